What follows belongs to an exercise in optimizing a design on an open flow for small area, a short achievable clock period and few clock cycles; a production flow would make more cautious choices.
Where RTL was checked, it was by simulation tests only, not by an equivalence proof against the original.
The runs stand in the order in which they began. Some may have run side by side, so a run need not build on the results above it, and the first need not be the original design.
Some runs may be left out. An edit can pass the tests and still lose a function that they never use.
Function not checked in runs 4 to 6: the RTL went through the layout flow alone.
Power is estimated from default activity; no workload was simulated.

===== run.sh =====
#!/bin/bash
# synth_recipe.tcl (not shown) runs the flow's synth.tcl, then flattens the netlist and writes it again
# the make line also repeats each setting of config.mk as NAME=value (left out here)
make -C /OpenROAD-flow-scripts/flow DESIGN_CONFIG=/design/flow/config.mk WORK_HOME=/design/flow/orfs CLKGATE_MAP_FILE= SYNTH_SCRIPT=/design/flow/synth_recipe.tcl finish

===== config.mk =====
export PLATFORM = sky130hd
export DESIGN_NAME = matmul
export DESIGN_NICKNAME = matmul
export VERILOG_FILES = /design/flow/design.v
export SDC_FILE = /design/flow/constraint.sdc
export NUM_CORES = 4
export LEC_CHECK = 0
export CAP_MARGIN = 20
export CORE_MARGIN = 2
export CORE_UTILIZATION = 40
export SLEW_MARGIN = 20

===== constraint.sdc =====
create_clock -name core_clock -period 5.0 [get_ports {clk_i}]
set_input_delay 1.0000 -clock core_clock [delete_from_list [all_inputs] [get_ports {clk_i}]]
set_output_delay 1.0000 -clock core_clock [all_outputs]
set_load 0.01 [all_outputs]

===== design.v =====
`resetall
`timescale 1ns/10ps
module address_decoder(clk_i, rst_ni,paddr_i,
			Address_sel_Mat_A,Address_sel_Mat_B,Address_sel_control_reg,Address_sel_SP,Address_sel_flags_reg);
input clk_i, rst_ni;
input [2:0] paddr_i;
output reg  Address_sel_Mat_A,Address_sel_Mat_B,Address_sel_control_reg,Address_sel_SP,Address_sel_flags_reg;
always @(*) begin 
	if(!rst_ni) begin 
		Address_sel_Mat_A       =	0;
		Address_sel_Mat_B       =	0;
		Address_sel_control_reg       =	0;
		Address_sel_flags_reg	=0;
		Address_sel_SP	=	0;
	end else begin 
		if(paddr_i[0] && !paddr_i[1] && !paddr_i[2]) begin 
			Address_sel_Mat_A       =	1;
			Address_sel_Mat_B       =	0;
			Address_sel_control_reg =	0;
			Address_sel_flags_reg	= 0;
			Address_sel_SP	=	0;
		end
		else if(!paddr_i[0] && paddr_i[1] && !paddr_i[2]) begin						
			Address_sel_Mat_B      =	1;		
			Address_sel_Mat_A      =	0;
			Address_sel_control_reg       =	0;
			Address_sel_flags_reg	= 0;
			Address_sel_SP	=	0;
		end
		else if(!paddr_i[0] && !paddr_i[1] && !paddr_i[2] ) begin
			Address_sel_control_reg       =	1;
			Address_sel_Mat_A       =	0;
			Address_sel_Mat_B       =	0;
			Address_sel_flags_reg	= 0;
	        Address_sel_SP	=	0;
		end	
		else if(paddr_i[0] && paddr_i[1] && !paddr_i[2]) begin
			Address_sel_Mat_A       =	0;
			Address_sel_Mat_B       =	0;
			Address_sel_control_reg       =	0;
			Address_sel_flags_reg	=1;
			Address_sel_SP	=	0;
		end
		else if(paddr_i[2] ) begin
			Address_sel_Mat_A       =	0;
			Address_sel_Mat_B       =	0;
			Address_sel_control_reg       =	0;
			Address_sel_flags_reg	= 0;
			Address_sel_SP	=	1;
		end
		else begin 
		Address_sel_Mat_A      =	0;
		Address_sel_Mat_B       =	0;
		Address_sel_control_reg    =	0;
		Address_sel_flags_reg	= 0;
		Address_sel_SP	=	0;
		end
	end
end
endmodule
`resetall
`timescale 1ns/10ps
module control_reg(clk_i,rst_ni,done,ena_write_control_reg,start_bit,mode_bit,write_target,read_target,dataflow_type,dimension_n,dimension_k
					,dimension_m,reload_operand_a,reload_operand_b,control_register);
  input clk_i;      
  input rst_ni;
  input done;
  input ena_write_control_reg;  
  input start_bit;
  input mode_bit;
  input [1:0] write_target;
  input [1:0] read_target;
  input [1:0] dataflow_type;
  input [1:0] dimension_n;
  input [1:0] dimension_k;
  input [1:0] dimension_m;
  input reload_operand_a;
  input reload_operand_b;
  output wire [15:0] control_register;   
  reg [15:0] data_reg;
  always @(posedge clk_i ) begin
    if (!rst_ni) begin
		data_reg  <= 0;
    end 
	else if (ena_write_control_reg) begin
		data_reg [0]  <= done ? 0:start_bit;
		data_reg [1]  <= mode_bit;
		data_reg [3:2] <= write_target;
		data_reg [5:4] <= read_target;
		data_reg [7:6] <= dataflow_type;
		data_reg [9:8] <= dimension_n;  
		data_reg [11:10] <= dimension_k;  
		data_reg [13:12] <= dimension_m;  
		data_reg [14] <= reload_operand_a;  
		data_reg [15] <= reload_operand_b;  
    end
  end
  assign control_register = data_reg;
endmodule
module scratchpad#(parameter BUS_WIDTH = 16,parameter DATA_WIDTH = 8,parameter SP_NTARGETS = 2)  
			(clk_i, rst_ni,write_target,ena_write,address_i_for_op_c,sub_address_i,address_i,
			Data_i, Data_o,Mat_o);
	localparam MAX_DIM = BUS_WIDTH/DATA_WIDTH;
	input wire [BUS_WIDTH*MAX_DIM**2-1:0] Data_i;
	input wire [1:0]  write_target;
	input wire [1:0]  address_i;
	input wire [1:0]  address_i_for_op_c;
	input wire [2*$clog2(MAX_DIM)-1:0] sub_address_i;
	input wire clk_i, rst_ni,ena_write;
	output wire [BUS_WIDTH*MAX_DIM**2-1:0] Mat_o;
	output reg[BUS_WIDTH-1:0] Data_o;
	reg [BUS_WIDTH - 1:0] scratchpad_reg [SP_NTARGETS-1:0][MAX_DIM**2-1:0];
	integer i;
	wire [BUS_WIDTH-1:0] zeros = 0;
	genvar num_mat;
	generate for(num_mat = 0 ; num_mat < SP_NTARGETS ; num_mat = num_mat + 1) begin : write_block
		genvar num_element;
		for(num_element = 0; num_element < MAX_DIM**2 ; num_element = 	num_element + 1) begin : write_element
			always @(posedge clk_i) begin
				if(!rst_ni) begin 
					scratchpad_reg[num_mat][num_element]  <= zeros;
				end 
				else  if(ena_write && num_mat[1:0] == write_target[1:0]) begin 		 
					scratchpad_reg[num_mat][num_element]  <= Data_i[(num_element+1)*BUS_WIDTH - 1:num_element*BUS_WIDTH];
				end
			end
		end
	end
	endgenerate
	always @(*) begin 
		Data_o	= scratchpad_reg[address_i][sub_address_i];
	end
	genvar j;
	generate for(j=0;j<MAX_DIM**2;j=j+1) begin : read_mat_block
		assign Mat_o[BUS_WIDTH*(j+1)-1:BUS_WIDTH*j] = scratchpad_reg[address_i_for_op_c][j];
	end
	endgenerate
endmodule
`resetall
`timescale 1ns/10ps
module pe#(parameter DATA_WIDTH = 32,parameter BUS_WIDTH = 64)(
	up_i, left_i, clk_i, rst_ni,start_bit, down_o, right_o, c_i, res_o, overflow_o,start_bit_o,mode_bit,done,counter);
	localparam MAX_DIM  = BUS_WIDTH/DATA_WIDTH;
	input signed  [DATA_WIDTH-1:0] up_i, left_i;
	input signed  [BUS_WIDTH-1:0] c_i;
	output reg signed [DATA_WIDTH-1:0] down_o, right_o;
	input wire clk_i, rst_ni,start_bit,mode_bit;
	output reg start_bit_o;
	output reg overflow_o;
	output reg signed [BUS_WIDTH -1:0] res_o;
	output reg  done;
	output reg   [$clog2(3*MAX_DIM-2) -1:0] counter;
	reg  signed [BUS_WIDTH-1:0] res_temp;
	reg signed [BUS_WIDTH-1:0] A_mul_B;
	reg  signed [DATA_WIDTH-1:0] A_prev;
	reg  signed [DATA_WIDTH-1:0] B_prev;
	wire signed [BUS_WIDTH-1:0] acc_a = (counter == 0) ? (mode_bit ? c_i : {BUS_WIDTH{1'b0}}) : res_temp;
	wire signed [BUS_WIDTH-1:0] acc_sum = acc_a + A_mul_B;
	wire acc_ovf = (acc_a[BUS_WIDTH-1] == A_mul_B[BUS_WIDTH-1]) && (acc_sum[BUS_WIDTH-1] != acc_a[BUS_WIDTH-1]);
	always @(posedge clk_i) begin
	if(!rst_ni || !start_bit) begin
		down_o <= 0;
		right_o <= 0;
		overflow_o <= 0;
		start_bit_o <= 0;
		counter <=0;
		done <= 0;
		res_temp <= 0;
		A_prev <= 0;
        B_prev	<= 0;
		A_mul_B <= 0;
	end
	else if (start_bit ) begin
			A_prev <= left_i;
			B_prev	<= up_i;
			res_temp <= acc_sum;
			A_mul_B[BUS_WIDTH-1:0] <= up_i*left_i;
		if(acc_ovf) begin 
			overflow_o <= 1;
		end
		else  begin 
			overflow_o <= overflow_o ;
		end
		right_o <= left_i;
		down_o <= up_i;
		start_bit_o <= start_bit;
		if(counter[$clog2(3*MAX_DIM-2) -1:0] == 2*MAX_DIM-2) begin  
			done<=1;
		end
		else begin 
			done <= 0;
		end
		counter <= counter + 1;
		res_o <= res_temp[BUS_WIDTH -1:0];
	end
	end
endmodule
`resetall
`timescale 1ns/10ps
module matmul_calculator#(parameter BUS_WIDTH = 16,parameter DATA_WIDTH = 8)(
	 clk_i, rst_ni, A, B, C, M, flags,start_bit,mode_bit,done,counter); 
	localparam MAX_DIM  = BUS_WIDTH/DATA_WIDTH; 
	input wire [BUS_WIDTH-1:0] A, B;
	input wire [BUS_WIDTH*MAX_DIM*MAX_DIM-1:0]  C;
	output wire [BUS_WIDTH*MAX_DIM*MAX_DIM-1:0]  M;
	input wire clk_i, rst_ni,start_bit,mode_bit;
	output wire [MAX_DIM*MAX_DIM-1:0] flags;
	output wire done;
	output wire   [$clog2(3*MAX_DIM-2) -1:0] counter;
	wire [DATA_WIDTH-1:0] A_internal [MAX_DIM*MAX_DIM - 1:0] ;
	wire [DATA_WIDTH-1:0] B_internal [MAX_DIM*MAX_DIM - 1:0] ;
	wire [0:0] done_internal[MAX_DIM*MAX_DIM - 1:0], start_bit_internal[MAX_DIM*MAX_DIM - 1:0] ;
	wire [$clog2(3*MAX_DIM-2) -1:0] counter_i [MAX_DIM*MAX_DIM - 1:0] ;
	genvar row;
	generate for(row=0; row<MAX_DIM;row = row + 1) begin: GEN_DIM_X
		genvar col;
		for(col=0; col<MAX_DIM;col = col + 1) begin: GEN_DIM_Y
				wire signed [DATA_WIDTH-1:0] A_in	;
				wire signed [DATA_WIDTH-1:0] B_in	;
				wire start_bit_i ;
				if (row == 0 && col == 0) begin 
					assign A_in = A[DATA_WIDTH-1:0];
					assign B_in = B[DATA_WIDTH-1:0];
					assign start_bit_i = start_bit;
				end	
				else if (row == 0) begin 
					assign A_in = A_internal[col - 1];
					assign B_in = B[(col + 1 )*DATA_WIDTH-1:( col )*DATA_WIDTH];
					assign start_bit_i = start_bit_internal[col-1];
				end	
				else if (col == 0 ) begin 
					assign A_in = A[(row + 1 )*DATA_WIDTH-1:(row)*DATA_WIDTH];
					assign B_in = B_internal[(row-1)*MAX_DIM];
					assign start_bit_i = start_bit_internal[(row-1)*MAX_DIM];
				end	
				else  begin 
					assign A_in = A_internal[row*MAX_DIM + col - 1];
				    assign B_in = B_internal[(row-1)*MAX_DIM + col];
					assign start_bit_i = start_bit_internal[(row-1)*MAX_DIM + col];
				end	
				assign done = done_internal[MAX_DIM**2-1];
				assign counter = counter_i[0];
				pe #(.DATA_WIDTH(DATA_WIDTH),.BUS_WIDTH(BUS_WIDTH)) pe_generate_0_j (
						.up_i(B_in),
						.left_i(A_in),
						.c_i(C[(row*MAX_DIM+col+1)*BUS_WIDTH-1:(row*MAX_DIM+col)*BUS_WIDTH]),
						.clk_i(clk_i),
						.rst_ni(rst_ni),
						.down_o(B_internal[row*MAX_DIM + col]),
						.right_o(A_internal[row*MAX_DIM + col]),
						.res_o(M[(row*MAX_DIM + col+1)*BUS_WIDTH-1:(row*MAX_DIM + col)*BUS_WIDTH]),
						.overflow_o(flags[(row*MAX_DIM + col + 1 )-1:(row*MAX_DIM + col )]),
						.start_bit(start_bit_i),
						.mode_bit(mode_bit),
						.start_bit_o(start_bit_internal[(row)*MAX_DIM+col]),
						.done(done_internal[row*MAX_DIM + col])	,
						.counter(counter_i[row*MAX_DIM+col])
			    	);
		end
	end endgenerate
endmodule
`resetall
`timescale 1ns/10ps
module operand_register_a#(parameter BUS_WIDTH = 16,parameter DATA_WIDTH = 8)(
	clk_i, rst_ni,start_bit, pwdata_i,counter, addr_Mat_i,write_en_Mat_i, pstrb_i, read_data_Mat_o,addr_rd_i,buff,reload_op,n,k);
localparam MAX_DIM  = BUS_WIDTH/DATA_WIDTH;		
input wire clk_i;          
input wire rst_ni;
input wire start_bit;
input wire reload_op;            
input wire [BUS_WIDTH-1:0] pwdata_i;  
input wire [$clog2(3*MAX_DIM-2) -1:0] counter;  
input wire [$clog2(MAX_DIM)-1:0] addr_Mat_i;   
input wire [$clog2(MAX_DIM)-1:0] addr_rd_i;   
input wire [2-1:0] n,k;   
input wire write_en_Mat_i;               
input wire [MAX_DIM-1:0] pstrb_i;  
output reg [BUS_WIDTH-1:0] read_data_Mat_o;  
output reg [BUS_WIDTH-1:0] buff;  
wire [DATA_WIDTH-1:0] zeros = 0;
reg [DATA_WIDTH-1:0] matrix_Mat [0:MAX_DIM-1][0:MAX_DIM-1];
reg [DATA_WIDTH-1:0] write_data_Mat [0:MAX_DIM-1];
genvar r;
generate for(r=0;r<MAX_DIM;r=r+1) begin : generate_buffer_mult
	always @(posedge clk_i) begin 
		if(!rst_ni) begin
			buff[(r+1)*DATA_WIDTH-1:r*DATA_WIDTH] <= zeros;
		end
		else if(start_bit) begin 
			if( counter - r[$clog2(3*MAX_DIM-2) -1:0] < MAX_DIM) begin
				if(r[1:0] <= n && (counter[1:0] - r[1:0] ) <= k) begin 
					buff[(r+1)*DATA_WIDTH-1:r*DATA_WIDTH] <= matrix_Mat[r][counter-r];
				end 
				else begin 
					buff[(r+1)*DATA_WIDTH-1:r*DATA_WIDTH] <= zeros;
				end
			end
			else begin 
				buff[(r+1)*DATA_WIDTH-1:r*DATA_WIDTH] <= zeros;
			end
		end
	end
end
endgenerate
genvar c;
generate
    for (c = 0; c < MAX_DIM; c = c + 1) begin: generate_vaild_word
        always @(*) begin
			if(pstrb_i[c]) begin 
				if(c>k) begin 
					write_data_Mat[c] <= 0;
				end
				else begin
					write_data_Mat[c] <= pwdata_i[(c+1)*DATA_WIDTH-1:c*DATA_WIDTH];
				end
			end 
			else begin 
				write_data_Mat[c] <= matrix_Mat[addr_Mat_i][c];
			end
        end
    end
endgenerate
genvar u;
generate for(u = 0; u < MAX_DIM; u = u + 1) begin: generate_write_mat_row
	genvar j;
	for (j = 0; j < MAX_DIM; j = j + 1) begin: generate_write_mat_col
		always @(posedge clk_i ) begin
			if (!rst_ni) begin
				matrix_Mat[u][j] <= 0;
			end
			else if(write_en_Mat_i && u[$clog2(MAX_DIM)-1:0] == addr_Mat_i) begin
					if(u > n) begin 
						matrix_Mat[u][j] <= 0;
					end
					else begin 				
						matrix_Mat[u][j]	<=	write_data_Mat[j];
					end
			end
			else if(u > n || j > k) begin 
				matrix_Mat[u][j] <= 0;
			end
		end
	end
  end
  endgenerate
genvar w;
generate for(w=0;w<MAX_DIM;w=w+1) begin :generate_read_mat
  always @(*) begin
  	if (!rst_ni) begin
		read_data_Mat_o[(w+1)*DATA_WIDTH - 1:w*DATA_WIDTH] <= 0;
	end 
	else begin			
		read_data_Mat_o[(w+1)*DATA_WIDTH - 1:w*DATA_WIDTH] <= matrix_Mat[addr_rd_i][w];
	end
  end
 end
 endgenerate
endmodule
`resetall
`timescale 1ns/10ps
module operand_register_b#(parameter BUS_WIDTH = 16,parameter DATA_WIDTH = 8)(
	clk_i, rst_ni,start_bit, pwdata_i,counter, addr_Mat_i,write_en_Mat_i, pstrb_i, read_data_Mat_o,addr_rd_i,buff,reload_op,k,m);
localparam MAX_DIM  = BUS_WIDTH/DATA_WIDTH;		
input wire clk_i;          
input wire rst_ni;
input wire start_bit; 
input wire reload_op;                   
input wire [BUS_WIDTH-1:0] pwdata_i;  
input wire [$clog2(3*MAX_DIM-2) -1:0] counter;  
input wire [$clog2(MAX_DIM)-1:0] addr_Mat_i;   
input wire [$clog2(MAX_DIM)-1:0] addr_rd_i;   
input wire [2-1:0] k,m;   
input wire write_en_Mat_i;               
input wire [MAX_DIM-1:0] pstrb_i;  
output reg [BUS_WIDTH-1:0] read_data_Mat_o;  
output reg [BUS_WIDTH-1:0] buff;  
wire [DATA_WIDTH-1:0] zeros = 0;
reg [DATA_WIDTH-1:0] matrix_Mat [0:MAX_DIM-1][0:MAX_DIM-1];
reg [DATA_WIDTH-1:0] write_data_Mat [0:MAX_DIM-1];
genvar r;
generate for(r=0;r<MAX_DIM;r=r+1) begin  : generate_buffer_mult
	always @(posedge clk_i) begin 
		if(!rst_ni) begin
			buff[(r+1)*DATA_WIDTH-1:r*DATA_WIDTH] <= zeros;
		end
		else if(start_bit) begin 
			if(counter - r[$clog2(3*MAX_DIM-2) -1:0] < MAX_DIM) begin
				if(counter[1:0] - r[1:0] <= k && r[1:0] <= m) begin 
					buff[(r+1)*DATA_WIDTH-1:r*DATA_WIDTH] <= matrix_Mat[counter-r][r];
				end 
				else begin
					buff[(r+1)*DATA_WIDTH-1:r*DATA_WIDTH] <= zeros;
				end
			end
			else begin 
				buff[(r+1)*DATA_WIDTH-1:r*DATA_WIDTH] <= zeros;
			end
		end
	end
end
endgenerate
genvar c;
generate
    for (c = 0; c < MAX_DIM; c = c + 1) begin: generate_vaild_word
        always @(*) begin
		if(pstrb_i[c]) begin 
				if(c>m) begin 
					write_data_Mat[c] = 0;
				end
				else begin
					write_data_Mat[c] = pwdata_i[(c+1)*DATA_WIDTH-1:c*DATA_WIDTH];
				end
			end 
			else begin 
				write_data_Mat[c] = matrix_Mat[addr_Mat_i][c];
			end
        end
    end
endgenerate
genvar u;
generate for(u = 0; u < MAX_DIM; u = u + 1) begin: generate_write_mat_row
	genvar j;
	for (j = 0; j < MAX_DIM; j = j + 1) begin: generate_write_mat_col
		always @(posedge clk_i ) begin
			if (!rst_ni) begin
				matrix_Mat[u][j] <= 0;
			end
			else if(write_en_Mat_i && u[$clog2(MAX_DIM)-1:0] == addr_Mat_i) begin
					if(u > k) begin 
						matrix_Mat[u][j] <= 0;
					end
					else begin 				
						matrix_Mat[u][j]	<=	write_data_Mat[j];
					end
			end
			else if(u>k || j>m) begin 
				matrix_Mat[u][j] <= 0;
			end
		end
	end
  end
  endgenerate
genvar w;
generate for(w=0;w<MAX_DIM;w=w+1) begin :generate_read_mat
  always @(*) begin
  	if (!rst_ni) begin
		read_data_Mat_o[(w+1)*DATA_WIDTH - 1:w*DATA_WIDTH] <= 0;
	end 
	else begin			
		read_data_Mat_o[(w+1)*DATA_WIDTH - 1:w*DATA_WIDTH] <= matrix_Mat[addr_rd_i][w];
	end
  end
 end
 endgenerate
endmodule
`resetall
`timescale 1ns/10ps
module matmul#(parameter BUS_WIDTH = 16,parameter DATA_WIDTH = 4,parameter ADDR_WIDTH = 32,parameter SP_NTARGETS = 4)(clk_i, rst_ni, psel_i, penable_i,
			pwrite_i, pstrb_i, pwdata_i, paddr_i,
			pready_o, pslverr_o, prdata_o, busy_o, done_o);
    localparam MAX_DIM  = BUS_WIDTH/DATA_WIDTH;			
	input clk_i, rst_ni, psel_i, penable_i, pwrite_i;	
	input [MAX_DIM-1:0] pstrb_i;
	input [BUS_WIDTH-1:0] pwdata_i;
	input [ADDR_WIDTH-1:0] paddr_i;
	output reg  pready_o, pslverr_o;
	output reg [BUS_WIDTH-1:0] prdata_o;
	output wire busy_o,done_o;
	wire [BUS_WIDTH-1:0] read_data_Mat_A,read_data_Mat_B,read_data_SP;
	reg [BUS_WIDTH-1:0] write_data_Mat_A,write_data_Mat_B;
	reg [MAX_DIM-1:0] write_strb;  
	reg [15:0] write_data_control;
	wire [BUS_WIDTH-1:0] buffer_Mat_A,buffer_Mat_B;
	reg [BUS_WIDTH-1:0] prdata_mux;
	wire [MAX_DIM**2 - 1:0] flags_i;
	reg [MAX_DIM**2 - 1:0] flags_reg;
	wire [15:0] control_register;
	wire [BUS_WIDTH*MAX_DIM**2 - 1:0] MAT_RES,operand_C_i;
	reg [BUS_WIDTH*MAX_DIM**2 - 1:0] operand_C_o;
	wire [1:0] n;
	wire [1:0] k;
	wire [1:0] m;
	wire done;
	wire   [$clog2(3*MAX_DIM-2) -1:0] counter;
	reg [0:0] state;
	reg busy_signal,start_bit ;
	reg [5+$clog2(MAX_DIM)-1:5] sub_addressing_operand ;
	reg [5+2*$clog2(MAX_DIM)-1:5] sub_addressing_sp ;
	wire  Address_sel_Mat_A,Address_sel_Mat_B,Address_sel_control_reg,Address_sel_SP,Address_sel_flags_reg;
	reg  write_ena_Mat_A,write_ena_Mat_B,write_ena_control_reg;
	wire [1:0] write_target_sp,read_target_sp;
	assign write_target_sp = control_register[3:2];
	assign read_target_sp = write_ena_control_reg ? write_data_control[5:4] : control_register[5:4];
	  operand_register_a #(
		.DATA_WIDTH(DATA_WIDTH),
		.BUS_WIDTH(BUS_WIDTH)
	  ) operand_A_inst (
		.clk_i(clk_i),
		.rst_ni(rst_ni),
		.start_bit(control_register [0]),
		.reload_op(control_register[14]),
		.pwdata_i(write_data_Mat_A),
		.read_data_Mat_o(read_data_Mat_A),
		.addr_rd_i(paddr_i[5+$clog2(MAX_DIM)-1:5]),
		.buff(buffer_Mat_A),
		.addr_Mat_i(sub_addressing_operand),
		.write_en_Mat_i(write_ena_Mat_A),
		.pstrb_i(write_strb),
		.counter(counter),
		.n(n),
		.k(k)
	  );
	  operand_register_b #(
		.DATA_WIDTH(DATA_WIDTH),
		.BUS_WIDTH(BUS_WIDTH)
	  ) operand_B_inst (
		.clk_i(clk_i),
		.rst_ni(rst_ni),
		.start_bit(control_register [0]),
		.reload_op(control_register[15]),
		.pwdata_i(write_data_Mat_B),
		.read_data_Mat_o(read_data_Mat_B),
		.addr_rd_i(paddr_i[5+$clog2(MAX_DIM)-1:5]),
		.buff(buffer_Mat_B),
		.addr_Mat_i(sub_addressing_operand),
		.write_en_Mat_i(write_ena_Mat_B),
		.pstrb_i(write_strb),
		.counter(counter),
		.k(k),
		.m(m)
	  );
	control_reg control_register_module (        
		.clk_i(clk_i),
		.rst_ni(rst_ni),
		.done(done),
		.ena_write_control_reg(write_ena_control_reg||done),
		.start_bit(start_bit),
		.mode_bit(write_data_control[1]),
		.write_target(write_data_control[3:2]),
        .read_target(write_data_control[5:4]),
		.dataflow_type(write_data_control[7:6]),
		.dimension_n(write_data_control[9:8]),
		.dimension_k(write_data_control[11:10]),
		.dimension_m(write_data_control[13:12]),
		.reload_operand_a(write_data_control[14]),
		.reload_operand_b(write_data_control[15]),
		.control_register(control_register)
		);
	address_decoder  address_decoder_inst (
		.clk_i(clk_i),
		.rst_ni(rst_ni),
		.paddr_i(paddr_i[4:2]),
		.Address_sel_Mat_A(Address_sel_Mat_A),
		.Address_sel_Mat_B(Address_sel_Mat_B),
		.Address_sel_control_reg(Address_sel_control_reg),
		.Address_sel_SP(Address_sel_SP),
		.Address_sel_flags_reg(Address_sel_flags_reg)
	  );
	scratchpad#(.BUS_WIDTH(BUS_WIDTH),.DATA_WIDTH(DATA_WIDTH),.SP_NTARGETS(SP_NTARGETS)) scratchpad_inst
			(.clk_i(clk_i), 
			 .rst_ni(rst_ni),
			 .write_target(write_target_sp),
			 .address_i(paddr_i[3:2]),
			 .address_i_for_op_c(read_target_sp),
			 .ena_write(busy_signal && control_register[0]),
			 .sub_address_i(sub_addressing_sp),
			 .Data_i(MAT_RES),
 			 .Data_o(read_data_SP),
			 .Mat_o(operand_C_i));
    matmul_calculator#(.DATA_WIDTH(DATA_WIDTH),.BUS_WIDTH(BUS_WIDTH)) matmul_calculator_by_systolic_array (
        .A(buffer_Mat_A),
		.B(buffer_Mat_B),
		.C(operand_C_o),
		.clk_i(clk_i),
		.rst_ni(rst_ni),
		.start_bit(control_register [0]),
		.mode_bit(control_register[1]),
		.flags(flags_i),
        .M(MAT_RES),
		.done(done),
		.counter(counter)
    );
assign n = control_register[9:8];
assign k = control_register[11:10];
assign m = control_register[13:12]; 
 always	@(*) begin : mux_for_pdata_o
	if(!rst_ni) begin 
		prdata_mux <= 0;
	end
	else begin 
		if(Address_sel_Mat_A) begin 
			prdata_mux<=read_data_Mat_A;
		end 
		else if(Address_sel_Mat_B) begin 
			prdata_mux<=read_data_Mat_B;
		end
		else if(Address_sel_control_reg) begin 
			prdata_mux<=control_register;
		end
		else if(Address_sel_SP) begin 
			prdata_mux	<=	read_data_SP;
		end
		else if(Address_sel_flags_reg) begin 
			prdata_mux	<=	flags_reg;
		end
		else begin 
			prdata_mux <= 0;
		end
	end
end
always @(posedge clk_i) begin 
	if(!rst_ni) begin 
		operand_C_o <= 0;
	end
	else if(!control_register[0]) begin  
		operand_C_o <= operand_C_i;
	end
	else begin 
		operand_C_o <= operand_C_o;
	end
end
 always @(posedge clk_i)
 begin
   if(!rst_ni)
     begin
		state <= 1'b0;  
		prdata_o <= 0;
		pready_o <=0;
		busy_signal	<=	0;
		pslverr_o	<= 1'b0;	
		write_ena_control_reg <= 0;	
		write_ena_Mat_B <= 0;
		write_ena_Mat_A <= 0;
		start_bit <= 0;
		flags_reg <= 0;
     end
   else
     begin
		case (state)
		1'b0: begin 
			prdata_o <= 0;
			busy_signal <= done ? 0:busy_signal;
			start_bit <= done ?   0:start_bit;
			write_ena_control_reg <= 0;
			write_ena_Mat_A <= 0;
			write_ena_Mat_B <= 0;
			if(psel_i) begin
				pready_o <= 1'b1;
				state <= 1'b1;
				sub_addressing_sp <= paddr_i[5+2*$clog2(MAX_DIM)-1:5];
			end
			else begin
				pready_o	<= 1'b0;
				state <= 1'b0;
			end								
		end
		1'b1: begin
			if(psel_i) begin 
				pready_o <= 1'b1;
				state <= 1'b1;
				sub_addressing_sp <= paddr_i[5+2*$clog2(MAX_DIM)-1:5];
			end
			else begin 
				state <= 1'b0;
				pready_o <= 1'b0;
			end
			if(psel_i&&penable_i) begin 
				prdata_o <= prdata_mux;
				if(pwrite_i) begin
					busy_signal <= done ? 0:busy_signal;
					if(busy_signal || pstrb_i == 0) begin 
						pslverr_o	<= 1'b1;
					end
					else if(!paddr_i[2] && !paddr_i[3] && !paddr_i[4]) begin 
						write_data_control[15:1] <= pwdata_i[15:1];
						start_bit <= pwdata_i[0];
						write_data_control[0] <= pwdata_i[0];
						busy_signal <= pwdata_i[0];
						write_ena_control_reg <= 1;
						write_ena_Mat_A <= 0;
						write_ena_Mat_B <= 0;
					end
					else if(paddr_i[2] && !paddr_i[3] && !paddr_i[4]) begin 
						write_data_Mat_A <= pwdata_i;
						write_ena_Mat_A <= 1;
						write_strb <= pstrb_i;
						write_ena_Mat_B <= 0;
						write_ena_control_reg <= 0;
						sub_addressing_operand <= paddr_i[5+$clog2(MAX_DIM)-1:5];
					end
					else if(!paddr_i[2] && paddr_i[3] && !paddr_i[4]) begin 
						write_data_Mat_B <= pwdata_i;
						write_ena_Mat_B <= 1;
						write_strb <= pstrb_i;
						write_ena_Mat_A <= 0;
						write_ena_control_reg <= 0;
						sub_addressing_operand <= paddr_i[5+$clog2(MAX_DIM)-1:5];
					end
					else begin 
						write_ena_control_reg <= 0;
						write_ena_Mat_A <= 0;
						write_ena_Mat_B <= 0;
					end
				end
				else begin 
					busy_signal <= done ? 0:busy_signal;
					start_bit <= done ? 0:start_bit;
				end
			end
			else begin 
				busy_signal <= done ? 0:busy_signal;
				start_bit <= done ? 0:start_bit;	
			end
		end	
		default: begin
			state = 1'b0;
		end
		endcase
		flags_reg  <= done? flags_i:flags_reg;
	end
end
assign  busy_o = busy_signal;
assign done_o = done;
endmodule

==> impl_metrics.yaml, run 1 <==
grt:
  grt_start_max_net_pins: 197
  antenna_found_initial: 31
  use_met3: 0.0684
  grt_pass1_vias: 92835
  met1_usage: 0.439
  top_usage_layer: "met2"
  overflow: 0
  use_met2: 0.492
  grt_pass1_wl_microns: 721000
  grt.total_usage: 0.335
timing:
  tightest_slew_ns: 1.20
  max_freq_ghz: 0.233
  relSlewSlack: 0.198
  rsz0062_at_grt: "false"
  final.setup.tns_ns: 0
  layout_setup_ws_ns: 0.700
  slew_viol_final: 0
  fin_skew_ns: 0.0528
  period_share: 0.860
  finalHoldViolations: 0
  finalSetupViolations: 0
  period_needed_ns: 4.30
drt:
  antenna_left: 0
  vias_per_cell: 6.03
  wl_microns: 520000
  avgRoutedWirePerCell_microns: 30.9
  vias: 101558
  drt_first_pass_iters: 8
  remaining_drc_errors: 0
  drt_iter0_markers: 13478
cts:
  clk_path_buf_depth: 4
  hold_buffers: 0
  h-tree-depth: 5
  cts_made_buffers: 274
  cts.clk_slew.worst_paths_ns: 0.06
  cts_setup_buffers: 0
  cts.sinks: 2375
  cts_resized: 0
  cts_root_buf: "clkbuf_16"
  cts_tree: "built"
  clk_latency_ns: 0.94
yosys:
  synth_edf_count: 313
  netlist_area_sq_um: 118000
  synth.distinct_cells: 90
  ys_ff_latch: 2375
  syn-mean-instance-area_sq_um: 9.22
  ys_async_sr_fraction: 0
  ys.flop_type: "dfxtp_1"
  syn_nets: 13488
  yosysWarnings: 13
  synth_cells: 12789
  yosysSeqAreaShare: 0.430
place:
  place_congestion: 1.07
  place.detailed.hpwl_microns: 385000
  io_buffers: 51
  place_ws_ns: 0.438
outcome:
  status: "complete, no violations"
worst_setup_path:
  slowest_stage: "nand2_1"
  path_cells: "inv_1 -> ha_1 -> nand2_1 -> o21ai_0 -> ha_1 -> a211oi_1 -> nor2_1 -> o31a_1 -> a211o_1 -> o41ai_1 -> o21a_1 -> a31oi_1 -> a21oi_1"
  cp.arrival_ns: 5.14
  critical_path_class: "reg -> reg"
  path_max_fanout: 14
  worstPathRequired_ns: 5.84
  cp-start-kind: "register"
  cpPeakStageDelay_ns: 0.65
  timing.critical_path.mode_cell: "ha_1"
  end_kind: "register"
floorplan:
  die_h_microns: 547
  core-area_sq_um: 294000
  initial_core_util: 0.402
  die_w_microns: 547
  floorplan.rows: 199
  ios: 77
  fp.dieArea_sq_um: 299000
final_layout:
  drive_gt1_frac: 0.0966
  layout_commonest_cell: "nand2_1"
  area_growth_pct: 12.8
  layout_common_cells: "nand2_1 (3071), dfxtp_1 (2060), a21boi_0 (1062)"
  layout.nets: 13345
worst_hold_path:
  hp-class: "reg -> reg"
job:
  cap_violations: 0
-- Yosys cell counts, types with 21 or more instances --
cell | n | share of area
mux2i_1 | 40 | 0.0034
nor3b_1 | 23 | 0.0015
clkbuf_1 | 708 | 0.023
and3_1 | 200 | 0.011
a21boi_0 | 1062 | 0.068
and2_1 | 235 | 0.012
ha_1 | 482 | 0.051
nor4_1 | 37 | 0.0020
a222oi_1 | 27 | 0.0023
a211oi_1 | 65 | 0.0041
edfxtp_1 | 313 | 0.080
o21a_1 | 74 | 0.0047
nor3_1 | 133 | 0.0056
nand3_1 | 158 | 0.0067
o211ai_1 | 21 | 0.0013
dfxtp_1 | 2062 | 0.35
nand4_1 | 60 | 0.0032
o21ai_0 | 491 | 0.021
xnor2_1 | 190 | 0.014
buf_1 | 35 | 0.0011
xor2_1 | 100 | 0.0074
nand2b_1 | 67 | 0.0036
nor2b_1 | 106 | 0.0056
a21o_1 | 87 | 0.0055
a22o_1 | 291 | 0.022
a221oi_1 | 29 | 0.0022
fa_1 | 160 | 0.027
nor2_1 | 580 | 0.018
inv_1 | 335 | 0.011
buf_2 | 71 | 0.0030
a21oi_1 | 219 | 0.0093
a22oi_1 | 526 | 0.033
nand2_1 | 3078 | 0.098
or3_1 | 34 | 0.0018
a31oi_1 | 69 | 0.0037
a32oi_1 | 21 | 0.0016
mux4_2 | 320 | 0.061
-- worst paths after layout --
check                 from        to  slack, ns  depth (start not counted)
setup / recovery  register  register       0.70                         13
hold / removal    register  register       0.41                          0
setup reg to reg  register  register       0.70                         13
hold reg to reg   register  register       0.41                          0
-- per-layer routing --
| metal | vias up | part of all wire |
|---|---|---|
| li1 | 44747 | - |
| met1 | 49683 | 0.40 |
| met2 | 5698 | 0.42 |
| met3 | 1416 | 0.095 |
| met4 | 14 | 0.085 |
| met5 | - | 0.00019 |
-- worst max-delay path, delay by kind of cell, from the launching register on --
| family | cells | cell delay (ns) |
|---|---|---|
| AOI/OAI and AO/OA | 8 | 2.46 |
| adders and majority gates | 2 | 0.54 |
| buffers and inverters | 1 | 0.06 |
| DFF | 1 | 0.37 |
| and+or+nand+nor | 2 | 0.78 |
-- cell type report --
| class | count | area [sq um] |
|---|---|---|
| Fill cell | 28138 | 161000 |
| Multi-Input combinational cell | 9250 | 63000 |
| Sequential cell | 2375 | 50700 |
| Clock buffer | 397 | 8080 |
| Tap cell | 3919 | 4900 |
| Timing Repair Buffer | 406 | 3840 |
| Inverter | 339 | 1280 |
| Clock inverter | 104 | 1140 |
| Antenna cell | 41 | 103 |
-- metrics by stage --
stage               hold WS, ns  utilization  instances  area (sq um)
detailed placement        0.412        0.421      16289        124000
global route              0.412        0.453      16828        133000
finish                    0.411        0.453      16831        133000
floorplan                 0.408            -      12789        118000
global placement          0.409        0.421      16288        124000
CTS                       0.408        0.453      16790        133000
-- kinds of logic after synthesis --
group | synth area share
simple gates | 0.176
compound gates | 0.191
flops | 0.430
buf+inv | 0.0382
fa+ha+maj | 0.0783
mux | 0.0656
xor+xnor | 0.0217
Testbench counts, summed over its fixed seeds: cycles 21,309.
Power of run 1 is not shown: the default activity estimate is doubtful for this run.
==> inputs of run 2 (changes only) <==
==> design.v (replaced) <==
`resetall
`timescale 1ns/10ps
module matmul #(parameter BUS_WIDTH = 16, parameter DATA_WIDTH = 4, parameter ADDR_WIDTH = 32, parameter SP_NTARGETS = 4) (
  clk_i, rst_ni, psel_i, penable_i, pwrite_i, pstrb_i, pwdata_i, paddr_i,
  pready_o, pslverr_o, prdata_o, busy_o, done_o);
  input clk_i, rst_ni, psel_i, penable_i, pwrite_i;
  input [3:0] pstrb_i;
  input [15:0] pwdata_i;
  input [31:0] paddr_i;
  output reg pready_o, pslverr_o;
  output reg [15:0] prdata_o;
  output reg busy_o, done_o;
  reg        rst_q;             
  reg [6:2]  a_q;               
  reg [3:0]  rsel_q;            
  reg [15:0] wd_q;
  reg [3:0]  st_q;
  reg        wr_q;
  reg [3:0]  ph;                
  always @(posedge clk_i) begin
    rst_q  <= ~rst_ni;
    a_q    <= paddr_i[6:2];
    rsel_q <= {paddr_i[3:2], paddr_i[8:7]} + ph + 4'd1;
    wd_q   <= pwdata_i;
    st_q   <= pstrb_i;
    wr_q   <= pwrite_i;
  end
  always @(posedge clk_i)
    if (!rst_ni) ph <= 4'd0;
    else         ph <= ph + 4'd1;
  reg [15:1] ctl;
  reg [3:0]  valid;             
  reg [3:0]  nb;                
  reg        nbacc;
  reg [15:0] flags;
  reg        pA, pB, pC;        
  reg        wr_act;            
  reg [3:0]  cnt;               
  reg [1:0]  dly;
  reg        slowop;
  wire acc     = psel_i & penable_i;
  wire wr_acc  = acc & wr_q;
  wire wr_ok   = wr_acc & (|st_q) & ~busy_o;
  wire ctl_wr  = wr_ok & (a_q[4:2] == 3'b000);
  wire start   = ctl_wr & wd_q[0];
  wire same_dims = (wd_q[13:8] == ctl[13:8]);
  wire near    = wd_q[1] & valid[wd_q[5:4]] & nb[wd_q[5:4]];
  wire [1:0] n = ctl[9:8];
  wire [1:0] k = ctl[11:10];
  wire [1:0] m = ctl[13:12];
  always @(posedge clk_i) begin
    pready_o <= psel_i & rst_ni;
    if (!rst_ni) begin
      pslverr_o <= 1'b0;
      pA <= 1'b0; pB <= 1'b0; pC <= 1'b0;
      wr_act <= 1'b0; cnt <= 4'd0; dly <= 2'd0; slowop <= 1'b0;
      busy_o <= 1'b0; done_o <= 1'b0;
    end else begin
      if (wr_acc & (~|st_q | busy_o)) pslverr_o <= 1'b1;
      pA <= wr_ok & (a_q[4:2] == 3'b001);
      pB <= wr_ok & (a_q[4:2] == 3'b010);
      pC <= ctl_wr;
      done_o <= wr_act & (cnt == 4'd14);
      if (start) busy_o <= 1'b1;
      else if (done_o) busy_o <= 1'b0;
      if (start) begin
        if (same_dims & ~near) begin wr_act <= 1'b1; cnt <= 4'd12; end
        else begin dly <= 2'd2; slowop <= near; end
      end else begin
        if (dly != 2'd0) begin
          dly <= dly - 2'd1;
          if (dly == 2'd1) begin wr_act <= 1'b1; cnt <= {~slowop, ~slowop, 2'b00}; end
        end
        if (wr_act) begin
          cnt <= cnt + 4'd1;
          if (cnt == 4'd15) wr_act <= 1'b0;
        end
      end
    end
  end
  always @(posedge clk_i)
    if (rst_q) ctl <= 15'd0;
    else if (ctl_wr) ctl <= wd_q[15:1];
  reg [63:0] Am, Bm;
  genvar gr, gj;
  generate
    for (gr = 0; gr < 4; gr = gr + 1) begin : g_row
      for (gj = 0; gj < 4; gj = gj + 1) begin : g_col
        always @(posedge clk_i) begin
          if (rst_q)
            Am[16*gr+4*gj +: 4] <= 4'd0;
          else if (pA && a_q[6:5] == gr && st_q[gj] && gr <= n && gj <= k)
            Am[16*gr+4*gj +: 4] <= wd_q[4*gj +: 4];
          else if (pC && (gr > n || gj > k))
            Am[16*gr+4*gj +: 4] <= 4'd0;
        end
        always @(posedge clk_i) begin
          if (rst_q)
            Bm[16*gr+4*gj +: 4] <= 4'd0;
          else if (pB && a_q[6:5] == gr && st_q[gj] && gr <= k && gj <= m)
            Bm[16*gr+4*gj +: 4] <= wd_q[4*gj +: 4];
          else if (pC && (gr > k || gj > m))
            Bm[16*gr+4*gj +: 4] <= 4'd0;
        end
      end
    end
  endgenerate
  reg [1:0] qn;
  always @(*) begin
    if (wr_act && cnt != 4'd15) qn = cnt[3:2] + {1'b0, &cnt[1:0]};
    else if (dly == 2'd1)       qn = {~slowop, ~slowop};
    else                        qn = 2'd3;
  end
  wire [1:0]  rn    = ~(ph[1:0] + 2'd1);    
  wire [1:0]  arsel = (a_q[4:2] == 3'b001 && !busy_o) ? a_q[6:5] : rn;
  wire [15:0] arow  = Am[16*arsel +: 16];
  wire [15:0] arm   = {arow[15:12] & {4{qn == 2'd3}}, arow[11:8] & {4{qn[1]}},
                       arow[7:4] & {4{qn != 2'd0}}, arow[3:0]};
  reg [39:0] abq;    
  genvar gc, gq, gi, gk;
  generate
    for (gc = 0; gc < 4; gc = gc + 1) begin : g_dot
      wire [63:0] pp;
      for (gq = 0; gq < 4; gq = gq + 1) begin : g_q
        wire [3:0] a = arm[4*gq +: 4];
        wire [3:0] b = Bm[16*gq+4*gc +: 4];
        assign pp[16*gq +: 16] = {
          a[3] & b[3],
          ~(a[3] & b[2]), ~(a[3] & b[1]), ~(a[3] & b[0]),
          ~(a[2] & b[3]), ~(a[1] & b[3]), ~(a[0] & b[3]),
          a[2] & b[2], a[2] & b[1], a[2] & b[0],
          a[1] & b[2], a[1] & b[1], a[1] & b[0],
          a[0] & b[2], a[0] & b[1], a[0] & b[0]};
      end
      wire [9:0] s = 10'd576
        + pp[0] + pp[16] + pp[32] + pp[48]
        + {pp[1], 1'b0} + {pp[17], 1'b0} + {pp[33], 1'b0} + {pp[49], 1'b0}
        + {pp[3], 1'b0} + {pp[19], 1'b0} + {pp[35], 1'b0} + {pp[51], 1'b0}
        + {pp[2], 2'b0} + {pp[18], 2'b0} + {pp[34], 2'b0} + {pp[50], 2'b0}
        + {pp[4], 2'b0} + {pp[20], 2'b0} + {pp[36], 2'b0} + {pp[52], 2'b0}
        + {pp[6], 2'b0} + {pp[22], 2'b0} + {pp[38], 2'b0} + {pp[54], 2'b0}
        + {pp[5], 3'b0} + {pp[21], 3'b0} + {pp[37], 3'b0} + {pp[53], 3'b0}
        + {pp[7], 3'b0} + {pp[23], 3'b0} + {pp[39], 3'b0} + {pp[55], 3'b0}
        + {pp[9], 3'b0} + {pp[25], 3'b0} + {pp[41], 3'b0} + {pp[57], 3'b0}
        + {pp[12], 3'b0} + {pp[28], 3'b0} + {pp[44], 3'b0} + {pp[60], 3'b0}
        + {pp[8], 4'b0} + {pp[24], 4'b0} + {pp[40], 4'b0} + {pp[56], 4'b0}
        + {pp[10], 4'b0} + {pp[26], 4'b0} + {pp[42], 4'b0} + {pp[58], 4'b0}
        + {pp[13], 4'b0} + {pp[29], 4'b0} + {pp[45], 4'b0} + {pp[61], 4'b0}
        + {pp[11], 5'b0} + {pp[27], 5'b0} + {pp[43], 5'b0} + {pp[59], 5'b0}
        + {pp[14], 5'b0} + {pp[30], 5'b0} + {pp[46], 5'b0} + {pp[62], 5'b0}
        + {pp[15], 6'b0} + {pp[31], 6'b0} + {pp[47], 6'b0} + {pp[63], 6'b0};
      always @(posedge clk_i) abq[10*gc +: 10] <= s;
    end
  endgenerate
  reg [1023:0] ring;    
  wire [1:0] kw  = ctl[3:2] + ph[3:2];     
  wire [1:0] kr  = ctl[5:4] + ph[3:2];     
  wire [1:0] wj  = kw + 2'd1;
  wire [1:0] rc  = ~ph[1:0];               
  wire       cen = ctl[1] & valid[ctl[5:4]];
  wire       wen = wr_act & (cnt[3:2] == 2'd3);
  wire [1:0]  g3sel = busy_o ? kr : rsel_q[3:2];
  wire [63:0] craw  = ring[64*{g3sel, 2'b11} +: 64];
  wire [63:0] res;
  wire [3:0]  ovf, nbr;
  generate
    for (gc = 0; gc < 4; gc = gc + 1) begin : g_acc
      wire [15:0] c  = cen ? craw[16*gc +: 16] : 16'd0;
      wire [9:0]  ab = abq[10*gc +: 10];
      wire [15:0] r  = c + {{6{ab[9]}}, ab};
      assign res[16*gc +: 16] = r;
      assign ovf[gc] = (c[15] == ab[9]) & (r[15] != c[15]);
      assign nbr[gc] = (r[15:8] == 8'h7f) | (r[15:8] == 8'h80);
    end
  endgenerate
  genvar gs;
  generate
    for (gs = 0; gs < 16; gs = gs + 1) begin : g_ring
      if (gs % 4 == 0) begin : g_wp
        always @(posedge clk_i)
          if (wen && wj == gs / 4) ring[64*gs +: 64] <= res;
          else ring[64*gs +: 64] <= ring[64*((gs + 15) % 16) +: 64];
      end else begin : g_sh
        always @(posedge clk_i) ring[64*gs +: 64] <= ring[64*(gs - 1) +: 64];
      end
    end
  endgenerate
  always @(posedge clk_i) begin
    if (rst_q) begin
      valid <= 4'd0;
      nb    <= 4'd0;
      nbacc <= 1'b0;
      flags <= 16'd0;
    end else begin
      if (start) flags <= 16'd0;
      else if (wr_act) flags[4*rc +: 4] <= flags[4*rc +: 4] | ovf;
      if (wen) begin
        nbacc <= (cnt[1:0] != 2'd0 && nbacc) || (|nbr);
        if (cnt[1:0] == 2'd3) begin
          valid[ctl[3:2]] <= 1'b1;
          nb[ctl[3:2]]    <= nbacc | (|nbr);
        end
      end
    end
  end
  wire [1:0]  g    = rsel_q[1:0];
  wire [63:0] rrow = (g == 2'd3) ? craw : ring[64*{rsel_q[3:2], g} +: 64];
  wire [15:0] rel  = rrow[16*a_q[6:5] +: 16];
  always @(posedge clk_i)
    case (a_q[4:2])
      3'b000:  prdata_o <= {ctl, 1'b0};
      3'b001:  prdata_o <= arow;
      3'b010:  prdata_o <= Bm[16*a_q[6:5] +: 16];
      3'b011:  prdata_o <= flags;
      default: prdata_o <= valid[a_q[3:2]] ? rel : 16'd0;
    endcase
endmodule
==> run 2 against run 1 <==
The layout now fails its checks (negative setup slack). Clock skew is 0.012 ns higher. Register-to-register slack worse by 2.1 ns. Critical path type unchanged. Largest cell class unchanged. Final area is 49% lower. Final cell count is 56% lower. Synthesized area is 53% lower. Sequential cell count is 1077 lower. Highest routed layer unchanged. Clock-buffer cell count is 212 lower. Global-route usage is 10 points lower. Non-clock buffer count is 169 higher. First-iteration DRC count is 75% lower.
==> impl_metrics.yaml, run 2 <==
power_and_ir_drop:
  seqPwrFrac: 0.457
  power_density_nw_per_um2: 336
  p_sw_uw: 5660
  vdd_drop_max_v: 0.000331
  internal-power_uw: 17300
  clkPwrFrac: 0.462
  combPwrFrac: 0.082
  swShare: 0.247
  leakage_uw: 0.0272
floorplan:
  floorplan.rows: 137
  core-area_sq_um: 139000
  initial_core_util: 0.402
  die_w_microns: 378
  die_h_microns: 378
  ios: 77
  fp.dieArea_sq_um: 143000
worst_setup_path:
  cp.arrival_ns: 7.07
  path_max_fanout: 8
  end_kind: "register"
  worstPathRequired_ns: 5.69
  critical_path_class: "reg -> reg"
  timing.critical_path.mode_cell: "fa_1"
  slowest_stage: "mux4_2"
  cpPeakStageDelay_ns: 0.51
  cp-start-kind: "register"
job:
  cap_violations: 0
final_layout:
  largest-register: "ring"
  final_util: 0.492
  largest_register_ffs: 1024
  drive_gt1_frac: 0.258
  layout_commonest_cell: "dfxtp_1"
  layout_common_cells: "dfxtp_1 (1285), nand2_1 (599), buf_4 (453)"
  layout.nets: 5864
  area_growth_pct: 22.3
  top_regs: "ring: 1024 flops, Am: 64 flops, Bm: 64 flops"
  fin_cells: 7399
timing:
  max_freq_ghz: 0.157
  holdWs_ns: 0.318
  finalHoldViolations: 0
  layout_setup_ws_ns: -1.38
  rsz0062_at_grt: "true"
  fin_skew_ns: 0.0646
  relSlewSlack: 0.232
  finalSetupViolations: 33
  period_needed_ns: 6.38
  tightest_slew_ns: 1.15
  slew_viol_final: 0
  period_share: 1.28
place:
  io_buffers: 51
  place.detailed.hpwl_microns: 118000
  placedCellCount: 7086
  place_congestion: 0.906
yosys:
  yosysWarnings: 1
  syn_nets: 5418
  synth_edf_count: 0
  syn-mean-instance-area_sq_um: 11.2
  synth_top_cells_by_area: "dfxtp_1 (47%), mux4_2 (13%), fa_1 (7.4%), ha_1 (4.2%), nand2_1 (4.1%)"
  netlist.area_leader.share: 0.465
  yosys.area.top_type: "dfxtp_1"
  synth.most_common_cell: "dfxtp_1"
  ys.flop_type: "dfxtp_1"
  ys_ff_latch: 1298
  ys_async_sr_fraction: 0
  yosys-top-cells-count: "dfxtp_1 (1298), nand2_1 (609), o21ai_0 (323)"
  yosysSeqAreaShare: 0.465
  synth.distinct_cells: 83
  synth_cells: 4969
  netlist_area_sq_um: 55900
drt:
  vias: 39852
  antenna_left: 0
  vias_per_cell: 5.39
  drt_first_pass_iters: 6
  met1_length_microns: 74400
  wl_microns: 167000
  drt_iter0_markers: 3357
  top_layer: "met5"
  route.met3.wl_microns: 11900
  wl_met2_microns: 74500
  avgRoutedWirePerCell_microns: 22.6
  remaining_drc_errors: 0
worst_hold_path:
  hp-class: "reg -> reg"
grt:
  antenna_found_initial: 4
  grt_pass1_vias: 40111
  grt_pass1_wl_microns: 251000
  overflow: 0
  grt.total_usage: 0.234
  grt_start_max_net_pins: 85
cts:
  cts_tree: "built"
  cts_root_buf: "clkbuf_16"
  clk_latency_ns: 0.80
  cts.sinks: 1298
  cts.clk_slew.worst_paths_ns: 0.06
  clk_path_buf_depth: 3
  cts_made_buffers: 136
  hold_buffers: 0
  h-tree-depth: 4
outcome:
  status: "finished with violations"
  so_faults: "negative setup slack"
run 2: cell count changes in the layout (fill, tap and decap cells not counted), moves of 152 or more:
cell,previous run,this run
nand2_1,3071,599
a21boi_0,1062,4
dfxtp_1,2060,1285
a22oi_1,526,28
ha_1,477,137
nor2_1,534,214
edfxtp_1,313,0
a22o_1,291,1
o21ai_0,489,311
clkbuf_16,291,137
buf_4,301,453
run 2: power groups by stage:
stage	clock, uW	combinational, uW	sequential, uW
after CTS	10800	1860	10500
after floorplan	0	1160	10600
after global routing	11200	1970	10500
after global placement	0	1760	10700
after detailed placement	0	1750	10700
final	10600	1880	10500
run 2: per-layer routing:
layer,vias up,track usage
met3,297,0.0458
met4,6,0.0900
met5,-,0
met2,1441,0.359
met1,19870,0.325
li1,18238,-
run 2: logic make-up after synthesis:
group                      after synthesis  share of synthesized area
adders and majority gates              392                      0.115
and+or+nand+nor                       1328                      0.109
DFF                                   1298                      0.465
muxes                                  606                      0.183
xor gates and xnor gates                92                     0.0151
buffers and inverters                  521                     0.0358
AOI/OAI and AO/OA                      732                     0.0762
run 2: metrics by stage:
| stage | area [sq um] | setup TNS, ns | total power, uW | worst slack, ns |
|---|---|---|---|---|
| after detailed placement | 61900 | -34.54 | 12500 | -1.44 |
| after floorplan | 56200 | -29.39 | 11800 | -1.43 |
| final | 68300 | -31.72 | 23000 | -1.38 |
| after global routing | 68300 | -37.18 | 23700 | -1.60 |
| after global placement | 61800 | -32.26 | 12500 | -1.38 |
| after CTS | 67800 | -31.76 | 23200 | -1.38 |
run 2: final cells by class:
cell class	count	area, sq um
tap	1876	2350
inverter	252	946
sequential	1298	26000
clock buffer	185	3840
clock inverter	59	908
antenna	2	5.00
multi-input combinational	3152	29200
timing repair buffer	575	5050
fill	12357	70700
run 2: final timing paths:
check,from,end,slack [ns],cells after the start
worst max-delay path,a_q[3]$_DFF_P_,abq[18]$_DFF_P_,-1.38,26
worst min-delay path,ring[33]$_DFF_P_,ring[97]$_DFF_P_,0.32,0
worst max register to register,a_q[3]$_DFF_P_,abq[18]$_DFF_P_,-1.38,26
worst min register to register,ring[33]$_DFF_P_,ring[97]$_DFF_P_,0.32,0
run 2: critical path: cells and delay by family (launching register included):
| kind | cells | cell delay [ns] |
|---|---|---|
| fa+ha+maj | 7 | 3.14 |
| simple gates | 7 | 1.08 |
| buf+inv | 6 | 0.55 |
| compound gates | 4 | 0.53 |
| mux | 1 | 0.51 |
| flops | 1 | 0.33 |
| xor+xnor | 1 | 0.11 |
run 2: what timing repair did:
action                     in CTS  in global routing
buffers inserted               41                 28
setup endpoints to repair      38                 38
resized for setup             146                104
gates cloned                    5                  0
pin swaps                      75                 72
Testbench counts for the RTL of run 2, summed over its fixed seeds: cycles 17,085.
==> inputs of run 3 (changes only) <==
==> design.v (replaced) <==
`resetall
`timescale 1ns/10ps
module pe (clk_i, bc, ns, bcol, c, x, y);
  input clk_i;
  input [23:0] bc;      
  input [4:0] ns;       
  input [15:0] bcol;    
  input [15:0] c;       
  output reg [15:0] x, y;
  wire w1 = (bc[0] & bcol[0]) ^ bc[2];
  wire w2 = ((bc[0] & bcol[1]) | (bc[1] & bcol[0])) ^ bc[2];
  wire w3 = ((bc[0] & bcol[2]) | (bc[1] & bcol[1])) ^ bc[2];
  wire w4 = ((bc[0] & bcol[3]) | (bc[1] & bcol[2])) ^ bc[2];
  wire w5 = ((bc[0] | bc[1]) & bcol[3]) ^ bc[2];
  wire w6 = ~w5;
  wire w7 = (bc[3] & bcol[0]) ^ bc[5];
  wire w8 = ((bc[3] & bcol[1]) | (bc[4] & bcol[0])) ^ bc[5];
  wire w9 = ((bc[3] & bcol[2]) | (bc[4] & bcol[1])) ^ bc[5];
  wire w10 = ((bc[3] & bcol[3]) | (bc[4] & bcol[2])) ^ bc[5];
  wire w11 = ((bc[3] | bc[4]) & bcol[3]) ^ bc[5];
  wire w12 = ~w11;
  wire w13 = (bc[6] & bcol[4]) ^ bc[8];
  wire w14 = ((bc[6] & bcol[5]) | (bc[7] & bcol[4])) ^ bc[8];
  wire w15 = ((bc[6] & bcol[6]) | (bc[7] & bcol[5])) ^ bc[8];
  wire w16 = ((bc[6] & bcol[7]) | (bc[7] & bcol[6])) ^ bc[8];
  wire w17 = ((bc[6] | bc[7]) & bcol[7]) ^ bc[8];
  wire w18 = ~w17;
  wire w19 = (bc[9] & bcol[4]) ^ bc[11];
  wire w20 = ((bc[9] & bcol[5]) | (bc[10] & bcol[4])) ^ bc[11];
  wire w21 = ((bc[9] & bcol[6]) | (bc[10] & bcol[5])) ^ bc[11];
  wire w22 = ((bc[9] & bcol[7]) | (bc[10] & bcol[6])) ^ bc[11];
  wire w23 = ((bc[9] | bc[10]) & bcol[7]) ^ bc[11];
  wire w24 = ~w23;
  wire w25 = (bc[12] & bcol[8]) ^ bc[14];
  wire w26 = ((bc[12] & bcol[9]) | (bc[13] & bcol[8])) ^ bc[14];
  wire w27 = ((bc[12] & bcol[10]) | (bc[13] & bcol[9])) ^ bc[14];
  wire w28 = ((bc[12] & bcol[11]) | (bc[13] & bcol[10])) ^ bc[14];
  wire w29 = ((bc[12] | bc[13]) & bcol[11]) ^ bc[14];
  wire w30 = ~w29;
  wire w31 = (bc[15] & bcol[8]) ^ bc[17];
  wire w32 = ((bc[15] & bcol[9]) | (bc[16] & bcol[8])) ^ bc[17];
  wire w33 = ((bc[15] & bcol[10]) | (bc[16] & bcol[9])) ^ bc[17];
  wire w34 = ((bc[15] & bcol[11]) | (bc[16] & bcol[10])) ^ bc[17];
  wire w35 = ((bc[15] | bc[16]) & bcol[11]) ^ bc[17];
  wire w36 = ~w35;
  wire w37 = (bc[18] & bcol[12]) ^ bc[20];
  wire w38 = ((bc[18] & bcol[13]) | (bc[19] & bcol[12])) ^ bc[20];
  wire w39 = ((bc[18] & bcol[14]) | (bc[19] & bcol[13])) ^ bc[20];
  wire w40 = ((bc[18] & bcol[15]) | (bc[19] & bcol[14])) ^ bc[20];
  wire w41 = ((bc[18] | bc[19]) & bcol[15]) ^ bc[20];
  wire w42 = ~w41;
  wire w43 = (bc[21] & bcol[12]) ^ bc[23];
  wire w44 = ((bc[21] & bcol[13]) | (bc[22] & bcol[12])) ^ bc[23];
  wire w45 = ((bc[21] & bcol[14]) | (bc[22] & bcol[13])) ^ bc[23];
  wire w46 = ((bc[21] & bcol[15]) | (bc[22] & bcol[14])) ^ bc[23];
  wire w47 = ((bc[21] | bc[22]) & bcol[15]) ^ bc[23];
  wire w48 = ~w47;
  wire w49 = w3 ^ w7 ^ w15;
  wire w50 = (w3 & w7) | (w3 & w15) | (w7 & w15);
  wire w51 = w19 ^ w27;
  wire w52 = w19 & w27;
  wire w53 = w4 ^ w8 ^ w16;
  wire w54 = (w4 & w8) | (w4 & w16) | (w8 & w16);
  wire w55 = w20 ^ w28 ^ w32;
  wire w56 = (w20 & w28) | (w20 & w32) | (w28 & w32);
  wire w57 = w40 ^ w44;
  wire w58 = w40 & w44;
  wire w59 = w5 ^ w9 ^ w17;
  wire w60 = (w5 & w9) | (w5 & w17) | (w9 & w17);
  wire w61 = w21 ^ w29 ^ w33;
  wire w62 = (w21 & w29) | (w21 & w33) | (w29 & w33);
  wire w63 = w41 ^ w45 ^ ns[4];
  wire w64 = (w41 & w45) | (w41 & ns[4]) | (w45 & ns[4]);
  wire w65 = w6 ^ w10 ^ w18;
  wire w66 = (w6 & w10) | (w6 & w18) | (w10 & w18);
  wire w67 = w22 ^ w30 ^ w34;
  wire w68 = (w22 & w30) | (w22 & w34) | (w30 & w34);
  wire w69 = w42 ^ w46;
  wire w70 = w42 & w46;
  wire w71 = w11 ^ w23;
  wire w72 = w11 & w23;
  wire w73 = w1 ^ w13;
  wire w74 = w1 & w13;
  wire w75 = w2 ^ w14 ^ w26;
  wire w76 = (w2 & w14) | (w2 & w26) | (w14 & w26);
  wire w77 = w49 ^ w51 ^ w31;
  wire w78 = (w49 & w51) | (w49 & w31) | (w51 & w31);
  wire w79 = w39 ^ w43;
  wire w80 = w39 & w43;
  wire w81 = w53 ^ w55 ^ w57;
  wire w82 = (w53 & w55) | (w53 & w57) | (w55 & w57);
  wire w83 = ns[3] ^ w50 ^ w52;
  wire w84 = (ns[3] & w50) | (ns[3] & w52) | (w50 & w52);
  wire w85 = w59 ^ w61 ^ w63;
  wire w86 = (w59 & w61) | (w59 & w63) | (w61 & w63);
  wire w87 = w54 ^ w56 ^ w58;
  wire w88 = (w54 & w56) | (w54 & w58) | (w56 & w58);
  wire w89 = w65 ^ w67 ^ w69;
  wire w90 = (w65 & w67) | (w65 & w69) | (w67 & w69);
  wire w91 = w60 ^ w62 ^ w64;
  wire w92 = (w60 & w62) | (w60 & w64) | (w62 & w64);
  wire w93 = w71 ^ w35 ^ w47;
  wire w94 = (w71 & w35) | (w71 & w47) | (w35 & w47);
  wire w95 = w66 ^ w68 ^ w70;
  wire w96 = (w66 & w68) | (w66 & w70) | (w68 & w70);
  wire w97 = w12 ^ w24 ^ w36;
  wire w98 = (w12 & w24) | (w12 & w36) | (w24 & w36);
  wire w99 = ~(w48 ^ w72);
  wire w100 = w48 | w72;
  reg m0;
  reg m1;
  reg m2;
  reg m3;
  reg m4;
  reg m5;
  reg m6;
  reg m7;
  reg m8;
  reg m9;
  reg m10;
  reg m11;
  reg m12;
  reg m13;
  reg m14;
  reg m15;
  reg m16;
  reg m17;
  reg m18;
  reg m19;
  reg m20;
  reg m21;
  reg m22;
  reg m23;
  reg m24;
  reg m25;
  reg m26;
  reg m27;
  reg m28;
  reg m29;
  reg m30;
  reg m31;
  reg m32;
  reg m33;
  always @(posedge clk_i) begin
    m0 <= w73;
    m1 <= w25;
    m2 <= w37;
    m3 <= ns[0];
    m4 <= w75;
    m5 <= w38;
    m6 <= ns[1];
    m7 <= w74;
    m8 <= w77;
    m9 <= w79;
    m10 <= ns[2];
    m11 <= w76;
    m12 <= w81;
    m13 <= w83;
    m14 <= w78;
    m15 <= w80;
    m16 <= w85;
    m17 <= w87;
    m18 <= w82;
    m19 <= w84;
    m20 <= w89;
    m21 <= w91;
    m22 <= w86;
    m23 <= w88;
    m24 <= w93;
    m25 <= w95;
    m26 <= w90;
    m27 <= w92;
    m28 <= w97;
    m29 <= w99;
    m30 <= w94;
    m31 <= w96;
    m32 <= w98;
    m33 <= w100;
  end
  wire w101 = m0 ^ m1;
  wire w102 = m0 & m1;
  wire w103 = m4 ^ m5 ^ m6;
  wire w104 = (m4 & m5) | (m4 & m6) | (m5 & m6);
  wire w105 = m8 ^ m9 ^ m10;
  wire w106 = (m8 & m9) | (m8 & m10) | (m9 & m10);
  wire w107 = m12 ^ m13 ^ m14;
  wire w108 = (m12 & m13) | (m12 & m14) | (m13 & m14);
  wire w109 = m16 ^ m17 ^ m18;
  wire w110 = (m16 & m17) | (m16 & m18) | (m17 & m18);
  wire w111 = m20 ^ m21 ^ m22;
  wire w112 = (m20 & m21) | (m20 & m22) | (m21 & m22);
  wire w113 = m24 ^ m25 ^ m26;
  wire w114 = (m24 & m25) | (m24 & m26) | (m25 & m26);
  wire w115 = m28 ^ m29 ^ m30;
  wire w116 = (m28 & m29) | (m28 & m30) | (m29 & m30);
  wire w117 = ~m32;
  wire w118 = w101 ^ m2;
  wire w119 = w101 & m2;
  wire w120 = w103 ^ m7 ^ w102;
  wire w121 = (w103 & m7) | (w103 & w102) | (m7 & w102);
  wire w122 = w105 ^ m11 ^ w104;
  wire w123 = (w105 & m11) | (w105 & w104) | (m11 & w104);
  wire w124 = w107 ^ m15 ^ w106;
  wire w125 = (w107 & m15) | (w107 & w106) | (m15 & w106);
  wire w126 = w109 ^ m19 ^ w108;
  wire w127 = (w109 & m19) | (w109 & w108) | (m19 & w108);
  wire w128 = w111 ^ m23 ^ w110;
  wire w129 = (w111 & m23) | (w111 & w110) | (m23 & w110);
  wire w130 = w113 ^ m27 ^ w112;
  wire w131 = (w113 & m27) | (w113 & w112) | (m27 & w112);
  wire w132 = w115 ^ m31 ^ w114;
  wire w133 = (w115 & m31) | (w115 & w114) | (m31 & w114);
  wire w134 = w117 ^ m33 ^ w116;
  wire w135 = (w117 & m33) | (w117 & w116) | (m33 & w116);
  wire w136 = w118 ^ m3 ^ c[0];
  wire w137 = (w118 & m3) | (w118 & c[0]) | (m3 & c[0]);
  wire w138 = w120 ^ w119 ^ c[1];
  wire w139 = (w120 & w119) | (w120 & c[1]) | (w119 & c[1]);
  wire w140 = w122 ^ w121 ^ c[2];
  wire w141 = (w122 & w121) | (w122 & c[2]) | (w121 & c[2]);
  wire w142 = w124 ^ w123 ^ c[3];
  wire w143 = (w124 & w123) | (w124 & c[3]) | (w123 & c[3]);
  wire w144 = w126 ^ w125 ^ c[4];
  wire w145 = (w126 & w125) | (w126 & c[4]) | (w125 & c[4]);
  wire w146 = w128 ^ w127 ^ c[5];
  wire w147 = (w128 & w127) | (w128 & c[5]) | (w127 & c[5]);
  wire w148 = w130 ^ w129 ^ c[6];
  wire w149 = (w130 & w129) | (w130 & c[6]) | (w129 & c[6]);
  wire w150 = w132 ^ w131 ^ c[7];
  wire w151 = (w132 & w131) | (w132 & c[7]) | (w131 & c[7]);
  wire w152 = w134 ^ w133 ^ c[8];
  wire w153 = (w134 & w133) | (w134 & c[8]) | (w133 & c[8]);
  wire w154 = m32 ^ w135 ^ c[9];
  wire w155 = (m32 & w135) | (m32 & c[9]) | (w135 & c[9]);
  wire w156 = ~c[10];
  wire w157 = ~c[11];
  wire w158 = ~c[12];
  wire w159 = ~c[13];
  wire w160 = ~c[14];
  wire w161 = ~c[15];
  always @(posedge clk_i) begin
    x <= {w161, w160, w159, w158, w157, w156, w154, w152, w150, w148, w146, w144, w142, w140, w138, w136};
    y <= {c[14], c[13], c[12], c[11], c[10], w155, w153, w151, w149, w147, w145, w143, w141, w139, w137, 1'b0};
  end
endmodule
`resetall
`timescale 1ns/10ps
module matmul #(parameter BUS_WIDTH = 16, parameter DATA_WIDTH = 4, parameter ADDR_WIDTH = 32, parameter SP_NTARGETS = 4) (
  clk_i, rst_ni, psel_i, penable_i, pwrite_i, pstrb_i, pwdata_i, paddr_i,
  pready_o, pslverr_o, prdata_o, busy_o, done_o);
  input clk_i, rst_ni, psel_i, penable_i, pwrite_i;
  input [3:0] pstrb_i;
  input [15:0] pwdata_i;
  input [31:0] paddr_i;
  output reg pready_o, pslverr_o;
  output reg [15:0] prdata_o;
  output reg busy_o, done_o;
  reg        rst_q;             
  reg [6:2]  a_q;
  reg [4:0]  typ;               
  reg [15:0] rs_oh;             
  reg [3:0]  col_oh;            
  reg [3:0]  brow;              
  reg [3:0]  arp;               
  reg [3:0]  awp;               
  reg [15:0] wd_q;
  reg [3:0]  st_q;
  reg        wr_q;
  reg [3:0]  ph;                
  wire [3:0] rsn = {paddr_i[3:2], paddr_i[8:7]} + ph + 4'd1;
  wire [1:0] ph0 = ph[1:0];
  always @(posedge clk_i) begin
    rst_q  <= ~rst_ni;
    a_q    <= paddr_i[6:2];
    typ    <= paddr_i[4] ? 5'b10000 : (5'b00001 << paddr_i[3:2]);
    rs_oh  <= 16'd1 << rsn;
    col_oh <= 4'd1 << paddr_i[6:5];
    brow   <= 4'd1 << paddr_i[6:5];
    arp    <= 4'd1 << (paddr_i[6:5] + ph0 + 2'd1);
    awp    <= 4'd1 << (paddr_i[6:5] + ph0 + 2'd2);
    wd_q   <= pwdata_i;
    st_q   <= pstrb_i;
    wr_q   <= pwrite_i;
  end
  always @(posedge clk_i)
    if (!rst_ni) ph <= 4'd0;
    else         ph <= ph + 4'd1;
  reg [15:1] ctl;
  reg [3:0]  valid;             
  reg [3:0]  nb;                
  reg        nbacc;             
  reg [15:0] flags;
  reg        wr_act;            
  reg [3:0]  cnt;               
  reg [1:0]  dly;
  reg        slowop;
  wire acc     = psel_i & penable_i;
  wire wr_acc  = acc & wr_q;
  wire wr_ok   = wr_acc & (|st_q) & ~busy_o;
  wire ctl_wr  = wr_ok & typ[0];
  wire a_wr    = wr_ok & typ[1];
  wire b_wr    = wr_ok & typ[2];
  wire start   = ctl_wr & wd_q[0];
  wire same_dims = (wd_q[13:8] == ctl[13:8]);
  wire near    = wd_q[1] & valid[wd_q[5:4]] & nb[wd_q[5:4]];
  wire [1:0] n = ctl[9:8];
  wire [1:0] k = ctl[11:10];
  wire [1:0] m = ctl[13:12];
  wire [1:0] nn = wd_q[9:8];       
  wire [1:0] kn = wd_q[11:10];
  wire [1:0] mn = wd_q[13:12];
  always @(posedge clk_i) begin
    pready_o <= psel_i & rst_ni;
    if (!rst_ni) begin
      pslverr_o <= 1'b0;
      wr_act <= 1'b0; cnt <= 4'd0; dly <= 2'd0; slowop <= 1'b0;
      busy_o <= 1'b0; done_o <= 1'b0;
    end else begin
      if (wr_acc & (~|st_q | busy_o)) pslverr_o <= 1'b1;
      done_o <= wr_act & (cnt == 4'd14);
      if (start) busy_o <= 1'b1;
      else if (done_o) busy_o <= 1'b0;
      if (start) begin
        if (same_dims & ~near) begin wr_act <= 1'b1; cnt <= 4'd12; end
        else begin dly <= 2'd3; slowop <= near; end
      end else begin
        if (dly != 2'd0) begin
          dly <= dly - 2'd1;
          if (dly == 2'd1) begin wr_act <= 1'b1; cnt <= {~slowop, ~slowop, 2'b00}; end
        end
        if (wr_act) begin
          cnt <= cnt + 4'd1;
          if (cnt == 4'd15) wr_act <= 1'b0;
        end
      end
    end
  end
  always @(posedge clk_i)
    if (rst_q) ctl <= 15'd0;
    else if (ctl_wr) ctl <= wd_q[15:1];
  reg [63:0] Ar, Bm;
  genvar gr, gj;
  generate
    for (gr = 0; gr < 4; gr = gr + 1) begin : g_row
      wire [1:0] rin = gr - 1 - ph0;    
      for (gj = 0; gj < 4; gj = gj + 1) begin : g_col
        always @(posedge clk_i) begin
          if (rst_q)
            Ar[16*gr+4*gj +: 4] <= 4'd0;
          else if (a_wr && awp[gr] && st_q[gj] && a_q[6:5] <= n && gj <= k)
            Ar[16*gr+4*gj +: 4] <= wd_q[4*gj +: 4];
          else if (ctl_wr && (rin > nn || gj > kn))
            Ar[16*gr+4*gj +: 4] <= 4'd0;
          else
            Ar[16*gr+4*gj +: 4] <= Ar[16*((gr+3)%4)+4*gj +: 4];
        end
        always @(posedge clk_i) begin
          if (rst_q)
            Bm[16*gr+4*gj +: 4] <= 4'd0;
          else if (b_wr && brow[gr] && st_q[gj] && gr <= k && gj <= m)
            Bm[16*gr+4*gj +: 4] <= wd_q[4*gj +: 4];
          else if (ctl_wr && (gr > kn || gj > mn))
            Bm[16*gr+4*gj +: 4] <= 4'd0;
        end
      end
    end
  endgenerate
  reg [1:0] q3;
  always @(posedge clk_i) begin
    if (!rst_ni)          q3 <= 2'd3;
    else if (start)       q3 <= {~near, ~near};
    else if (wr_act)      q3 <= (cnt <= 4'd11) ? cnt[3:2] + 2'd1 : 2'd3;
    else if (dly != 2'd0) q3 <= {~slowop, ~slowop};
    else                  q3 <= 2'd3;
  end
  wire [15:0] arow = Ar[15:0];
  wire [15:0] arm  = {arow[15:12] & {4{q3 == 2'd3}}, arow[11:8] & {4{q3[1]}},
                      arow[7:4] & {4{q3 != 2'd0}}, arow[3:0]};
  reg [23:0] bc;     
  reg [4:0]  ns;     
  wire [23:0] bcn;
  genvar gq, gk;
  generate
    for (gq = 0; gq < 4; gq = gq + 1) begin : g_enc
      wire [4:0] x = {arm[4*gq +: 4], 1'b0};
      for (gk = 0; gk < 2; gk = gk + 1) begin : g_dig
        wire b0 = x[2*gk], b1 = x[2*gk+1], b2 = x[2*gk+2];
        assign bcn[6*gq+3*gk]   = b1 ^ b0;                                
        assign bcn[6*gq+3*gk+1] = (b2 & ~b1 & ~b0) | (~b2 & b1 & b0);     
        assign bcn[6*gq+3*gk+2] = b2 & ~(b1 & b0);                        
      end
    end
  endgenerate
  wire [2:0] n0 = bcn[2] + bcn[8] + bcn[14] + bcn[20];
  wire [2:0] n1 = bcn[5] + bcn[11] + bcn[17] + bcn[23];
  always @(posedge clk_i) begin
    bc <= bcn;
    ns <= {n1, 2'b00} + {2'b00, n0};
  end
  reg [1023:0] ring;    
  wire [1:0] kw  = ctl[3:2] + ph[3:2];     
  wire [1:0] wj  = kw + 2'd1;
  wire [1:0] rc  = ~ph[1:0];               
  wire       wen = wr_act & (cnt[3:2] == 2'd3);
  wire [1:0] rt_s  = ctl_wr ? wd_q[5:4] : (busy_o & ~done_o) ? ctl[5:4] : pwdata_i[5:4];
  wire       md_s  = ctl_wr ? wd_q[1]   : (busy_o & ~done_o) ? ctl[1]   : pwdata_i[1];
  wire [3:0] ph2   = ph + 4'd2;
  wire       lastw = wen & (cnt[1:0] == 2'd3);        
  wire [3:0] vnx   = valid | ({3'd0, lastw} << ctl[3:2]);
  reg  [3:0] cse;                                     
  always @(posedge clk_i)
    cse <= (4'b0001 << (rt_s + ph2[3:2])) & {4{md_s & vnx[rt_s] & ~rst_q}};
  wire [63:0] cin = (ring[64*2 +: 64] & {64{cse[0]}}) | (ring[64*6 +: 64] & {64{cse[1]}}) |
                    (ring[64*10 +: 64] & {64{cse[2]}}) | (ring[64*14 +: 64] & {64{cse[3]}});
  wire [63:0] xs, ys;
  reg  [7:0]  cs;    
  genvar gc;
  generate
    for (gc = 0; gc < 4; gc = gc + 1) begin : g_dot
      pe u_pe (.clk_i(clk_i), .bc(bc), .ns(ns),
               .bcol({Bm[48+4*gc +: 4], Bm[32+4*gc +: 4], Bm[16+4*gc +: 4], Bm[4*gc +: 4]}),
               .c(cin[16*gc +: 16]), .x(xs[16*gc +: 16]), .y(ys[16*gc +: 16]));
      always @(posedge clk_i)
        cs[2*gc +: 2] <= {cin[16*gc+15], cin[16*gc+15] ^ cin[16*gc+14]};
    end
  endgenerate
  wire [63:0] res;
  wire [3:0]  ovf;
  generate
    for (gc = 0; gc < 4; gc = gc + 1) begin : g_acc
      wire [15:0] r = xs[16*gc +: 16] + ys[16*gc +: 16];
      assign res[16*gc +: 16] = r;
      assign ovf[gc] = (cs[2*gc+1] ^ r[15]) & cs[2*gc];
    end
  endgenerate
  genvar gs;
  generate
    for (gs = 0; gs < 16; gs = gs + 1) begin : g_ring
      if (gs % 4 == 0) begin : g_wp
        always @(posedge clk_i)
          if (wen && wj == gs / 4) ring[64*gs +: 64] <= res;
          else ring[64*gs +: 64] <= ring[64*((gs + 15) % 16) +: 64];
      end else begin : g_sh
        always @(posedge clk_i) ring[64*gs +: 64] <= ring[64*(gs - 1) +: 64];
      end
    end
  endgenerate
  reg [3:0]  ovq;
  reg [3:0]  ovrow;              
  wire [15:0] ovf16 = {{4{ovrow[3]}} & ovq, {4{ovrow[2]}} & ovq, {4{ovrow[1]}} & ovq, {4{ovrow[0]}} & ovq};
  wire       nbr = cs[0] | cs[2] | cs[4] | cs[6];
  always @(posedge clk_i) begin
    ovq   <= ovf;
    ovrow <= wr_act ? 4'b0001 << rc : 4'b0000;
    if (rst_q) begin
      valid <= 4'd0;
      nb    <= 4'd0;
      nbacc <= 1'b0;
      flags <= 16'd0;
      ovrow <= 4'b0000;
    end else begin
      if (start) flags <= 16'd0;
      else flags <= flags | ovf16;
      if (wen) nbacc <= (cnt[1:0] != 2'd0 && nbacc) || nbr;
      if (lastw) begin
        valid[ctl[3:2]] <= 1'b1;
        nb[ctl[3:2]]    <= nbacc | nbr;
      end
    end
  end
  reg [15:0] rel;
  integer is, ic;
  always @(*) begin
    rel = 16'd0;
    for (is = 0; is < 16; is = is + 1)
      for (ic = 0; ic < 4; ic = ic + 1)
        rel = rel | (ring[64*is+16*ic +: 16] & {16{rs_oh[is] & col_oh[ic]}});
  end
  wire [15:0] ard = (Ar[15:0] & {16{arp[0]}}) | (Ar[31:16] & {16{arp[1]}}) |
                    (Ar[47:32] & {16{arp[2]}}) | (Ar[63:48] & {16{arp[3]}});
  wire [15:0] brd = (Bm[15:0] & {16{brow[0]}}) | (Bm[31:16] & {16{brow[1]}}) |
                    (Bm[47:32] & {16{brow[2]}}) | (Bm[63:48] & {16{brow[3]}});
  always @(posedge clk_i)
    prdata_o <= ({ctl, 1'b0} & {16{typ[0]}}) | (ard & {16{typ[1]}}) | (brd & {16{typ[2]}}) |
                ((flags | ovf16) & {16{typ[3]}}) | (rel & {16{typ[4] & valid[a_q[3:2]]}});
endmodule
--- a/config.mk
+++ b/config.mk
@@ -7,5 +7,8 @@
 export LEC_CHECK = 0
 export CAP_MARGIN = 20
 export CORE_MARGIN = 2
-export CORE_UTILIZATION = 40
+export CORE_UTILIZATION = 60
+export CTS_CLUSTER_DIAMETER = 80
+export CTS_CLUSTER_SIZE = 30
+export SETUP_SLACK_MARGIN = 2.55
 export SLEW_MARGIN = 20
==> run 3 against run 2 <==
Combinational power decreased by 31%. Clock skew is 0.022 ns lower. Sequential cell count rose by 287. The run now finishes clean. Critical endpoint is now ring[63]$_DFF_P_. Synthesized area increased by 4.6%. Critical path depth shrank 15. Setup slack improved by 3.7 ns. First-iteration DRC count rose by 110%. Critical path type unchanged.
==> impl_metrics.yaml, run 3 <==
outcome:
  status: "complete, no violations"
yosys:
  yosysSeqAreaShare: 0.543
  ys_async_sr_fraction: 0
  synth_top_cells_by_area: "dfxtp_1 (54%), a22oi_1 (7.8%), fa_1 (6.3%), nand2_1 (5.0%), ha_1 (2.7%)"
  yosys.area.top_type: "dfxtp_1"
  synth.distinct_cells: 77
  yosys-top-cells-count: "dfxtp_1 (1585), nand2_1 (786), a22oi_1 (609)"
  syn_nets: 5997
  yosysWarnings: 2
  netlist_area_sq_um: 58500
  synth.most_common_cell: "dfxtp_1"
  netlist.area_leader.share: 0.543
  syn-mean-instance-area_sq_um: 10.4
  synth_cells: 5632
  ys_ff_latch: 1585
  ys.flop_type: "dfxtp_1"
  synth_edf_count: 0
cts:
  cts_tree: "built"
  cts_made_buffers: 66
  cts.clk_slew.worst_paths_ns: 0.11
  h-tree-depth: 3
  cts_root_buf: "clkbuf_16"
  clk_path_buf_depth: 3
  clk_latency_ns: 0.70
  cts.sinks: 1585
  hold_buffers: 0
grt:
  grt_start_max_net_pins: 89
  grt.total_usage: 0.403
  grt_pass1_wl_microns: 293000
  antenna_found_initial: 9
  grt_pass1_vias: 43429
  overflow: 0
power_and_ir_drop:
  swShare: 0.249
  combPwrFrac: 0.061
  internal-power_uw: 15800
  leakage_uw: 0.0264
  vdd_drop_max_v: 0.000349
  power_density_nw_per_um2: 321
  seqPwrFrac: 0.616
  p_sw_uw: 5220
  clkPwrFrac: 0.323
final_layout:
  nFillCells: 7427
  drive_gt1_frac: 0.114
  largest-register: "ring"
  layout_common_cells: "dfxtp_1 (1515), nand2_1 (781), a22oi_1 (603)"
  layout_commonest_cell: "dfxtp_1"
  area_growth_pct: 12.0
  layout.nets: 6010
  final_util: 0.678
  largest_register_ffs: 1024
timing:
  finalHoldViolations: 0
  max_freq_ghz: 0.379
  fin_skew_ns: 0.0428
  final.setup.tns_ns: 0
  relSlewSlack: 0.214
  finalSetupViolations: 0
  rsz0062_at_grt: "true"
  tightest_slew_ns: 1.18
  layout_setup_ws_ns: 2.36
  slew_viol_final: 0
  period_share: 0.527
  period_needed_ns: 2.64
drt:
  avgRoutedWirePerCell_microns: 30.0
  wl_microns: 208000
  antenna_left: 0
  vias_per_cell: 6.54
  drt_iter0_markers: 7010
  drt_first_pass_iters: 9
  remaining_drc_errors: 0
  vias: 45443
floorplan:
  die_w_microns: 316
  initial_core_util: 0.605
  ios: 77
  floorplan.rows: 114
  die_h_microns: 316
  core-area_sq_um: 96600
  fp.dieArea_sq_um: 99900
worst_hold_path:
  hp-class: "reg -> reg"
place:
  place_ws_ns: 1.22
  io_buffers: 51
  place_congestion: 0.930
  place.detailed.hpwl_microns: 127000
job:
  cap_violations: 0
worst_setup_path:
  critical_path_class: "reg -> reg"
  slowest_stage: "dfxtp_2"
  cpPeakStageDelay_ns: 0.36
  path_cells: "ha_4 -> inv_2 -> fa_2 -> nor2b_2 -> o31a_1 -> o221a_4 -> o31ai_4 -> mux2i_2 -> buf_6 -> xor2_4 -> o21ai_1"
  cp-start-kind: "register"
  path_max_fanout: 4
  critPathTopFamily: "compound AO/OA/AOI/OAI gates"
  crit_buf_inv: 2
  cp.arrival_ns: 3.21
  end_kind: "register"
  worstPathRequired_ns: 5.57
run 3: cell types whose count changed after synthesis, moves of 58 or more:
cell,previous run,this run
a221oi_1,4,68
clkbuf_1,207,265
o21ai_0,323,158
and2_1,142,21
a22oi_1,28,609
dfxtp_1,1298,1585
mux4_2,321,1
a22o_1,1,152
a222oi_1,0,63
ha_1,186,125
xnor2_1,66,176
nand2_1,609,786
mux2i_1,179,12
run 3: repair_timing:
| action | 4_1_cts | 5_1_grt |
|---|---|---|
| endpoints found under the setup margin | 505 | 340 |
| pin swaps | 58 | 70 |
| buffers inserted | 93 | 52 |
| resized for setup | 246 | 147 |
| cloned | 6 | 3 |
run 3: final timing paths:
check | start | end | slack (ns) | cells after the start
min | ns[2]$_DFF_P_ | g_dot[3].u_pe.m10$_DFF_P_ | 0.33 | 0
min reg2reg | ns[2]$_DFF_P_ | g_dot[3].u_pe.m10$_DFF_P_ | 0.33 | 0
max reg2reg | g_dot[3].u_pe.y[1]$_DFF_P_ | ring[63]$_DFF_P_ | 2.36 | 11
max | g_dot[3].u_pe.y[1]$_DFF_P_ | ring[63]$_DFF_P_ | 2.36 | 11
run 3: worst register-to-register path: cells and delay by family, from the launching register on:
family                   cells  cell delay, ns
AO/OA/AOI/OAI                4            0.99
XOR/XNOR                     1            0.24
adder cells (fa/ha/maj)      2            0.39
buffers and inverters        2            0.22
flip-flops                   1            0.36
multiplexers                 1            0.27
AND/OR/NAND/NOR              1            0.05
run 3: power by group through the flow:
stage          logic, uW  clock network (uW)  registers, uW
2_1_floorplan        531                   0          13000
3_3_place_gp         750                   0          13300
3_5_place_dp         755                   0          13300
4_1_cts             1110                6790          12900
5_1_grt             1290                7220          12900
6_report            1290                6780          12900
run 3: area by class of cell:
| type | count | area, sq um | share of cell area |
|---|---|---|---|
| Clock buffer | 75 | 1790 | 0.0273 |
| Tap cell | 1276 | 1600 | 0.0244 |
| Timing Repair Buffer | 289 | 3220 | 0.0492 |
| Multi-Input combinational cell | 3402 | 25600 | 0.391 |
| Antenna cell | 1 | 2.50 | 0.0000382 |
| Inverter | 301 | 1130 | 0.0173 |
| Sequential cell | 1585 | 31900 | 0.487 |
| Clock inverter | 15 | 203 | 0.00310 |
run 3: metal layers:
layer  part of all wire  vias up  track usage
met4              0.066        8        0.223
met3               0.13      647       0.0947
met2               0.42     3103        0.594
li1                   -    19646            -
met5            0.00027        -            0
met1               0.39    22039        0.548
run 3: through the flow:
step | instance area [sq um] | cells | hold WS (ns) | total power, uW
after floorplan | 58500 | 5632 | 0.310 | 13600
after global placement | 60200 | 6699 | 0.313 | 14100
after detailed placement | 60200 | 6699 | 0.312 | 14100
after CTS | 64300 | 6888 | 0.336 | 20800
after global routing | 65500 | 6943 | 0.339 | 21400
final | 65500 | 6944 | 0.332 | 21000
run 3: cell families (layout without fill, tap and decap cells):
kind of cell               count (synthesis)  count (layout)  synth area share
other                                      0               1                 0
DFF                                     1585            1585             0.543
and+or+nand+nor                         1427            1429             0.107
adders and majority gates                308             308            0.0894
buffers and inverters                    647             680            0.0422
muxes                                     62              62            0.0121
xor gates and xnor gates                 247             247            0.0374
AOI/OAI and AO/OA                       1356            1356             0.169
Testbench counts for the RTL of run 3, summed over its fixed seeds: cycles 17,085.
==> inputs of run 4 (changes only) <==
--- a/design.v
+++ b/design.v
@@ -263,6 +263,9 @@
   reg [3:0]  brow;              
   reg [3:0]  arp;               
   reg [3:0]  awp;               
+  reg        arok, brok;        
+  reg [3:0]  alane, blane;      
+  reg [3:0]  byp;               
   reg [15:0] wd_q;
   reg [3:0]  st_q;
   reg        wr_q;
@@ -278,6 +281,13 @@
     brow   <= 4'd1 << paddr_i[6:5];
     arp    <= 4'd1 << (paddr_i[6:5] + ph0 + 2'd1);
     awp    <= 4'd1 << (paddr_i[6:5] + ph0 + 2'd2);
+    arok   <= paddr_i[6:5] <= ctl[9:8];
+    brok   <= paddr_i[6:5] <= ctl[11:10];
+    alane  <= pstrb_i & {ctl[11:10] == 2'd3, ctl[11:10] >= 2'd2, ctl[11:10] != 2'd0, 1'b1};
+    blane  <= pstrb_i & {ctl[13:12] == 2'd3, ctl[13:12] >= 2'd2, ctl[13:12] != 2'd0, 1'b1};
+    byp    <= {4{pwrite_i & (|pstrb_i) & (~busy_o | done_o) & (paddr_i[4:2] == 3'b001) &
+                 (paddr_i[6:5] + ph0 + 2'd2 == 2'd1) & (paddr_i[6:5] <= ctl[9:8])}} &
+              pstrb_i & {ctl[11:10] == 2'd3, ctl[11:10] >= 2'd2, ctl[11:10] != 2'd0, 1'b1};
     wd_q   <= pwdata_i;
     st_q   <= pstrb_i;
     wr_q   <= pwrite_i;
@@ -303,6 +313,7 @@
   wire start   = ctl_wr & wd_q[0];
   wire same_dims = (wd_q[13:8] == ctl[13:8]);
   wire near    = wd_q[1] & valid[wd_q[5:4]] & nb[wd_q[5:4]];
+  wire start_f = start & same_dims & ~near;
   wire [1:0] n = ctl[9:8];
   wire [1:0] k = ctl[11:10];
   wire [1:0] m = ctl[13:12];
@@ -321,7 +332,7 @@
       if (start) busy_o <= 1'b1;
       else if (done_o) busy_o <= 1'b0;
       if (start) begin
-        if (same_dims & ~near) begin wr_act <= 1'b1; cnt <= 4'd12; end
+        if (start_f) begin wr_act <= 1'b1; cnt <= 4'd13; end
         else begin dly <= 2'd3; slowop <= near; end
       end else begin
         if (dly != 2'd0) begin
@@ -347,7 +358,7 @@
         always @(posedge clk_i) begin
           if (rst_q)
             Ar[16*gr+4*gj +: 4] <= 4'd0;
-          else if (a_wr && awp[gr] && st_q[gj] && a_q[6:5] <= n && gj <= k)
+          else if (a_wr && awp[gr] && alane[gj] && arok)
             Ar[16*gr+4*gj +: 4] <= wd_q[4*gj +: 4];
           else if (ctl_wr && (rin > nn || gj > kn))
             Ar[16*gr+4*gj +: 4] <= 4'd0;
@@ -357,7 +368,7 @@
         always @(posedge clk_i) begin
           if (rst_q)
             Bm[16*gr+4*gj +: 4] <= 4'd0;
-          else if (b_wr && brow[gr] && st_q[gj] && gr <= k && gj <= m)
+          else if (b_wr && brow[gr] && blane[gj] && brok)
             Bm[16*gr+4*gj +: 4] <= wd_q[4*gj +: 4];
           else if (ctl_wr && (gr > kn || gj > mn))
             Bm[16*gr+4*gj +: 4] <= 4'd0;
@@ -373,43 +384,59 @@
     else if (dly != 2'd0) q3 <= {~slowop, ~slowop};
     else                  q3 <= 2'd3;
   end
-  wire [15:0] arow = Ar[15:0];
-  wire [15:0] arm  = {arow[15:12] & {4{q3 == 2'd3}}, arow[11:8] & {4{q3[1]}},
-                      arow[7:4] & {4{q3 != 2'd0}}, arow[3:0]};
+  wire [15:0] arw;
+  genvar gq, gk, ge;
+  generate
+    for (gj = 0; gj < 4; gj = gj + 1) begin : g_byp
+      assign arw[4*gj +: 4] = byp[gj] ? wd_q[4*gj +: 4] : Ar[4*gj +: 4];
+    end
+  endgenerate
   reg [23:0] bc;     
   reg [4:0]  ns;     
-  wire [23:0] bcn;
-  genvar gq, gk;
+  wire [23:0] bce [0:1];
+  wire [4:0]  nse [0:1];
   generate
-    for (gq = 0; gq < 4; gq = gq + 1) begin : g_enc
-      wire [4:0] x = {arm[4*gq +: 4], 1'b0};
-      for (gk = 0; gk < 2; gk = gk + 1) begin : g_dig
-        wire b0 = x[2*gk], b1 = x[2*gk+1], b2 = x[2*gk+2];
-        assign bcn[6*gq+3*gk]   = b1 ^ b0;                                
-        assign bcn[6*gq+3*gk+1] = (b2 & ~b1 & ~b0) | (~b2 & b1 & b0);     
-        assign bcn[6*gq+3*gk+2] = b2 & ~(b1 & b0);                        
+    for (ge = 0; ge < 2; ge = ge + 1) begin : g_e
+      wire [15:0] arow = ge ? arw : Ar[15:0];
+      wire [15:0] arm  = {arow[15:12] & {4{q3 == 2'd3}}, arow[11:8] & {4{q3[1]}},
+                          arow[7:4] & {4{q3 != 2'd0}}, arow[3:0]};
+      wire [23:0] bcn;
+      for (gq = 0; gq < 4; gq = gq + 1) begin : g_enc
+        wire [4:0] x = {arm[4*gq +: 4], 1'b0};
+        for (gk = 0; gk < 2; gk = gk + 1) begin : g_dig
+          wire b0 = x[2*gk], b1 = x[2*gk+1], b2 = x[2*gk+2];
+          assign bcn[6*gq+3*gk]   = b1 ^ b0;                                
+          assign bcn[6*gq+3*gk+1] = (b2 & ~b1 & ~b0) | (~b2 & b1 & b0);     
+          assign bcn[6*gq+3*gk+2] = b2 & ~(b1 & b0);                        
+        end
       end
+      wire [2:0] n0 = bcn[2] + bcn[8] + bcn[14] + bcn[20];
+      wire [2:0] n1 = bcn[5] + bcn[11] + bcn[17] + bcn[23];
+      assign bce[ge] = bcn;
+      assign nse[ge] = {n1, 2'b00} + {2'b00, n0};
     end
   endgenerate
-  wire [2:0] n0 = bcn[2] + bcn[8] + bcn[14] + bcn[20];
-  wire [2:0] n1 = bcn[5] + bcn[11] + bcn[17] + bcn[23];
   always @(posedge clk_i) begin
-    bc <= bcn;
-    ns <= {n1, 2'b00} + {2'b00, n0};
+    bc <= acc ? bce[1] : bce[0];
+    ns <= acc ? nse[1] : nse[0];
   end
   reg [1023:0] ring;    
-  wire [1:0] kw  = ctl[3:2] + ph[3:2];     
+  wire [1:0] wt_e = wr_act ? ctl[3:2] : wd_q[3:2];    
+  wire [1:0] kw  = wt_e + ph[3:2];         
   wire [1:0] wj  = kw + 2'd1;
   wire [1:0] rc  = ~ph[1:0];               
-  wire       wen = wr_act & (cnt[3:2] == 2'd3);
+  wire       wen = (wr_act & (cnt[3:2] == 2'd3)) | start_f;
   wire [1:0] rt_s  = ctl_wr ? wd_q[5:4] : (busy_o & ~done_o) ? ctl[5:4] : pwdata_i[5:4];
   wire       md_s  = ctl_wr ? wd_q[1]   : (busy_o & ~done_o) ? ctl[1]   : pwdata_i[1];
   wire [3:0] ph2   = ph + 4'd2;
-  wire       lastw = wen & (cnt[1:0] == 2'd3);        
+  wire       lastw = wr_act & (cnt == 4'd15);         
   wire [3:0] vnx   = valid | ({3'd0, lastw} << ctl[3:2]);
-  reg  [3:0] cse;                                     
+  reg  [3:0] cseq;                                    
   always @(posedge clk_i)
-    cse <= (4'b0001 << (rt_s + ph2[3:2])) & {4{md_s & vnx[rt_s] & ~rst_q}};
+    cseq <= (4'b0001 << (rt_s + ph2[3:2])) & {4{md_s & vnx[rt_s] & ~rst_q}};
+  wire [3:0] ph1   = ph + 4'd1;
+  wire [3:0] csp   = (4'b0001 << (pwdata_i[5:4] + ph1[3:2])) & {4{pwdata_i[1] & valid[pwdata_i[5:4]]}};
+  wire [3:0] cse   = busy_o ? cseq : csp;
   wire [63:0] cin = (ring[64*2 +: 64] & {64{cse[0]}}) | (ring[64*6 +: 64] & {64{cse[1]}}) |
                     (ring[64*10 +: 64] & {64{cse[2]}}) | (ring[64*14 +: 64] & {64{cse[3]}});
   wire [63:0] xs, ys;
@@ -428,7 +455,8 @@
   wire [3:0]  ovf;
   generate
     for (gc = 0; gc < 4; gc = gc + 1) begin : g_acc
-      wire [15:0] r = xs[16*gc +: 16] + ys[16*gc +: 16];
+      wire [15:0] r;
+      add16 u_add (.a(xs[16*gc +: 16]), .b(ys[16*gc +: 16]), .s(r));
       assign res[16*gc +: 16] = r;
       assign ovf[gc] = (cs[2*gc+1] ^ r[15]) & cs[2*gc];
     end
@@ -451,7 +479,7 @@
   wire       nbr = cs[0] | cs[2] | cs[4] | cs[6];
   always @(posedge clk_i) begin
     ovq   <= ovf;
-    ovrow <= wr_act ? 4'b0001 << rc : 4'b0000;
+    ovrow <= (wr_act | start_f) ? 4'b0001 << rc : 4'b0000;
     if (rst_q) begin
       valid <= 4'd0;
       nb    <= 4'd0;
@@ -461,7 +489,8 @@
     end else begin
       if (start) flags <= 16'd0;
       else flags <= flags | ovf16;
-      if (wen) nbacc <= (cnt[1:0] != 2'd0 && nbacc) || nbr;
+      if (start_f) nbacc <= nbr;
+      else if (wen) nbacc <= (cnt[1:0] != 2'd0 && nbacc) || nbr;
       if (lastw) begin
         valid[ctl[3:2]] <= 1'b1;
         nb[ctl[3:2]]    <= nbacc | nbr;
@@ -484,3 +513,44 @@
     prdata_o <= ({ctl, 1'b0} & {16{typ[0]}}) | (ard & {16{typ[1]}}) | (brd & {16{typ[2]}}) |
                 ((flags | ovf16) & {16{typ[3]}}) | (rel & {16{typ[4] & valid[a_q[3:2]]}});
 endmodule
+module add16 (a, b, s);
+  input  [15:0] a, b;
+  output [15:0] s;
+  wire [15:0] g0 = a & b;
+  wire [15:0] p0 = a ^ b;
+  wire [15:0] g1, p1, g2, p2, g3, p3, g4, p4;
+  genvar i;
+  generate
+    for (i = 0; i < 16; i = i + 1) begin : g_l
+      if (i % 2 == 1) begin : g_a1
+        assign g1[i] = g0[i] | (p0[i] & g0[i-1]);
+        assign p1[i] = p0[i] & p0[i-1];
+      end else begin : g_b1
+        assign g1[i] = g0[i];
+        assign p1[i] = p0[i];
+      end
+      if (i % 4 >= 2) begin : g_a2
+        assign g2[i] = g1[i] | (p1[i] & g1[i - i % 4 + 1]);
+        assign p2[i] = p1[i] & p1[i - i % 4 + 1];
+      end else begin : g_b2
+        assign g2[i] = g1[i];
+        assign p2[i] = p1[i];
+      end
+      if (i % 8 >= 4) begin : g_a3
+        assign g3[i] = g2[i] | (p2[i] & g2[i - i % 8 + 3]);
+        assign p3[i] = p2[i] & p2[i - i % 8 + 3];
+      end else begin : g_b3
+        assign g3[i] = g2[i];
+        assign p3[i] = p2[i];
+      end
+      if (i % 16 >= 8) begin : g_a4
+        assign g4[i] = g3[i] | (p3[i] & g3[7]);
+        assign p4[i] = p3[i] & p3[7];
+      end else begin : g_b4
+        assign g4[i] = g3[i];
+        assign p4[i] = p3[i];
+      end
+    end
+  endgenerate
+  assign s = p0 ^ {g4[14:0], 1'b0};
+endmodule
==> run 4 against run 3 <==
Non-clock buffer count is 218 higher. Critical path depth is 2 lower. Highest routed layer unchanged. Combinational power increased by 39%. Hold slack about the same. Clock-buffer cell count fell by 9. Synthesized cell count fell by 1.2%. Largest cell class unchanged. Synthesized area rose by 2.9%. Register-to-register slack lost 0.60 ns. Clock power shrank 3.8%. Global-route usage is 3.6 points higher. Setup slack got worse by 0.62 ns.
==> impl_metrics.yaml, run 4 <==
yosys:
  synth_edf_count: 0
  synth.distinct_cells: 88
  netlist_area_sq_um: 60200
  ys.flop_type: "dfxtp_1"
  ys_async_sr_fraction: 0
  yosysSeqAreaShare: 0.531
  synth_cells: 5566
  syn-mean-instance-area_sq_um: 10.8
  synth.most_common_cell: "dfxtp_1"
  yosys-top-cells-count: "dfxtp_1 (1595), a22oi_1 (529), nand2_1 (400)"
  netlist.area_leader.share: 0.531
  syn_nets: 5953
  ys_ff_latch: 1595
  yosys.area.top_type: "dfxtp_1"
  yosysWarnings: 2
  synth_top_cells_by_area: "dfxtp_1 (53%), a22oi_1 (6.6%), fa_1 (6.4%), ha_1 (2.8%), xnor2_1 (2.6%)"
final_layout:
  largest_register_ffs: 1024
  design_area_sq_um: 72100
  layout_commonest_cell: "dfxtp_1"
  area_growth_pct: 19.8
  nFillCells: 7098
  drive_gt1_frac: 0.207
  layout.nets: 6184
  largest-register: "ring"
  final_util: 0.723
  layout_common_cells: "dfxtp_1 (1536), a22oi_1 (512), nand2_1 (325)"
worst_setup_path:
  worstPathRequired_ns: 5.72
  end_kind: "register"
  path_cells: "clkdlybuf4s15_2 -> mux4_2 -> nand3b_4 -> buf_4 -> o21ai_4 -> buf_12 -> a222oi_1 -> nand2_1 -> fa_2"
  slowest_stage: "mux4_2"
  cp-start-kind: "primary input"
  crit_buf_inv: 3
  critical_path_class: "in -> reg"
  path_max_fanout: 56
  cpPeakStageDelay_ns: 0.66
  critPathTopFamily: "multiplexers"
  cp.arrival_ns: 3.98
timing:
  slew_viol_final: 0
  finalSetupViolations: 0
  tightest_slew_ns: 1.00
  holdWs_ns: 0.332
  relSlewSlack: 0.331
  fin_skew_ns: 0.0501
  period_share: 0.652
  rsz0062_at_grt: "true"
  period_needed_ns: 3.26
  final.setup.tns_ns: 0
  finalHoldViolations: 0
  max_freq_ghz: 0.307
floorplan:
  fp.dieArea_sq_um: 103000
  die_h_microns: 321
  die_w_microns: 321
  floorplan.rows: 116
  ios: 77
  core-area_sq_um: 99700
  initial_core_util: 0.604
drt:
  drt_first_pass_iters: 10
  avgRoutedWirePerCell_microns: 33.3
  drt_iter0_markers: 7812
  wl_microns: 237000
  antenna_left: 0
  vias: 48195
  remaining_drc_errors: 0
  vias_per_cell: 6.77
place:
  place_congestion: 0.964
  io_buffers: 51
  dpl-instance-area_sq_um: 62800
  place.detailed.hpwl_microns: 136000
cts:
  clk_path_buf_depth: 3
  h-tree-depth: 2
  cts_made_buffers: 61
  hold_buffers: 0
  cts_tree: "built"
  clk_latency_ns: 0.78
  cts.sinks: 1595
  cts.clk_slew.worst_paths_ns: 0.11
  cts_root_buf: "clkbuf_16"
job:
  cap_violations: 0
grt:
  use_met3: 0.114
  antenna_found_initial: 8
  grt.total_usage: 0.439
  grt_start_max_net_pins: 75
  top_usage_layer: "met2"
  met1_usage: 0.564
  grt_pass1_vias: 45458
  use_met2: 0.653
  overflow: 0
  grt_pass1_wl_microns: 325000
power_and_ir_drop:
  vdd_drop_max_v: 0.000330
  power_density_nw_per_um2: 296
  power_uw: 21400
  leakage_uw: 0.0285
outcome:
  status: "complete, no violations"
worst_hold_path:
  hp-class: "reg -> reg"
run 4: power breakdown:
group          switching [uW]  internal, uW
sequential                254         12800
clock                    4090          2420
combinational            1160           633
run 4: cell families (layout without fill, tap and decap cells):
family                   count (synthesis)  count (layout)  share of synthesized area
AO/OA/AOI/OAI                         1367            1369                      0.166
XOR/XNOR                               241             241                     0.0357
adder cells (fa/ha/maj)                330             330                     0.0927
buffers and inverters                  651             896                     0.0440
flip-flops                            1595            1595                      0.531
multiplexers                           214             214                     0.0399
other                                    0               3                          0
AND/OR/NAND/NOR                       1168            1168                     0.0915
run 4: worst paths after layout:
path	end	cells past startpoint	start	slack [ns]
setup / recovery	g_dot[3].u_pe.x[2]$_DFF_P_	9	pwdata_i[4]	1.74
setup reg to reg	g_dot[0].u_pe.x[7]$_DFF_P_	13	ph[0]$_SDFF_PN0_	1.76
hold reg to reg	ring[694]$_DFF_P_	0	ring[630]$_DFF_P_	0.33
hold / removal	ring[694]$_DFF_P_	0	ring[630]$_DFF_P_	0.33
run 4: area by class of cell:
| type | instances | area (sq um) | area share |
|---|---|---|---|
| inverters | 310 | 1200 | 0.0166 |
| repair buffers | 507 | 6930 | 0.0961 |
| clock inverters | 13 | 219 | 0.00304 |
| diodes | 3 | 7.51 | 0.000104 |
| well taps | 1298 | 1620 | 0.0225 |
| multi-input cells | 3322 | 28500 | 0.395 |
| flip-flops and latches | 1595 | 32100 | 0.445 |
| clock buffers | 66 | 1550 | 0.0214 |
run 4: metal layers:
metal | vias up | wire length (microns)
li1 | 20251 | -
met1 | 23545 | 86100
met2 | 3426 | 99300
met3 | 965 | 30100
met4 | 8 | 21000
met5 | - | 51
run 4: metrics by stage:
step,instances,setup slack (ns)
floorplan,5566,1.85
global placement,6688,0.487
detailed placement,6688,0.480
CTS,7009,1.82
global route,7111,1.70
finish,7114,1.74
run 4: timing repair:
action	4_1_cts	5_1_grt
pin swaps	162	143
resized for setup	542	332
gates cloned	47	9
endpoints found under the setup margin	618	494
setup buffers	195	93
==> inputs of run 5 (changes only) <==
--- a/design.v
+++ b/design.v
@@ -256,54 +256,49 @@
   output reg [15:0] prdata_o;
   output reg busy_o, done_o;
   reg        rst_q;             
-  reg [6:2]  a_q;
   reg [4:0]  typ;               
   reg [15:0] rs_oh;             
   reg [3:0]  col_oh;            
-  reg [3:0]  brow;              
   reg [3:0]  arp;               
   reg [3:0]  awp;               
   reg        arok, brok;        
   reg [3:0]  alane, blane;      
-  reg [3:0]  byp;               
+  reg [3:1]  hit;               
   reg [15:0] wd_q;
   reg [3:0]  st_q;
   reg        wr_q;
   reg [3:0]  ph;                
   wire [3:0] rsn = {paddr_i[3:2], paddr_i[8:7]} + ph + 4'd1;
   wire [1:0] ph0 = ph[1:0];
+  always @(posedge clk_i)
+    if (!rst_ni) ph <= 4'd0;
+    else         ph <= ph + 4'd1;
+  reg [15:1] ctl;
+  reg [3:0]  valid;             
+  reg [3:0]  nb;                
+  reg        nbacc;             
+  reg [15:0] flags;
+  reg        wr_act;            
+  reg [3:0]  cnt;               
+  reg [1:0]  dly;
+  reg        slowop;
+  wire       lastw = wr_act & (cnt == 4'd15);         
+  wire [3:0] vnx   = valid | ({3'd0, lastw} << ctl[3:2]);
   always @(posedge clk_i) begin
     rst_q  <= ~rst_ni;
-    a_q    <= paddr_i[6:2];
     typ    <= paddr_i[4] ? 5'b10000 : (5'b00001 << paddr_i[3:2]);
-    rs_oh  <= 16'd1 << rsn;
+    rs_oh  <= (16'd1 << rsn) & {16{paddr_i[4] & vnx[paddr_i[3:2]]}};    
     col_oh <= 4'd1 << paddr_i[6:5];
-    brow   <= 4'd1 << paddr_i[6:5];
     arp    <= 4'd1 << (paddr_i[6:5] + ph0 + 2'd1);
     awp    <= 4'd1 << (paddr_i[6:5] + ph0 + 2'd2);
     arok   <= paddr_i[6:5] <= ctl[9:8];
     brok   <= paddr_i[6:5] <= ctl[11:10];
     alane  <= pstrb_i & {ctl[11:10] == 2'd3, ctl[11:10] >= 2'd2, ctl[11:10] != 2'd0, 1'b1};
     blane  <= pstrb_i & {ctl[13:12] == 2'd3, ctl[13:12] >= 2'd2, ctl[13:12] != 2'd0, 1'b1};
-    byp    <= {4{pwrite_i & (|pstrb_i) & (~busy_o | done_o) & (paddr_i[4:2] == 3'b001) &
-                 (paddr_i[6:5] + ph0 + 2'd2 == 2'd1) & (paddr_i[6:5] <= ctl[9:8])}} &
-              pstrb_i & {ctl[11:10] == 2'd3, ctl[11:10] >= 2'd2, ctl[11:10] != 2'd0, 1'b1};
     wd_q   <= pwdata_i;
     st_q   <= pstrb_i;
     wr_q   <= pwrite_i;
   end
-  always @(posedge clk_i)
-    if (!rst_ni) ph <= 4'd0;
-    else         ph <= ph + 4'd1;
-  reg [15:1] ctl;
-  reg [3:0]  valid;             
-  reg [3:0]  nb;                
-  reg        nbacc;             
-  reg [15:0] flags;
-  reg        wr_act;            
-  reg [3:0]  cnt;               
-  reg [1:0]  dly;
-  reg        slowop;
   wire acc     = psel_i & penable_i;
   wire wr_acc  = acc & wr_q;
   wire wr_ok   = wr_acc & (|st_q) & ~busy_o;
@@ -313,7 +308,9 @@
   wire start   = ctl_wr & wd_q[0];
   wire same_dims = (wd_q[13:8] == ctl[13:8]);
   wire near    = wd_q[1] & valid[wd_q[5:4]] & nb[wd_q[5:4]];
-  wire start_f = start & same_dims & ~near;
+  wire czero   = ~(wd_q[1] & valid[wd_q[5:4]]);
+  wire start_f = start & same_dims & ~near & czero & ~hit[3];    
+  wire start_g = start & same_dims & ~near & ~(czero & ~hit[3]);  
   wire [1:0] n = ctl[9:8];
   wire [1:0] k = ctl[11:10];
   wire [1:0] m = ctl[13:12];
@@ -333,6 +330,7 @@
       else if (done_o) busy_o <= 1'b0;
       if (start) begin
         if (start_f) begin wr_act <= 1'b1; cnt <= 4'd13; end
+        else if (start_g) begin wr_act <= 1'b1; cnt <= 4'd12; end
         else begin dly <= 2'd3; slowop <= near; end
       end else begin
         if (dly != 2'd0) begin
@@ -368,7 +366,7 @@
         always @(posedge clk_i) begin
           if (rst_q)
             Bm[16*gr+4*gj +: 4] <= 4'd0;
-          else if (b_wr && brow[gr] && blane[gj] && brok)
+          else if (b_wr && col_oh[gr] && blane[gj] && brok)
             Bm[16*gr+4*gj +: 4] <= wd_q[4*gj +: 4];
           else if (ctl_wr && (gr > kn || gj > mn))
             Bm[16*gr+4*gj +: 4] <= 4'd0;
@@ -384,59 +382,48 @@
     else if (dly != 2'd0) q3 <= {~slowop, ~slowop};
     else                  q3 <= 2'd3;
   end
-  wire [15:0] arw;
-  genvar gq, gk, ge;
-  generate
-    for (gj = 0; gj < 4; gj = gj + 1) begin : g_byp
-      assign arw[4*gj +: 4] = byp[gj] ? wd_q[4*gj +: 4] : Ar[4*gj +: 4];
-    end
-  endgenerate
+  wire [15:0] arow = Ar[15:0];
+  wire [15:0] arm  = {arow[15:12] & {4{q3 == 2'd3}}, arow[11:8] & {4{q3[1]}},
+                      arow[7:4] & {4{q3 != 2'd0}}, arow[3:0]};
   reg [23:0] bc;     
   reg [4:0]  ns;     
-  wire [23:0] bce [0:1];
-  wire [4:0]  nse [0:1];
+  wire [23:0] bcn;
+  genvar gq, gk;
   generate
-    for (ge = 0; ge < 2; ge = ge + 1) begin : g_e
-      wire [15:0] arow = ge ? arw : Ar[15:0];
-      wire [15:0] arm  = {arow[15:12] & {4{q3 == 2'd3}}, arow[11:8] & {4{q3[1]}},
-                          arow[7:4] & {4{q3 != 2'd0}}, arow[3:0]};
-      wire [23:0] bcn;
-      for (gq = 0; gq < 4; gq = gq + 1) begin : g_enc
-        wire [4:0] x = {arm[4*gq +: 4], 1'b0};
-        for (gk = 0; gk < 2; gk = gk + 1) begin : g_dig
-          wire b0 = x[2*gk], b1 = x[2*gk+1], b2 = x[2*gk+2];
-          assign bcn[6*gq+3*gk]   = b1 ^ b0;                                
-          assign bcn[6*gq+3*gk+1] = (b2 & ~b1 & ~b0) | (~b2 & b1 & b0);     
-          assign bcn[6*gq+3*gk+2] = b2 & ~(b1 & b0);                        
-        end
+    for (gq = 0; gq < 4; gq = gq + 1) begin : g_enc
+      wire [4:0] x = {arm[4*gq +: 4], 1'b0};
+      for (gk = 0; gk < 2; gk = gk + 1) begin : g_dig
+        wire b0 = x[2*gk], b1 = x[2*gk+1], b2 = x[2*gk+2];
+        assign bcn[6*gq+3*gk]   = b1 ^ b0;                                
+        assign bcn[6*gq+3*gk+1] = (b2 & ~b1 & ~b0) | (~b2 & b1 & b0);     
+        assign bcn[6*gq+3*gk+2] = b2 & ~(b1 & b0);                        
       end
-      wire [2:0] n0 = bcn[2] + bcn[8] + bcn[14] + bcn[20];
-      wire [2:0] n1 = bcn[5] + bcn[11] + bcn[17] + bcn[23];
-      assign bce[ge] = bcn;
-      assign nse[ge] = {n1, 2'b00} + {2'b00, n0};
     end
   endgenerate
+  wire [2:0] n0 = bcn[2] + bcn[8] + bcn[14] + bcn[20];
+  wire [2:0] n1 = bcn[5] + bcn[11] + bcn[17] + bcn[23];
   always @(posedge clk_i) begin
-    bc <= acc ? bce[1] : bce[0];
-    ns <= acc ? nse[1] : nse[0];
+    bc <= bcn;
+    ns <= {n1, 2'b00} + {2'b00, n0};
   end
+  always @(posedge clk_i)
+    hit <= {hit[2:1], a_wr & awp[1] & arok & (|alane)};
   reg [1023:0] ring;    
-  wire [1:0] wt_e = wr_act ? ctl[3:2] : wd_q[3:2];    
-  wire [1:0] kw  = wt_e + ph[3:2];         
-  wire [1:0] wj  = kw + 2'd1;
+  wire [1:0] wt_s = ctl_wr ? wd_q[3:2] : (busy_o & ~done_o) ? ctl[3:2] : pwdata_i[3:2];
+  wire [3:0] ph1 = ph + 4'd1;
+  reg  [3:0] wpo;
+  always @(posedge clk_i)
+    wpo <= 4'b0001 << (wt_s + ph1[3:2] + 2'd1);
   wire [1:0] rc  = ~ph[1:0];               
   wire       wen = (wr_act & (cnt[3:2] == 2'd3)) | start_f;
   wire [1:0] rt_s  = ctl_wr ? wd_q[5:4] : (busy_o & ~done_o) ? ctl[5:4] : pwdata_i[5:4];
-  wire       md_s  = ctl_wr ? wd_q[1]   : (busy_o & ~done_o) ? ctl[1]   : pwdata_i[1];
+  wire       md_s  = ctl_wr ? wd_q[1]   : (busy_o & ~done_o) ? ctl[1]   :
+                     pwdata_i[1] & psel_i & ~penable_i;
   wire [3:0] ph2   = ph + 4'd2;
-  wire       lastw = wr_act & (cnt == 4'd15);         
-  wire [3:0] vnx   = valid | ({3'd0, lastw} << ctl[3:2]);
   reg  [3:0] cseq;                                    
   always @(posedge clk_i)
     cseq <= (4'b0001 << (rt_s + ph2[3:2])) & {4{md_s & vnx[rt_s] & ~rst_q}};
-  wire [3:0] ph1   = ph + 4'd1;
-  wire [3:0] csp   = (4'b0001 << (pwdata_i[5:4] + ph1[3:2])) & {4{pwdata_i[1] & valid[pwdata_i[5:4]]}};
-  wire [3:0] cse   = busy_o ? cseq : csp;
+  wire [3:0] cse   = cseq;
   wire [63:0] cin = (ring[64*2 +: 64] & {64{cse[0]}}) | (ring[64*6 +: 64] & {64{cse[1]}}) |
                     (ring[64*10 +: 64] & {64{cse[2]}}) | (ring[64*14 +: 64] & {64{cse[3]}});
   wire [63:0] xs, ys;
@@ -466,7 +453,7 @@
     for (gs = 0; gs < 16; gs = gs + 1) begin : g_ring
       if (gs % 4 == 0) begin : g_wp
         always @(posedge clk_i)
-          if (wen && wj == gs / 4) ring[64*gs +: 64] <= res;
+          if (wen && wpo[gs / 4]) ring[64*gs +: 64] <= res;
           else ring[64*gs +: 64] <= ring[64*((gs + 15) % 16) +: 64];
       end else begin : g_sh
         always @(posedge clk_i) ring[64*gs +: 64] <= ring[64*(gs - 1) +: 64];
@@ -507,11 +494,11 @@
   end
   wire [15:0] ard = (Ar[15:0] & {16{arp[0]}}) | (Ar[31:16] & {16{arp[1]}}) |
                     (Ar[47:32] & {16{arp[2]}}) | (Ar[63:48] & {16{arp[3]}});
-  wire [15:0] brd = (Bm[15:0] & {16{brow[0]}}) | (Bm[31:16] & {16{brow[1]}}) |
-                    (Bm[47:32] & {16{brow[2]}}) | (Bm[63:48] & {16{brow[3]}});
+  wire [15:0] brd = (Bm[15:0] & {16{col_oh[0]}}) | (Bm[31:16] & {16{col_oh[1]}}) |
+                    (Bm[47:32] & {16{col_oh[2]}}) | (Bm[63:48] & {16{col_oh[3]}});
   always @(posedge clk_i)
     prdata_o <= ({ctl, 1'b0} & {16{typ[0]}}) | (ard & {16{typ[1]}}) | (brd & {16{typ[2]}}) |
-                ((flags | ovf16) & {16{typ[3]}}) | (rel & {16{typ[4] & valid[a_q[3:2]]}});
+                ((flags | ovf16) & {16{typ[3]}}) | rel;
 endmodule
 module add16 (a, b, s);
   input  [15:0] a, b;
==> run 5 against run 4 <==
Sequential cell count stayed put. Highest routed layer unchanged. Synthesized cell count down 4.6%. Non-clock buffer count fell by 218. Critical endpoint is now ring[1]$_DFF_P_. Still clean.
==> impl_metrics.yaml, run 5 <==
timing:
  tightest_slew_ns: 1.21
  period_share: 0.518
  rsz0062_at_grt: "true"
  finalHoldViolations: 0
  finalSetupViolations: 0
  fin_skew_ns: 0.0406
  final.setup.tns_ns: 0
  relSlewSlack: 0.188
  period_needed_ns: 2.59
  slew_viol_final: 0
  max_freq_ghz: 0.386
yosys:
  netlist.area_leader.share: 0.541
  yosysSeqAreaShare: 0.541
  yosys-top-cells-count: "dfxtp_1 (1595), a22oi_1 (580), inv_1 (334)"
  ys.flop_type: "dfxtp_1"
  synth_edf_count: 0
  syn-mean-instance-area_sq_um: 11.1
  synth_cells: 5308
  yosysWarnings: 2
  syn_nets: 5683
  synth.most_common_cell: "dfxtp_1"
  ys_ff_latch: 1595
  synth.distinct_cells: 69
  synth_top_cells_by_area: "dfxtp_1 (54%), a22oi_1 (7.4%), fa_1 (6.5%), mux2_2 (4.2%), ha_1 (2.7%)"
  netlist_area_sq_um: 59000
  ys_async_sr_fraction: 0
  yosys.area.top_type: "dfxtp_1"
cts:
  clk_path_buf_depth: 3
  cts_made_buffers: 61
  cts.clk_slew.worst_paths_ns: 0.12
  cts.sinks: 1595
  cts_root_buf: "clkbuf_16"
  cts_tree: "built"
  hold_buffers: 0
  h-tree-depth: 2
  clk_latency_ns: 0.77
worst_setup_path:
  r2r_end: "ring[1]$_DFF_P_"
  critPathTopFamily: "simple AND/OR/NAND/NOR gates"
  path_cells: "buf_12 -> or4_4 -> and4_4 -> and2_4 -> and4b_4 -> o21ai_4 -> buf_12 -> buf_12 -> buf_16 -> mux2_1"
  slowest_stage: "or4_4"
  cp.arrival_ns: 3.24
  path_max_fanout: 6
  r2r_start: "st_q[0]$_DFF_P_"
  worstPathRequired_ns: 5.64
  r2r_slack_ns: 2.41
  cp-startpoint: "st_q[0]$_DFF_P_"
  cpPeakStageDelay_ns: 0.42
  reg2regPathDepth: 10
  cp.depth: 10
  end_kind: "register"
  worstSetupEndpoint: "ring[1]$_DFF_P_"
  crit_buf_inv: 4
  critical_path_class: "reg -> reg"
  cp-start-kind: "register"
  timing.critical_path.mode_cell: "buf_12"
power_and_ir_drop:
  power_uw: 20100
  power_density_nw_per_um2: 302
  leakage_uw: 0.0268
  vdd_drop_max_v: 0.000387
worst_hold_path:
  hp-class: "reg -> reg"
final_layout:
  drive_gt1_frac: 0.141
  largest-register: "ring"
  nFillCells: 7518
  multi_input_area_sq_um: 25900
  layout_common_cells: "dfxtp_1 (1527), a22oi_1 (580), inv_1 (328)"
  area_growth_pct: 12.8
  largest_register_ffs: 1024
  regArea_sq_um: 32100
  layout.nets: 5708
  layout_commonest_cell: "dfxtp_1"
floorplan:
  floorplan.rows: 115
  ios: 77
  die_w_microns: 318
  core-area_sq_um: 97800
  fp.dieArea_sq_um: 101000
  initial_core_util: 0.603
  die_h_microns: 318
drt:
  wl_microns: 223000
  vias: 45057
  remaining_drc_errors: 0
  vias_per_cell: 6.78
  drt_first_pass_iters: 9
  avgRoutedWirePerCell_microns: 33.6
  drt_iter0_markers: 6846
  antenna_left: 0
grt:
  grt.total_usage: 0.428
  grt_pass1_vias: 43239
  overflow: 0
  antenna_found_initial: 12
  grt_pass1_wl_microns: 311000
  grt_start_max_net_pins: 94
place:
  place_congestion: 0.951
  place.detailed.hpwl_microns: 141000
  io_buffers: 51
job:
  cap_violations: 0
outcome:
  status: "complete, no violations"
run 5: final cells by class:
| class | count | area share |
|---|---|---|
| multi-input cells | 3052 | 0.389 |
| diodes | 11 | 0.000414 |
| clock inverters | 13 | 0.00286 |
| well taps | 1287 | 0.0242 |
| clock buffers | 67 | 0.0238 |
| repair buffers | 289 | 0.0576 |
| inverters | 334 | 0.0192 |
| flip-flops and latches | 1595 | 0.483 |
run 5: how the worst min path moves through the flow:
stage / cells past startpoint / from / slack [ns] / end
5_1_grt: 0 / ring[853]$_DFF_P_ / 0.34 / ring[917]$_DFF_P_
2_1_floorplan: 0 / ns[2]$_DFF_P_ / 0.31 / g_dot[3].u_pe.m10$_DFF_P_
3_3_place_gp: 0 / hit[2]$_DFF_P_ / 0.31 / hit[3]$_DFF_P_
6_report: 0 / ring[853]$_DFF_P_ / 0.33 / ring[917]$_DFF_P_
4_1_cts: 0 / ring[853]$_DFF_P_ / 0.33 / ring[917]$_DFF_P_
3_5_place_dp: 0 / hit[2]$_DFF_P_ / 0.31 / hit[3]$_DFF_P_
run 5: logic make-up (layout without fill, tap and decap cells):
logic type | count (synthesis) | count (layout) | synth area share
buf+inv | 661 | 703 | 0.0453
simple gates | 930 | 930 | 0.0760
flops | 1595 | 1595 | 0.541
xor+xnor | 225 | 225 | 0.0334
fa+ha+maj | 318 | 318 | 0.0918
mux | 275 | 275 | 0.0522
other cells | 0 | 11 | 0
compound gates | 1304 | 1304 | 0.160
run 5: worst register-to-register path: cells and delay by family (launching register included):
| kind | cells | cell delay, ns |
|---|---|---|
| multiplexers | 1 | 0.34 |
| AO/OA/AOI/OAI | 1 | 0.22 |
| buffers and inverters | 4 | 0.60 |
| AND/OR/NAND/NOR | 4 | 1.00 |
| flip-flops | 1 | 0.34 |
run 5: metal layers:
metal,vias to the layer above,GRT usage,part of all wire
met1,22090,0.572,0.39
met4,10,0.230,0.066
met5,-,0,0.00028
met2,3241,0.631,0.42
li1,18945,-,-
met3,771,0.119,0.13
run 5: what timing repair did:
item,CTS,global route
setup endpoints to repair,519,349
pin swaps,28,27
endpoints found under the hold margin,0,0
gates cloned,29,3
resized for setup,309,151
buffers inserted,72,38
run 5: stage by stage:
stage | instance area, sq um | hold slack [ns] | util | setup slack, ns | instances
after floorplan | 59400 | 0.310 | - | 2.13 | 5308
after global placement | 61000 | 0.312 | 0.624 | 1.11 | 6413
after detailed placement | 61000 | 0.314 | 0.624 | 1.06 | 6414
after CTS | 65400 | 0.334 | 0.669 | 2.43 | 6595
after global routing | 66500 | 0.342 | 0.680 | 2.38 | 6637
final | 66500 | 0.334 | 0.680 | 2.41 | 6648
run 5: power breakdown:
group | total (uW) | switching, uW | internal, uW
Sequential | 13000 | 187 | 12800
Combinational | 673 | 450 | 223
Clock | 6460 | 4040 | 2420
Total | 20100 | 4680 | 15400
==> inputs of run 6 (changes only) <==
--- a/config.mk
+++ b/config.mk
@@ -10,5 +10,5 @@
 export CORE_UTILIZATION = 60
 export CTS_CLUSTER_DIAMETER = 80
 export CTS_CLUSTER_SIZE = 30
-export SETUP_SLACK_MARGIN = 2.55
+export SETUP_SLACK_MARGIN = 2.75
 export SLEW_MARGIN = 20
==> run 6 against run 5 <==
Clock-buffer cell count increased by 8. Sequential share of layout area decreased by 1.2 points. Clock skew decreased by 0.00084 ns. Core utilization increased by 1.9 points. Final area increased by 2.8%. Sequential power about the same. Non-clock buffer count increased by 65.
==> impl_metrics.yaml, run 6 <==
timing:
  finalHoldViolations: 0
  period_share: 0.520
  final.setup.tns_ns: 0
  max_freq_ghz: 0.384
  rsz0062_at_grt: "true"
  relSlewSlack: 0.132
  period_needed_ns: 2.60
  finalSetupViolations: 0
  layout_setup_ws_ns: 2.40
  fin_skew_ns: 0.0397
  tightest_slew_ns: 1.30
  slew_viol_final: 0
drt:
  remaining_drc_errors: 0
  wl_microns: 230000
  avgRoutedWirePerCell_microns: 34.2
  drt_first_pass_iters: 9
  vias: 46009
  vias_per_cell: 6.85
  antenna_left: 0
  drt_iter0_markers: 7019
floorplan:
  floorplan.rows: 115
  die_w_microns: 318
  core-area_sq_um: 97800
  fp.dieArea_sq_um: 101000
  die_h_microns: 318
  initial_core_util: 0.603
  ios: 77
worst_setup_path:
  reg2regPathDepth: 8
  cp-start-kind: "register"
  worstPathRequired_ns: 5.58
  critPathTopFamily: "multiplexers"
  timing.critical_path.mode_cell: "buf_12"
  crit_buf_inv: 3
  path_max_fanout: 12
  slowest_stage: "dfxtp_2"
  critical_path_class: "reg -> reg"
  path_cells: "mux4_2 -> nand2_1 -> and4b_4 -> o21ai_4 -> buf_12 -> buf_12 -> buf_16 -> mux2_4"
  end_kind: "register"
  cp.depth: 8
  cpPeakStageDelay_ns: 0.66
  cp.arrival_ns: 3.19
yosys:
  ys.flop_type: "dfxtp_1"
  synth.distinct_cells: 69
  netlist_area_sq_um: 59000
  ys_async_sr_fraction: 0
  yosysSeqAreaShare: 0.541
  synth_top_cells_by_area: "dfxtp_1 (54%), a22oi_1 (7.4%), fa_1 (6.5%), mux2_2 (4.2%), ha_1 (2.7%)"
  yosys.area.top_type: "dfxtp_1"
  syn_nets: 5683
  yosysWarnings: 2
  synth.most_common_cell: "dfxtp_1"
  synth_cells: 5308
  yosys-top-cells-count: "dfxtp_1 (1595), a22oi_1 (580), inv_1 (334)"
  ys_ff_latch: 1595
  syn-mean-instance-area_sq_um: 11.1
  synth_edf_count: 0
  netlist.area_leader.share: 0.541
final_layout:
  layout_commonest_cell: "dfxtp_1"
  design_area_sq_um: 68400
  largest-register: "ring"
  layout.nets: 5778
  area_growth_pct: 16.0
  layout_common_cells: "dfxtp_1 (1501), a22oi_1 (553), inv_1 (324)"
  drive_gt1_frac: 0.193
  largest_register_ffs: 1024
  nFillCells: 7232
cts:
  cts.clk_slew.worst_paths_ns: 0.11
  hold_buffers: 0
  cts.sinks: 1595
  cts_root_buf: "clkbuf_16"
  cts_tree: "built"
  clk_latency_ns: 0.72
  cts_made_buffers: 66
  clk_path_buf_depth: 3
  h-tree-depth: 3
grt:
  antenna_found_initial: 17
  grt_pass1_vias: 43354
  overflow: 0
  grt_start_max_net_pins: 93
  grt.total_usage: 0.434
  grt_pass1_wl_microns: 315000
job:
  cap_violations: 0
worst_hold_path:
  hp-class: "reg -> reg"
  min_path_cells: 0
place:
  place.detailed.hpwl_microns: 141000
  io_buffers: 51
  dpl-instance-area_sq_um: 61300
  place_congestion: 0.956
  place_ws_ns: 1.13
power_and_ir_drop:
  leakage_uw: 0.0274
  vdd_drop_max_v: 0.000341
  power_density_nw_per_um2: 300
outcome:
  status: "complete, no violations"
## run 6: cell counts after synthesis
Identical to the previous run, type by type.
## run 6: kinds of logic after synthesis
family,after synthesis,share of synthesized area
AND/OR/NAND/NOR,930,0.0760
flip-flops,1595,0.541
multiplexers,275,0.0522
buffers and inverters,661,0.0453
adder cells (fa/ha/maj),318,0.0918
XOR/XNOR,225,0.0334
AO/OA/AOI/OAI,1304,0.160
## run 6: worst paths after layout
kind	start	end	slack, ns
max	wd_q[5]$_DFF_P_	ring[822]$_DFF_P_	2.40
min	ring[49]$_DFF_P_	ring[113]$_DFF_P_	0.33
max reg2reg	wd_q[5]$_DFF_P_	ring[822]$_DFF_P_	2.40
min reg2reg	ring[49]$_DFF_P_	ring[113]$_DFF_P_	0.33
## run 6: report_power, final
group	switching [uW]	internal (uW)	leakage (uW)
logic	493	279	0.0135
registers	189	12800	0.0129
clock network	4110	2660	0.000960
## run 6: worst register-to-register path: cells and delay by family, from the launching register on
family | cells | cell delay [ns]
multiplexers | 2 | 0.78
buffers and inverters | 3 | 0.49
AND/OR/NAND/NOR | 2 | 0.49
AO/OA/AOI/OAI | 1 | 0.09
flip-flops | 1 | 0.66
## run 6: final cells by class
cell class                      count  area, sq um  share of cell area
Clock inverter                     15          144             0.00210
Clock buffer                       75         1800              0.0263
Antenna cell                        9         22.5            0.000329
Sequential cell                  1595        32200               0.470
Timing Repair Buffer              354         4370              0.0638
Multi-Input combinational cell   3052        27000               0.395
Tap cell                         1287         1610              0.0235
Inverter                          334         1300              0.0190
## run 6: routing by layer
| layer | share of wire | vias to the layer above | wire (microns) | GRT usage |
|---|---|---|---|---|
| met4 | 0.077 | 14 | 17600 | 0.255 |
| met3 | 0.13 | 831 | 30200 | 0.121 |
| met5 | 0.00045 | - | 103 | 0 |
| met2 | 0.42 | 3409 | 95800 | 0.641 |
| li1 | - | 19080 | - | - |
| met1 | 0.37 | 22675 | 86100 | 0.573 |
## run 6: timing repair
action	4_1_cts	5_1_grt
buffers inserted	102	68
setup endpoints to repair	577	446
resized for setup	445	328
pin swaps	71	113
gates cloned	19	10
## run 6: stage by stage
step | hold WS (ns) | cells | utilization | total power (uW)
2_1_floorplan | 0.310 | 5308 | - | 13500
3_3_place_gp | 0.313 | 6423 | 0.626 | 13800
3_5_place_dp | 0.316 | 6423 | 0.626 | 13800
4_1_cts | 0.342 | 6634 | 0.676 | 20400
5_1_grt | 0.342 | 6714 | 0.699 | 20900
6_report | 0.335 | 6721 | 0.699 | 20500
==> inputs of run 7 (changes only) <==
--- a/design.v
+++ b/design.v
@@ -265,8 +265,6 @@
   reg [3:0]  alane, blane;      
   reg [3:1]  hit;               
   reg [15:0] wd_q;
-  reg [3:0]  st_q;
-  reg        wr_q;
   reg [3:0]  ph;                
   wire [3:0] rsn = {paddr_i[3:2], paddr_i[8:7]} + ph + 4'd1;
   wire [1:0] ph0 = ph[1:0];
@@ -284,6 +282,13 @@
   reg        slowop;
   wire       lastw = wr_act & (cnt == 4'd15);         
   wire [3:0] vnx   = valid | ({3'd0, lastw} << ctl[3:2]);
+  wire       nbacc_n;                                  
+  wire [3:0] nbx   = lastw ? (nb & ~(4'b0001 << ctl[3:2])) | ({3'd0, nbacc_n} << ctl[3:2]) : nb;
+  wire       bsn   = busy_o & ~done_o;                 
+  wire       sd_p  = pwdata_i[13:8] == ctl[13:8];
+  wire       near_p = pwdata_i[1] & vnx[pwdata_i[5:4]] & nbx[pwdata_i[5:4]];
+  wire       cz_p  = ~(pwdata_i[1] & vnx[pwdata_i[5:4]]);
+  reg        okq, errq, stq, nearq, sfq, sgq;
   always @(posedge clk_i) begin
     rst_q  <= ~rst_ni;
     typ    <= paddr_i[4] ? 5'b10000 : (5'b00001 << paddr_i[3:2]);
@@ -296,21 +301,22 @@
     alane  <= pstrb_i & {ctl[11:10] == 2'd3, ctl[11:10] >= 2'd2, ctl[11:10] != 2'd0, 1'b1};
     blane  <= pstrb_i & {ctl[13:12] == 2'd3, ctl[13:12] >= 2'd2, ctl[13:12] != 2'd0, 1'b1};
     wd_q   <= pwdata_i;
-    st_q   <= pstrb_i;
-    wr_q   <= pwrite_i;
+    okq    <= pwrite_i & (|pstrb_i) & ~bsn;
+    errq   <= pwrite_i & (~(|pstrb_i) | bsn);
+    stq    <= pwrite_i & (|pstrb_i) & ~bsn & (paddr_i[4:2] == 3'b000) & pwdata_i[0];
+    nearq  <= near_p;
+    sfq    <= sd_p & ~near_p & cz_p & ~hit[2];
+    sgq    <= sd_p & ~near_p & ~(cz_p & ~hit[2]);
   end
   wire acc     = psel_i & penable_i;
-  wire wr_acc  = acc & wr_q;
-  wire wr_ok   = wr_acc & (|st_q) & ~busy_o;
+  wire wr_ok   = acc & okq;
   wire ctl_wr  = wr_ok & typ[0];
   wire a_wr    = wr_ok & typ[1];
   wire b_wr    = wr_ok & typ[2];
-  wire start   = ctl_wr & wd_q[0];
-  wire same_dims = (wd_q[13:8] == ctl[13:8]);
-  wire near    = wd_q[1] & valid[wd_q[5:4]] & nb[wd_q[5:4]];
-  wire czero   = ~(wd_q[1] & valid[wd_q[5:4]]);
-  wire start_f = start & same_dims & ~near & czero & ~hit[3];    
-  wire start_g = start & same_dims & ~near & ~(czero & ~hit[3]);  
+  wire start   = acc & stq;
+  wire near    = nearq;
+  wire start_f = start & sfq;
+  wire start_g = start & sgq;
   wire [1:0] n = ctl[9:8];
   wire [1:0] k = ctl[11:10];
   wire [1:0] m = ctl[13:12];
@@ -324,7 +330,7 @@
       wr_act <= 1'b0; cnt <= 4'd0; dly <= 2'd0; slowop <= 1'b0;
       busy_o <= 1'b0; done_o <= 1'b0;
     end else begin
-      if (wr_acc & (~|st_q | busy_o)) pslverr_o <= 1'b1;
+      if (acc & errq) pslverr_o <= 1'b1;
       done_o <= wr_act & (cnt == 4'd14);
       if (start) busy_o <= 1'b1;
       else if (done_o) busy_o <= 1'b0;
@@ -464,6 +470,7 @@
   reg [3:0]  ovrow;              
   wire [15:0] ovf16 = {{4{ovrow[3]}} & ovq, {4{ovrow[2]}} & ovq, {4{ovrow[1]}} & ovq, {4{ovrow[0]}} & ovq};
   wire       nbr = cs[0] | cs[2] | cs[4] | cs[6];
+  assign nbacc_n = nbacc | nbr;
   always @(posedge clk_i) begin
     ovq   <= ovf;
     ovrow <= (wr_act | start_f) ? 4'b0001 << rc : 4'b0000;
--- a/config.mk
+++ b/config.mk
@@ -10,5 +10,5 @@
 export CORE_UTILIZATION = 60
 export CTS_CLUSTER_DIAMETER = 80
 export CTS_CLUSTER_SIZE = 30
-export SETUP_SLACK_MARGIN = 2.75
+export SETUP_SLACK_MARGIN = 2.6
 export SLEW_MARGIN = 20
==> run 7 against run 6 <==
Clock skew down 0.0034 ns. Synthesized cell count up 3.1%. Setup slack better by 0.15 ns. Still clean on timing, DRC and antenna. Routed wire length down 7.2%. Die area down 1.3%. Combinational power down 27%. Fmax up 6.2%. Synthesized area down 1.3%. Sequential power about the same.
==> impl_metrics.yaml, run 7 <==
timing:
  layout_setup_ws_ns: 2.55
  fin_skew_ns: 0.0363
  slew_viol_final: 0
  period_needed_ns: 2.45
  max_freq_ghz: 0.408
  finalHoldViolations: 0
  rsz0062_at_grt: "true"
  tightest_slew_ns: 1.12
  period_share: 0.490
  final.setup.tns_ns: 0
  finalSetupViolations: 0
  relSlewSlack: 0.254
final_layout:
  nFillCells: 7707
  largest_register_ffs: 1024
  fin_cells: 6707
  area_growth_pct: 9.14
  layout_commonest_cell: "dfxtp_1"
  layout_common_cells: "dfxtp_1 (1534), a22oi_1 (639), nand2_1 (465)"
  final_util: 0.659
  layout.nets: 5782
  drive_gt1_frac: 0.0914
  largest-register: "ring"
worst_setup_path:
  cp.arrival_ns: 3.10
  end_kind: "register"
  slowest_stage: "dfxtp_4"
  reg2regPathDepth: 5
  r2r_end: "prdata_o[8]$_DFF_P_"
  cp-start-kind: "register"
  path_max_fanout: 35
  path_cells: "buf_4 -> a22oi_1 -> o22ai_1 -> nor3_1 -> nand4_1"
  critical_path_class: "reg -> reg"
  r2r_start: "rs_oh[5]$_DFF_P_"
  worstPathRequired_ns: 5.65
  r2r_slack_ns: 2.55
  cpPeakStageDelay_ns: 0.87
place:
  place_ws_ns: 1.23
  place_congestion: 0.952
  placedCellCount: 6544
  place.detailed.hpwl_microns: 137000
  io_buffers: 51
cts:
  cts.sinks: 1596
  cts_made_buffers: 61
  cts.clk_slew.worst_paths_ns: 0.11
  cts_tree: "built"
  clk_path_buf_depth: 3
  cts_root_buf: "clkbuf_16"
  h-tree-depth: 2
  clk_latency_ns: 0.76
yosys:
  netlist_area_sq_um: 58200
  yosys-top-cells-count: "dfxtp_1 (1596), a22oi_1 (640), nand2_1 (471)"
  ys_async_sr_fraction: 0
  yosysSeqAreaShare: 0.549
  synth_edf_count: 0
  netlist.area_leader.share: 0.549
  yosys.area.top_type: "dfxtp_1"
  synth_cells: 5470
  syn_nets: 5845
  synth_top_cells_by_area: "dfxtp_1 (55%), a22oi_1 (8.3%), fa_1 (6.6%), nand2_1 (3.0%), ha_1 (2.7%)"
  yosysWarnings: 2
  ys_ff_latch: 1596
  ys.flop_type: "dfxtp_1"
  syn-mean-instance-area_sq_um: 10.6
  synth.most_common_cell: "dfxtp_1"
  synth.distinct_cells: 71
power_and_ir_drop:
  leakage_uw: 0.0244
  vdd_drop_max_v: 0.000313
  power_density_nw_per_um2: 315
floorplan:
  initial_core_util: 0.604
  ios: 77
  fp.dieArea_sq_um: 99500
  floorplan.rows: 114
  die_w_microns: 316
  die_h_microns: 316
  core-area_sq_um: 96400
grt:
  overflow: 0
  grt_pass1_vias: 42535
  antenna_found_initial: 17
  grt.total_usage: 0.417
  grt_start_max_net_pins: 92
  grt_pass1_wl_microns: 299000
drt:
  drt_first_pass_iters: 7
  antenna_left: 0
  vias_per_cell: 6.64
  avgRoutedWirePerCell_microns: 31.8
  wl_microns: 213000
  remaining_drc_errors: 0
  drt_iter0_markers: 6668
  vias: 44562
worst_hold_path:
  hp-class: "reg -> reg"
  min_path_cells: 0
  hold_start: "ns[2]$_DFF_P_"
  min_delay_worst_endpoint: "g_dot[3].u_pe.m10$_DFF_P_"
job:
  cap_violations: 0
outcome:
  status: "complete, no violations"
## run 7: cells by family after synthesis
| kind of cell | after synthesis | share of synthesized area |
|---|---|---|
| DFF | 1596 | 0.549 |
| AOI/OAI and AO/OA | 1504 | 0.182 |
| and+or+nand+nor | 1081 | 0.0833 |
| buffers and inverters | 655 | 0.0427 |
| adders and majority gates | 318 | 0.0930 |
| xor gates and xnor gates | 236 | 0.0355 |
| muxes | 80 | 0.0152 |
## run 7: power by group
part           internal [uW]  total [uW]  switching, uW
sequential             12800       13000            195
combinational            185         568            384
clock                   2440        6460           4020
## run 7: worst max path at each step
stage	cells after the start	endpoint	slack (ns)	start
floorplan	10	wpo[2]$_SDFF_PN0_	2.40	psel_i
finish	5	prdata_o[8]$_DFF_P_	2.55	rs_oh[5]$_DFF_P_
global route	7	rs_oh[2]$_DFF_P_	2.52	cnt[0]$_SDFFE_PN0P_
global placement	6	ring[512]$_DFF_P_	1.28	psel_i
detailed placement	7	ring[525]$_DFF_P_	1.23	psel_i
CTS	7	ring[797]$_DFF_P_	2.59	g_dot[1].u_pe.y[8]$_DFF_P_
## run 7: area by class of cell
class	instances	area, sq um	area share
antenna	5	12.5	0.000197
clock buffer	70	1600	0.0252
clock inverter	12	195	0.00307
inverter	312	1180	0.0186
multi-input combinational	3220	24400	0.385
sequential	1596	32100	0.505
tap	1276	1600	0.0251
timing repair buffer	216	2390	0.0376
## run 7: routing by layer
metal / share of wire / GRT usage
met3: 0.13 / 0.114
met2: 0.42 / 0.613
met5: 0.00053 / 0
met1: 0.38 / 0.553
met4: 0.068 / 0.241
## run 7: timing repair
action	CTS	global route
gates cloned	2	1
hold buffers	0	0
pin swaps	21	25
setup buffers	36	37
gates resized for setup	159	79
endpoints found under the setup margin	490	243
## run 7: metrics by stage
step           hold WS (ns)  power, uW  area, sq um
3_3_place_gp          0.313      13700        59900
4_1_cts               0.336      19900        62700
6_report              0.336      20000        63500
2_1_floorplan         0.310      13500        58300
3_5_place_dp          0.313      13700        59900
5_1_grt               0.341      20400        63500
## run 7: worst max-delay path: cells and delay by family (launching register included)
kind,cells,cell delay (ns)
compound gates,2,0.44
simple gates,2,0.36
flops,1,0.87
buf+inv,1,0.62
Testbench counts for the RTL of run 7, summed over its fixed seeds: cycles 16,898.
==> inputs of run 8 (changes only) <==
--- a/config.mk
+++ b/config.mk
@@ -10,5 +10,5 @@
 export CORE_UTILIZATION = 60
 export CTS_CLUSTER_DIAMETER = 80
 export CTS_CLUSTER_SIZE = 30
-export SETUP_SLACK_MARGIN = 2.6
+export SETUP_SLACK_MARGIN = 2.45
 export SLEW_MARGIN = 20
==> run 8 against run 7 <==
Still clean. Final cell count fell by 0.85%. Register-to-register slack worse by 0.15 ns. Global-route usage down 1.7 points. Die area unchanged. Routed wire length fell by 4.6%. Sequential share of layout area increased by 0.94 points. Sequential cell count stayed put. Critical path depth rose by 1. Critical endpoint is now prdata_o[6]$_DFF_P_. Largest power group unchanged. Highest routed layer unchanged.
==> impl_metrics.yaml, run 8 <==
cts:
  cts.clk_slew.worst_paths_ns: 0.11
  cts_made_buffers: 61
  cts_root_buf: "clkbuf_16"
  clk_path_buf_depth: 3
  cts.sinks: 1596
  clk_latency_ns: 0.76
  h-tree-depth: 2
  cts_tree: "built"
worst_hold_path:
  min_delay_worst_endpoint: "g_dot[3].u_pe.m6$_DFF_P_"
  min_path_cells: 0
  hp-class: "reg -> reg"
  hold_start: "ns[1]$_DFF_P_"
floorplan:
  core-area_sq_um: 96400
  initial_core_util: 0.604
  ios: 77
  die_w_microns: 316
  die_h_microns: 316
  floorplan.rows: 114
  fp.dieArea_sq_um: 99500
timing:
  fin_skew_ns: 0.0241
  period_share: 0.519
  finalHoldViolations: 0
  tightest_slew_ns: 1.14
  relSlewSlack: 0.243
  slew_viol_final: 0
  final.setup.tns_ns: 0
  finalSetupViolations: 0
  max_freq_ghz: 0.385
  period_needed_ns: 2.60
  rsz0062_at_grt: "true"
power_and_ir_drop:
  power_uw: 19900
  clkPwrFrac: 0.322
  vdd_drop_max_v: 0.000316
  leakage_uw: 0.0240
  seqPwrFrac: 0.654
  combPwrFrac: 0.024
  swShare: 0.229
  internal-power_uw: 15300
  p_sw_uw: 4540
  power_density_nw_per_um2: 319
job:
  cap_violations: 0
grt:
  grt_pass1_wl_microns: 289000
  overflow: 0
  grt_pass1_vias: 42009
  antenna_found_initial: 18
  grt_start_max_net_pins: 94
  grt.total_usage: 0.399
yosys:
  netlist.area_leader.share: 0.549
  synth_top_cells_by_area: "dfxtp_1 (55%), a22oi_1 (8.3%), fa_1 (6.6%), nand2_1 (3.0%), ha_1 (2.7%)"
  synth_cells: 5470
  synth.most_common_cell: "dfxtp_1"
  syn_nets: 5845
  synth_edf_count: 0
  ys_ff_latch: 1596
  ys.flop_type: "dfxtp_1"
  ys_async_sr_fraction: 0
  synth.distinct_cells: 71
  syn-mean-instance-area_sq_um: 10.6
  yosys.area.top_type: "dfxtp_1"
  yosys-top-cells-count: "dfxtp_1 (1596), a22oi_1 (640), nand2_1 (471)"
  netlist_area_sq_um: 58200
  yosysWarnings: 2
  yosysSeqAreaShare: 0.549
drt:
  wl_microns: 203000
  avgRoutedWirePerCell_microns: 30.6
  antenna_left: 0
  remaining_drc_errors: 0
  vias_per_cell: 6.58
  drt_first_pass_iters: 9
  drt_iter0_markers: 6092
  vias: 43775
worst_setup_path:
  worstPathRequired_ns: 5.58
  r2r_slack_ns: 2.40
  critPathTopFamily: "simple AND/OR/NAND/NOR gates"
  reg2regPathDepth: 6
  slowest_stage: "or4_1"
  r2r_start: "col_oh[2]$_SDFF_PN0_"
  cp-start-kind: "register"
  r2r_end: "prdata_o[6]$_DFF_P_"
  cp.arrival_ns: 3.18
  end_kind: "register"
  cpPeakStageDelay_ns: 0.70
  crit_buf_inv: 1
  path_cells: "buf_4 -> nand3_1 -> nand2_1 -> a311oi_1 -> o2111ai_1 -> or4_1"
  critical_path_class: "reg -> reg"
  path_max_fanout: 35
place:
  place_congestion: 0.958
  place.detailed.hpwl_microns: 136000
  io_buffers: 51
final_layout:
  drive_gt1_frac: 0.0706
  layout_commonest_cell: "dfxtp_1"
  largest-register: "ring"
  area_growth_pct: 7.01
  largest_register_ffs: 1024
  layout_common_cells: "dfxtp_1 (1548), a22oi_1 (639), nand2_1 (466)"
  layout.nets: 5722
outcome:
  status: "complete, no violations"
-- run 8: cell counts after synthesis --
Identical to the previous run, type by type.
-- run 8: worst max path at each step --
stage                          endpoint  depth (start not counted)                 start
CTS                 prdata_o[8]$_DFF_P_                          6  col_oh[3]$_SDFF_PN0_
global placement        ring[0]$_DFF_P_                          6             penable_i
finish              prdata_o[6]$_DFF_P_                          6  col_oh[2]$_SDFF_PN0_
floorplan             wpo[2]$_SDFF_PN0_                         10                psel_i
global route        prdata_o[9]$_DFF_P_                          6      rs_oh[1]$_DFF_P_
detailed placement      ring[8]$_DFF_P_                          6                psel_i
-- run 8: cells by family after synthesis --
group / count (synthesis) / share of synthesized area
multiplexers: 80 / 0.0152
AO/OA/AOI/OAI: 1504 / 0.182
AND/OR/NAND/NOR: 1081 / 0.0833
adder cells (fa/ha/maj): 318 / 0.0930
buffers and inverters: 655 / 0.0427
XOR/XNOR: 236 / 0.0355
flip-flops: 1596 / 0.549
-- run 8: area by class of cell --
cell class              count  area [sq um]
well taps                1276          1600
diodes                      7          17.5
repair buffers            156          1490
clock inverters            13           158
clock buffers              70          1610
multi-input cells        3220         24200
inverters                 312          1180
fillers                  7887         34100
flip-flops and latches   1596         32100
-- run 8: metrics by stage --
stage | hold slack [ns] | setup slack, ns | area (sq um) | std cells | util
floorplan | 0.310 | 2.40 | 58300 | 5470 | -
global placement | 0.313 | 1.35 | 59900 | 6538 | 0.621
detailed placement | 0.318 | 1.28 | 59900 | 6538 | 0.621
CTS | 0.338 | 2.40 | 62000 | 6633 | 0.643
global route | 0.345 | 2.34 | 62300 | 6643 | 0.646
finish | 0.336 | 2.40 | 62300 | 6650 | 0.646
-- run 8: per-layer routing --
| metal | vias up | GRT usage | wire (microns) |
|---|---|---|---|
| li1 | 19023 | - | - |
| met1 | 21488 | 0.541 | 80500 |
| met2 | 2641 | 0.596 | 86400 |
| met3 | 607 | 0.107 | 24500 |
| met4 | 16 | 0.191 | 11800 |
| met5 | - | 0 | 107 |
-- run 8: timing repair --
item                                    in CTS  in global routing
hold buffers                                 0                  0
buffers inserted                            11                 10
gates cloned                                 1                  0
gates resized for setup                     84                 43
pin swaps                                    8                  9
endpoints found under the setup margin     381                129
-- run 8: power by group through the flow --
| stage | clock network (uW) | logic [uW] | registers [uW] |
|---|---|---|---|
| final | 6410 | 468 | 13000 |
| after global routing | 6860 | 496 | 13000 |
| after CTS | 6410 | 440 | 13000 |
| after detailed placement | 0 | 432 | 13300 |
| after global placement | 0 | 424 | 13300 |
| after floorplan | 0 | 347 | 13100 |
==> inputs of run 9 (changes only) <==
--- a/design.v
+++ b/design.v
@@ -289,6 +289,7 @@
   wire       near_p = pwdata_i[1] & vnx[pwdata_i[5:4]] & nbx[pwdata_i[5:4]];
   wire       cz_p  = ~(pwdata_i[1] & vnx[pwdata_i[5:4]]);
   reg        okq, errq, stq, nearq, sfq, sgq;
+  reg [3:0]  arowx, alanex, browx, blanex;
   always @(posedge clk_i) begin
     rst_q  <= ~rst_ni;
     typ    <= paddr_i[4] ? 5'b10000 : (5'b00001 << paddr_i[3:2]);
@@ -305,6 +306,11 @@
     errq   <= pwrite_i & (~(|pstrb_i) | bsn);
     stq    <= pwrite_i & (|pstrb_i) & ~bsn & (paddr_i[4:2] == 3'b000) & pwdata_i[0];
     nearq  <= near_p;
+    arowx  <= {2'd1 - ph0 > pwdata_i[9:8], 2'd0 - ph0 > pwdata_i[9:8],
+               2'd3 - ph0 > pwdata_i[9:8], 2'd2 - ph0 > pwdata_i[9:8]};
+    alanex <= {2'd3 > pwdata_i[11:10], 2'd2 > pwdata_i[11:10], 2'd1 > pwdata_i[11:10], 1'b0};
+    browx  <= {2'd3 > pwdata_i[11:10], 2'd2 > pwdata_i[11:10], 2'd1 > pwdata_i[11:10], 1'b0};
+    blanex <= {2'd3 > pwdata_i[13:12], 2'd2 > pwdata_i[13:12], 2'd1 > pwdata_i[13:12], 1'b0};
     sfq    <= sd_p & ~near_p & cz_p & ~hit[2];
     sgq    <= sd_p & ~near_p & ~(cz_p & ~hit[2]);
   end
@@ -357,14 +363,13 @@
   genvar gr, gj;
   generate
     for (gr = 0; gr < 4; gr = gr + 1) begin : g_row
-      wire [1:0] rin = gr - 1 - ph0;    
       for (gj = 0; gj < 4; gj = gj + 1) begin : g_col
         always @(posedge clk_i) begin
           if (rst_q)
             Ar[16*gr+4*gj +: 4] <= 4'd0;
           else if (a_wr && awp[gr] && alane[gj] && arok)
             Ar[16*gr+4*gj +: 4] <= wd_q[4*gj +: 4];
-          else if (ctl_wr && (rin > nn || gj > kn))
+          else if (ctl_wr && (arowx[gr] || alanex[gj]))
             Ar[16*gr+4*gj +: 4] <= 4'd0;
           else
             Ar[16*gr+4*gj +: 4] <= Ar[16*((gr+3)%4)+4*gj +: 4];
@@ -374,7 +379,7 @@
             Bm[16*gr+4*gj +: 4] <= 4'd0;
           else if (b_wr && col_oh[gr] && blane[gj] && brok)
             Bm[16*gr+4*gj +: 4] <= wd_q[4*gj +: 4];
-          else if (ctl_wr && (gr > kn || gj > mn))
+          else if (ctl_wr && (browx[gr] || blanex[gj]))
             Bm[16*gr+4*gj +: 4] <= 4'd0;
         end
       end
==> run 9 against run 8 <==
Clock power down 0.8%. Critical path depth is 2 lower. Clock skew increased by 0.0062 ns. Via count grew 0.88%. Critical path type unchanged. Sequential cell count is 10 higher. Setup slack got worse by 0.023 ns. Synthesized area up 0.17%. Sequential power about the same. Register-to-register slack got worse by 0.02 ns.
==> impl_metrics.yaml, run 9 <==
outcome:
  status: "complete, no violations"
grt:
  overflow: 0
  grt_pass1_wl_microns: 293000
  grt_pass1_vias: 42342
  grt_start_max_net_pins: 90
  antenna_found_initial: 16
  grt.total_usage: 0.407
drt:
  remaining_drc_errors: 0
  vias: 44159
  avgRoutedWirePerCell_microns: 31.1
  wl_microns: 207000
  antenna_left: 0
  drt_iter0_markers: 6281
  vias_per_cell: 6.64
  drt_first_pass_iters: 10
power_and_ir_drop:
  vdd_drop_max_v: 0.000283
  power_density_nw_per_um2: 317
  power_uw: 19900
  leakage_uw: 0.0241
timing:
  rsz0062_at_grt: "true"
  finalSetupViolations: 0
  final.setup.tns_ns: 0
  fin_skew_ns: 0.0303
  relSlewSlack: 0.209
  period_share: 0.524
  tightest_slew_ns: 1.19
  period_needed_ns: 2.62
  finalHoldViolations: 0
  slew_viol_final: 0
  max_freq_ghz: 0.382
worst_setup_path:
  r2r_slack_ns: 2.38
  cpPeakStageDelay_ns: 1.02
  path_cells: "buf_6 -> a222oi_1 -> o22a_1 -> nand4_1"
  end_kind: "register"
  worstPathRequired_ns: 5.54
  critical_path_class: "reg -> reg"
  path_max_fanout: 39
  cp.arrival_ns: 3.16
  slowest_stage: "a222oi_1"
  cp-start-kind: "register"
yosys:
  synth_edf_count: 0
  synth.distinct_cells: 66
  yosysSeqAreaShare: 0.551
  synth.most_common_cell: "dfxtp_1"
  netlist_area_sq_um: 58300
  ys_ff_latch: 1606
  synth_top_cells_by_area: "dfxtp_1 (55%), a22oi_1 (8.1%), fa_1 (6.6%), nand2_1 (3.1%), ha_1 (2.7%)"
  yosys-top-cells-count: "dfxtp_1 (1606), a22oi_1 (629), nand2_1 (488)"
  synth_cells: 5482
  yosys.area.top_type: "dfxtp_1"
  ys.flop_type: "dfxtp_1"
  syn_nets: 5857
  ys_async_sr_fraction: 0
  yosysWarnings: 2
  netlist.area_leader.share: 0.551
  syn-mean-instance-area_sq_um: 10.6
final_layout:
  layout_commonest_cell: "dfxtp_1"
  layout.nets: 5735
  nFillCells: 7811
  largest_register_ffs: 1024
  layout_common_cells: "dfxtp_1 (1557), a22oi_1 (629), nand2_1 (481)"
  drive_gt1_frac: 0.0715
  largest-register: "ring"
  area_growth_pct: 7.37
floorplan:
  core-area_sq_um: 96600
  fp.dieArea_sq_um: 99700
  initial_core_util: 0.604
  floorplan.rows: 114
  ios: 77
  die_h_microns: 316
  die_w_microns: 316
cts:
  cts.clk_slew.worst_paths_ns: 0.11
  h-tree-depth: 2
  cts_root_buf: "clkbuf_16"
  cts_tree: "built"
  cts.sinks: 1606
  clk_latency_ns: 0.77
  cts_made_buffers: 61
  clk_path_buf_depth: 3
worst_hold_path:
  hp-class: "reg -> reg"
place:
  io_buffers: 51
  place.detailed.hpwl_microns: 134000
  place_congestion: 0.955
job:
  cap_violations: 0
run 9: cell types whose count changed after synthesis, moves of 10 or more:
cell / before / now
nand3_1: 147 / 166
a22oi_1: 640 / 629
a22o_1: 80 / 103
o31ai_1: 7 / 22
nand2_1: 471 / 488
a21o_1: 33 / 20
dfxtp_1: 1596 / 1606
o21ai_0: 279 / 262
clkbuf_1: 266 / 280
a21oi_1: 164 / 177
run 9: cell type report:
type                            count  area [sq um]  share of cell area
Sequential cell                  1606         32300               0.516
Multi-Input combinational cell   3221         24200               0.386
Timing Repair Buffer              154          1630              0.0261
Tap cell                         1276          1600              0.0255
Clock buffer                       67          1580              0.0252
Inverter                          316          1200              0.0191
Clock inverter                     10           133             0.00212
Antenna cell                        3          7.51            0.000120
run 9: cell families after synthesis:
| family | Yosys count | synth area share |
|---|---|---|
| multiplexers | 77 | 0.0147 |
| buffers and inverters | 655 | 0.0423 |
| adder cells (fa/ha/maj) | 318 | 0.0928 |
| AO/OA/AOI/OAI | 1502 | 0.182 |
| AND/OR/NAND/NOR | 1103 | 0.0840 |
| XOR/XNOR | 221 | 0.0332 |
| flip-flops | 1606 | 0.551 |
run 9: worst max-delay path, delay by kind of cell, from the launching register on:
family	cells	cell delay, ns
compound gates	2	1.32
flops	1	0.49
buf+inv	1	0.28
simple gates	1	0.27
run 9: final timing paths:
| check | from | to | cells after the start |
|---|---|---|---|
| worst max-delay path | col_oh[1]$_SDFF_PP0_ | prdata_o[12]$_DFF_P_ | 4 |
| worst min-delay path | ns[2]$_DFF_P_ | g_dot[3].u_pe.m10$_DFF_P_ | 0 |
| worst max register to register | col_oh[1]$_SDFF_PP0_ | prdata_o[12]$_DFF_P_ | 4 |
| worst min register to register | ns[2]$_DFF_P_ | g_dot[3].u_pe.m10$_DFF_P_ | 0 |
run 9: repair_timing:
item                                    CTS  global route
gates cloned                              3             0
pin swaps                                11            16
buffers inserted                         14            10
hold buffers                              0             0
gates resized for setup                 114            57
hold endpoints to repair                  0             0
endpoints found under the setup margin  347           227
run 9: power by group:
group	total [uW]	internal, uW	switching [uW]
logic	484	152	332
clock network	6360	2350	4010
registers	13000	12800	190
total	19900	15300	4530
run 9: routing by layer:
| layer | up-vias | routed length [microns] | global-route usage |
|---|---|---|---|
| met5 | - | 128 | 0 |
| met4 | 18 | 12200 | 0.200 |
| met3 | 672 | 26400 | 0.117 |
| met2 | 2940 | 88600 | 0.612 |
| met1 | 21474 | 79700 | 0.539 |
| li1 | 19055 | - | - |
run 9: stage by stage:
stage | cells | util | hold WS [ns] | area, sq um | setup WS (ns)
after floorplan | 5482 | - | 0.310 | 58300 | 2.44
after global placement | 6546 | 0.621 | 0.314 | 60000 | 1.31
after detailed placement | 6546 | 0.621 | 0.314 | 60000 | 1.18
after CTS | 6640 | 0.645 | 0.336 | 62300 | 2.38
after global routing | 6650 | 0.648 | 0.347 | 62600 | 2.38
final | 6653 | 0.648 | 0.336 | 62600 | 2.38
Testbench counts for the RTL of run 9, summed over its fixed seeds: cycles 16,898.
==> inputs of run 10 (changes only) <==
--- a/config.mk
+++ b/config.mk
@@ -10,5 +10,5 @@
 export CORE_UTILIZATION = 60
 export CTS_CLUSTER_DIAMETER = 80
 export CTS_CLUSTER_SIZE = 30
-export SETUP_SLACK_MARGIN = 2.45
+export SETUP_SLACK_MARGIN = 2.6
 export SLEW_MARGIN = 20
==> run 10 against run 9 <==
Combinational power rose by 13%. Synthesized cell count is the same. Sequential share of layout area shrank 0.93 points. Clock power is 6.3% higher. Die area did not move. Sequential cell count unchanged. Largest cell class unchanged. Highest routed layer unchanged. Synthesized area is the same. First-iteration DRC count increased by 5.4%.
==> impl_metrics.yaml, run 10 <==
cts:
  clk_latency_ns: 0.70
  cts_tree: "built"
  clk_path_buf_depth: 3
  cts_made_buffers: 66
  cts_root_buf: "clkbuf_16"
  cts.sinks: 1606
  cts.clk_slew.worst_paths_ns: 0.11
  h-tree-depth: 3
worst_setup_path:
  critPathTopFamily: "compound AO/OA/AOI/OAI gates"
  end_kind: "register"
  path_max_fanout: 5
  cp.arrival_ns: 3.08
  cpPeakStageDelay_ns: 1.00
  crit_buf_inv: 1
  path_cells: "buf_12 -> a222oi_1 -> nor2_1 -> nor4_1 -> nand3_1"
  critical_path_class: "reg -> reg"
  worstPathRequired_ns: 5.49
  slowest_stage: "a222oi_1"
  cp-start-kind: "register"
timing:
  rsz0062_at_grt: "true"
  relSlewSlack: 0.201
  finalSetupViolations: 0
  period_share: 0.519
  fin_skew_ns: 0.0286
  max_freq_ghz: 0.386
  tightest_slew_ns: 1.20
  period_needed_ns: 2.59
  final.setup.tns_ns: 0
  slew_viol_final: 0
  finalHoldViolations: 0
final_layout:
  area_growth_pct: 9.49
  largest_register_ffs: 1024
  layout_commonest_cell: "dfxtp_1"
  layout_common_cells: "dfxtp_1 (1540), a22oi_1 (628), nand2_1 (479)"
  final_util: 0.661
  fin_cells: 6734
  layout.nets: 5809
  drive_gt1_frac: 0.0968
  largest-register: "ring"
grt:
  antenna_found_initial: 9
  grt_pass1_vias: 42009
  grt_start_max_net_pins: 80
  grt_pass1_wl_microns: 297000
  grt.total_usage: 0.414
  overflow: 0
yosys:
  yosysSeqAreaShare: 0.551
  ys_ff_latch: 1606
  syn-mean-instance-area_sq_um: 10.6
  yosys.area.top_type: "dfxtp_1"
  ys.flop_type: "dfxtp_1"
  ys_async_sr_fraction: 0
  synth_cells: 5482
  yosysWarnings: 2
  synth_edf_count: 0
  netlist.area_leader.share: 0.551
  synth.most_common_cell: "dfxtp_1"
  synth.distinct_cells: 66
  netlist_area_sq_um: 58300
  synth_top_cells_by_area: "dfxtp_1 (55%), a22oi_1 (8.1%), fa_1 (6.6%), nand2_1 (3.1%), ha_1 (2.7%)"
  syn_nets: 5857
  yosys-top-cells-count: "dfxtp_1 (1606), a22oi_1 (629), nand2_1 (488)"
drt:
  avgRoutedWirePerCell_microns: 31.5
  drt_first_pass_iters: 10
  remaining_drc_errors: 0
  wl_microns: 212000
  drt_iter0_markers: 6618
  antenna_left: 0
  vias: 44798
  vias_per_cell: 6.65
power_and_ir_drop:
  seqPwrFrac: 0.641
  clkPwrFrac: 0.332
  p_sw_uw: 4650
  swShare: 0.229
  leakage_uw: 0.0247
  power_uw: 20300
  internal-power_uw: 15700
  vdd_drop_max_v: 0.000294
  combPwrFrac: 0.027
  power_density_nw_per_um2: 318
floorplan:
  die_w_microns: 316
  core-area_sq_um: 96600
  initial_core_util: 0.604
  ios: 77
  fp.dieArea_sq_um: 99700
  die_h_microns: 316
  floorplan.rows: 114
place:
  io_buffers: 51
  placedCellCount: 6557
  place_congestion: 0.937
  place.detailed.hpwl_microns: 136000
outcome:
  status: "complete, no violations"
worst_hold_path:
  hp-class: "reg -> reg"
job:
  cap_violations: 0
## run 10: cell counts after synthesis
No cell type changed its count.
## run 10: final cells by class
type	count	area, sq um
clock inverter	14	173
fill	7608	32700
inverter	316	1200
antenna	3	7.51
multi-input combinational	3225	24500
tap	1276	1600
clock buffer	75	1770
timing repair buffer	219	2280
sequential	1606	32300
## run 10: per-layer routing
metal	vias up	global-route usage	part of all wire
li1	19215	-	-
met5	-	0	0.00013
met2	3058	0.620	0.42
met3	680	0.115	0.13
met1	21841	0.552	0.38
met4	4	0.207	0.063
## run 10: path summary, 6_finish.rpt
path | from | endpoint | slack [ns] | cells past startpoint
worst min-delay path | ns[1]$_DFF_P_ | g_dot[3].u_pe.m6$_DFF_P_ | 0.33 | 0
worst min register to register | ns[1]$_DFF_P_ | g_dot[3].u_pe.m6$_DFF_P_ | 0.33 | 0
worst max-delay path | col_oh[1]$_SDFF_PP0_ | prdata_o[2]$_DFF_P_ | 2.41 | 5
worst max register to register | col_oh[1]$_SDFF_PP0_ | prdata_o[2]$_DFF_P_ | 2.41 | 5
## run 10: per-stage QoR
step / worst slack (ns) / hold WS, ns / instance area [sq um]
final: 2.41 / 0.333 / 63900
after global routing: 2.45 / 0.345 / 63800
after CTS: 2.52 / 0.332 / 63000
after detailed placement: 1.09 / 0.312 / 60000
after global placement: 1.10 / 0.312 / 60000
after floorplan: 2.48 / 0.310 / 58400
## run 10: worst register-to-register path, cell delays in order (launching register included)
cell      delay [ns]
dfxtp_4         0.41
buf_12          0.15
a222oi_1        1.00
nor2_1          0.18
nor4_1          0.36
nand3_1         0.29
## run 10: cell families after synthesis
kind of cell,share of synthesized area
DFF,0.551
AOI/OAI and AO/OA,0.182
and+or+nand+nor,0.0840
buffers and inverters,0.0423
adders and majority gates,0.0928
xor gates and xnor gates,0.0332
muxes,0.0147
## run 10: power groups by stage
| stage | Combinational, uW | Sequential [uW] | Clock, uW |
|---|---|---|---|
| floorplan | 330 | 13200 | 0 |
| global placement | 438 | 13300 | 0 |
| detailed placement | 441 | 13300 | 0 |
| CTS | 479 | 13000 | 6750 |
| global route | 572 | 13000 | 7200 |
| finish | 546 | 13000 | 6760 |
## run 10: timing repair
item / 4_1_cts / 5_1_grt
cloned: 6 / 1
buffers inserted: 35 / 43
gates resized for setup: 189 / 100
hold buffers: 0 / 0
setup endpoints to repair: 506 / 224
endpoints found under the hold margin: 0 / 0
pin swaps: 27 / 31

==> port drivers added, routing unchanged <==
In the flow no input, the clock included, has a driving cell. The finished layouts below were timed again as built, in two steps. Step 1 assumes that a clkbuf_16 drives the clock port and a buf_2 every other input. Step 2, shift: input delay + t, output delay - t, t = (earliest + latest rising clock arrival at the registers) / 2. This alone moves slack from input paths to output paths. Slacks: no drivers / after step 1 / after step 2; pairs: no drivers / after step 1.
run	t (ns)	setup slack, ns	worst setup path at the end
run 1	1.023	0.700 / 0.700 / 0.065	input to register
run 2	0.851	-1.383 / -1.383 / -1.383	register to register
run 3	0.746	2.365 / 2.365 / 1.967	input to register
run 4	0.831	1.741 / 1.760 / 0.961	input to register
run 5	0.823	2.409 / 2.409 / 1.673	input to register
run 6	0.767	2.399 / 2.399 / 1.935	input to register
run 7	0.816	2.550 / 2.550 / 1.870	input to register
run 8	0.816	2.404 / 2.404 / 1.750	input to register
run 9	0.824	2.381 / 2.381 / 1.923	input to register
run 10	0.756	2.406 / 2.406 / 2.019	input to register
For run 4, which loses most, drivers alone change the setup slack by +0.019 ns; drivers and shift together by -0.780 ns.
